Context: an optimization exercise on an open-source flow, tuned for a short achievable clock period. The choices shown serve that exercise and are no tape-out recipe.
Where RTL was checked, it was by simulation tests only, not by an equivalence proof against the original.
Order is by start time. A run may have started before the one above it ended, and the first run may already hold edits.
Some runs may be left out. An edit can pass the tests and still lose a function that they never use.
The RTL of runs 1 to 7 was laid out without a check of its function.
Power and IR drop assume default switching activity.

==> flow/design.v <==
module ALU (a, b, func, result);
input	[31:0] 	a, b;
input	[3:0] 	func;
output	[31:0] 	result;
reg		[31:0]	result;
always @ ( * )
	case (func)
		0:	result = a & b;
		1:	result = a | b;
		2:	result = a ^ b;
		3:	result = a + b;
		4:	result = a - b;
		default:	result = 0;
	endcase
endmodule
module FPSubInstructionDecode(
	FPSubInstruction,
	discard,
	WMem,
	INT_Wn,
	INT_WReg,
	INT_Rn,
	INT_RReg,
	FP_Wn,
	FP_WReg,
	FP_Rna,
	FP_Rnb,
	FP_InPathSel,
	FP_OutPathSel,
	FP_AddSub,
	FP_AbsOpp,
	iFMOV,
	iFADD_iFSUB,
	iTRNS,
	iFSVFL,
	iFMEM_iFSTK,
	iFSTK,
	LowWordSel
	);
localparam 					FPRegWidth = 43;
localparam					F_Null 		= 0;
localparam					F_AddSub 	= 1;
localparam					F_Mul 		= 2;
localparam					F_Div 		= 3;
localparam					F_Sqrt 		= 4;
localparam					F_AbsOpp 	= 5;
localparam					F_Trns 		= 6;
input	[14:0]			FPSubInstruction;
input					discard;
output					WMem;
output	[3:0]			INT_Wn;
output					INT_WReg;
output	[3:0]			INT_Rn;
output					INT_RReg;
output	[3:0]			FP_Wn;
output					FP_WReg;
output	[3:0]			FP_Rna, FP_Rnb;
output	[2:0]			FP_InPathSel;
output	[2:0]			FP_OutPathSel;
output					FP_AddSub;
output					FP_AbsOpp;
output					iFMOV;
output					iFADD_iFSUB;
output					iTRNS;
output					iFSVFL;
output					iFMEM_iFSTK;
output					iFSTK;
output					LowWordSel;
reg						FP_WReg;
reg		[2:0]			FP_InPathSel;
reg		[2:0]			FP_OutPathSel;
reg		[2:0]			FP_Fun;
reg						iTRNS;
reg						iFMOV;
reg						iFADD_iFSUB;
reg						iNOP;
reg						iFSVFL;
reg						iFMEM;
reg						iFSTK;
reg						FP_AddSub;		 
reg						FP_AbsOpp;		 
wire 	[3:0]			FPOpCode;
wire					FP_IsSend;
wire					LowWordSel;
wire					INT_WReg;
wire					iFMEM_iFSTK;
wire					WMem;
wire					RMem;
assign iFMEM_iFSTK = iFMEM | iFSTK;
assign FP_IsSend = FPSubInstruction[2];												 
assign LowWordSel = FPSubInstruction[1];											 
assign FPOpCode = FPSubInstruction[14:11];
assign INT_Wn = iFSTK ? 14 : FPSubInstruction[10:7];								 
assign INT_Rn = iFSTK ? 14 : FPSubInstruction[6:3];									 
assign FP_Wn = FPSubInstruction[10:7];
assign FP_Rna = (WMem | RMem) ? FPSubInstruction[10:7] : FPSubInstruction[6:3];
assign FP_Rnb = FPSubInstruction[10:7];
assign INT_RReg = (iTRNS && (!FP_IsSend)) || iFMEM_iFSTK;							 
assign INT_WReg = ((iTRNS && FP_IsSend) || iFSVFL || iFSTK) && (!discard);			 
assign WMem = (iFMEM_iFSTK && FP_IsSend) && (!discard);								 
assign RMem = (iFMEM_iFSTK && !FP_IsSend);											 
always @ ( * ) begin
	FP_WReg = 0;
	FP_InPathSel = F_Null;
	FP_OutPathSel = F_Null;
	FP_Fun = F_Null;
	iTRNS = 0;
	iFMOV = 0;
	iFADD_iFSUB = 0;
	iNOP = 0;
	iFSVFL = 0;
	iFMEM = 0;
	iFSTK = 0;
	FP_AddSub = 0;
	FP_AbsOpp = 0;
	case (FPOpCode)
		4'b0000 : begin			 
			iNOP = 1;
			end
		4'b0001 : begin			 
			FP_Fun = F_Trns;
			iTRNS = 1;
			end
		4'b0010 : begin			 
			FP_WReg = 1;
			iFMOV = 1;
			end
		4'b0011 : begin			 
			FP_Fun = F_AddSub;
			iFADD_iFSUB = 1;
			FP_AddSub = 1;
			end
		4'b0100 : begin			 
			FP_Fun = F_AddSub;
			iFADD_iFSUB = 1;
			FP_AddSub = 0;
			end
		4'b0101 : begin			 
			FP_Fun = F_Mul;
			end
		4'b0110 : begin			 
			FP_Fun = F_Div;
			end
		4'b0111 : begin			 
			FP_Fun = F_Sqrt;
			end
		4'b1000 : begin			 
			FP_Fun = F_AbsOpp;
			FP_AbsOpp = 1;
			FP_OutPathSel = F_AbsOpp;
			FP_WReg = 1;
			end
		4'b1001 : begin			 
			FP_Fun = F_AbsOpp;
			FP_AbsOpp = 0;
			FP_OutPathSel = F_AbsOpp;
			FP_WReg = 1;
			end
		4'b1010 : begin			 
			iFSVFL = 1;
			end
		4'b1011 : begin			 
			FP_Fun = F_Trns;
			iFMEM = 1;
			end
		4'b1100 : begin			 
			FP_Fun = F_Trns;
			iFSTK = 1;
			end
		default : ;
	endcase
	if(FP_IsSend)	begin
		FP_InPathSel = FP_Fun;
		end
	else begin
		FP_OutPathSel = FP_Fun;
		FP_WReg = 1;
		end
	if(discard || iNOP)	begin
		FP_InPathSel = F_Null;
		FP_OutPathSel = F_Null;		
		FP_WReg = 0;
		end
end
endmodule
module FPUPathSel (
	a1,
	b1,
	a2,
	b2,
	InSel1,
	InSel2,
	OutSel1,
	OutSel2,
	TrnsOut,
	AddSubOut,
	MulOut,
	DivOut,
	SqrtOut,
	AbsOpp1Out,
	AbsOpp2Out,
	TrnsIn,
	AddSubIn1,
	AddSubIn2,
	MulIn1,
	MulIn2,
	DivIn1,
	DivIn2,
	SqrtIn,
	AbsOpp1In,
	AbsOpp2In,
	result1,
	result2
	);
localparam 					FPRegWidth = 43;
localparam					F_Null 		= 0;
localparam					F_AddSub 	= 1;
localparam					F_Mul 		= 2;
localparam					F_Div 		= 3;
localparam					F_Sqrt 		= 4;
localparam					F_AbsOpp 	= 5;
localparam					F_Trns 		= 6;
input	[FPRegWidth - 1:0]	a1, b1, a2, b2;
input	[2:0]				InSel1, InSel2, OutSel1, OutSel2;
input	[FPRegWidth - 1:0]	TrnsOut;	 
input	[FPRegWidth - 1:0]	AddSubOut;
input	[FPRegWidth - 1:0]	MulOut;
input	[FPRegWidth - 1:0]	DivOut;
input	[FPRegWidth - 1:0]	SqrtOut;
input	[FPRegWidth - 1:0]	AbsOpp1Out, AbsOpp2Out;
output	[FPRegWidth - 1:0]	TrnsIn;		 
output	[FPRegWidth - 1:0]	AddSubIn1, AddSubIn2;
output	[FPRegWidth - 1:0]	MulIn1, MulIn2;
output	[FPRegWidth - 1:0]	DivIn1, DivIn2;
output	[FPRegWidth - 1:0]	SqrtIn;
output	[FPRegWidth - 1:0]	AbsOpp1In, AbsOpp2In;
output	[FPRegWidth - 1:0]	result1, result2;
reg		[FPRegWidth - 1:0]	TrnsIn;
reg		[FPRegWidth - 1:0]	AddSubIn1, AddSubIn2;
reg		[FPRegWidth - 1:0]	MulIn1, MulIn2;
reg		[FPRegWidth - 1:0]	DivIn1, DivIn2;
reg		[FPRegWidth - 1:0]	SqrtIn;
reg		[FPRegWidth - 1:0]	result1, result2;
always @ ( * ) begin
	if (InSel1 == F_Trns) begin
		TrnsIn = a1;
		end
	else begin
		TrnsIn = a2;
		end	
	end
always @ ( * ) begin
	if (InSel1 == F_AddSub) begin
		AddSubIn1 = a1;
		AddSubIn2 = b1;
		end
	else begin
		AddSubIn1 = a2;
		AddSubIn2 = b2;
		end	
	end
always @ ( * ) begin
	if (InSel1 == F_Mul) begin
		MulIn1 = a1;
		MulIn2 = b1;
		end
	else begin
		MulIn1 = a2;
		MulIn2 = b2;
		end	
	end
always @ ( * ) begin
	if (InSel1 == F_Div) begin
		DivIn1 = a1;
		DivIn2 = b1;
		end
	else begin
		DivIn1 = a2;
		DivIn2 = b2;
		end	
	end
always @ ( * ) begin
	if (InSel1 == F_Sqrt) begin
		SqrtIn = a1;
		end
	else begin
		SqrtIn = a2;
		end	
	end
assign AbsOpp1In = a1;
assign AbsOpp2In = a2;
always @ ( * )
	case (OutSel1)
	F_AddSub	: result1 = AddSubOut;
	F_Mul		: result1 = MulOut;
	F_Div		: result1 = DivOut;
	F_Sqrt		: result1 = SqrtOut;
	F_AbsOpp	: result1 = AbsOpp1Out;
	F_Trns		: result1 = TrnsOut;
	default		: result1 = 0;
	endcase
always @ ( * )
	case (OutSel2)
	F_AddSub	: result2 = AddSubOut;
	F_Mul		: result2 = MulOut;
	F_Div		: result2 = DivOut;
	F_Sqrt 		: result2 = SqrtOut;
	F_AbsOpp 	: result2 = AbsOpp2Out;
	F_Trns 		: result2 = TrnsOut;	
	default 	: result2 = 0;
	endcase
endmodule
module FP_ALU(
	clock,
	nReset,
	AddSubSel,
	AbsOpp1Sel,
	AbsOpp2Sel,
	AddSubOut,
	MulOut,
	DivOut,
	SqrtOut,
	AbsOpp1Out,
	AbsOpp2Out,
	AddSubIn1,
	AddSubIn2,
	MulIn1,
	MulIn2,
	DivIn1,
	DivIn2,
	SqrtIn,
	AbsOpp1In,
	AbsOpp2In
	);
localparam 					FPRegWidth = 43;
localparam					F_Null 		= 0;
localparam					F_AddSub 	= 1;
localparam					F_Mul 		= 2;
localparam					F_Div 		= 3;
localparam					F_Sqrt 		= 4;
localparam					F_AbsOpp 	= 5;
localparam					F_Trns 		= 6;
input 						clock;
input						nReset;
input						AddSubSel;
input						AbsOpp1Sel, AbsOpp2Sel;
input	[FPRegWidth - 1:0]	AddSubIn1, AddSubIn2;
input	[FPRegWidth - 1:0]	MulIn1, MulIn2;
input	[FPRegWidth - 1:0]	DivIn1, DivIn2;
input	[FPRegWidth - 1:0]	SqrtIn;
input	[FPRegWidth - 1:0]	AbsOpp1In, AbsOpp2In;
output	[FPRegWidth - 1:0]	AddSubOut;
output	[FPRegWidth - 1:0]	MulOut;
output	[FPRegWidth - 1:0]	DivOut;
output	[FPRegWidth - 1:0]	SqrtOut;
output	[FPRegWidth - 1:0]	AbsOpp1Out, AbsOpp2Out;
wire	[FPRegWidth - 1:0]	Abs1, Abs2, Opp1, Opp2;
assign Abs1 = {1'b0, AbsOpp1In[FPRegWidth - 2:0]};
assign Abs2 = {1'b0, AbsOpp2In[FPRegWidth - 2:0]};
assign Opp1 = {~AbsOpp1In[FPRegWidth - 1], AbsOpp1In[FPRegWidth - 2:0]};
assign Opp2 = {~AbsOpp2In[FPRegWidth - 1], AbsOpp2In[FPRegWidth - 2:0]};
assign AbsOpp1Out = AbsOpp1Sel ? Abs1 : Opp1;
assign AbsOpp2Out = AbsOpp2Sel ? Abs2 : Opp2;
assign AddSubOut = {FPRegWidth{1'b0}};
assign MulOut = {FPRegWidth{1'b0}};
assign DivOut = {FPRegWidth{1'b0}};
assign SqrtOut = {FPRegWidth{1'b0}};
endmodule
module RegFile (rna, rnb, d1, d2, wn1, wn2, we1, we2, clk, nClr, qa, qb);
input	[3:0]	rna, rnb, wn1, wn2;
input	[31:0]	d1, d2;
input			we1, we2, clk, nClr;
output	[31:0]	qa, qb;
reg		[31:0]	registers	[0:15];
integer 		i;
assign qa = registers[rna];
assign qb = registers[rnb];
always @(posedge clk or negedge nClr)
	if(!nClr) begin
		for(i = 0; i < 16; i = i + 1)
			registers[i] <= 0;
		end
	else begin
		if(we1)
			registers[wn1] <= d1;
		if(we2 && (!we1 || (wn1 != wn2)))
			registers[wn2] <= d2;
		end
endmodule
module FPRegFile (
	rn1a,
	rn1b,
	rn2a,
	rn2b,
	d1,
	d2,
	wn1,
	wn2,
	we1,
	we2,
	clk,
	nClr,
	q1a,
	q1b,
	q2a,
	q2b
	);
localparam 					FPRegWidth = 43;
localparam					F_Null 		= 0;
localparam					F_AddSub 	= 1;
localparam					F_Mul 		= 2;
localparam					F_Div 		= 3;
localparam					F_Sqrt 		= 4;
localparam					F_AbsOpp 	= 5;
localparam					F_Trns 		= 6;
input	[3:0]				rn1a, rn1b, wn1;
input	[3:0]				rn2a, rn2b, wn2;
input	[FPRegWidth - 1:0]	d1, d2;
input						we1, we2, clk, nClr;
output	[FPRegWidth - 1:0]	q1a, q1b, q2a, q2b;
reg		[FPRegWidth - 1:0]	registers	[0:15];
integer 		i;
assign q1a = registers[rn1a];
assign q1b = registers[rn1b];
assign q2a = registers[rn2a];
assign q2b = registers[rn2b];
always @(posedge clk or negedge nClr)
	if(!nClr) begin
		for(i = 0; i < 16; i = i + 1)
			registers[i] <= 0;
		end
	else begin
		if(we1)
			registers[wn1] <= d1;
		if(we2 && (!we1 || (wn1 != wn2)))
			registers[wn2] <= d2;
		end
endmodule
module InstructionFetch (clock, nReset, NPC1, NPCSel, freeze, IMemDataOut, IMemAddr, PC, instruction);
input			clock;
input			nReset;
input	[19:0]	NPC1;
input			NPCSel;
input			freeze;
input	[31:0]	IMemDataOut;
output	[19:0]	IMemAddr;
output	[31:0]	instruction;
output	[19:0]	PC;
reg		[19:0]	PC;
wire	[19:0]	NPC0;
wire	[19:0]	NextPC;
assign NPC0 = PC + 4;
assign IMemAddr = PC;
assign instruction = IMemDataOut;
assign NextPC = (NPCSel == 0) ? NPC0 : NPC1;
always @(posedge clock or negedge nReset)
	if(!nReset)
		PC <= 0;
	else if(!freeze)
		PC <= NextPC;
endmodule
module InstuctionDecode(
		clock,
		nReset,
		instruction,
		pc,
		INT_Zero,
		INT_Neg,
		qa,
		qb,
		ewn1,
		ewn2,
		ewreg1,
		ewreg2,
		ed1,
		ed2,
		FP_q1a,
		FP_q1b,
		FP_q2a,
		FP_q2b,
		eFP_Wn_CH1,
		eFP_Wn_CH2,
		eFP_WReg_CH1,
		eFP_WReg_CH2,
		eFP_ed1,
		eFP_ed2,
		FP_Neg_CH1,
		FP_Neg_CH2,
		FP_Zero_CH1,
		FP_Zero_CH2,		
		rna,
		rnb,
		wn1,
		wn2,
		wreg1,
		wreg2,
		wmem,
		da,
		db,
		ALUFun,
		NPCSel,
		NPC1,
		IFFreeze,
		DatRAMAddr,
		iLD,
		iPOP_iFPOP,
		wra,
		FP_Wn_CH1,
		FP_Wn_CH2,																
		FP_WReg_CH1,
		FP_WReg_CH2,
		FP_Rna_CH1,
		FP_Rnb_CH1,
		FP_Rna_CH2,
		FP_Rnb_CH2,
		FP_InPathSel_CH1,
		FP_InPathSel_CH2,
		FP_OutPathSel_CH1,
		FP_OutPathSel_CH2,
		FP_AddSub,
		FP_AbsOpp_CH1,
		FP_AbsOpp_CH2,
		FP_LowWordSel,
		FP_WMem,
		iFMOV_CH1,
		iFMOV_CH2,
		iFMEM_iFSTK_CH1,
		iFMEM_iFSTK_CH2,
		iTRNS2INT,
		FP_d1a,
		FP_d1b,
		FP_d2a,
		FP_d2b
		);
localparam 					FPRegWidth = 43;
localparam					F_Null 		= 0;
localparam					F_AddSub 	= 1;
localparam					F_Mul 		= 2;
localparam					F_Div 		= 3;
localparam					F_Sqrt 		= 4;
localparam					F_AbsOpp 	= 5;
localparam					F_Trns 		= 6;
input						clock;
input						nReset;
input	[31:0]				instruction;
input	[19:0]				pc;
input						INT_Zero;
input						INT_Neg;
input	[31:0]				qa;							 
input	[31:0]				qb;							 
input	[3:0]				ewn1, ewn2;					 
input						ewreg1, ewreg2;				 
input	[31:0]				ed1, ed2;					 
input	[FPRegWidth - 1:0]	FP_q1a, FP_q1b;				 
input	[FPRegWidth - 1:0]	FP_q2a, FP_q2b;				 
input	[3:0]				eFP_Wn_CH1, eFP_Wn_CH2;		 
input						eFP_WReg_CH1, eFP_WReg_CH2;	 
input	[FPRegWidth - 1:0]	eFP_ed1, eFP_ed2;			 
input						FP_Neg_CH1, FP_Neg_CH2;
input						FP_Zero_CH1, FP_Zero_CH2;
output	[3:0]				rna;																
output	[3:0]				rnb;																
output	[3:0]				wn1, wn2;																
output						wreg1, wreg2;																
output						wmem;																
output	[31:0]				da;																
output	[31:0]				db;																
output	[3:0]				ALUFun;																
output						NPCSel;																
output	[19:0]				NPC1;																
output						IFFreeze;																
output	[19:0]				DatRAMAddr;																
output						iLD;
output						iPOP_iFPOP;																
output						wra;																
output	[3:0]				FP_Wn_CH1, FP_Wn_CH2;																
output						FP_WReg_CH1, FP_WReg_CH2;
output	[3:0]				FP_Rna_CH1, FP_Rnb_CH1, FP_Rna_CH2, FP_Rnb_CH2;
output	[2:0]				FP_InPathSel_CH1, FP_InPathSel_CH2;
output	[2:0]				FP_OutPathSel_CH1, FP_OutPathSel_CH2;
output						FP_AddSub;
output						iFMOV_CH1, iFMOV_CH2;
output						iFMEM_iFSTK_CH1, iFMEM_iFSTK_CH2;
output						iTRNS2INT;									
output	[FPRegWidth - 1:0]	FP_d1a, FP_d1b;
output	[FPRegWidth - 1:0]	FP_d2a, FP_d2b;
output						FP_AbsOpp_CH1, FP_AbsOpp_CH2;
output						FP_LowWordSel;
output						FP_WMem;
reg		[19:0]				IDPC;
reg		[31:0]				IR;
reg							wreg1, wreg2;
reg							wmem;
reg							NextDiscard;
reg		[31:0]				da;
reg		[31:0]				db;
reg		[3:0]				ALUFun;
reg							NPCSel;
reg		[19:0]				NPC1;
reg		[19:0]				DatRAMAddr;
wire	[5:0]				OpCode;
wire						IFFreeze;
wire	[17:0]				imm;
wire	[31:0]				zeimm;		 
wire	[31:0]				seimm;		 
wire	[15:0]				luimm;
wire	[31:0]				fqa;
wire	[31:0]				fqb;
wire	[31:0]				fqa_p4, fqa_m4;
wire	[3:0]				RegALUFun;
wire	[14:0]				FPSubInstruction_CH1, FPSubInstruction_CH2;
wire						FP_WMem_CH1, FP_WMem_CH2;
wire	[3:0]				INT_Wn_CH1, INT_Wn_CH2;
wire						INT_WReg_CH1, INT_WReg_CH2;
wire	[3:0]				INT_Rn_CH1, INT_Rn_CH2;
wire						INT_RReg_CH1, INT_RReg_CH2;
wire	[3:0]				FP_Wn_CH1, FP_Wn_CH2;
wire						FP_WReg_CH1, FP_WReg_CH2;
wire	[3:0]				FP_Rna_CH1, FP_Rnb_CH1, FP_Rna_CH2, FP_Rnb_CH2;
wire	[2:0]				FP_InPathSel_CH1, FP_InPathSel_CH2;
wire	[2:0]				FP_OutPathSel_CH1, FP_OutPathSel_CH2;
wire						FP_AddSub_CH1, FP_AddSub_CH2;
wire						iFMOV_CH1, iFMOV_CH2;
wire						iFADD_iFSUB_CH1, iFADD_iFSUB_CH2;
wire						iTRNS_CH1, iTRNS_CH2;
wire						iFSVFL_CH1, iFSVFL_CH2;
wire						iFMEM_iFSTK_CH1, iFMEM_iFSTK_CH2;
wire						FP_LowWordSel_CH1, FP_LowWordSel_CH2;
wire						FP_LowWordSel;
wire	[FPRegWidth - 1:0]	FP_fq1a, FP_fq1b;
wire	[FPRegWidth - 1:0]	FP_fq2a, FP_fq2b;
wire						FP_Discard;
wire						FP_AddSub;
wire	[FPRegWidth - 1:0]	FP_d1a, FP_d1b;
wire	[FPRegWidth - 1:0]	FP_d2a, FP_d2b;
wire	[1:0]				FlagSel;
wire						INT_Pos;
wire						FP_Pos_CH1, FP_Pos_CH2;
wire	[3:0]				FP_Wn1;
wire						iPUSH_iPOP;
wire						iPOP_iFPOP;
wire						FP_WMem;
wire						iFSTK_CH1, iFSTK_CH2;
wire 						iFPUSH_CH1, iFPUSH_CH2, iFPOP_CH1, iFPOP_CH2;
reg							iLD;
reg							iCALL;
reg							iPUSH;
reg							iPOP;
reg							wra;
reg							iFP;
reg							discard;
reg							positive, negtive, zero;
reg		[3:0]				INT_Wn;
assign iPUSH_iPOP = iPUSH | iPOP | (iFP & (iFSTK_CH1 | iFSTK_CH2));
assign OpCode = IR[31:26];
assign FP_Wn1 = INT_WReg_CH1 ? INT_Wn_CH1 : INT_Wn_CH2;
always @ ( * )
	case ({iCALL, iPUSH_iPOP})
		2'b10 : INT_Wn = 15;				 
		2'b01 : INT_Wn = 14;				 
		default : INT_Wn = IR[25:22];		 
	endcase
assign wn1 = iFP ? FP_Wn1 : INT_Wn;
assign wn2 = iPOP ? IR[25:22] : wn1 | 4'b0001;
assign rna = iFP ? (INT_RReg_CH1 ? INT_Rn_CH1 : INT_Rn_CH2) : (iPUSH_iPOP ? 14 : IR[21:18]);
assign rnb = iFP ? (rna | 4'b0001) : IR[17:14];
assign imm = IR[17:0];
assign zeimm = {14'b0, IR[17:0]};
assign seimm = {{14{IR[17]}}, IR[17:0]};
assign luimm = IR[15:0];
assign RegALUFun = IR[3:0];
assign FlagSel = IR[21:20];
assign fqa = (ewn1 == rna && ewreg1) ? ed1 : 
			((ewn2 == rna && ewreg2) ? ed2 : qa);					
assign fqb = (ewn1 == rnb && ewreg1) ? ed1 :
			((ewn2 == rnb && ewreg2) ? ed2 : qb);
assign fqa_p4 = fqa + 4;
assign fqa_m4 = fqa - 4;
assign FP_fq1a = (eFP_Wn_CH1 == FP_Rna_CH1 && eFP_WReg_CH1) ? eFP_ed1 :
			((eFP_Wn_CH2 == FP_Rna_CH1 && eFP_WReg_CH2) ? eFP_ed2 : FP_q1a);
assign FP_fq1b = (eFP_Wn_CH1 == FP_Rnb_CH1 && eFP_WReg_CH1) ? eFP_ed1 :
			((eFP_Wn_CH2 == FP_Rnb_CH1 && eFP_WReg_CH2) ? eFP_ed2 : FP_q1b);
assign FP_fq2a = (eFP_Wn_CH1 == FP_Rna_CH2 && eFP_WReg_CH1) ? eFP_ed1 :
			((eFP_Wn_CH2 == FP_Rna_CH2 && eFP_WReg_CH2) ? eFP_ed2 : FP_q2a);
assign FP_fq2b = (eFP_Wn_CH1 == FP_Rnb_CH2 && eFP_WReg_CH1) ? eFP_ed1 :
			((eFP_Wn_CH2 == FP_Rnb_CH2 && eFP_WReg_CH2) ? eFP_ed2 : FP_q2b);
assign FP_d1a = FP_fq1a;
assign FP_d1b = FP_fq1b;
assign FP_d2a = FP_fq2a;
assign FP_d2b = FP_fq2b;
assign FP_Discard = discard | (~iFP);			
assign FP_AddSub = (iFADD_iFSUB_CH1 && !FP_WReg_CH1) ? FP_AddSub_CH1 : FP_AddSub_CH2;
assign FP_LowWordSel = iFMEM_iFSTK_CH1 ? FP_LowWordSel_CH1 : FP_LowWordSel_CH2;
assign iTRNS2INT = (iTRNS_CH1 && INT_WReg_CH1) | (iTRNS_CH2 && INT_WReg_CH2);
assign FP_WMem = wmem & iFP;
assign FPSubInstruction_CH1 = IR[29:15];
assign FPSubInstruction_CH2 = IR[14:0];
always @ ( * ) begin
	case (FlagSel)
		2'b01 : begin		 
			negtive = FP_Neg_CH1;
			zero = FP_Zero_CH1;
			positive = FP_Pos_CH1;			
			end
		2'b10 : begin		 
			negtive = FP_Neg_CH2;
			zero = FP_Zero_CH2;
			positive = FP_Pos_CH2;
			end
		default: begin		 
			negtive = INT_Neg;
			zero = INT_Zero;
			positive = INT_Pos;
			end
	endcase
end
assign INT_Pos = (~INT_Neg) & (~INT_Zero);
assign FP_Pos_CH1 = (~FP_Neg_CH1) & (~FP_Zero_CH1);
assign FP_Pos_CH2 = (~FP_Neg_CH2) & (~FP_Zero_CH2);
assign iFPUSH_CH1 = iFP & (iFSTK_CH1 & FP_WMem_CH1);
assign iFPUSH_CH2 = iFP & (iFSTK_CH2 & FP_WMem_CH2);
assign iFPOP_CH1 = iFP & (iFSTK_CH1 & FP_WReg_CH1);
assign iFPOP_CH2 = iFP & (iFSTK_CH2 & FP_WReg_CH2);
assign iPOP_iFPOP = iPOP | iFPOP_CH1 | iFPOP_CH2;
FPSubInstructionDecode FPSID_CH1(
	.FPSubInstruction(FPSubInstruction_CH1),
	.discard(FP_Discard),
	.WMem(FP_WMem_CH1),
	.INT_Wn(INT_Wn_CH1),
	.INT_WReg(INT_WReg_CH1),
	.INT_Rn(INT_Rn_CH1),
	.INT_RReg(INT_RReg_CH1),
	.FP_Wn(FP_Wn_CH1),
	.FP_WReg(FP_WReg_CH1),
	.FP_Rna(FP_Rna_CH1),
	.FP_Rnb(FP_Rnb_CH1),
	.FP_InPathSel(FP_InPathSel_CH1),
	.FP_OutPathSel(FP_OutPathSel_CH1),
	.FP_AddSub(FP_AddSub_CH1),
	.FP_AbsOpp(FP_AbsOpp_CH1),	
	.iFMOV(iFMOV_CH1),
	.iFADD_iFSUB(iFADD_iFSUB_CH1),
	.iTRNS(iTRNS_CH1),
	.iFSVFL(iFSVFL_CH1),
	.iFMEM_iFSTK(iFMEM_iFSTK_CH1),
	.iFSTK(iFSTK_CH1),	
	.LowWordSel(FP_LowWordSel_CH1)
	);
FPSubInstructionDecode FPSID_CH2(
	.FPSubInstruction(FPSubInstruction_CH2),
	.discard(FP_Discard),
	.WMem(FP_WMem_CH2),	
	.INT_Wn(INT_Wn_CH2),
	.INT_WReg(INT_WReg_CH2),
	.INT_Rn(INT_Rn_CH2),
	.INT_RReg(INT_RReg_CH2),
	.FP_Wn(FP_Wn_CH2),
	.FP_WReg(FP_WReg_CH2),
	.FP_Rna(FP_Rna_CH2),
	.FP_Rnb(FP_Rnb_CH2),
	.FP_InPathSel(FP_InPathSel_CH2),
	.FP_OutPathSel(FP_OutPathSel_CH2),
	.FP_AddSub(FP_AddSub_CH2),
	.FP_AbsOpp(FP_AbsOpp_CH2),
	.iFMOV(iFMOV_CH2),
	.iFADD_iFSUB(iFADD_iFSUB_CH2),
	.iTRNS(iTRNS_CH2),
	.iFSVFL(iFSVFL_CH2),
	.iFMEM_iFSTK(iFMEM_iFSTK_CH2),
	.iFSTK(iFSTK_CH2),
	.LowWordSel(FP_LowWordSel_CH2)
	);
always @(posedge clock or negedge nReset)
	if(!nReset)
		IDPC <= 0;
	else
		IDPC <= pc;
always @(posedge clock or negedge nReset)
	if(!nReset)
		IR <= 0;
	else
		IR <= instruction;			
always @(posedge clock or negedge nReset)
	if(!nReset)
		discard <= 1;
	else
		discard <= NextDiscard;
assign IFFreeze	= 0;
always @ ( * ) begin
	NPCSel = 0;
	NPC1 = IDPC + {imm, 2'b00};
	wreg1 = 0;
	wreg2 = 0;
	wmem = 0;
	ALUFun = 0;
	da = fqa;
	db = fqb;
	NextDiscard = 0;
	iLD = 0;
	iCALL = 0;
	iPUSH = 0;
	iPOP = 0;
	wra = 0;
	iFP = 0;
	DatRAMAddr = 0;
	casex (OpCode)
		6'b000000 : ;				 
		6'b000001 : begin			 
			ALUFun = RegALUFun;
			wreg1 = 1;
			end
		6'b000010 : begin			 
			NPCSel = 1;
			NPC1 = {imm, 2'b00};
			NextDiscard = 1;
			end
		6'b000011 : begin			 
			if(zero)	begin
				NPCSel = 1;
				NextDiscard = 1;
				end
			end
		6'b000100 : begin			 
			if(!zero) begin
				NPCSel = 1;
				NextDiscard = 1;
				end
			end
		6'b000101 : begin			 
			if(negtive) begin
				NPCSel = 1;
				NextDiscard = 1;
				end
			end
		6'b000110 : begin			 
			if(positive) begin
				NPCSel = 1;
				NextDiscard = 1;
				end
			end
		6'b000111 : begin			 
			db = seimm;
			ALUFun = 3;
			wreg1 = 1;
			end
		6'b001000 : begin			 
			db = seimm;
			ALUFun = 4;
			wreg1 = 1;
			end
		6'b001001 : begin			 
			db = zeimm;
			ALUFun = 0;
			wreg1 = 1;
			end
		6'b001010 : begin			 
			db = zeimm;
			ALUFun = 1;
			wreg1 = 1;
			end
		6'b001011 : begin			 
			db = zeimm;
			ALUFun = 2;
			wreg1 = 1;
			end
		6'b001100 : begin			 
			da = IDPC + 4;
			wra = 1;
			wreg1 = 1;
			NPCSel = 1;
			NPC1 = {imm, 2'b00};
			NextDiscard = 1;
			iCALL = 1;
			end
		6'b001101 : begin			 
			NPCSel = 1;
			NextDiscard = 1;
			NPC1 = fqa;
			end
		6'b001110 : begin			 
			wmem = 1;
			DatRAMAddr = fqa;
			end
		6'b001111 : begin			 
			wreg1 = 1;
			iLD = 1;
			DatRAMAddr = fqa;
			end
		6'b010000 : begin			 
			wreg1 = 1;
			wra = 1;
			da = {luimm, 16'b0};
			end
		6'b010001 : begin			 
			wreg1 = 1;
			wra = 1;
			da = {29'b0, INT_Zero, INT_Pos, INT_Neg};
			end
		6'b010010 : begin			 
			iPUSH = 1;
			end
		6'b010011 : begin			 
			iPOP = 1;			
			wreg2 = 1;
			end
		6'b11xxxx: begin			 
			wreg1 = INT_WReg_CH1 | INT_WReg_CH2;
			wreg2 = iTRNS2INT ? wreg1 : 0;
			wmem = FP_WMem_CH1 | FP_WMem_CH2;
			DatRAMAddr = FP_LowWordSel ? fqa : fqa_p4;				 
			iFP = 1;
			if(iFSVFL_CH1) begin
				wra = 1;
				da = {29'b0, FP_Zero_CH1, FP_Pos_CH1, FP_Neg_CH1};
				wreg2 = 0;
				end
			else if(iFSVFL_CH2) begin
				wra = 1;
				da = {29'b0, FP_Zero_CH2, FP_Pos_CH2, FP_Neg_CH2};		
				wreg2 = 0;
				end
			end
		default : ;
	endcase
	if(iPUSH | iFPUSH_CH1 | iFPUSH_CH2) begin
		wmem = 1;
		DatRAMAddr = fqa;
		wreg1 = 1;
		wra = 1;
		da = fqa_m4;			 
		end
	if(iPOP_iFPOP) begin
		wreg1 = 1;
		DatRAMAddr = fqa_p4;					
		end
	if(discard) begin
		wreg1 = 0;
		wreg2 = 0;
		wmem = 0;
		NextDiscard = 0;
		NPCSel = 0;
		end
end
endmodule
module execute (
		clock,
		nReset,
		da,
		db,
		DatRAMOut,
		ALUFun,
		DatRAMAddr,
		iLD,
		iPOP_iFPOP,
		wra,
		wn1,
		wn2,
		wreg1,
		wreg2,
		wmem,
		FP_Wn_CH1,
		FP_Wn_CH2,
		FP_WReg_CH1,
		FP_WReg_CH2,
		FP_InPathSel_CH1,
		FP_InPathSel_CH2,
		FP_OutPathSel_CH1,
		FP_OutPathSel_CH2,
		FP_AddSub,
		FP_AbsOpp_CH1,
		FP_AbsOpp_CH2,
		iFMOV_CH1,
		iFMOV_CH2,
		iFMEM_iFSTK_CH1,
		iFMEM_iFSTK_CH2,
		iTRNS2INT,
		FP_LowWordSel,		
		FP_WMem,
		FP_d1a,
		FP_d1b,
		FP_d2a,
		FP_d2b,
		ed1,
		ed2,
		eDatRAMAddr,
		DatRAMIn,
		ewn1,
		ewn2,
		ewreg1,
		ewreg2,
		INT_Neg,
		INT_Zero,
		ewmem,
		eFP_ed1,
		eFP_ed2,
		eFP_Wn_CH1,
		eFP_Wn_CH2,
		eFP_WReg_CH1,
		eFP_WReg_CH2,
		FP_Neg_CH1,
		FP_Neg_CH2,
		FP_Zero_CH1,
		FP_Zero_CH2
		);
localparam 					FPRegWidth = 43;
localparam					F_Null 		= 0;
localparam					F_AddSub 	= 1;
localparam					F_Mul 		= 2;
localparam					F_Div 		= 3;
localparam					F_Sqrt 		= 4;
localparam					F_AbsOpp 	= 5;
localparam					F_Trns 		= 6;
input						clock;
input						nReset;
input	[31:0]				da;
input	[31:0]				db;
input	[31:0]				DatRAMOut;
input	[3:0]				ALUFun;
input	[19:0]				DatRAMAddr;
input						iLD;
input						iPOP_iFPOP;
input						wra;
input	[3:0]				wn1, wn2;
input						wreg1, wreg2;
input						wmem;
input	[3:0]				FP_Wn_CH1, FP_Wn_CH2;																
input						FP_WReg_CH1, FP_WReg_CH2;
input	[2:0]				FP_InPathSel_CH1, FP_InPathSel_CH2;
input	[2:0]				FP_OutPathSel_CH1, FP_OutPathSel_CH2;
input						FP_AddSub;
input						FP_AbsOpp_CH1, FP_AbsOpp_CH2;
input						iFMOV_CH1, iFMOV_CH2;
input						iFMEM_iFSTK_CH1, iFMEM_iFSTK_CH2;
input						iTRNS2INT;
input						FP_WMem;
input						FP_LowWordSel;
input	[FPRegWidth - 1:0]	FP_d1a, FP_d1b;
input	[FPRegWidth - 1:0]	FP_d2a, FP_d2b;
output	[31:0]				ed1, ed2;
output	[3:0]				ewn1, ewn2;
output						ewreg1, ewreg2;
output						ewmem;
output	[19:0]				eDatRAMAddr;
output						INT_Neg;
output						INT_Zero;
output	[31:0]				DatRAMIn;
output	[FPRegWidth - 1:0]	eFP_ed1, eFP_ed2;
output	[3:0]				eFP_Wn_CH1, eFP_Wn_CH2;
output						eFP_WReg_CH1, eFP_WReg_CH2;
output						FP_Neg_CH1, FP_Neg_CH2;
output						FP_Zero_CH1, FP_Zero_CH2;
reg		[31:0]				ed1, ed2;
reg		[3:0]				ewn1, ewn2;
reg							ewreg1, ewreg2;
reg							ewmem;
reg		[19:0]				eDatRAMAddr;
reg		[3:0]				eALUFun;
reg		[31:0]				ea;
reg		[31:0]				eb;
reg							eiLD;
reg							eiPOP_iFPOP;
reg							ewra;
reg		[3:0]				eFP_Wn_CH1, eFP_Wn_CH2;
reg							eFP_WReg_CH1, eFP_WReg_CH2;
reg							eFP_AddSub;
reg							eFP_AbsOpp_CH1, eFP_AbsOpp_CH2;
reg							eiFMOV_CH1, eiFMOV_CH2;
reg							eiTRNS2INT;
reg							eFP_WMem;
reg		[FPRegWidth - 1:0]	eFP_d1a, eFP_d1b;
reg		[FPRegWidth - 1:0]	eFP_d2a, eFP_d2b;
reg		[2:0]				eFP_InPathSel_CH1, eFP_InPathSel_CH2;
reg		[2:0]				eFP_OutPathSel_CH1, eFP_OutPathSel_CH2;
reg							eiFMEM_iFSTK_CH1, eiFMEM_iFSTK_CH2;
reg							eFP_LowWordSel;
reg		[FPRegWidth - 1:0]	TrnsOut;
wire 	[31:0]				ALUResult;
wire	[31:0]				TrnsInLowWord, TrnsInHighWord;
wire	[FPRegWidth - 1:0]	eFP_ed1, eFP_ed2;
wire	[FPRegWidth - 1:0]	TrnsIn;
wire	[FPRegWidth - 1:0]	AddSubOut, AddSubIn1, AddSubIn2;
wire	[FPRegWidth - 1:0]	MulOut, MulIn1, MulIn2;
wire	[FPRegWidth - 1:0]	DivOut, DivIn1, DivIn2;
wire	[FPRegWidth - 1:0]	SqrtOut, SqrtIn;
wire	[FPRegWidth - 1:0]	AbsOpp1Out, AbsOpp2Out, AbsOpp1In, AbsOpp2In;
wire	[FPRegWidth - 1:0]	FP_result1, FP_result2;
wire	[FPRegWidth - 1:0]	FP_RMemDWord1, FP_RMemDWord2;
assign TrnsInLowWord = TrnsIn[31:0];
assign TrnsInHighWord = {{(32 - (FPRegWidth - 32)){1'b0}}, TrnsIn[FPRegWidth - 1:32]};
always @(posedge clock or negedge nReset)
if(!nReset)	begin
	ewreg1 <= 0;
	ewreg2 <= 0;
	end
else begin
	ewreg1 <= wreg1;
	ewreg2 <= wreg2;
	end
always @(posedge clock or negedge nReset)
if(!nReset)
	ewmem <= 0;
else
	ewmem <= wmem;
always @(posedge clock or negedge nReset)
if(!nReset)	begin
	eFP_WReg_CH1 <= 0;
	eFP_WReg_CH2 <= 0;
	end
else begin
	eFP_WReg_CH1 <= FP_WReg_CH1;
	eFP_WReg_CH2 <= FP_WReg_CH2;
	end
always @(posedge clock)
	begin
	ea <= da;
	eb <= db;
	ewn1 <= wn1;
	ewn2 <= wn2;	
	eALUFun <= ALUFun;
	eDatRAMAddr <= DatRAMAddr;
	eiLD <= iLD;
	eiPOP_iFPOP <= iPOP_iFPOP;
	ewra <= wra;
	eFP_Wn_CH1 <= FP_Wn_CH1;
	eFP_Wn_CH2 <= FP_Wn_CH2;
	eFP_AddSub <= FP_AddSub;
	eFP_AbsOpp_CH1 <= FP_AbsOpp_CH1;
	eFP_AbsOpp_CH2 <= FP_AbsOpp_CH2;
	eiFMOV_CH1 <= iFMOV_CH1;
	eiFMOV_CH2 <= iFMOV_CH2;
	eiTRNS2INT <= iTRNS2INT;	
	eFP_d1a <= FP_d1a;
	eFP_d1b <= FP_d1b;
	eFP_d2a <= FP_d2a;
	eFP_d2b <= FP_d2b;
	eFP_InPathSel_CH1 <= FP_InPathSel_CH1;
	eFP_InPathSel_CH2 <= FP_InPathSel_CH2;
	eFP_OutPathSel_CH1 <= FP_OutPathSel_CH1;
	eFP_OutPathSel_CH2 <= FP_OutPathSel_CH2;
	eFP_WMem <= FP_WMem;
	eiFMEM_iFSTK_CH1 <= iFMEM_iFSTK_CH1;
	eiFMEM_iFSTK_CH2 <= iFMEM_iFSTK_CH2;
	eFP_LowWordSel <= FP_LowWordSel;
	end
always @ ( * )
	case ({eiLD, ewra, eiTRNS2INT, eiPOP_iFPOP})
		4'b1000 : ed1 = DatRAMOut;			 
		4'b0100 : ed1 = ea;					 
		4'b0010 : ed1 = TrnsInLowWord;		 
		4'b0001 : ed1 = eDatRAMAddr;		 
		default : ed1 = ALUResult;
	endcase
always @ ( * ) begin
	if(eiPOP_iFPOP)
		ed2 = DatRAMOut;					 
	else
		ed2 = TrnsInHighWord;
	end
assign DatRAMIn = eFP_WMem ? (eFP_LowWordSel ? TrnsInLowWord : TrnsInHighWord) : eb;
ALU iALU(.a(ea), .b(eb), .func(eALUFun), .result(ALUResult));
assign FP_RMemDWord1 = eFP_LowWordSel ? {eFP_d1a[FPRegWidth - 1:32], DatRAMOut} : {DatRAMOut[FPRegWidth - 32 - 1:0], eFP_d1a[31:0]};
assign FP_RMemDWord2 = eFP_LowWordSel ? {eFP_d2a[FPRegWidth - 1:32], DatRAMOut} : {DatRAMOut[FPRegWidth - 32 - 1:0], eFP_d2a[31:0]};
always @ ( * )
	if (eiFMEM_iFSTK_CH1)
		TrnsOut = FP_RMemDWord1;
	else if (eiFMEM_iFSTK_CH2)
		TrnsOut = FP_RMemDWord2;
	else
		TrnsOut = {eb[FPRegWidth - 32 - 1 : 0], ea[31:0]};
assign eFP_ed1 = eiFMOV_CH1 ? eFP_d1a : FP_result1;
assign eFP_ed2 = eiFMOV_CH2 ? eFP_d2a : FP_result2;
assign INT_Zero = ~|ed1;
assign INT_Neg = ed1[31];
assign FP_Zero_CH1 = ~|eFP_ed1[FPRegWidth - 2:0];
assign FP_Zero_CH2 = ~|eFP_ed2[FPRegWidth - 2:0];
assign FP_Neg_CH1 = eFP_ed1[FPRegWidth - 1];
assign FP_Neg_CH2 = eFP_ed2[FPRegWidth - 1];
FPUPathSel iFPPathSel(
	.a1(eFP_d1a),
	.b1(eFP_d1b),
	.a2(eFP_d2a),
	.b2(eFP_d2b),
	.InSel1(eFP_InPathSel_CH1),
	.InSel2(eFP_InPathSel_CH2),
	.OutSel1(eFP_OutPathSel_CH1),
	.OutSel2(eFP_OutPathSel_CH2),
	.TrnsOut(TrnsOut),
	.AddSubOut(AddSubOut),
	.MulOut(MulOut),
	.DivOut(DivOut),
	.SqrtOut(SqrtOut),
	.AbsOpp1Out(AbsOpp1Out),
	.AbsOpp2Out(AbsOpp2Out),	
	.TrnsIn(TrnsIn),
	.AddSubIn1(AddSubIn1),
	.AddSubIn2(AddSubIn2),
	.MulIn1(MulIn1),
	.MulIn2(MulIn2),
	.DivIn1(DivIn1),
	.DivIn2(DivIn2),
	.SqrtIn(SqrtIn),
	.AbsOpp1In(AbsOpp1In),
	.AbsOpp2In(AbsOpp2In),	
	.result1(FP_result1),
	.result2(FP_result2)
	);
FP_ALU iFP_ALU(
	.clock(clock),
	.nReset(nReset),
	.AddSubSel(eFP_AddSub),
	.AbsOpp1Sel(eFP_AbsOpp_CH1),
	.AbsOpp2Sel(eFP_AbsOpp_CH2),
	.AddSubOut(AddSubOut),
	.MulOut(MulOut),
	.DivOut(DivOut),
	.SqrtOut(SqrtOut),
	.AbsOpp1Out(AbsOpp1Out),
	.AbsOpp2Out(AbsOpp2Out),	
	.AddSubIn1(AddSubIn1),
	.AddSubIn2(AddSubIn2),
	.MulIn1(MulIn1),
	.MulIn2(MulIn2),
	.DivIn1(DivIn1),
	.DivIn2(DivIn2),
	.SqrtIn(SqrtIn),
	.AbsOpp1In(AbsOpp1In),
	.AbsOpp2In(AbsOpp2In)
	);
endmodule
module CPU(clock, nReset, iMemOut, dMemOut, iAddr, dAddr, dWr, dMemIn);
localparam 					FPRegWidth = 43;
localparam					F_Null 		= 0;
localparam					F_AddSub 	= 1;
localparam					F_Mul 		= 2;
localparam					F_Div 		= 3;
localparam					F_Sqrt 		= 4;
localparam					F_AbsOpp 	= 5;
localparam					F_Trns 		= 6;
input						clock;
input						nReset;
input	[31:0]				iMemOut;
input	[31:0]				dMemOut;
output	[19:0]				iAddr;
output	[19:0]				dAddr;
output						dWr;
output	[31:0]				dMemIn;
wire	[31:0]				ed1, ed2;
wire						ewreg1, ewreg2;
wire						ewmem;
wire	[3:0]				rna, rnb, wn1, wn2, ewn1, ewn2;
wire	[31:0]				qa, qb, da, db;
wire	[19:0]				NPC1, PC, DatRAMAddr;
wire	[31:0]				instruction;
wire	[3:0]				ALUFun;
wire	[3:0]				rn1a, rn1b, rn2a, rn2b, eFP_Wn_CH1, eFP_Wn_CH2;
wire	[3:0]				FP_Wn_CH1, FP_Wn_CH2;
wire						eFP_WReg_CH1, eFP_WReg_CH2, FP_WReg_CH1, FP_WReg_CH2;
wire	[FPRegWidth - 1:0]	eFP_ed1, eFP_ed2, FP_q1a, FP_q1b, FP_q2a, FP_q2b;
wire	[2:0]				FP_InPathSel_CH1, FP_InPathSel_CH2, FP_OutPathSel_CH1, FP_OutPathSel_CH2;
wire						FP_AddSub, iFMOV_CH1, iFMOV_CH2;
wire	[FPRegWidth - 1:0]	FP_d1a, FP_d1b, FP_d2a, FP_d2b;
wire						FP_Neg_CH1, FP_Neg_CH2;
wire						FP_Zero_CH1, FP_Zero_CH2;
wire						FP_AbsOpp_CH1, FP_AbsOpp_CH2;
assign dWr = ewmem;
RegFile i_RegFile(
	.rna(rna),
	.rnb(rnb),
	.d1(ed1),
	.d2(ed2),
	.wn1(ewn1),
	.wn2(ewn2),
	.we1(ewreg1),
	.we2(ewreg2),
	.clk(clock),
	.nClr(nReset),
	.qa(qa),
	.qb(qb)
	);
FPRegFile i_FPRegFile(
	.rn1a(rn1a),
	.rn1b(rn1b),
	.rn2a(rn2a),
	.rn2b(rn2b),
	.d1(eFP_ed1),
	.d2(eFP_ed2),
	.wn1(eFP_Wn_CH1),
	.wn2(eFP_Wn_CH2),
	.we1(eFP_WReg_CH1),
	.we2(eFP_WReg_CH2),
	.clk(clock),
	.nClr(nReset),
	.q1a(FP_q1a),
	.q1b(FP_q1b),
	.q2a(FP_q2a),
	.q2b(FP_q2b)
	);	
InstructionFetch i_IF(
	.clock(clock),
	.nReset(nReset),
	.NPC1(NPC1),
	.NPCSel(NPCSel),
	.freeze(IFFreeze),
	.IMemDataOut(iMemOut),
	.IMemAddr(iAddr),
	.PC(PC),
	.instruction(instruction)
	);
InstuctionDecode i_ID(
	.clock(clock),
	.nReset(nReset),
	.instruction(instruction),
	.pc(PC),
	.INT_Zero(INT_Zero),
	.INT_Neg(INT_Neg),
	.qa(qa),
	.qb(qb),
	.ewn1(ewn1),
	.ewn2(ewn2),
	.ed1(ed1),
	.ed2(ed2),
	.FP_q1a(FP_q1a),
	.FP_q1b(FP_q1b),
	.FP_q2a(FP_q2a),
	.FP_q2b(FP_q2b),
	.eFP_Wn_CH1(eFP_Wn_CH1),
	.eFP_Wn_CH2(eFP_Wn_CH2),
	.eFP_WReg_CH1(eFP_WReg_CH1),
	.eFP_WReg_CH2(eFP_WReg_CH2),
	.eFP_ed1(eFP_ed1),
	.eFP_ed2(eFP_ed2),
	.FP_Neg_CH1(FP_Neg_CH1),
	.FP_Neg_CH2(FP_Neg_CH2),
	.FP_Zero_CH1(FP_Zero_CH1),
	.FP_Zero_CH2(FP_Zero_CH2),
	.rna(rna),
	.rnb(rnb),
	.wn1(wn1),
	.wn2(wn2),
	.ewreg1(ewreg1),
	.ewreg2(ewreg2),
	.wreg1(wreg1),
	.wreg2(wreg2),
	.wmem(wmem),
	.da(da),
	.db(db),
	.ALUFun(ALUFun),
	.NPCSel(NPCSel),
	.NPC1(NPC1),
	.IFFreeze(IFFreeze),
	.DatRAMAddr(DatRAMAddr),
	.iLD(iLD),
	.iPOP_iFPOP(iPOP_iFPOP),
	.wra(wra),
	.FP_Wn_CH1(FP_Wn_CH1),
	.FP_Wn_CH2(FP_Wn_CH2),																
	.FP_WReg_CH1(FP_WReg_CH1),
	.FP_WReg_CH2(FP_WReg_CH2),
	.FP_Rna_CH1(rn1a),
	.FP_Rnb_CH1(rn1b),
	.FP_Rna_CH2(rn2a),
	.FP_Rnb_CH2(rn2b),
	.FP_InPathSel_CH1(FP_InPathSel_CH1),
	.FP_InPathSel_CH2(FP_InPathSel_CH2),
	.FP_OutPathSel_CH1(FP_OutPathSel_CH1),
	.FP_OutPathSel_CH2(FP_OutPathSel_CH2),
	.FP_AddSub(FP_AddSub),
	.FP_AbsOpp_CH1(FP_AbsOpp_CH1),
	.FP_AbsOpp_CH2(FP_AbsOpp_CH2),
	.FP_LowWordSel(FP_LowWordSel),
	.FP_WMem(FP_WMem),	
	.iFMOV_CH1(iFMOV_CH1),
	.iFMOV_CH2(iFMOV_CH2),
	.iFMEM_iFSTK_CH1(iFMEM_iFSTK_CH1),
	.iFMEM_iFSTK_CH2(iFMEM_iFSTK_CH2),	
	.iTRNS2INT(iTRNS2INT),
	.FP_d1a(FP_d1a),
	.FP_d1b(FP_d1b),
	.FP_d2a(FP_d2a),
	.FP_d2b(FP_d2b)
	);
execute i_EXE(
	.clock(clock),
	.nReset(nReset),
	.da(da),
	.db(db),
	.DatRAMOut(dMemOut),
	.ALUFun(ALUFun),
	.DatRAMAddr(DatRAMAddr),
	.iLD(iLD),
	.iPOP_iFPOP(iPOP_iFPOP),
	.wra(wra),
	.wn1(wn1),
	.wn2(wn2),
	.wreg1(wreg1),
	.wreg2(wreg2),
	.wmem(wmem),
	.FP_Wn_CH1(FP_Wn_CH1),
	.FP_Wn_CH2(FP_Wn_CH2),
	.FP_WReg_CH1(FP_WReg_CH1),
	.FP_WReg_CH2(FP_WReg_CH2),
	.FP_InPathSel_CH1(FP_InPathSel_CH1),
	.FP_InPathSel_CH2(FP_InPathSel_CH2),
	.FP_OutPathSel_CH1(FP_OutPathSel_CH1),
	.FP_OutPathSel_CH2(FP_OutPathSel_CH2),
	.FP_AddSub(FP_AddSub),
	.FP_AbsOpp_CH1(FP_AbsOpp_CH1),
	.FP_AbsOpp_CH2(FP_AbsOpp_CH2),	
	.iFMOV_CH1(iFMOV_CH1),
	.iFMOV_CH2(iFMOV_CH2),
	.iFMEM_iFSTK_CH1(iFMEM_iFSTK_CH1),
	.iFMEM_iFSTK_CH2(iFMEM_iFSTK_CH2),	
	.iTRNS2INT(iTRNS2INT),
	.FP_LowWordSel(FP_LowWordSel),
	.FP_WMem(FP_WMem),	
	.FP_d1a(FP_d1a),
	.FP_d1b(FP_d1b),
	.FP_d2a(FP_d2a),
	.FP_d2b(FP_d2b),
	.ed1(ed1),
	.ed2(ed2),
	.eDatRAMAddr(dAddr),
	.DatRAMIn(dMemIn),
	.ewn1(ewn1),
	.ewn2(ewn2),
	.ewreg1(ewreg1),
	.ewreg2(ewreg2),
	.INT_Neg(INT_Neg),
	.INT_Zero(INT_Zero),
	.ewmem(ewmem),
	.eFP_ed1(eFP_ed1),
	.eFP_ed2(eFP_ed2),
	.eFP_Wn_CH1(eFP_Wn_CH1),
	.eFP_Wn_CH2(eFP_Wn_CH2),
	.eFP_WReg_CH1(eFP_WReg_CH1),
	.eFP_WReg_CH2(eFP_WReg_CH2),
	.FP_Neg_CH1(FP_Neg_CH1),
	.FP_Neg_CH2(FP_Neg_CH2),
	.FP_Zero_CH1(FP_Zero_CH1),
	.FP_Zero_CH2(FP_Zero_CH2)	
	);
endmodule
==> flow/run.sh <==
#!/bin/bash
# synth_recipe.tcl (not shown) runs the flow's synth.tcl, then flattens the netlist and writes it again
# the make line also repeats each setting of config.mk as NAME=value (left out here)
make -C /OpenROAD-flow-scripts/flow DESIGN_CONFIG=/design/flow/config.mk WORK_HOME=/design/flow/orfs CLKGATE_MAP_FILE= SYNTH_SCRIPT=/design/flow/synth_recipe.tcl finish
==> flow/config.mk <==
export PLATFORM = sky130hd
export DESIGN_NAME = CPU
export DESIGN_NICKNAME = CPU
export VERILOG_FILES = /design/flow/design.v
export SDC_FILE = /design/flow/constraint.sdc
export NUM_CORES = 8
export LEC_CHECK = 0
export CAP_MARGIN = 20
export CORE_MARGIN = 2
export CORE_UTILIZATION = 40
export SLEW_MARGIN = 20
==> flow/constraint.sdc <==
create_clock -name core_clock -period 9.0 [get_ports {clock}]
set_input_delay 1.8000 -clock core_clock [delete_from_list [all_inputs] [get_ports {clock}]]
set_output_delay 1.8000 -clock core_clock [all_outputs]
set_load 0.01 [all_outputs]
==> summary.txt, run 1 <==
* Count of vias placed by the detailed router at 103000
* Worst hold stages at 0
* # hold bufs at CTS at 0
* Number of buffers created by CTS at 175
* Fraction of layout instances using a drive strength above 1 at 9.82%
* Die Width at 483 µm
* # IOs at 139
* Post-Route Setup TNS at 0 ps
* Number of DRC violations after detailed-routing iteration 0 at 20400
* Count of endpoints failing setup in the final report at 0
* Chip height at 483 µm
* Crit path max-delay family: simple AND/OR/NAND/NOR gates
* Initial antenna violation count at 44
* Post-detailed-placement half-perimeter wirelength at 318 mm
* Endpoints failing hold at 0
* TritonCTS clock tree: done
* RSZ-0062 raised after global routing: false
* Per-cell routed wire length at 38.3 µm
* Number of H-tree levels at 4
* Most used cell, CP: nand4_1
* Highest achievable clock rate at 135 MHz
* Maximum number of pins on one net before global-route repair at 158
* Insertion delay of the later-clocked pin in the worst-skew pair at 900 ps
* Leak Pwr at 37.9 nW
* Yosys top cell by area: dfrtp_1
* Post_cts resized at 0
* Max-capacitance violation count at 0
* Critical path endpoint category: flop
* YS warnings at 25
* Total global routing overflow at 0
* Number of library cell types mapped by synthesis at 105
* Cells along the critical path: nor3_1 -> nand4_1 -> nor3_1 -> nor2_1 -> xnor2_1 -> ha_1 -> a21oi_1 -> o21ai_0 -> a2111oi_0 -> a211oi_1 -> a211oi_2 -> buf_4 -> nand4_1 -> nor4_1 -> nand4_1 -> or4b_1 -> a21bo_2 -> a32oi_2 -> buf_4 -> mux2_2
* WP data required at 9790 ps
* Clock-pin slew of the registers on the worst-case setup and hold paths at 70 ps
* Number of max-slew violations in the final report at 0
* Master of the slowest instance on the critical path: a2111oi_0
* Starting Density at 40.3%
* Overall routing resource usage at 43.6%
* GPL Wtd Cong at 1.03
* Seq/Total Area, Yosys at 39.5%
* Total core area at 0.227 mm²
* Cell depth of the worst flop-to-flop path at 20
* Detailed-routing iteration count for the pre-antenna-repair pass at 13
* Clk sinks at 1489
* Mapped Cells at 10900
* Relative max-transition margin at 9.63%
* Total power density per cell area at 282 mW/mm²
* Final standard cell count with taps included and fillers excluded at 13700
* Final worst path period need at 7430 ps
* Share of async-settable or async-resettable flops after synthesis at 85.8%
* Biggest cell delay along the critical path at 730 ps
* Placed insts at 13400
* DRC errors left at 0
* Worst hold path class: reg2reg
* Worst VDD drop at 0.183 mV
* Final Cycle Share at 82.5%
* Setup Fix Bufs, Post-CTS at 0
* Most used standard cells in the synthesized netlist: nand2_1, o21ai_0, dfrtp_1, o211ai_1, clkbuf_1
* Mean area per synthesized cell at 8.38 µm²
* Cell with the most instances after synthesis: nand2_1
* Port Buf Inserts at 138
* Final #Nets at 10700
* Flops & latches, synth at 1489
* Number of vias per cell after detailed routing at 7.51
* Leading register cell type out of synthesis: dfrtp_1
* Residual antenna-violating net count after detailed routing at 0
* Area share of the largest cell type after synthesis at 34.9%
* Logic depth of the worst setup path including buffers at 20
* # rows at 175
* Vias in the first global route at 95000
* Data arrival time at the worst-slack endpoint at 8220 ps
* Critical path buffer and inverter count at 2
* Result of the run: complete, no violations
* Measured slew at the worst slew-check pin at 1350 ps
* Wire length of the first global-routing pass at 731 mm
* Clock tree root buffer cell: clkbuf_16
* Growth of design area from synthesis to finish at 12.7%
* Type of origin of the critical path: flop
* Die outline area at 0.233 mm²
* Max Buffers Root-to-Sink at 3
* Number of synthesized flops with an enable pin at 0
* Fin Clk Skew at 117 ps
* Fill count at 21800
* Total routed wirelength at 525 mm
* Critical setup path kind: reg2reg
* Worst-path maximum fanout at 21
* Biggest area contributors in the synthesized netlist: dfrtp_1, o211ai_1, o21ai_0, nand2_1, a22oi_1
* Post-synthesis cell area at 0.0916 mm²
-- state kept, by name, summed over array words and instances, names as in the netlist, 3 cells and up --
signal,flops
i_FPRegFile.registers,688
i_EXE.eFP_Wn_CH2,4
i_EXE.eFP_OutPathSel_CH1,3
i_EXE.eb,32
i_EXE.eFP_InPathSel_CH1,3
i_EXE.ewn1,4
i_EXE.eFP_Wn_CH1,4
i_IF.PC,20
i_ID.IR,32
i_EXE.eFP_d2a,43
i_EXE.ewn2,4
i_EXE.eFP_d1a,43
i_EXE.eFP_OutPathSel_CH2,3
i_EXE.eALUFun,4
i_EXE.ea,32
i_RegFile.registers,512
i_EXE.eDatRAMAddr,20
i_ID.IDPC,20
-- per-stage QoR --
step | total power (W) | hold slack, ps | worst slack (ps) | area (µm²) | utilization [%]
after global routing | 0.0301 | 437 | 1140 | 103000 | 45.4
after floorplan | 0.0162 | 384 | 3190 | 91600 | -
after CTS | 0.0284 | 432 | 1790 | 103000 | 45.3
after global placement | 0.0203 | 411 | 1460 | 96700 | 42.5
after detailed placement | 0.0205 | 412 | 1460 | 96700 | 42.5
final | 0.0291 | 431 | 1570 | 103000 | 45.4
-- worst reg2reg max path: cells and delay by family (launching register included) --
kind	cells	cell delay (ps)
buffers and inverters	2	690
adder cells (fa/ha/maj)	1	380
flip-flops	1	370
XOR/XNOR	1	160
AO/OA/AOI/OAI	7	2030
AND/OR/NAND/NOR	8	3290
multiplexers	1	390
-- layout make-up --
cell class / instances / area [µm²] / share of cell area (%)
repair buffers: 578 / 5020 / 4.86
well taps: 3009 / 3760 / 3.65
diodes: 27 / 67.6 / 0.0654
multi-input cells: 8159 / 51400 / 49.8
clock buffers: 245 / 5080 / 4.92
inverters: 124 / 465 / 0.451
flip-flops and latches: 1489 / 36200 / 35.1
clock inverters: 84 / 1270 / 1.23
-- logic make-up after synthesis --
group / after synthesis / share of synthesized area (%)
AOI/OAI and AO/OA: 4820 / 35.2
and+or+nand+nor: 2780 / 13.3
DFF: 1489 / 39.5
buffers and inverters: 1278 / 5.54
muxes: 274 / 3.11
xor gates and xnor gates: 155 / 1.49
adders and majority gates: 130 / 1.79
-- final timing paths --
kind	startpoint	end	slack [ps]
worst max-delay path	i_EXE.eb[2]	i_IF.PC[1]	1570
worst min-delay path	i_IF.PC[0]	i_ID.IDPC[0]	430
worst max register to register	i_EXE.eb[2]	i_IF.PC[1]	1570
worst min register to register	i_IF.PC[0]	i_ID.IDPC[0]	430
max in group asynchronous	nReset	i_FPRegFile.registers[1][0]	6020
min in group asynchronous	nReset	i_RegFile.registers[8][12]	840
-- per-layer routing --
layer	global-route usage [%]	wire length (µm)
met1	55.3	188000
met2	58.0	200000
met3	19.8	88800
met4	31.0	48900
met5	0.0817	270
-- cell usage in the layout (no fill, tap or decap), types with 78 or more instances in the layout --
master and n:
dfrtp_1 1277, o211ai_1 1224, o22a_1 91, nand3_1 185
a211oi_1 126, nor3_1 78, a21oi_1 493, nand4_1 196
o21ai_0 1422, nor2_1 389, a22oi_1 705, clkdlybuf4s50_1 137
ha_1 128, dfxtp_1 205, a32oi_1 107, nand2_1 1569
mux2i_1 196, xnor2_1 108, inv_1 124, buf_4 416
clkbuf_16 176, o221ai_1 81, a221oi_1 137, a22o_1 116
-- power breakdown --
group / internal [W] / total, W / switching, W
registers: 0.00892 / 0.0115 / 0.00259
clock network: 0.00459 / 0.00795 / 0.00336
logic: 0.00374 / 0.00967 / 0.00593
total: 0.0173 / 0.0291 / 0.0119
==> run 2: changes to the inputs <==
==> flow/design.v (replaced) <==
module CPU(clock, nReset, iMemOut, dMemOut, iAddr, dAddr, dWr, dMemIn);
input						clock;
input						nReset;
input	[31:0]				iMemOut;
input	[31:0]				dMemOut;
output	[19:0]				iAddr;
output	[19:0]				dAddr;
output						dWr;
output	[31:0]				dMemIn;
genvar gi;
integer k;
reg		[19:0]	PC;
reg		[31:0]	IR;
reg		[19:0]	IDPC;
reg				discard;
reg		[31:0]	ea;				 
reg		[31:0]	ebx;			 
reg				eADD, eAND, eOR, eXOR, eCIN;
reg				sMem, sAlu, sAndM4, sEa, sEaM4, sTrns, sAddr;
reg		[3:0]	ewn1, ewn2;
reg				ewreg1, ewreg2;
reg				ewmem;
reg		[19:0]	eDatRAMAddr;
reg		[31:0]	eDMemIn;
reg				eiPOP_iFPOP;
reg		[42:0]	eFP_d1a, eFP_d2a;
reg		[3:0]	eFP_Wn_CH1, eFP_Wn_CH2;
reg				eFP_WReg_CH1, eFP_WReg_CH2;
reg				eiFMOV_CH1, eiFMOV_CH2;
reg				eoAbs_CH1, eoAbs_CH2, eoTrns_CH1, eoTrns_CH2;
reg				eAbs_CH1, eAbs_CH2;
reg				eMS_CH1, eMS_CH2;
reg				eLWS;
reg				eInTrns1;
reg		[31:0]	wd1, wd2;
reg		[3:0]	wwn1, wwn2;
reg				wwe1, wwe2;
reg		[42:0]	wfd1, wfd2;
reg		[3:0]	wfwn1, wfwn2;
reg				wfwe1, wfwe2;
assign iAddr = PC;
assign dAddr = eDatRAMAddr;
assign dWr = ewmem;
assign dMemIn = eDMemIn;
wire	[511:0]	Rflat;
reg		[15:0]	Rv;
wire	[687:0]	Fflat;
reg		[15:0]	Fv;
wire	[15:0]	w1hit, w2hit, fw1hit, fw2hit;
generate for (gi = 0; gi < 16; gi = gi + 1) begin : GREG
	reg [31:0] r;
	reg [42:0] f;
	assign Rflat[gi*32 +: 32] = r;
	assign Fflat[gi*43 +: 43] = f;
	assign w1hit[gi] = wwe1 & (wwn1 == gi);
	assign w2hit[gi] = wwe2 & (wwn2 == gi);
	assign fw1hit[gi] = wfwe1 & (wfwn1 == gi);
	assign fw2hit[gi] = wfwe2 & (wfwn2 == gi);
	always @(posedge clock)
		if (w1hit[gi])
			r <= wd1;
		else if (w2hit[gi])
			r <= wd2;
	always @(posedge clock)
		if (fw1hit[gi])
			f <= wfd1;
		else if (fw2hit[gi])
			f <= wfd2;
end endgenerate
always @(posedge clock or negedge nReset)
	if (!nReset) begin
		Rv <= 16'b0;
		Fv <= 16'b0;
	end else begin
		Rv <= Rv | w1hit | w2hit;
		Fv <= Fv | fw1hit | fw2hit;
	end
function [31:0] rd32;
	input [511:0] flat;
	input [15:0] v;
	input [3:0] n;
	integer j;
	begin
		rd32 = 32'b0;
		for (j = 0; j < 16; j = j + 1)
			if (n == j && v[j])
				rd32 = rd32 | flat[j*32 +: 32];
	end
endfunction
function [42:0] rd43;
	input [687:0] flat;
	input [15:0] v;
	input [3:0] n;
	integer j;
	begin
		rd43 = 43'b0;
		for (j = 0; j < 16; j = j + 1)
			if (n == j && v[j])
				rd43 = rd43 | flat[j*43 +: 43];
	end
endfunction
wire	[31:0]	aluSum = ea + ebx + {31'b0, eCIN};
wire	[31:0]	aluLog = ({32{eAND}} & (ea & ebx)) | ({32{eOR}} & (ea | ebx)) | ({32{eXOR}} & (ea ^ ebx));
wire	[31:0]	aluRes = eADD ? aluSum : aluLog;
wire	[31:0]	aluT = ea ^ ebx;
wire	[31:0]	aluK = {ea[30:0] | ebx[30:0], eCIN};
wire			aluSumZero = (aluT == aluK);
wire			aluZero = eADD ? aluSumZero : ~|aluLog;
wire	[19:0]	csS = ea[19:0] ^ ebx[19:0] ^ 20'h4;
wire	[19:0]	csC = {(ea[18:0] & ebx[18:0]) | {16'b0, ea[2] | ebx[2], 2'b0}, eCIN};
wire	[19:0]	aluSumP4 = csS + csC;
wire	[19:0]	aluLogP4 = aluLog[19:0] + 20'd4;
wire	[19:0]	aluResP4 = eADD ? aluSumP4 : aluLogP4;
wire	[31:0]	eaM4 = ea - 32'd4;
wire	[31:0]	andM4 = eaM4 & ebx;
wire	[42:0]	TrnsIn = eInTrns1 ? eFP_d1a : eFP_d2a;
wire	[31:0]	TrnsLow = TrnsIn[31:0];
wire	[31:0]	TrnsHigh = {21'b0, TrnsIn[42:32]};
wire	[31:0]	addr32 = {12'b0, eDatRAMAddr};
wire	[31:0]	early1 = ({32{sEa}} & ea) | ({32{sEaM4}} & eaM4) | ({32{sAndM4}} & andM4) |
					({32{sTrns}} & TrnsLow) | ({32{sAddr}} & addr32);
wire	[19:0]	early1P4 = ({20{sEa}} & (ea[19:0] + 20'd4)) | ({20{sEaM4}} & ea[19:0]) |
					({20{sAndM4}} & (andM4[19:0] + 20'd4)) | ({20{sTrns}} & (TrnsLow[19:0] + 20'd4)) |
					({20{sAddr}} & (eDatRAMAddr + 20'd4));
wire	[19:0]	memP4 = dMemOut[19:0] + 20'd4;
wire	[31:0]	ed1 = sMem ? dMemOut : (sAlu ? aluRes : early1);
wire	[19:0]	ed1P4 = sMem ? memP4 : (sAlu ? aluResP4 : early1P4);
wire	[31:0]	ed2 = eiPOP_iFPOP ? dMemOut : TrnsHigh;
wire	[19:0]	ed2P4 = eiPOP_iFPOP ? memP4 : (TrnsHigh[19:0] + 20'd4);
wire			earlyZero = ~|early1;
wire			INT_Zero = sMem ? ~|dMemOut : (sAlu ? aluZero : earlyZero);
wire			INT_Neg = ed1[31];
wire	[42:0]	RMem1 = eLWS ? {eFP_d1a[42:32], dMemOut} : {dMemOut[10:0], eFP_d1a[31:0]};
wire	[42:0]	RMem2 = eLWS ? {eFP_d2a[42:32], dMemOut} : {dMemOut[10:0], eFP_d2a[31:0]};
wire	[42:0]	TrnsOut = eMS_CH1 ? RMem1 : (eMS_CH2 ? RMem2 : {ebx[10:0], ea[31:0]});
wire	[42:0]	AbsOpp1 = {eAbs_CH1 ? 1'b0 : ~eFP_d1a[42], eFP_d1a[41:0]};
wire	[42:0]	AbsOpp2 = {eAbs_CH2 ? 1'b0 : ~eFP_d2a[42], eFP_d2a[41:0]};
wire	[42:0]	eFP_ed1 = eiFMOV_CH1 ? eFP_d1a : (eoAbs_CH1 ? AbsOpp1 : (eoTrns_CH1 ? TrnsOut : 43'b0));
wire	[42:0]	eFP_ed2 = eiFMOV_CH2 ? eFP_d2a : (eoAbs_CH2 ? AbsOpp2 : (eoTrns_CH2 ? TrnsOut : 43'b0));
wire			FP_Zero_CH1 = ~|eFP_ed1[41:0];
wire			FP_Zero_CH2 = ~|eFP_ed2[41:0];
wire			FP_Neg_CH1 = eFP_ed1[42];
wire			FP_Neg_CH2 = eFP_ed2[42];
wire	[5:0]	OpCode = IR[31:26];
wire			isFP = OpCode[5] & OpCode[4];
wire			iALU  = OpCode == 6'd1;
wire			iJMP  = OpCode == 6'd2;
wire			iJZ   = OpCode == 6'd3;
wire			iJNZ  = OpCode == 6'd4;
wire			iJNEG = OpCode == 6'd5;
wire			iJPOS = OpCode == 6'd6;
wire			iADDI = OpCode == 6'd7;
wire			iSUBI = OpCode == 6'd8;
wire			iANDI = OpCode == 6'd9;
wire			iORI  = OpCode == 6'd10;
wire			iXORI = OpCode == 6'd11;
wire			iCALL = OpCode == 6'd12;
wire			iLDPC = OpCode == 6'd13;
wire			iST   = OpCode == 6'd14;
wire			iLD   = OpCode == 6'd15;
wire			iLUI  = OpCode == 6'd16;
wire			iSVFL = OpCode == 6'd17;
wire			iPUSH = OpCode == 6'd18;
wire			iPOP  = OpCode == 6'd19;
wire			fdisc = discard | ~isFP;
wire	[14:0]	s1 = IR[29:15];
wire	[14:0]	s2 = IR[14:0];
wire	[3:0]	fop1 = s1[14:11], fop2 = s2[14:11];
wire			send1 = s1[2], send2 = s2[2];
wire			lws1 = s1[1], lws2 = s2[1];
wire	[3:0]	fw1 = s1[10:7], fw2 = s2[10:7];
wire	[3:0]	fr1 = s1[6:3], fr2 = s2[6:3];
wire			tr1 = fop1 == 4'd1, tr2 = fop2 == 4'd1;
wire			mv1 = fop1 == 4'd2, mv2 = fop2 == 4'd2;
wire			abs1 = fop1 == 4'd8, abs2 = fop2 == 4'd8;
wire			ao1 = (fop1 == 4'd8) | (fop1 == 4'd9), ao2 = (fop2 == 4'd8) | (fop2 == 4'd9);
wire			svfl1 = fop1 == 4'd10, svfl2 = fop2 == 4'd10;
wire			fmem1 = fop1 == 4'd11, fmem2 = fop2 == 4'd11;
wire			fstk1 = fop1 == 4'd12, fstk2 = fop2 == 4'd12;
wire			nop1 = fop1 == 4'd0, nop2 = fop2 == 4'd0;
wire			ms1 = fmem1 | fstk1, ms2 = fmem2 | fstk2;
wire			funTrns1 = tr1 | ms1, funTrns2 = tr2 | ms2;
wire			act1 = ~fdisc & ~nop1, act2 = ~fdisc & ~nop2;
wire			FP_WReg_CH1 = act1 & (mv1 | ao1 | ~send1);
wire			FP_WReg_CH2 = act2 & (mv2 | ao2 | ~send2);
wire			oAbs1 = act1 & ao1, oAbs2 = act2 & ao2;				 
wire			oTrns1 = act1 & ~send1 & funTrns1, oTrns2 = act2 & ~send2 & funTrns2;	 
wire			inTrns1 = act1 & send1 & funTrns1;					 
wire	[3:0]	INT_Wn_CH1 = fstk1 ? 4'd14 : fw1, INT_Wn_CH2 = fstk2 ? 4'd14 : fw2;
wire	[3:0]	INT_Rn_CH1 = fstk1 ? 4'd14 : fr1, INT_Rn_CH2 = fstk2 ? 4'd14 : fr2;
wire			WMem_CH1 = ms1 & send1 & ~fdisc, WMem_CH2 = ms2 & send2 & ~fdisc;
wire			RMem_CH1 = ms1 & ~send1, RMem_CH2 = ms2 & ~send2;
wire	[3:0]	FP_Rna_CH1 = (WMem_CH1 | RMem_CH1) ? fw1 : fr1;
wire	[3:0]	FP_Rna_CH2 = (WMem_CH2 | RMem_CH2) ? fw2 : fr2;
wire			INT_RReg_CH1 = (tr1 & ~send1) | ms1, INT_RReg_CH2 = (tr2 & ~send2) | ms2;
wire			INT_WReg_CH1 = ((tr1 & send1) | svfl1 | fstk1) & ~fdisc;
wire			INT_WReg_CH2 = ((tr2 & send2) | svfl2 | fstk2) & ~fdisc;
wire			FP_LowWordSel = ms1 ? lws1 : lws2;
wire			iTRNS2INT = (tr1 & INT_WReg_CH1) | (tr2 & INT_WReg_CH2);
wire			iFPUSH = isFP & ((fstk1 & WMem_CH1) | (fstk2 & WMem_CH2));
wire			iFPOP = isFP & ((fstk1 & FP_WReg_CH1) | (fstk2 & FP_WReg_CH2));
wire			iPUSH_iPOP = iPUSH | iPOP | (isFP & (fstk1 | fstk2));
wire			iPOP_iFPOP = iPOP | iFPOP;
wire			pushAny = iPUSH | iFPUSH;
wire	[3:0]	INT_Wn = iCALL ? 4'd15 : (iPUSH_iPOP ? 4'd14 : IR[25:22]);
wire	[3:0]	FP_Wn1 = INT_WReg_CH1 ? INT_Wn_CH1 : INT_Wn_CH2;
wire	[3:0]	wn1 = isFP ? FP_Wn1 : INT_Wn;
wire	[3:0]	wn2 = iPOP ? IR[25:22] : (wn1 | 4'b0001);
wire	[3:0]	rna = isFP ? (INT_RReg_CH1 ? INT_Rn_CH1 : INT_Rn_CH2) : (iPUSH_iPOP ? 4'd14 : IR[21:18]);
wire	[3:0]	rnb = isFP ? (rna | 4'b0001) : IR[17:14];
wire	[31:0]	qa = rd32(Rflat, Rv, rna);
wire	[31:0]	qb = rd32(Rflat, Rv, rnb);
wire			mEa1 = ewreg1 & (ewn1 == rna), mEa2 = ewreg2 & (ewn2 == rna);
wire			mWa1 = wwe1 & (wwn1 == rna), mWa2 = wwe2 & (wwn2 == rna);
wire			mEb1 = ewreg1 & (ewn1 == rnb), mEb2 = ewreg2 & (ewn2 == rnb);
wire			mWb1 = wwe1 & (wwn1 == rnb), mWb2 = wwe2 & (wwn2 == rnb);
wire	[31:0]	fqaEarly = mWa1 ? wd1 : (mWa2 ? wd2 : qa);
wire	[31:0]	fqbEarly = mWb1 ? wd1 : (mWb2 ? wd2 : qb);
wire	[31:0]	fqa = mEa1 ? ed1 : (mEa2 ? ed2 : fqaEarly);
wire	[31:0]	fqb = mEb1 ? ed1 : (mEb2 ? ed2 : fqbEarly);
wire	[19:0]	fqaP4 = mEa1 ? ed1P4 : (mEa2 ? ed2P4 : (fqaEarly[19:0] + 20'd4));
wire	[42:0]	fq1Early, fq2Early;
wire	[42:0]	FP_q1a = rd43(Fflat, Fv, FP_Rna_CH1);
wire	[42:0]	FP_q2a = rd43(Fflat, Fv, FP_Rna_CH2);
assign fq1Early = (wfwe1 & (wfwn1 == FP_Rna_CH1)) ? wfd1 : ((wfwe2 & (wfwn2 == FP_Rna_CH1)) ? wfd2 : FP_q1a);
assign fq2Early = (wfwe1 & (wfwn1 == FP_Rna_CH2)) ? wfd1 : ((wfwe2 & (wfwn2 == FP_Rna_CH2)) ? wfd2 : FP_q2a);
wire	[42:0]	FP_d1a = (eFP_WReg_CH1 & (eFP_Wn_CH1 == FP_Rna_CH1)) ? eFP_ed1 :
					((eFP_WReg_CH2 & (eFP_Wn_CH2 == FP_Rna_CH1)) ? eFP_ed2 : fq1Early);
wire	[42:0]	FP_d2a = (eFP_WReg_CH1 & (eFP_Wn_CH1 == FP_Rna_CH2)) ? eFP_ed1 :
					((eFP_WReg_CH2 & (eFP_Wn_CH2 == FP_Rna_CH2)) ? eFP_ed2 : fq2Early);
wire			INT_Pos = ~INT_Neg & ~INT_Zero;
wire			FP_Pos_CH1 = ~FP_Neg_CH1 & ~FP_Zero_CH1;
wire			FP_Pos_CH2 = ~FP_Neg_CH2 & ~FP_Zero_CH2;
wire	[1:0]	FlagSel = IR[21:20];
wire			zero = (FlagSel == 2'b01) ? FP_Zero_CH1 : ((FlagSel == 2'b10) ? FP_Zero_CH2 : INT_Zero);
wire			negtive = (FlagSel == 2'b01) ? FP_Neg_CH1 : ((FlagSel == 2'b10) ? FP_Neg_CH2 : INT_Neg);
wire			positive = ~zero & ~negtive;
wire			condTaken = (iJZ & zero) | (iJNZ & ~zero) | (iJNEG & negtive) | (iJPOS & positive);
wire			NPCSel = ~discard & (iJMP | iCALL | iLDPC | condTaken);
wire	[19:0]	immTgt = {IR[17:0], 2'b00};
wire	[19:0]	brTgt = (iJMP | iCALL) ? immTgt : (IDPC + immTgt);
wire	[19:0]	NPC1 = iLDPC ? fqa[19:0] : brTgt;
wire	[19:0]	NextPC = NPCSel ? NPC1 : (PC + 20'd4);
wire			wregFP = INT_WReg_CH1 | INT_WReg_CH2;
wire			wreg1 = ~discard & (iALU | iADDI | iSUBI | iANDI | iORI | iXORI | iCALL | iLD | iLUI | iSVFL |
							iPOP | (isFP & wregFP) | pushAny | iPOP_iFPOP);
wire			wreg2 = ~discard & (iPOP | (isFP & iTRNS2INT & wregFP & ~svfl1 & ~svfl2));
wire			wmem = ~discard & (iST | (isFP & (WMem_CH1 | WMem_CH2)) | pushAny);
wire			wra = iCALL | iLUI | iSVFL | (isFP & (svfl1 | svfl2)) | pushAny;
wire	[3:0]	RegFun = IR[3:0];
wire			fADD = (iALU & RegFun == 4'd3) | iADDI;
wire			fSUB = (iALU & RegFun == 4'd4) | iSUBI;
wire			fAND = (iALU & RegFun == 4'd0) | iANDI | ~(iALU | iADDI | iSUBI | iANDI | iORI | iXORI);
wire			fOR  = (iALU & RegFun == 4'd1) | iORI;
wire			fXOR = (iALU & RegFun == 4'd2) | iXORI;
wire	[31:0]	seimm = {{14{IR[17]}}, IR[17:0]};
wire	[31:0]	zeimm = {14'b0, IR[17:0]};
wire	[31:0]	db = (iADDI | iSUBI) ? seimm : ((iANDI | iORI | iXORI) ? zeimm : fqb);
wire	[31:0]	da = iCALL ? ({12'b0, IDPC} + 32'd4) :
				 iLUI ? {IR[15:0], 16'b0} :
				 iSVFL ? {29'b0, INT_Zero, INT_Pos, INT_Neg} :
				 (isFP & ~pushAny & svfl1) ? {29'b0, FP_Zero_CH1, FP_Pos_CH1, FP_Neg_CH1} :
				 (isFP & ~pushAny & svfl2) ? {29'b0, FP_Zero_CH2, FP_Pos_CH2, FP_Neg_CH2} :
				 fqa;			 
wire	[3:0]	srcVec = {iLD, wra, iTRNS2INT, iPOP_iFPOP};
wire			nsMem  = srcVec == 4'b1000;
wire			nsEaAny = srcVec == 4'b0100;
wire			nsTrns = srcVec == 4'b0010;
wire			nsAddr = srcVec == 4'b0001;
wire			nsAluAny = ~(nsMem | nsEaAny | nsTrns | nsAddr);
wire			useP = iPOP_iFPOP | (isFP & ~FP_LowWordSel & ~iFPUSH);
wire			useA = ~useP & (iST | iLD | pushAny | isFP);
wire	[19:0]	DatRAMAddr = useP ? fqaP4 : (useA ? fqa[19:0] : 20'b0);
wire	[42:0]	TrnsInD = inTrns1 ? FP_d1a : FP_d2a;
wire	[31:0]	DMemInD = isFP ? (FP_LowWordSel ? TrnsInD[31:0] : {21'b0, TrnsInD[42:32]}) : fqb;
always @(posedge clock or negedge nReset)
	if (!nReset) begin
		PC <= 20'b0;
		IR <= 32'b0;
		IDPC <= 20'b0;
		discard <= 1'b1;
		ewreg1 <= 1'b0;
		ewreg2 <= 1'b0;
		ewmem <= 1'b0;
		eFP_WReg_CH1 <= 1'b0;
		eFP_WReg_CH2 <= 1'b0;
		wwe1 <= 1'b0;
		wwe2 <= 1'b0;
		wfwe1 <= 1'b0;
		wfwe2 <= 1'b0;
	end else begin
		PC <= NextPC;
		IR <= iMemOut;
		IDPC <= PC;
		discard <= NPCSel;
		ewreg1 <= wreg1;
		ewreg2 <= wreg2;
		ewmem <= wmem;
		eFP_WReg_CH1 <= FP_WReg_CH1;
		eFP_WReg_CH2 <= FP_WReg_CH2;
		wwe1 <= ewreg1;
		wwe2 <= ewreg2;
		wfwe1 <= eFP_WReg_CH1;
		wfwe2 <= eFP_WReg_CH2;
	end
always @(posedge clock) begin
	ea <= da;
	ebx <= fSUB ? ~db : db;
	eADD <= fADD | fSUB;
	eCIN <= fSUB;
	eAND <= fAND;
	eOR <= fOR;
	eXOR <= fXOR;
	sMem <= nsMem;
	sAlu <= nsAluAny & ~pushAny;
	sAndM4 <= nsAluAny & pushAny;
	sEa <= nsEaAny & ~pushAny;
	sEaM4 <= nsEaAny & pushAny;
	sTrns <= nsTrns;
	sAddr <= nsAddr;
	ewn1 <= wn1;
	ewn2 <= wn2;
	eDatRAMAddr <= DatRAMAddr;
	eDMemIn <= DMemInD;
	eiPOP_iFPOP <= iPOP_iFPOP;
	eFP_d1a <= FP_d1a;
	eFP_d2a <= FP_d2a;
	eFP_Wn_CH1 <= fw1;
	eFP_Wn_CH2 <= fw2;
	eiFMOV_CH1 <= mv1;
	eiFMOV_CH2 <= mv2;
	eoAbs_CH1 <= oAbs1;
	eoAbs_CH2 <= oAbs2;
	eoTrns_CH1 <= oTrns1;
	eoTrns_CH2 <= oTrns2;
	eAbs_CH1 <= abs1;
	eAbs_CH2 <= abs2;
	eMS_CH1 <= ms1;
	eMS_CH2 <= ms2;
	eLWS <= FP_LowWordSel;
	eInTrns1 <= inTrns1;
	wd1 <= ed1;
	wd2 <= ed2;
	wwn1 <= ewn1;
	wwn2 <= ewn2;
	wfd1 <= eFP_ed1;
	wfd2 <= eFP_ed2;
	wfwn1 <= eFP_Wn_CH1;
	wfwn2 <= eFP_Wn_CH2;
end
endmodule
==> run 2 against run 1 <==
  * Still clean on timing, DRC and antenna
  * Power down 13%
  * Die area up 12%
  * Worst hold slack worse by 140 ps
  * First-iteration DRC count down 1.5%
  * Core utilization down 0.66 points
  * Sequential share of layout area up 5.9 points
  * Clock-buffer cell count up 24
  * Fmax up 5.0%
  * Largest power group unchanged
==> summary.txt, run 2 <==
* Xor/xnor cell area share of the yosys netlist at 2.83%
* Overall routing resource usage at 38.6%
* Number of flip-flops in the largest register at 688
* Total core area at 0.257 mm²
* Initial antenna violation count at 38
* TritonCTS clock tree: done
* Data arrival time at the worst-slack endpoint at 7770 ps
* Fraction of the mapped netlist area in adder cells at 1.79%
* Port Buf Inserts at 138
* Yosys top cell by area: edfxtp_1
* Starting Density at 40.2%
* Post-detailed-placement half-perimeter wirelength at 343 mm
* Maximum number of pins on one net before global-route repair at 65
* Die Width at 512 µm
* Detailed-routing iteration count for the pre-antenna-repair pass at 15
* Biggest cell delay along the critical path at 1140 ps
* Internal Pwr Total at 0.0161 W
* Final worst path period need at 7080 ps
* Clock-pin slew of the registers on the worst-case setup and hold paths at 60 ps
* Commonest non-fill, non-tap cell in the layout: mux2_2
* Crit path max-delay family: compound AO/OA/AOI/OAI gates
* Number of library cell types mapped by synthesis at 111
* Post-placement worst setup slack at 2060 ps
* Max Buffers Root-to-Sink at 4
* Flops & latches, synth at 1723
* Clock tree root buffer cell: clkbuf_16
* Sequential group share of total power at 40.5%
* Total power density per cell area at 220 mW/mm²
* Result of the run: complete, no violations
* Insertion delay of the later-clocked pin in the worst-skew pair at 930 ps
* Worst-path maximum fanout at 28
* Cell with the most instances after synthesis: mux2_2
* Endpoints failing hold at 0
* WP data required at 9690 ps
* Post_cts resized at 0
* YS warnings at 1
* Per-cell routed wire length at 41.1 µm
* Number of H-tree levels at 4
* Cells along the critical path: nand4bb_1 -> a22oi_1 -> buf_4 -> mux2i_1 -> and3_2 -> buf_4 -> a22o_1 -> a221oi_1 -> nand4_1 -> mux2i_1 -> a21o_1 -> mux2_2 -> a21oi_1 -> o22ai_1 -> a211oi_2
* Worst hold path class: reg2reg
* Count of vias placed by the detailed router at 95300
* Leak Pwr at 42.7 nW
* Clk sinks at 1723
* Fraction of layout instances using a drive strength above 1 at 22.2%
* Switch Pwr at 0.00921 W
* Fin Clk Skew at 136 ps
* Max-capacitance violation count at 0
* Highest achievable clock rate at 141 MHz
* Number of buffers created by CTS at 201
* Number of DRC violations after detailed-routing iteration 0 at 20100
* Mean area per synthesized cell at 10.7 µm²
* Worst VDD drop at 0.175 mV
* Crit path setup slack, layout at 1920 ps
* Share of async-settable or async-resettable flops after synthesis at 6.62%
* Final #Nets at 9573
* Critical setup path kind: reg2reg
* Most used cells in the layout excluding fill and tap cells: mux2_2, edfxtp_1, nand2_1
* Biggest area contributors in the synthesized netlist: edfxtp_1, mux2_2, dfxtp_1, a221oi_1, a22o_1
* Relative max-transition margin at 14.4%
* Measured slew at the worst slew-check pin at 1280 ps
* Fraction of synthesized area in multiplexers at 16.2%
* Leading registers by flop count: GREG.f: 688 flops, GREG.r: 512 flops
* Mapped Cells at 9654
* Proportion of power drawn by the clock network at 32.4%
* Chip height at 512 µm
* Most used standard cells in the synthesized netlist: mux2_2, edfxtp_1, clkbuf_1, nor2_1, nand2_1
* Master of the slowest instance on the critical path: and3_2
* Setup Fix Bufs, Post-CTS at 0
* Synth Area in Simple Gates at 10.3%
* Vias in the first global route at 89800
* Power after layout at 0.0253 W
* Type of origin of the critical path: flop
* Post-synthesis cell area at 0.103 mm²
* # IOs at 139
* Area fraction in compound gates after synthesis at 18.9%
* RSZ-0062 raised after global routing: false
* DRC errors left at 0
* # hold bufs at CTS at 0
* Critical path buffer and inverter count at 2
* Area share of the largest cell type after synthesis at 34.9%
* Count of endpoints failing setup in the final report at 0
* Total global routing overflow at 0
* Post-Route Setup TNS at 0 ps
* Leading register cell type out of synthesis: edfxtp_1
* Largest register by flop count: GREG.f
* Number of vias per cell after detailed routing at 7.37
* Final Cycle Share at 78.7%
* Wire length of the first global-routing pass at 720 mm
* Combinational power share at 27.1%
* GPL Wtd Cong at 1.09
* Number of max-slew violations in the final report at 0
* Total routed wirelength at 531 mm
* Seq/Total Area, Yosys at 45.7%
* Growth of design area from synthesis to finish at 11.4%
* Residual antenna-violating net count after detailed routing at 0
* # rows at 186
* Die outline area at 0.262 mm²
* Number of synthesized flops with an enable pin at 1200
* Largest family of logic cells by synthesized area: compound AO/OA/AOI/OAI gates
* Critical path endpoint category: flop
* Switching Fraction at 36.4%
run 2: logic make-up (layout without fill, tap and decap cells):
group	Yosys count	count (layout)
other	0	18
DFF	1723	1723
muxes	1512	1512
buffers and inverters	1168	1047
AOI/OAI and AO/OA	2647	2647
and+or+nand+nor	2136	2136
adders and majority gates	135	135
xor gates and xnor gates	333	333
run 2: routing by layer:
layer	up-vias	track usage, %	share of wire [%]
met4	20	24.5	8.1
met1	46400	48.7	35
met3	2395	14.9	16
met2	9348	55.1	41
met5	-	0.219	0.037
li1	37100	-	-
run 2: worst register-to-register path: stages, from the launching register on:
cell	delay [ps]
dfrtp_1	700
nand4bb_1	630
a22oi_1	400
buf_4	320
mux2i_1	820
and3_2	1150
buf_4	520
a22o_1	180
a221oi_1	50
nand4_1	220
mux2i_1	220
a21o_1	280
mux2_2	260
a21oi_1	140
o22ai_1	300
a211oi_2	770
run 2: metrics by stage:
stage               util [%]  hold slack (ps)  instances  cell area, µm²
floorplan                  -              345       9654          103000
global placement        42.2              384      12500          108000
detailed placement      42.2              385      12500          108000
CTS                     44.7              308      12900          115000
global route            44.7              323      12900          115000
finish                  44.7              291      12900          115000
run 2: area by class of cell:
type / count / area (µm²)
inverters: 216 / 811
well taps: 3384 / 4230
repair buffers: 467 / 3890
flip-flops and latches: 1723 / 47100
diodes: 18 / 45.0
clock buffers: 269 / 5540
fillers: 23900 / 142000
clock inverters: 95 / 801
multi-input cells: 6763 / 52400
run 2: path summary, 6_finish.rpt:
kind | start | slack, ps | depth (start not counted) | to
min in group asynchronous | nReset | 890 | 1 | IR[5]
max in group asynchronous | nReset | 6550 | 2 | Rv[11]
hold reg to reg | eFP_Wn_CH2[2] | 290 | 0 | wfwn2[2]
hold / removal | eFP_Wn_CH2[2] | 290 | 0 | wfwn2[2]
setup / recovery | IR[27] | 1920 | 15 | eDMemIn[7]
setup reg to reg | IR[27] | 1920 | 15 | eDMemIn[7]
run 2: power by group through the flow:
stage | registers, W | logic [W] | clock network (W)
floorplan | 0.00964 | 0.00393 | 0
global route | 0.0102 | 0.00701 | 0.00846
finish | 0.0102 | 0.00687 | 0.00818
CTS | 0.0101 | 0.00646 | 0.00815
global placement | 0.0103 | 0.00639 | 0
detailed placement | 0.0103 | 0.00642 | 0
==> run 3: changes to the inputs <==
--- a/flow/design.v
+++ b/flow/design.v
@@ -10,7 +10,58 @@
 genvar gi;
-integer k;
+localparam PDW = 63;
+function [PDW-1:0] predecode;
+	input [31:0] x;
+	reg [5:0] op;
+	reg isFP, iPUSH, iPOP, iCALL;
+	reg [3:0] fop1, fop2;
+	reg fstk1, fstk2, ms1, ms2, tr1, tr2, send1, send2, rr1;
+	reg [3:0] rna, rnb, frna1, frna2;
+	begin
+		op = x[31:26];
+		isFP = op[5] & op[4];
+		iPUSH = op == 6'd18;
+		iPOP = op == 6'd19;
+		iCALL = op == 6'd12;
+		fop1 = x[29:26];
+		fop2 = x[14:11];
+		send1 = x[17];
+		send2 = x[2];
+		tr1 = fop1 == 4'd1;
+		tr2 = fop2 == 4'd1;
+		fstk1 = fop1 == 4'd12;
+		fstk2 = fop2 == 4'd12;
+		ms1 = (fop1 == 4'd11) | fstk1;
+		ms2 = (fop2 == 4'd11) | fstk2;
+		rr1 = (tr1 & ~send1) | ms1;
+		if (isFP)
+			rna = rr1 ? (fstk1 ? 4'd14 : x[21:18]) : (fstk2 ? 4'd14 : x[6:3]);
+		else
+			rna = (iPUSH | iPOP) ? 4'd14 : x[21:18];
+		rnb = isFP ? (rna | 4'b0001) : x[17:14];
+		frna1 = ms1 ? x[25:22] : x[21:18];
+		frna2 = ms2 ? x[10:7] : x[6:3];
+		predecode = {
+			frna2, frna1, rnb, rna,								 
+			isFP,												 
+			op == 6'd1, op == 6'd2, op == 6'd3, op == 6'd4,		 
+			op == 6'd5, op == 6'd6, op == 6'd7, op == 6'd8,		 
+			op == 6'd9, op == 6'd10, op == 6'd11, iCALL,			 
+			op == 6'd13, op == 6'd14, op == 6'd15, op == 6'd16,	 
+			op == 6'd17, iPUSH, iPOP,								 
+			tr1, fop1 == 4'd2, fop1 == 4'd8, (fop1 == 4'd8) | (fop1 == 4'd9),
+			fop1 == 4'd10, ms1, fstk1, fop1 == 4'd0, send1, x[16], tr1 | ms1,
+			tr2, fop2 == 4'd2, fop2 == 4'd8, (fop2 == 4'd8) | (fop2 == 4'd9),
+			fop2 == 4'd10, ms2, fstk2, fop2 == 4'd0, send2, x[1], tr2 | ms2,
+			x[3:0] == 4'd4, x[3:0] == 4'd3, x[3:0] == 4'd2, x[3:0] == 4'd1, x[3:0] == 4'd0
+		};
+	end
+endfunction
 reg		[19:0]	PC;
 reg		[31:0]	IR;
+reg		[PDW-1:0] PD;
 reg		[19:0]	IDPC;
 reg				discard;
+reg		[15:0]	selA, selB, selF1, selF2;
+reg				mEa1, mEa2, mWa1, mWa2, mEb1, mEb2, mWb1, mWb2;
+reg				mF1E1, mF1E2, mF1W1, mF1W2, mF2E1, mF2E2, mF2W1, mF2W2;
 reg		[31:0]	ea;				 
@@ -28,7 +79,5 @@
 reg				eFP_WReg_CH1, eFP_WReg_CH2;
-reg				eiFMOV_CH1, eiFMOV_CH2;
-reg				eoAbs_CH1, eoAbs_CH2, eoTrns_CH1, eoTrns_CH2;
+reg				pD1, pAb1, pL1a, pH1a, pL1b, pH1b, pE1;
+reg				pD2, pAb2, pL2a, pH2a, pL2b, pH2b, pE2;
 reg				eAbs_CH1, eAbs_CH2;
-reg				eMS_CH1, eMS_CH2;
-reg				eLWS;
 reg				eInTrns1;
@@ -49,2 +98,4 @@
 wire	[15:0]	w1hit, w2hit, fw1hit, fw2hit;
+wire	[15:0]	RvNext = Rv | w1hit | w2hit;
+wire	[15:0]	FvNext = Fv | fw1hit | fw2hit;
 generate for (gi = 0; gi < 16; gi = gi + 1) begin : GREG
@@ -74,4 +125,4 @@
 	end else begin
-		Rv <= Rv | w1hit | w2hit;
-		Fv <= Fv | fw1hit | fw2hit;
+		Rv <= RvNext;
+		Fv <= FvNext;
 	end
@@ -79,4 +130,3 @@
 	input [511:0] flat;
-	input [15:0] v;
-	input [3:0] n;
+	input [15:0] sel;
 	integer j;
@@ -85,4 +135,3 @@
 		for (j = 0; j < 16; j = j + 1)
-			if (n == j && v[j])
-				rd32 = rd32 | flat[j*32 +: 32];
+			rd32 = rd32 | ({32{sel[j]}} & flat[j*32 +: 32]);
 	end
@@ -91,4 +140,3 @@
 	input [687:0] flat;
-	input [15:0] v;
-	input [3:0] n;
+	input [15:0] sel;
 	integer j;
@@ -97,4 +145,11 @@
 		for (j = 0; j < 16; j = j + 1)
-			if (n == j && v[j])
-				rd43 = rd43 | flat[j*43 +: 43];
+			rd43 = rd43 | ({43{sel[j]}} & flat[j*43 +: 43]);
+	end
+endfunction
+function [15:0] onehot4;
+	input [3:0] n;
+	integer j;
+	begin
+		for (j = 0; j < 16; j = j + 1)
+			onehot4[j] = (n == j);
 	end
@@ -129,55 +184,38 @@
 wire	[19:0]	ed2P4 = eiPOP_iFPOP ? memP4 : (TrnsHigh[19:0] + 20'd4);
-wire			earlyZero = ~|early1;
-wire			INT_Zero = sMem ? ~|dMemOut : (sAlu ? aluZero : earlyZero);
+wire			memZero32 = ~|dMemOut;
+wire			memZero10 = ~|dMemOut[9:0];
+wire			INT_Zero = sMem ? memZero32 : (sAlu ? aluZero : ~|early1);
 wire			INT_Neg = ed1[31];
-wire	[42:0]	RMem1 = eLWS ? {eFP_d1a[42:32], dMemOut} : {dMemOut[10:0], eFP_d1a[31:0]};
-wire	[42:0]	RMem2 = eLWS ? {eFP_d2a[42:32], dMemOut} : {dMemOut[10:0], eFP_d2a[31:0]};
-wire	[42:0]	TrnsOut = eMS_CH1 ? RMem1 : (eMS_CH2 ? RMem2 : {ebx[10:0], ea[31:0]});
 wire	[42:0]	AbsOpp1 = {eAbs_CH1 ? 1'b0 : ~eFP_d1a[42], eFP_d1a[41:0]};
 wire	[42:0]	AbsOpp2 = {eAbs_CH2 ? 1'b0 : ~eFP_d2a[42], eFP_d2a[41:0]};
-wire	[42:0]	eFP_ed1 = eiFMOV_CH1 ? eFP_d1a : (eoAbs_CH1 ? AbsOpp1 : (eoTrns_CH1 ? TrnsOut : 43'b0));
-wire	[42:0]	eFP_ed2 = eiFMOV_CH2 ? eFP_d2a : (eoAbs_CH2 ? AbsOpp2 : (eoTrns_CH2 ? TrnsOut : 43'b0));
-wire			FP_Zero_CH1 = ~|eFP_ed1[41:0];
-wire			FP_Zero_CH2 = ~|eFP_ed2[41:0];
-wire			FP_Neg_CH1 = eFP_ed1[42];
-wire			FP_Neg_CH2 = eFP_ed2[42];
-wire	[5:0]	OpCode = IR[31:26];
-wire			isFP = OpCode[5] & OpCode[4];
-wire			iALU  = OpCode == 6'd1;
-wire			iJMP  = OpCode == 6'd2;
-wire			iJZ   = OpCode == 6'd3;
-wire			iJNZ  = OpCode == 6'd4;
-wire			iJNEG = OpCode == 6'd5;
-wire			iJPOS = OpCode == 6'd6;
-wire			iADDI = OpCode == 6'd7;
-wire			iSUBI = OpCode == 6'd8;
-wire			iANDI = OpCode == 6'd9;
-wire			iORI  = OpCode == 6'd10;
-wire			iXORI = OpCode == 6'd11;
-wire			iCALL = OpCode == 6'd12;
-wire			iLDPC = OpCode == 6'd13;
-wire			iST   = OpCode == 6'd14;
-wire			iLD   = OpCode == 6'd15;
-wire			iLUI  = OpCode == 6'd16;
-wire			iSVFL = OpCode == 6'd17;
-wire			iPUSH = OpCode == 6'd18;
-wire			iPOP  = OpCode == 6'd19;
+wire	[42:0]	pairE = {ebx[10:0], ea[31:0]};
+wire	[42:0]	fpE1 = ({43{pD1}} & eFP_d1a) | ({43{pAb1}} & AbsOpp1) | ({43{pE1}} & pairE) |
+					({43{pL1a}} & {eFP_d1a[42:32], 32'b0}) | ({43{pH1a}} & {11'b0, eFP_d1a[31:0]}) |
+					({43{pL1b}} & {eFP_d2a[42:32], 32'b0}) | ({43{pH1b}} & {11'b0, eFP_d2a[31:0]});
+wire	[42:0]	fpE2 = ({43{pD2}} & eFP_d2a) | ({43{pAb2}} & AbsOpp2) | ({43{pE2}} & pairE) |
+					({43{pL2a}} & {eFP_d1a[42:32], 32'b0}) | ({43{pH2a}} & {11'b0, eFP_d1a[31:0]}) |
+					({43{pL2b}} & {eFP_d2a[42:32], 32'b0}) | ({43{pH2b}} & {11'b0, eFP_d2a[31:0]});
+wire			pL1 = pL1a | pL1b, pH1 = pH1a | pH1b;
+wire			pL2 = pL2a | pL2b, pH2 = pH2a | pH2b;
+wire	[42:0]	eFP_ed1 = fpE1 | ({43{pL1}} & {11'b0, dMemOut}) | ({43{pH1}} & {dMemOut[10:0], 32'b0});
+wire	[42:0]	eFP_ed2 = fpE2 | ({43{pL2}} & {11'b0, dMemOut}) | ({43{pH2}} & {dMemOut[10:0], 32'b0});
+wire			FP_Zero_CH1 = ~|fpE1[41:0] & (~pL1 | memZero32) & (~pH1 | memZero10);
+wire			FP_Zero_CH2 = ~|fpE2[41:0] & (~pL2 | memZero32) & (~pH2 | memZero10);
+wire			FP_Neg_CH1 = fpE1[42] | (pH1 & dMemOut[10]);
+wire			FP_Neg_CH2 = fpE2[42] | (pH2 & dMemOut[10]);
+wire	[3:0]	rna = PD[50:47];
+wire	[3:0]	rnb = PD[54:51];
+wire			isFP = PD[46];
+wire			iALU = PD[45], iJMP = PD[44], iJZ = PD[43], iJNZ = PD[42];
+wire			iJNEG = PD[41], iJPOS = PD[40], iADDI = PD[39], iSUBI = PD[38];
+wire			iANDI = PD[37], iORI = PD[36], iXORI = PD[35], iCALL = PD[34];
+wire			iLDPC = PD[33], iST = PD[32], iLD = PD[31], iLUI = PD[30];
+wire			iSVFL = PD[29], iPUSH = PD[28], iPOP = PD[27];
+wire			tr1 = PD[26], mv1 = PD[25], abs1 = PD[24], ao1 = PD[23], svfl1 = PD[22];
+wire			ms1 = PD[21], fstk1 = PD[20], nop1 = PD[19], send1 = PD[18], lws1 = PD[17], funTrns1 = PD[16];
+wire			tr2 = PD[15], mv2 = PD[14], abs2 = PD[13], ao2 = PD[12], svfl2 = PD[11];
+wire			ms2 = PD[10], fstk2 = PD[9], nop2 = PD[8], send2 = PD[7], lws2 = PD[6], funTrns2 = PD[5];
+wire			rf4 = PD[4], rf3 = PD[3], rf2 = PD[2], rf1 = PD[1], rf0 = PD[0];
+wire	[3:0]	fw1 = IR[25:22], fw2 = IR[10:7];
 wire			fdisc = discard | ~isFP;
-wire	[14:0]	s1 = IR[29:15];
-wire	[14:0]	s2 = IR[14:0];
-wire	[3:0]	fop1 = s1[14:11], fop2 = s2[14:11];
-wire			send1 = s1[2], send2 = s2[2];
-wire			lws1 = s1[1], lws2 = s2[1];
-wire	[3:0]	fw1 = s1[10:7], fw2 = s2[10:7];
-wire	[3:0]	fr1 = s1[6:3], fr2 = s2[6:3];
-wire			tr1 = fop1 == 4'd1, tr2 = fop2 == 4'd1;
-wire			mv1 = fop1 == 4'd2, mv2 = fop2 == 4'd2;
-wire			abs1 = fop1 == 4'd8, abs2 = fop2 == 4'd8;
-wire			ao1 = (fop1 == 4'd8) | (fop1 == 4'd9), ao2 = (fop2 == 4'd8) | (fop2 == 4'd9);
-wire			svfl1 = fop1 == 4'd10, svfl2 = fop2 == 4'd10;
-wire			fmem1 = fop1 == 4'd11, fmem2 = fop2 == 4'd11;
-wire			fstk1 = fop1 == 4'd12, fstk2 = fop2 == 4'd12;
-wire			nop1 = fop1 == 4'd0, nop2 = fop2 == 4'd0;
-wire			ms1 = fmem1 | fstk1, ms2 = fmem2 | fstk2;
-wire			funTrns1 = tr1 | ms1, funTrns2 = tr2 | ms2;
 wire			act1 = ~fdisc & ~nop1, act2 = ~fdisc & ~nop2;
@@ -189,10 +227,7 @@
 wire	[3:0]	INT_Wn_CH1 = fstk1 ? 4'd14 : fw1, INT_Wn_CH2 = fstk2 ? 4'd14 : fw2;
-wire	[3:0]	INT_Rn_CH1 = fstk1 ? 4'd14 : fr1, INT_Rn_CH2 = fstk2 ? 4'd14 : fr2;
 wire			WMem_CH1 = ms1 & send1 & ~fdisc, WMem_CH2 = ms2 & send2 & ~fdisc;
-wire			RMem_CH1 = ms1 & ~send1, RMem_CH2 = ms2 & ~send2;
-wire	[3:0]	FP_Rna_CH1 = (WMem_CH1 | RMem_CH1) ? fw1 : fr1;
-wire	[3:0]	FP_Rna_CH2 = (WMem_CH2 | RMem_CH2) ? fw2 : fr2;
-wire			INT_RReg_CH1 = (tr1 & ~send1) | ms1, INT_RReg_CH2 = (tr2 & ~send2) | ms2;
-wire			INT_WReg_CH1 = ((tr1 & send1) | svfl1 | fstk1) & ~fdisc;
-wire			INT_WReg_CH2 = ((tr2 & send2) | svfl2 | fstk2) & ~fdisc;
+wire			INT_WRegN_CH1 = (tr1 & send1) | svfl1 | fstk1;		 
+wire			INT_WRegN_CH2 = (tr2 & send2) | svfl2 | fstk2;
+wire			INT_WReg_CH1 = INT_WRegN_CH1 & ~fdisc;
+wire			INT_WReg_CH2 = INT_WRegN_CH2 & ~fdisc;
 wire			FP_LowWordSel = ms1 ? lws1 : lws2;
@@ -205,13 +240,7 @@
 wire	[3:0]	INT_Wn = iCALL ? 4'd15 : (iPUSH_iPOP ? 4'd14 : IR[25:22]);
-wire	[3:0]	FP_Wn1 = INT_WReg_CH1 ? INT_Wn_CH1 : INT_Wn_CH2;
+wire	[3:0]	FP_Wn1 = INT_WRegN_CH1 ? INT_Wn_CH1 : INT_Wn_CH2;
 wire	[3:0]	wn1 = isFP ? FP_Wn1 : INT_Wn;
 wire	[3:0]	wn2 = iPOP ? IR[25:22] : (wn1 | 4'b0001);
-wire	[3:0]	rna = isFP ? (INT_RReg_CH1 ? INT_Rn_CH1 : INT_Rn_CH2) : (iPUSH_iPOP ? 4'd14 : IR[21:18]);
-wire	[3:0]	rnb = isFP ? (rna | 4'b0001) : IR[17:14];
-wire	[31:0]	qa = rd32(Rflat, Rv, rna);
-wire	[31:0]	qb = rd32(Rflat, Rv, rnb);
-wire			mEa1 = ewreg1 & (ewn1 == rna), mEa2 = ewreg2 & (ewn2 == rna);
-wire			mWa1 = wwe1 & (wwn1 == rna), mWa2 = wwe2 & (wwn2 == rna);
-wire			mEb1 = ewreg1 & (ewn1 == rnb), mEb2 = ewreg2 & (ewn2 == rnb);
-wire			mWb1 = wwe1 & (wwn1 == rnb), mWb2 = wwe2 & (wwn2 == rnb);
+wire	[31:0]	qa = rd32(Rflat, selA);
+wire	[31:0]	qb = rd32(Rflat, selB);
 wire	[31:0]	fqaEarly = mWa1 ? wd1 : (mWa2 ? wd2 : qa);
@@ -221,11 +250,8 @@
 wire	[19:0]	fqaP4 = mEa1 ? ed1P4 : (mEa2 ? ed2P4 : (fqaEarly[19:0] + 20'd4));
-wire	[42:0]	fq1Early, fq2Early;
-wire	[42:0]	FP_q1a = rd43(Fflat, Fv, FP_Rna_CH1);
-wire	[42:0]	FP_q2a = rd43(Fflat, Fv, FP_Rna_CH2);
-assign fq1Early = (wfwe1 & (wfwn1 == FP_Rna_CH1)) ? wfd1 : ((wfwe2 & (wfwn2 == FP_Rna_CH1)) ? wfd2 : FP_q1a);
-assign fq2Early = (wfwe1 & (wfwn1 == FP_Rna_CH2)) ? wfd1 : ((wfwe2 & (wfwn2 == FP_Rna_CH2)) ? wfd2 : FP_q2a);
-wire	[42:0]	FP_d1a = (eFP_WReg_CH1 & (eFP_Wn_CH1 == FP_Rna_CH1)) ? eFP_ed1 :
-					((eFP_WReg_CH2 & (eFP_Wn_CH2 == FP_Rna_CH1)) ? eFP_ed2 : fq1Early);
-wire	[42:0]	FP_d2a = (eFP_WReg_CH1 & (eFP_Wn_CH1 == FP_Rna_CH2)) ? eFP_ed1 :
-					((eFP_WReg_CH2 & (eFP_Wn_CH2 == FP_Rna_CH2)) ? eFP_ed2 : fq2Early);
+wire	[42:0]	FP_q1a = rd43(Fflat, selF1);
+wire	[42:0]	FP_q2a = rd43(Fflat, selF2);
+wire	[42:0]	fq1Early = mF1W1 ? wfd1 : (mF1W2 ? wfd2 : FP_q1a);
+wire	[42:0]	fq2Early = mF2W1 ? wfd1 : (mF2W2 ? wfd2 : FP_q2a);
+wire	[42:0]	FP_d1a = mF1E1 ? eFP_ed1 : (mF1E2 ? eFP_ed2 : fq1Early);
+wire	[42:0]	FP_d2a = mF2E1 ? eFP_ed1 : (mF2E2 ? eFP_ed2 : fq2Early);
 wire			INT_Pos = ~INT_Neg & ~INT_Zero;
@@ -246,11 +272,10 @@
 							iPOP | (isFP & wregFP) | pushAny | iPOP_iFPOP);
-wire			wreg2 = ~discard & (iPOP | (isFP & iTRNS2INT & wregFP & ~svfl1 & ~svfl2));
+wire			wreg2 = ~discard & (iPOP | (isFP & iTRNS2INT & ~svfl1 & ~svfl2));
 wire			wmem = ~discard & (iST | (isFP & (WMem_CH1 | WMem_CH2)) | pushAny);
 wire			wra = iCALL | iLUI | iSVFL | (isFP & (svfl1 | svfl2)) | pushAny;
-wire	[3:0]	RegFun = IR[3:0];
-wire			fADD = (iALU & RegFun == 4'd3) | iADDI;
-wire			fSUB = (iALU & RegFun == 4'd4) | iSUBI;
-wire			fAND = (iALU & RegFun == 4'd0) | iANDI | ~(iALU | iADDI | iSUBI | iANDI | iORI | iXORI);
-wire			fOR  = (iALU & RegFun == 4'd1) | iORI;
-wire			fXOR = (iALU & RegFun == 4'd2) | iXORI;
+wire			fADD = (iALU & rf3) | iADDI;
+wire			fSUB = (iALU & rf4) | iSUBI;
+wire			fAND = (iALU & rf0) | iANDI | ~(iALU | iADDI | iSUBI | iANDI | iORI | iXORI);
+wire			fOR  = (iALU & rf1) | iORI;
+wire			fXOR = (iALU & rf2) | iXORI;
 wire	[31:0]	seimm = {{14{IR[17]}}, IR[17:0]};
@@ -270,2 +295,7 @@
 wire			nsAluAny = ~(nsMem | nsEaAny | nsTrns | nsAddr);
+wire			nD1 = mv1, nD2 = mv2;
+wire			nAb1 = ~mv1 & oAbs1, nAb2 = ~mv2 & oAbs2;
+wire			nT1 = ~mv1 & ~oAbs1 & oTrns1, nT2 = ~mv2 & ~oAbs2 & oTrns2;
+wire			nT1a = nT1 & ms1, nT1b = nT1 & ~ms1 & ms2, nT1e = nT1 & ~ms1 & ~ms2;
+wire			nT2a = nT2 & ms1, nT2b = nT2 & ~ms1 & ms2, nT2e = nT2 & ~ms1 & ~ms2;
 wire			useP = iPOP_iFPOP | (isFP & ~FP_LowWordSel & ~iFPUSH);
@@ -275,2 +305,4 @@
 wire	[31:0]	DMemInD = isFP ? (FP_LowWordSel ? TrnsInD[31:0] : {21'b0, TrnsInD[42:32]}) : fqb;
+wire	[PDW-1:0] pdN = predecode(iMemOut);
+wire	[3:0]	rnaN = pdN[50:47], rnbN = pdN[54:51], frna1N = pdN[58:55], frna2N = pdN[62:59];
 always @(posedge clock or negedge nReset)
@@ -279,4 +311,13 @@
 		IR <= 32'b0;
+		PD <= predecode(32'b0);
 		IDPC <= 20'b0;
 		discard <= 1'b1;
+		selA <= 16'b0;
+		selB <= 16'b0;
+		selF1 <= 16'b0;
+		selF2 <= 16'b0;
+		mEa1 <= 1'b0; mEa2 <= 1'b0; mWa1 <= 1'b0; mWa2 <= 1'b0;
+		mEb1 <= 1'b0; mEb2 <= 1'b0; mWb1 <= 1'b0; mWb2 <= 1'b0;
+		mF1E1 <= 1'b0; mF1E2 <= 1'b0; mF1W1 <= 1'b0; mF1W2 <= 1'b0;
+		mF2E1 <= 1'b0; mF2E2 <= 1'b0; mF2W1 <= 1'b0; mF2W2 <= 1'b0;
 		ewreg1 <= 1'b0;
@@ -293,4 +334,25 @@
 		IR <= iMemOut;
+		PD <= pdN;
 		IDPC <= PC;
 		discard <= NPCSel;
+		selA <= onehot4(rnaN) & RvNext;
+		selB <= onehot4(rnbN) & RvNext;
+		selF1 <= onehot4(frna1N) & FvNext;
+		selF2 <= onehot4(frna2N) & FvNext;
+		mEa1 <= wreg1 & (wn1 == rnaN);
+		mEa2 <= wreg2 & (wn2 == rnaN);
+		mWa1 <= ewreg1 & (ewn1 == rnaN);
+		mWa2 <= ewreg2 & (ewn2 == rnaN);
+		mEb1 <= wreg1 & (wn1 == rnbN);
+		mEb2 <= wreg2 & (wn2 == rnbN);
+		mWb1 <= ewreg1 & (ewn1 == rnbN);
+		mWb2 <= ewreg2 & (ewn2 == rnbN);
+		mF1E1 <= FP_WReg_CH1 & (fw1 == frna1N);
+		mF1E2 <= FP_WReg_CH2 & (fw2 == frna1N);
+		mF1W1 <= eFP_WReg_CH1 & (eFP_Wn_CH1 == frna1N);
+		mF1W2 <= eFP_WReg_CH2 & (eFP_Wn_CH2 == frna1N);
+		mF2E1 <= FP_WReg_CH1 & (fw1 == frna2N);
+		mF2E2 <= FP_WReg_CH2 & (fw2 == frna2N);
+		mF2W1 <= eFP_WReg_CH1 & (eFP_Wn_CH1 == frna2N);
+		mF2W2 <= eFP_WReg_CH2 & (eFP_Wn_CH2 == frna2N);
 		ewreg1 <= wreg1;
@@ -329,13 +391,12 @@
 	eFP_Wn_CH2 <= fw2;
-	eiFMOV_CH1 <= mv1;
-	eiFMOV_CH2 <= mv2;
-	eoAbs_CH1 <= oAbs1;
-	eoAbs_CH2 <= oAbs2;
-	eoTrns_CH1 <= oTrns1;
-	eoTrns_CH2 <= oTrns2;
+	pD1 <= nD1;  pAb1 <= nAb1;
+	pL1a <= nT1a & FP_LowWordSel;  pH1a <= nT1a & ~FP_LowWordSel;
+	pL1b <= nT1b & FP_LowWordSel;  pH1b <= nT1b & ~FP_LowWordSel;
+	pE1 <= nT1e;
+	pD2 <= nD2;  pAb2 <= nAb2;
+	pL2a <= nT2a & FP_LowWordSel;  pH2a <= nT2a & ~FP_LowWordSel;
+	pL2b <= nT2b & FP_LowWordSel;  pH2b <= nT2b & ~FP_LowWordSel;
+	pE2 <= nT2e;
 	eAbs_CH1 <= abs1;
 	eAbs_CH2 <= abs2;
-	eMS_CH1 <= ms1;
-	eMS_CH2 <= ms2;
-	eLWS <= FP_LowWordSel;
 	eInTrns1 <= inTrns1;
--- a/flow/config.mk
+++ b/flow/config.mk
@@ -7,2 +7,3 @@
 export LEC_CHECK = 0
+export ABC_CLOCK_PERIOD_IN_PS = 2500
 export CAP_MARGIN = 20
@@ -10,2 +11,4 @@
 export CORE_UTILIZATION = 40
+export SETUP_SLACK_MARGIN = 5
 export SLEW_MARGIN = 20
+export TNS_END_PERCENT = 100
==> run 3 against run 2 <==
  * Largest power group unchanged
  * Still clean
  * Critical path type unchanged
  * Fmax is 58% higher
  * Highest routed layer unchanged
  * Synthesized cell count is 2.5% lower
  * Combinational power up 23%
  * Clock-buffer cell count increased by 10
==> summary.txt, run 3 <==
* Result of the run: complete, no violations
* Mean area per synthesized cell at 11.1 µm²
* Most used standard cells in the synthesized netlist: mux2_2, edfxtp_1, clkbuf_1, a22o_1, a221oi_1
* Number of max-slew violations in the final report at 0
* Total power density per cell area at 237 mW/mm²
* Worst hold path class: reg2reg
* Maximum number of pins on one net before global-route repair at 131
* Endpoints failing hold at 0
* Die Width at 515 µm
* Worst setup path startpoint: pH2a
* Number of H-tree levels at 4
* Fin Clk Skew at 97.5 ps
* Register-to-register setup slack at 4510 ps
* Worst setup endpoint: PC[1]
* Number of vias per cell after detailed routing at 7.32
* Biggest area contributors in the synthesized netlist: edfxtp_1, mux2_2, dfxtp_1, dfrtp_1, a22o_1
* DRC errors left at 0
* Max-capacitance violation count at 0
* Mapped Cells at 9416
* Critical path endpoint category: flop
* Clock-pin slew of the registers on the worst-case setup and hold paths at 60 ps
* Number of synthesized flops with an enable pin at 1200
* Fill count at 23900
* Leading registers by flop count: GREG.f: 688 flops, GREG.r: 512 flops, PD: 47 flops
* Post-Route Setup TNS at 0 ps
* Switch Pwr at 0.0107 W
* Count of vias placed by the detailed router at 94400
* Internal Pwr Total at 0.0178 W
* RSZ-0062 raised after global routing: true
* # IOs at 139
* Leading register cell type out of synthesis: edfxtp_1
* Leak Pwr at 44.0 nW
* Die outline area at 0.265 mm²
* Count of endpoints failing setup in the final report at 0
* Worst-path maximum fanout at 29
* Yosys top cell by area: edfxtp_1
* Share of async-settable or async-resettable flops after synthesis at 12.4%
* Worst VDD drop at 0.258 mV
* Total routed wirelength at 547 mm
* Number of buffers created by CTS at 204
* Overall routing resource usage at 39.6%
* Starting Density at 40.2%
* Fraction of layout instances using a drive strength above 1 at 26.4%
* Finished layout cell area at 0.120 mm²
* Post-synthesis cell area at 0.104 mm²
* Flops & latches, synth at 1843
* Total global routing overflow at 0
* Chip height at 515 µm
* Residual antenna-violating net count after detailed routing at 0
* Area share of the largest cell type after synthesis at 34.5%
* Initial antenna violation count at 33
* Largest register by flop count: GREG.f
* Type of origin of the critical path: flop
* Combinational power share at 29.7%
* Cell depth of the worst flop-to-flop path at 13
* Clock tree root buffer cell: clkbuf_16
* Vias in the first global route at 89000
* Total core area at 0.260 mm²
* Growth of design area from synthesis to finish at 15.1%
* Number of library cell types mapped by synthesis at 100
* Clk sinks at 1843
* Cell with the most instances after synthesis: mux2_2
* GPL Wtd Cong at 1.10
* WP data required at 9750 ps
* Relative max-transition margin at 9.47%
* Most used cells in the layout excluding fill and tap cells: mux2_2, edfxtp_1, a22o_1
* YS warnings at 1
* TritonCTS clock tree: done
* Highest achievable clock rate at 223 MHz
* Data arrival time at the worst-slack endpoint at 5240 ps
* # rows at 187
* Final #Nets at 9489
* Per-cell routed wire length at 42.4 µm
* Final worst path period need at 4490 ps
* # hold bufs at CTS at 0
* Hold Startpoint: PD[24]
* Proportion of power drawn by the clock network at 31.2%
* Switching Fraction at 37.5%
* Post-DP Area at 0.110 mm²
* Max Buffers Root-to-Sink at 3
* Detailed-routing iteration count for the pre-antenna-repair pass at 10
* Critical R2R Launch: pH2a
* Port Buf Inserts at 138
* Final Cycle Share at 49.9%
* Seq/Total Area, Yosys at 47.9%
* Post-detailed-placement half-perimeter wirelength at 341 mm
* End of the worst register-to-register path: PC[1]
* Number of DRC violations after detailed-routing iteration 0 at 18400
* Number of flip-flops in the largest register at 688
* Commonest non-fill, non-tap cell in the layout: mux2_2
* Wire length of the first global-routing pass at 735 mm
* Sequential group share of total power at 39.1%
* Measured slew at the worst slew-check pin at 1350 ps
* Critical setup path kind: reg2reg
* Insertion delay of the later-clocked pin in the worst-skew pair at 920 ps
-- run 3: cell count changes in the layout (fill, tap and decap cells not counted), sizes merged, moves of 69 or more --
| cell | before | now |
|---|---|---|
| and3 | 121 | 36 |
| a22oi | 366 | 169 |
| nor2 | 527 | 419 |
| buf | 328 | 413 |
| o22ai | 107 | 38 |
| dfrtp | 113 | 225 |
| a221oi | 390 | 583 |
| a21oi | 373 | 264 |
| nand3 | 238 | 130 |
| a22o | 385 | 593 |
-- run 3: what timing repair did --
action	CTS	global route
gates resized for setup	315	222
setup endpoints to repair	171	115
cloned	3	3
buffers inserted	78	47
pin swaps	37	63
-- run 3: area by class of cell --
cell class	count	area [µm²]	share of cell area [%]
diodes	29	72.6	0.0604
multi-input cells	6438	52400	43.6
well taps	3402	4260	3.54
clock inverters	107	1260	1.05
flip-flops and latches	1843	50300	41.9
clock buffers	279	5790	4.81
repair buffers	554	5150	4.29
inverters	247	955	0.794
-- run 3: metrics by stage --
step	total power [W]	hold WS, ps	cells	util (%)	setup slack (ps)
6_report	0.0285	378	12900	46.3	4510
5_1_grt	0.0289	397	12900	46.3	4530
4_1_cts	0.0276	383	12800	45.7	4710
3_5_place_dp	0.0183	338	12400	42.2	3210
3_3_place_gp	0.0182	336	12400	42.2	3240
2_1_floorplan	0.0146	324	9416	-	4440
-- run 3: critical path: stages, from the launching register on --
cell and delay, ps:
dfxtp_1 520, buf_4 380, a22oi_2 540, nand4_1 150, nor4b_1 590, nand3_1 420
nor4_2 400, a211o_1 170, o41ai_2 90, a31o_1 240, a211oi_4 200, buf_6 200
buf_12 150, mux2_4 300
-- run 3: cells by family (layout without fill, tap and decap cells) --
logic type / count (synthesis) / after routing / synth area share, %
adder cells (fa/ha/maj): 135 / 135 / 1.77
other: 0 / 29 / 0
XOR/XNOR: 323 / 323 / 2.71
multiplexers: 1516 / 1516 / 16.0
AND/OR/NAND/NOR: 1880 / 1880 / 8.80
flip-flops: 1843 / 1843 / 47.9
buffers and inverters: 1135 / 1187 / 4.10
AO/OA/AOI/OAI: 2584 / 2584 / 18.7
-- run 3: power by group through the flow --
stage	registers [W]	clock network, W	logic, W
2_1_floorplan	0.0104	0	0.00421
3_3_place_gp	0.0112	0	0.00708
3_5_place_dp	0.0112	0	0.00710
4_1_cts	0.0110	0.00886	0.00772
5_1_grt	0.0111	0.00918	0.00861
6_report	0.0111	0.00888	0.00847
-- run 3: metal layers --
| metal | GRT usage, % | share of wire, % | vias to the layer above |
|---|---|---|---|
| met4 | 28.6 | 9.1 | 14 |
| met1 | 50.7 | 36 | 46300 |
| met5 | 0.0183 | 0.049 | - |
| met3 | 13.8 | 15 | 2358 |
| met2 | 54.9 | 40 | 9269 |
| li1 | - | - | 36400 |
-- run 3: worst min-delay path by stage --
| stage | to | slack, ps | cells past startpoint |
|---|---|---|---|
| after floorplan | eAbs_CH1 | 320 | 0 |
| after global placement | eAbs_CH2 | 340 | 0 |
| after detailed placement | eAbs_CH1 | 340 | 0 |
| after CTS | eAbs_CH1 | 380 | 0 |
| after global routing | wfwn1[0] | 400 | 0 |
| final | eAbs_CH1 | 380 | 0 |
==> run 4: changes to the inputs <==
--- a/flow/design.v
+++ b/flow/design.v
@@ -156,3 +156,65 @@
 endfunction
-wire	[31:0]	aluSum = ea + ebx + {31'b0, eCIN};
+function [31:0] add32;
+	input [31:0] a, b;
+	input cin;
+	reg [31:0] g, p, gn, pn;
+	integer i, d;
+	begin
+		g = a & b;
+		p = a ^ b;
+		g[0] = g[0] | (p[0] & cin);
+		for (d = 1; d < 32; d = d * 2) begin
+			gn = g;
+			pn = p;
+			for (i = d; i < 32; i = i + 1) begin
+				gn[i] = g[i] | (p[i] & g[i-d]);
+				pn[i] = p[i] & p[i-d];
+			end
+			g = gn;
+			p = pn;
+		end
+		add32 = a ^ b ^ {g[30:0], cin};
+	end
+endfunction
+function [19:0] add20;
+	input [19:0] a, b;
+	input cin;
+	reg [19:0] g, p, gn, pn;
+	integer i, d;
+	begin
+		g = a & b;
+		p = a ^ b;
+		g[0] = g[0] | (p[0] & cin);
+		for (d = 1; d < 20; d = d * 2) begin
+			gn = g;
+			pn = p;
+			for (i = d; i < 20; i = i + 1) begin
+				gn[i] = g[i] | (p[i] & g[i-d]);
+				pn[i] = p[i] & p[i-d];
+			end
+			g = gn;
+			p = pn;
+		end
+		add20 = a ^ b ^ {g[18:0], cin};
+	end
+endfunction
+function [19:0] inc4;
+	input [19:0] x;
+	integer i;
+	begin
+		inc4[1:0] = x[1:0];
+		for (i = 2; i < 20; i = i + 1)
+			inc4[i] = x[i] ^ (&(x[19:2] | ({18{1'b1}} << (i - 2))));
+	end
+endfunction
+function [31:0] dec4;
+	input [31:0] x;
+	integer i;
+	begin
+		dec4[1:0] = x[1:0];
+		for (i = 2; i < 32; i = i + 1)
+			dec4[i] = x[i] ^ ~(|(x[31:2] & ~({30{1'b1}} << (i - 2))));
+	end
+endfunction
+wire	[31:0]	aluSum = add32(ea, ebx, eCIN);
 wire	[31:0]	aluLog = ({32{eAND}} & (ea & ebx)) | ({32{eOR}} & (ea | ebx)) | ({32{eXOR}} & (ea ^ ebx));
@@ -165,6 +227,6 @@
 wire	[19:0]	csC = {(ea[18:0] & ebx[18:0]) | {16'b0, ea[2] | ebx[2], 2'b0}, eCIN};
-wire	[19:0]	aluSumP4 = csS + csC;
-wire	[19:0]	aluLogP4 = aluLog[19:0] + 20'd4;
+wire	[19:0]	aluSumP4 = add20(csS, csC, 1'b0);
+wire	[19:0]	aluLogP4 = inc4(aluLog[19:0]);
 wire	[19:0]	aluResP4 = eADD ? aluSumP4 : aluLogP4;
-wire	[31:0]	eaM4 = ea - 32'd4;
+wire	[31:0]	eaM4 = dec4(ea);
 wire	[31:0]	andM4 = eaM4 & ebx;
@@ -176,6 +238,6 @@
 					({32{sTrns}} & TrnsLow) | ({32{sAddr}} & addr32);
-wire	[19:0]	early1P4 = ({20{sEa}} & (ea[19:0] + 20'd4)) | ({20{sEaM4}} & ea[19:0]) |
-					({20{sAndM4}} & (andM4[19:0] + 20'd4)) | ({20{sTrns}} & (TrnsLow[19:0] + 20'd4)) |
-					({20{sAddr}} & (eDatRAMAddr + 20'd4));
-wire	[19:0]	memP4 = dMemOut[19:0] + 20'd4;
+wire	[19:0]	early1P4 = ({20{sEa}} & inc4(ea[19:0])) | ({20{sEaM4}} & ea[19:0]) |
+					({20{sAndM4}} & inc4(andM4[19:0])) | ({20{sTrns}} & inc4(TrnsLow[19:0])) |
+					({20{sAddr}} & inc4(eDatRAMAddr));
+wire	[19:0]	memP4 = inc4(dMemOut[19:0]);
 wire	[31:0]	ed1 = sMem ? dMemOut : (sAlu ? aluRes : early1);
@@ -183,3 +245,3 @@
 wire	[31:0]	ed2 = eiPOP_iFPOP ? dMemOut : TrnsHigh;
-wire	[19:0]	ed2P4 = eiPOP_iFPOP ? memP4 : (TrnsHigh[19:0] + 20'd4);
+wire	[19:0]	ed2P4 = eiPOP_iFPOP ? memP4 : inc4(TrnsHigh[19:0]);
 wire			memZero32 = ~|dMemOut;
@@ -249,3 +311,3 @@
 wire	[31:0]	fqb = mEb1 ? ed1 : (mEb2 ? ed2 : fqbEarly);
-wire	[19:0]	fqaP4 = mEa1 ? ed1P4 : (mEa2 ? ed2P4 : (fqaEarly[19:0] + 20'd4));
+wire	[19:0]	fqaP4 = mEa1 ? ed1P4 : (mEa2 ? ed2P4 : inc4(fqaEarly[19:0]));
 wire	[42:0]	FP_q1a = rd43(Fflat, selF1);
@@ -266,5 +328,5 @@
 wire	[19:0]	immTgt = {IR[17:0], 2'b00};
-wire	[19:0]	brTgt = (iJMP | iCALL) ? immTgt : (IDPC + immTgt);
+wire	[19:0]	brTgt = (iJMP | iCALL) ? immTgt : add20(IDPC, immTgt, 1'b0);
 wire	[19:0]	NPC1 = iLDPC ? fqa[19:0] : brTgt;
-wire	[19:0]	NextPC = NPCSel ? NPC1 : (PC + 20'd4);
+wire	[19:0]	NextPC = NPCSel ? NPC1 : inc4(PC);
 wire			wregFP = INT_WReg_CH1 | INT_WReg_CH2;
==> flow/flow/run.sh (new file) <==
#!/bin/bash
set -euo pipefail
bash standard.sh SETUP_SLACK_MARGIN=6.3 finish > standard_flow.log 2>&1
==> flow/standard.sh (new file) <==
#!/bin/bash
# synth_recipe.tcl (not shown) runs the flow's synth.tcl, then flattens the netlist and writes it again
# the make line also repeats each setting of config.mk as NAME=value (left out here)
make -C /OpenROAD-flow-scripts/flow DESIGN_CONFIG=/design/flow/config.mk WORK_HOME=/design/flow/orfs CLKGATE_MAP_FILE= SYNTH_SCRIPT=/design/flow/synth_recipe.tcl "${@:-finish}"
--- a/flow/config.mk
+++ b/flow/config.mk
@@ -7,7 +7,6 @@
 export LEC_CHECK = 0
-export ABC_CLOCK_PERIOD_IN_PS = 2500
+export ABC_CLOCK_PERIOD_IN_PS = 2000
 export CAP_MARGIN = 20
 export CORE_MARGIN = 2
-export CORE_UTILIZATION = 40
-export SETUP_SLACK_MARGIN = 5
+export CORE_UTILIZATION = 50
 export SLEW_MARGIN = 20
removed: flow/run.sh
==> run 4 against run 3 <==
  * Synthesized area shrank 0.46%
  * Synthesized cell count shrank 0.51%
  * Combinational power grew about 20%
  * Worst hold slack lost 24 ps
  * Worst setup slack lost 420 ps
  * Cell count shrank 2.4%
  * Largest cell class unchanged
  * Clock skew shrank 14 ps
  * Register-to-register slack lost 420 ps
  * Critical path depth grew 8
  * Die area shrank 20%
  * Sequential share of layout area shrank 2.8 points
  * Clock power shrank 2.6%
  * Still clean
==> summary.txt, run 4 <==
* Result of the run: complete, no violations
* Switching Fraction at 37.7%
* Final #Nets at 9914
* Fin Clk Skew at 83.0 ps
* Mean area per synthesized cell at 11.1 µm²
* Post-Route Setup TNS at 0 ps
* Critical path endpoint category: flop
* Combinational power share at 34.0%
* Commonest non-fill, non-tap cell in the layout: edfxtp_1
* Logic depth of the worst setup path including buffers at 21
* Worst-path maximum fanout at 5
* Chip height at 460 µm
* Clock tree root buffer cell: clkbuf_16
* Measured slew at the worst slew-check pin at 1220 ps
* Highest achievable clock rate at 204 MHz
* Detailed-routing iteration count for the pre-antenna-repair pass at 10
* Post-Route Hold Slack at 354 ps
* Per-cell routed wire length at 44.5 µm
* Cell depth of the worst flop-to-flop path at 21
* Port Buf Inserts at 138
* Master of the slowest instance on the critical path: or4_4
* Growth of design area from synthesis to finish at 24.5%
* Total global routing overflow at 0
* Count of vias placed by the detailed router at 97100
* Yosys top cell by area: edfxtp_1
* Max Buffers Root-to-Sink at 3
* Number of buffers created by CTS at 200
* Number of library cell types mapped by synthesis at 91
* Critical setup path kind: reg2reg
* Fill count at 16400
* Starting Density at 50.3%
* Switch Pwr at 0.0113 W
* Max-capacitance violation count at 0
* Leak Pwr at 47.7 nW
* Cells along the critical path: inv_4 -> ha_4 -> or3b_4 -> clkinv_4 -> nand2_8 -> nor4_4 -> ha_4 -> inv_2 -> a222oi_1 -> nand3_2 -> or4_4 -> nor4_4 -> nand4_1 -> nor4_4 -> buf_4 -> o211a_1 -> o31ai_4 -> a31oi_4 -> buf_12 -> buf_16 -> mux2_4
* Number of flip-flops in the largest register at 688
* # rows at 167
* Most used cell, CP: nor4_4
* Overall routing resource usage at 51.3%
* Number of max-slew violations in the final report at 0
* Critical R2R Launch: ea[3]
* Worst setup endpoint: PC[14]
* TritonCTS clock tree: done
* RSZ-0062 raised after global routing: true
* Total core area at 0.207 mm²
* Initial antenna violation count at 47
* Count of endpoints failing setup in the final report at 0
* Worst VDD drop at 0.247 mV
* Leading register cell type out of synthesis: edfxtp_1
* Critical path buffer and inverter count at 6
* Final worst path period need at 4910 ps
* GPL Wtd Cong at 1.03
* Total power density per cell area at 231 mW/mm²
* Number of H-tree levels at 4
* Clock-pin slew of the registers on the worst-case setup and hold paths at 70 ps
* Sequential group share of total power at 37.1%
* Post-DP Area at 0.109 mm²
* Register-to-register setup slack at 4090 ps
* Biggest area contributors in the synthesized netlist: edfxtp_1, mux2_2, dfxtp_1, dfrtp_1, a22o_1
* Wire length of the first global-routing pass at 754 mm
* Most used cells in the layout excluding fill and tap cells: edfxtp_1, mux2_2, nand2_1
* Most used standard cells in the synthesized netlist: mux2_2, edfxtp_1, clkbuf_1, nand2_1, a22o_1
* Seq/Total Area, Yosys at 48.1%
* Crit path max-delay family: simple AND/OR/NAND/NOR gates
* Post-detailed-placement half-perimeter wirelength at 337 mm
* Final Cycle Share at 54.6%
* Post-synthesis cell area at 0.104 mm²
* Number of vias per cell after detailed routing at 7.72
* Leading registers by flop count: GREG.f: 688 flops, GREG.r: 512 flops, PD: 45 flops
* Mapped Cells at 9368
* Endpoints failing hold at 0
* Die Width at 460 µm
* Type of origin of the critical path: flop
* Clk sinks at 1843
* Die outline area at 0.212 mm²
* Share of async-settable or async-resettable flops after synthesis at 12.4%
* Power after layout at 0.0299 W
* Biggest cell delay along the critical path at 590 ps
* # IOs at 139
* Area share of the largest cell type after synthesis at 34.7%
* End of the worst register-to-register path: PC[14]
* Maximum number of pins on one net before global-route repair at 145
* DRC errors left at 0
* Number of synthesized flops with an enable pin at 1200
* Relative max-transition margin at 17.9%
* Number of DRC violations after detailed-routing iteration 0 at 18600
* Fraction of layout instances using a drive strength above 1 at 36.8%
* Vias in the first global route at 91500
* Worst hold path class: reg2reg
* Cell with the most instances after synthesis: mux2_2
* YS warnings at 1
* Residual antenna-violating net count after detailed routing at 0
* Data arrival time at the worst-slack endpoint at 5660 ps
* Worst setup path startpoint: ea[3]
* Finished layout cell area at 0.129 mm²
* Proportion of power drawn by the clock network at 28.9%
* Largest register by flop count: GREG.f
* Internal Pwr Total at 0.0186 W
* WP data required at 9750 ps
* Flops & latches, synth at 1843
* Insertion delay of the later-clocked pin in the worst-skew pair at 910 ps
* Total routed wirelength at 560 mm
* Core utilization of the finished layout at 62.6%
-- run 4: cell types whose count changed after synthesis, moves of 33 or more --
cell / change
a22oi_1: +66
o21ai_0: +41
ha_1: +39
nand2_1: +39
a22o_1: -37
mux2_2: -33
-- run 4: how the worst min path moves through the flow --
stage | cells past startpoint | to | slack (ps) | from
floorplan | 0 | eAbs_CH1 | 320 | PD[24]
global placement | 0 | eAbs_CH2 | 340 | PD[13]
detailed placement | 0 | eAbs_CH2 | 340 | PD[13]
CTS | 0 | eAbs_CH2 | 350 | PD[13]
global route | 0 | eAbs_CH2 | 360 | PD[13]
finish | 0 | eAbs_CH2 | 350 | PD[13]
-- run 4: logic make-up after synthesis --
group | Yosys count | share of synthesized area [%]
fa+ha+maj | 174 | 2.25
simple gates | 1840 | 8.52
flops | 1843 | 48.1
xor+xnor | 280 | 2.36
mux | 1474 | 15.7
compound gates | 2626 | 18.9
buf+inv | 1131 | 4.11
-- run 4: final cells by class --
| class | instances | area (µm²) | area share (%) |
|---|---|---|---|
| diodes | 29 | 72.6 | 0.0561 |
| clock buffers | 285 | 5760 | 4.45 |
| clock inverters | 93 | 1000 | 0.775 |
| inverters | 251 | 998 | 0.771 |
| multi-input cells | 6396 | 56700 | 43.8 |
| flip-flops and latches | 1843 | 50500 | 39.0 |
| well taps | 2704 | 3380 | 2.61 |
| repair buffers | 981 | 11000 | 8.53 |
| repair inverters | 1 | 5.00 | 0.00387 |
-- run 4: per-stage QoR --
step,worst slack [ps],instances
floorplan,4690,9368
global placement,2730,11600
detailed placement,2730,11600
CTS,4230,12500
global route,4070,12600
finish,4090,12600
-- run 4: power groups by stage --
| stage | logic [W] | registers (W) | clock network, W |
|---|---|---|---|
| 2_1_floorplan | 0.00463 | 0.0104 | 0 |
| 3_3_place_gp | 0.00734 | 0.0112 | 0 |
| 3_5_place_dp | 0.00738 | 0.0112 | 0 |
| 4_1_cts | 0.00920 | 0.0110 | 0.00859 |
| 5_1_grt | 0.0103 | 0.0111 | 0.00892 |
| 6_report | 0.0102 | 0.0111 | 0.00865 |
-- run 4: timing repair --
| action | in CTS | in global routing |
|---|---|---|
| endpoints found under the setup margin | 1798 | 747 |
| gates cloned | 28 | 3 |
| resized for setup | 1788 | 353 |
| hold buffers | 0 | 0 |
| pin swaps | 356 | 270 |
| setup buffers | 471 | 93 |
-- run 4: per-layer routing --
layer | vias up | GRT usage [%] | wire length (µm)
met1 | 47700 | 64.1 | 196000
met2 | 9340 | 71.6 | 225000
met3 | 2801 | 17.9 | 82600
li1 | 37200 | - | -
met4 | 32 | 40.8 | 57000
met5 | - | 0.827 | 412
==> run 5: changes to the inputs <==
==> flow/run.sh (new file) <==
#!/bin/bash
# synth_recipe.tcl (not shown) runs the flow's synth.tcl, then flattens the netlist and writes it again
# the make line also repeats each setting of config.mk as NAME=value (left out here)
make -C /OpenROAD-flow-scripts/flow DESIGN_CONFIG=/design/flow/config.mk WORK_HOME=/design/flow/orfs CLKGATE_MAP_FILE= SYNTH_SCRIPT=/design/flow/synth_recipe.tcl finish
--- a/flow/config.mk
+++ b/flow/config.mk
@@ -11,2 +11,3 @@
 export CORE_UTILIZATION = 50
+export SETUP_SLACK_MARGIN = 5
 export SLEW_MARGIN = 20
removed: flow/flow/run.sh
removed: flow/standard.sh
==> run 5 against run 4 <==
  * Sequential cell count stayed put
  * Cell area is 9.0% lower
  * Die area stayed put
  * Still clean on timing, DRC and antenna
  * Non-clock buffer count fell by 477
  * Core utilization down 5.7 points
  * Largest power group unchanged
==> summary.txt, run 5 <==
* Result of the run: complete, no violations
* Sequential group share of total power at 39.0%
* Cells along the critical path: buf_4 -> a222oi_1 -> nand4_1 -> nor4_1 -> and4b_2 -> nand2_1 -> o211ai_1 -> buf_4 -> o2111ai_4 -> o31ai_4 -> a31oi_4 -> buf_6 -> buf_16 -> mux2_4
* Commonest non-fill, non-tap cell in the layout: mux2_2
* Worst-path maximum fanout at 37
* Share of async-settable or async-resettable flops after synthesis at 12.4%
* Clock-pin slew of the registers on the worst-case setup and hold paths at 70 ps
* Final #Nets at 9435
* Biggest area contributors in the synthesized netlist: edfxtp_1, mux2_2, dfxtp_1, dfrtp_1, a22o_1
* Insertion delay of the later-clocked pin in the worst-skew pair at 900 ps
* Total global routing overflow at 0
* Final worst path period need at 4870 ps
* Clock tree root buffer cell: clkbuf_16
* Count of vias placed by the detailed router at 93300
* Mean area per synthesized cell at 11.1 µm²
* Number of buffers created by CTS at 200
* RSZ-0062 raised after global routing: true
* Number of H-tree levels at 4
* Core utilization of the finished layout at 56.9%
* Crit path setup slack, layout at 4130 ps
* Total routed wirelength at 532 mm
* # rows at 167
* Switching Fraction at 37.1%
* # IOs at 139
* Residual antenna-violating net count after detailed routing at 0
* Worst VDD drop at 0.231 mV
* Number of synthesized flops with an enable pin at 1200
* Clk sinks at 1843
* Fraction of layout instances using a drive strength above 1 at 25.1%
* Count of endpoints failing setup in the final report at 0
* Combinational power share at 30.2%
* Initial antenna violation count at 45
* Biggest cell delay along the critical path at 980 ps
* Critical path endpoint category: flop
* Internal Pwr Total at 0.0177 W
* Master of the slowest instance on the critical path: a222oi_1
* Vias in the first global route at 88600
* Fin Clk Skew at 57.6 ps
* Relative max-transition margin at 12.8%
* DRC errors left at 0
* Highest achievable clock rate at 205 MHz
* Seq/Total Area, Yosys at 48.1%
* YS warnings at 1
* Leading register cell type out of synthesis: edfxtp_1
* Port Buf Inserts at 138
* Chip height at 460 µm
* Wire length of the first global-routing pass at 720 mm
* Flops & latches, synth at 1843
* Max-capacitance violation count at 0
* Die outline area at 0.212 mm²
* Number of flip-flops in the largest register at 688
* Number of library cell types mapped by synthesis at 91
* Number of max-slew violations in the final report at 0
* Total power density per cell area at 239 mW/mm²
* Yosys top cell by area: edfxtp_1
* Fill count at 17600
* Type of origin of the critical path: flop
* Post-Route Hold Slack at 397 ps
* Post-synthesis cell area at 0.104 mm²
* GPL Wtd Cong at 1.05
* Die Width at 460 µm
* Largest register by flop count: GREG.f
* WP data required at 9760 ps
* Most used cell, CP: buf_4
* Worst hold path class: reg2reg
* Area share of the largest cell type after synthesis at 34.7%
* Post-detailed-placement half-perimeter wirelength at 336 mm
* Most used standard cells in the synthesized netlist: mux2_2, edfxtp_1, clkbuf_1, nand2_1, a22o_1
* Post-placement worst setup slack at 2230 ps
* Post-Route Setup TNS at 0 ps
* Overall routing resource usage at 48.8%
* Number of vias per cell after detailed routing at 7.71
* Growth of design area from synthesis to finish at 13.2%
* Endpoints failing hold at 0
* Maximum number of pins on one net before global-route repair at 100
* Leak Pwr at 43.1 nW
* TritonCTS clock tree: done
* Switch Pwr at 0.0105 W
* Most used cells in the layout excluding fill and tap cells: mux2_2, edfxtp_1, nand2_1
* Critical setup path kind: reg2reg
* Final Cycle Share at 54.1%
* Total core area at 0.207 mm²
* Mapped Cells at 9368
* Leading registers by flop count: GREG.f: 688 flops, GREG.r: 512 flops, PD: 45 flops
* Starting Density at 50.3%
* Per-cell routed wire length at 44.0 µm
* Number of DRC violations after detailed-routing iteration 0 at 16500
* Measured slew at the worst slew-check pin at 1290 ps
* Cell with the most instances after synthesis: mux2_2
* # hold bufs at CTS at 0
* Detailed-routing iteration count for the pre-antenna-repair pass at 10
* Proportion of power drawn by the clock network at 30.8%
* Max Buffers Root-to-Sink at 3
* Data arrival time at the worst-slack endpoint at 5630 ps
run 5: cell counts after synthesis:
No cell type changed its count.
run 5: worst paths after layout:
path	start	end	slack (ps)	cells after the start
setup / recovery	pE2	PC[7]	4130	14
hold / removal	eFP_Wn_CH1[2]	wfwn1[2]	400	0
setup reg to reg	pE2	PC[7]	4130	14
hold reg to reg	eFP_Wn_CH1[2]	wfwn1[2]	400	0
max in group asynchronous	nReset	selA[12]	6430	2
min in group asynchronous	nReset	PD[3]	910	1
run 5: layout make-up:
type,count,area (µm²),share of cell area [%]
diodes,28,70.1,0.0595
clock buffers,288,5710,4.85
clock inverters,94,1080,0.920
inverters,251,973,0.827
multi-input cells,6395,51800,44.0
flip-flops and latches,1843,50300,42.7
well taps,2704,3380,2.87
repair buffers,504,4460,3.79
run 5: logic make-up after synthesis:
logic type	after synthesis	synth area share, %
mux	1474	15.7
xor+xnor	280	2.36
simple gates	1840	8.52
fa+ha+maj	174	2.25
compound gates	2626	18.9
flops	1843	48.1
buf+inv	1131	4.11
run 5: power by group through the flow:
| stage | sequential [W] | clock (W) | combinational [W] |
|---|---|---|---|
| after global placement | 0.0111 | 0 | 0.00730 |
| after floorplan | 0.0104 | 0 | 0.00442 |
| after CTS | 0.0109 | 0.00865 | 0.00781 |
| after global routing | 0.0110 | 0.00895 | 0.00874 |
| after detailed placement | 0.0111 | 0 | 0.00733 |
| final | 0.0110 | 0.00867 | 0.00850 |
run 5: metal layers:
metal	GRT usage [%]	part of all wire, %
met4	34.6	9.1
met2	71.1	42
met5	0.482	0.057
met3	16.3	14
met1	60.6	35
run 5: worst max-delay path, delay by kind of cell (launching register included):
kind	cells	cell delay [ps]
AOI/OAI and AO/OA	5	1620
and+or+nand+nor	4	1440
buffers and inverters	4	880
DFF	1	500
muxes	1	290
run 5: repair_timing:
action / CTS / global route
gates resized for setup: 262 / 176
endpoints found under the setup margin: 168 / 122
pin swaps: 44 / 45
cloned: 2 / 1
buffers inserted: 54 / 43
run 5: through the flow:
step	cells	power (W)	area (µm²)
2_1_floorplan	9368	0.0148	104000
3_3_place_gp	11600	0.0184	108000
3_5_place_dp	11600	0.0184	108000
4_1_cts	12000	0.0274	116000
5_1_grt	12100	0.0287	118000
6_report	12100	0.0282	118000
==> run 6: changes to the inputs <==
--- a/flow/design.v
+++ b/flow/design.v
@@ -1 +1,14 @@
+module BranchSel (
+	input	discard,
+	input	kUnc, kJZ, kJNZ, kJNEG, kJPOS,	 
+	input	Ze, Ne,							 
+	input	cz32, cz10, czA,				 
+	input	cn31, cn10, cnA,				 
+	input	z32, z10, d31, d10, aluZ, alu31,
+	output	T
+	);
+wire zero = Ze & (~cz32 | z32) & (~cz10 | z10) & (~czA | aluZ);
+wire neg = Ne | (cn31 & d31) | (cn10 & d10) | (cnA & alu31);
+assign T = ~discard & (kUnc | (kJZ & zero) | (kJNZ & ~zero) | (kJNEG & neg) | (kJPOS & ~zero & ~neg));
+endmodule
 module CPU(clock, nReset, iMemOut, dMemOut, iAddr, dAddr, dWr, dMemIn);
@@ -83,2 +96,3 @@
 reg				eInTrns1;
+reg				bI, bF1, bF2, bz32, bz10, bzA, bz31;
 reg		[31:0]	wd1, wd2;
@@ -321,8 +335,14 @@
 wire			FP_Pos_CH2 = ~FP_Neg_CH2 & ~FP_Zero_CH2;
-wire	[1:0]	FlagSel = IR[21:20];
-wire			zero = (FlagSel == 2'b01) ? FP_Zero_CH1 : ((FlagSel == 2'b10) ? FP_Zero_CH2 : INT_Zero);
-wire			negtive = (FlagSel == 2'b01) ? FP_Neg_CH1 : ((FlagSel == 2'b10) ? FP_Neg_CH2 : INT_Neg);
-wire			positive = ~zero & ~negtive;
-wire			condTaken = (iJZ & zero) | (iJNZ & ~zero) | (iJNEG & negtive) | (iJPOS & positive);
-wire			NPCSel = ~discard & (iJMP | iCALL | iLDPC | condTaken);
+wire			NPCSel;
+BranchSel i_BranchSel(
+	.discard(discard),
+	.kUnc(iJMP | iCALL | iLDPC), .kJZ(iJZ), .kJNZ(iJNZ), .kJNEG(iJNEG), .kJPOS(iJPOS),
+	.Ze((bI & (sMem | sAlu | ~|early1)) | (bF1 & ~|fpE1[41:0]) | (bF2 & ~|fpE2[41:0])),
+	.Ne((bI & ~sMem & ~sAlu & early1[31]) | (bF1 & fpE1[42]) | (bF2 & fpE2[42])),
+	.cz32(bz32), .cz10(bz10), .czA(bzA),
+	.cn31(bz31), .cn10(bz10), .cnA(bzA),
+	.z32(memZero32), .z10(memZero10), .d31(dMemOut[31]), .d10(dMemOut[10]),
+	.aluZ(aluZero), .alu31(aluRes[31]),
+	.T(NPCSel)
+	);
 wire	[19:0]	immTgt = {IR[17:0], 2'b00};
@@ -369,2 +389,7 @@
 wire	[3:0]	rnaN = pdN[50:47], rnbN = pdN[54:51], frna1N = pdN[58:55], frna2N = pdN[62:59];
+wire	[1:0]	fsN = iMemOut[21:20];
+wire			fsF1N = fsN == 2'b01, fsF2N = fsN == 2'b10, fsIN = ~fsF1N & ~fsF2N;
+wire			nsAlu = nsAluAny & ~pushAny;
+wire			nL1 = (nT1a | nT1b) & FP_LowWordSel, nH1 = (nT1a | nT1b) & ~FP_LowWordSel;
+wire			nL2 = (nT2a | nT2b) & FP_LowWordSel, nH2 = (nT2a | nT2b) & ~FP_LowWordSel;
 always @(posedge clock or negedge nReset)
@@ -438,3 +463,3 @@
 	sMem <= nsMem;
-	sAlu <= nsAluAny & ~pushAny;
+	sAlu <= nsAlu;
 	sAndM4 <= nsAluAny & pushAny;
@@ -464,2 +489,9 @@
 	eInTrns1 <= inTrns1;
+	bI <= fsIN;
+	bF1 <= fsF1N;
+	bF2 <= fsF2N;
+	bz32 <= (fsIN & nsMem) | (fsF1N & nL1) | (fsF2N & nL2);
+	bz10 <= (fsF1N & nH1) | (fsF2N & nH2);
+	bzA <= fsIN & nsAlu;
+	bz31 <= fsIN & nsMem;
 	wd1 <= ed1;
==> flow/flow/run.sh (new file) <==
#!/bin/bash
# The standard layout (standard.sh: unchanged synthesis, floorplan,
# power grid, placement, CTS and routing steps) with three repair settings:
#  - resizing may change a cell's footprint (drive strength);
#  - port buffers are buf_4 cells rather than the library's default pick.
# The constraints (constraint.sdc, the design's clock period) are unchanged.
set -euo pipefail
bash standard.sh SETUP_SLACK_MARGIN=6.3 MATCH_CELL_FOOTPRINT=0 \
	"BUFFER_PORTS_ARGS=-buffer_cell sky130_fd_sc_hd__buf_4" finish > standard_flow.log 2>&1
==> flow/standard.sh (new file) <==
#!/bin/bash
# synth_recipe.tcl (not shown) runs the flow's synth.tcl, then flattens the netlist and writes it again
# the make line also repeats each setting of config.mk as NAME=value (left out here)
make -C /OpenROAD-flow-scripts/flow DESIGN_CONFIG=/design/flow/config.mk WORK_HOME=/design/flow/orfs CLKGATE_MAP_FILE= SYNTH_SCRIPT=/design/flow/synth_recipe.tcl "${@:-finish}"
--- a/flow/config.mk
+++ b/flow/config.mk
@@ -11,4 +11,5 @@
 export CORE_UTILIZATION = 50
-export SETUP_SLACK_MARGIN = 5
 export SLEW_MARGIN = 20
+export SYNTH_HIERARCHICAL = 1
+export SYNTH_MINIMUM_KEEP_SIZE = 0
 export TNS_END_PERCENT = 100
removed: flow/run.sh
==> run 6 against run 5 <==
  * Sequential share of layout area shrank 3.7 points
  * Routed wire length increased by 5.5%
  * Register-to-register slack worse by 110 ps
  * Clock-buffer cell count decreased by 18
  * Cell count grew 4.2%
  * Sequential power barely moved
  * Still clean
  * Clock power rose by 0.6%
  * Highest routed layer unchanged
  * Worst setup slack worse by 110 ps
  * Clock skew is 5.4 ps higher
  * Combinational power hardly changed
  * Non-clock buffer count rose by 513
  * Sequential cell count grew 5
==> summary.txt, run 6 <==
* Result of the run: complete, no violations
* Starting Density at 50.2%
* Commonest non-fill, non-tap cell in the layout: mux2_2
* Post-detailed-placement half-perimeter wirelength at 336 mm
* Count of vias placed by the detailed router at 97100
* Wire length of the first global-routing pass at 746 mm
* RSZ-0062 raised after global routing: true
* Data arrival time at the worst-slack endpoint at 5730 ps
* Total core area at 0.207 mm²
* Share of async-settable or async-resettable flops after synthesis at 12.3%
* Number of H-tree levels at 4
* Area share of the largest cell type after synthesis at 34.7%
* Most used standard cells in the synthesized netlist: mux2_2, edfxtp_1, clkbuf_1, nand2_1, a221oi_1
* # IOs at 139
* Die outline area at 0.211 mm²
* Seq/Total Area, Yosys at 48.3%
* Relative max-transition margin at 14.4%
* Critical path endpoint category: flop
* Vias in the first global route at 90100
* Measured slew at the worst slew-check pin at 1280 ps
* DRC errors left at 0
* Leak Pwr at 48.6 nW
* Clock tree root buffer cell: clkbuf_16
* Maximum number of pins on one net before global-route repair at 134
* Number of buffers created by CTS at 202
* Flops & latches, synth at 1848
* Finished layout cell area at 0.130 mm²
* Critical setup path kind: reg2reg
* Number of max-slew violations in the final report at 0
* Post-synthesis cell area at 0.104 mm²
* Worst VDD drop at 0.235 mV
* Port Buf Inserts at 138
* Final standard cell count with taps included and fillers excluded at 12600
* Final #Nets at 9952
* Endpoints failing hold at 0
* Fraction of layout instances using a drive strength above 1 at 38.4%
* Total global routing overflow at 0
* Max Buffers Root-to-Sink at 3
* Per-cell routed wire length at 44.5 µm
* Initial antenna violation count at 38
* Total routed wirelength at 562 mm
* Final Cycle Share at 55.3%
* Total power density per cell area at 215 mW/mm²
* # rows at 167
* Worst-path maximum fanout at 10
* Clk sinks at 1848
* Number of DRC violations after detailed-routing iteration 0 at 18900
* Number of vias per cell after detailed routing at 7.70
* Biggest area contributors in the synthesized netlist: edfxtp_1, mux2_2, dfxtp_1, dfrtp_1, a221oi_1
* Yosys top cell by area: edfxtp_1
* Overall routing resource usage at 50.9%
* Placed insts at 11600
* Mapped Cells at 9362
* Post-Route Setup TNS at 0 ps
* YS warnings at 7
* Leading registers by flop count: GREG.f: 688 flops, GREG.r: 512 flops, PD: 45 flops
* GPL Wtd Cong at 1.05
* Clock-pin slew of the registers on the worst-case setup and hold paths at 60 ps
* Type of origin of the critical path: flop
* Number of library cell types mapped by synthesis at 100
* Chip height at 460 µm
* WP data required at 9750 ps
* Leading register cell type out of synthesis: edfxtp_1
* Insertion delay of the later-clocked pin in the worst-skew pair at 910 ps
* Mean area per synthesized cell at 11.1 µm²
* Count of endpoints failing setup in the final report at 0
* Final worst path period need at 4980 ps
* Number of synthesized flops with an enable pin at 1200
* Growth of design area from synthesis to finish at 25.2%
* Power after layout at 0.0280 W
* Highest achievable clock rate at 201 MHz
* Die Width at 460 µm
* Residual antenna-violating net count after detailed routing at 0
* # hold bufs at CTS at 0
* Most used cells in the layout excluding fill and tap cells: mux2_2, edfxtp_1, nand2_1
* Detailed-routing iteration count for the pre-antenna-repair pass at 8
* TritonCTS clock tree: done
* Number of flip-flops in the largest register at 688
* Max-capacitance violation count at 0
* Cell with the most instances after synthesis: mux2_2
* Post-DP Area at 0.109 mm²
* Fin Clk Skew at 63.1 ps
* Worst hold path class: reg2reg
* Largest register by flop count: GREG.f
* Post-Route Hold Slack at 358 ps
## run 6: cells by family (layout without fill, tap and decap cells)
kind of cell | Yosys count | in the layout | share of synthesized area [%]
xor gates and xnor gates | 288 | 288 | 2.45
adders and majority gates | 176 | 176 | 2.27
AOI/OAI and AO/OA | 2591 | 2593 | 18.5
DFF | 1848 | 1848 | 48.3
and+or+nand+nor | 1870 | 1874 | 8.63
other | 0 | 22 | 0
buffers and inverters | 1134 | 1654 | 4.25
muxes | 1455 | 1455 | 15.5
## run 6: final cells by class
type	instances	area, µm²
Antenna cell	22	55.1
Sequential cell	1848	50600
Tap cell	2704	3380
Fill cell	16300	76700
Timing Repair Buffer	1017	11300
Multi-Input combinational cell	6386	56700
Clock inverter	112	1090
Clock buffer	270	5750
Inverter	255	993
## run 6: final timing paths
path                              to  startpoint  cells past startpoint  slack, ps
max                           PC[16]         pD2                     16       4020
min                         eAbs_CH1      PD[24]                      0        360
max reg2reg                   PC[16]         pD2                     16       4020
min reg2reg                 eAbs_CH1      PD[24]                      0        360
max in group asynchronous  selF2[12]      nReset                      2       6570
min in group asynchronous     PD[18]      nReset                      1        950
## run 6: power breakdown
| group | total (W) | switching, W | internal, W |
|---|---|---|---|
| clock network | 0.00872 | 0.00384 | 0.00488 |
| registers | 0.0108 | 0.00114 | 0.00966 |
| logic | 0.00848 | 0.00506 | 0.00342 |
| total | 0.0280 | 0.0100 | 0.0180 |
## run 6: what timing repair did
action                     4_1_cts  5_1_grt
gates cloned                    27        7
buffers inserted               472      145
setup endpoints to repair     1541      617
pin swaps                      343      282
gates resized for setup       1485      441
## run 6: critical path, cell delays in order, from the launching register on
cell and delay (ps):
dfxtp_1 320, or3_1 570, a222oi_1 730, nand2_1 90
or4_1 440, nor3_1 280, nand4_1 180, a2111oi_2 530
a22oi_1 310, o21ai_1 210, o2111ai_2 180, mux2i_4 250
buf_12 150, buf_6 110, a21oi_4 210, buf_12 170
a31oi_4 80
## run 6: routing by layer
metal | track usage (%) | vias to the layer above | wire (µm) | share of wire [%]
met4 | 35.3 | 31 | 49800 | 8.9
met1 | 66.0 | 47600 | 198000 | 35
li1 | - | 37200 | - | -
met5 | 1.03 | - | 483 | 0.086
met2 | 68.9 | 9789 | 221000 | 39
met3 | 20.2 | 2543 | 93000 | 17
## run 6: Yosys stat by module (local to each module, per instance)
module / cell area, µm² / times used / flip-flops and latches / cells
BranchSel: 85.1 / 1 / 0 / 11
CPU: 104000 / 1 / 1848 / 9351
## run 6: stage by stage
stage	setup WS [ps]	utilization, %
after floorplan	4700	-
after global placement	2750	52.5
after detailed placement	2870	52.5
after CTS	4150	61.1
after global routing	3910	62.9
final	4020	62.9
==> run 7: changes to the inputs <==
--- a/flow/design.v
+++ b/flow/design.v
@@ -3,5 +3,8 @@
 	input	kUnc, kJZ, kJNZ, kJNEG, kJPOS,	 
-	input	Ze, Ne,							 
+	input	bI, bF1, bF2,					 
+	input	sMA,							 
+	input	zEarly, nEarly,					 
+	input	zE1, nE1, zE2, nE2,				 
 	input	cz32, cz10, czA,				 
-	input	cn31, cn10, cnA,				 
+	input	cn31,							 
 	input	z32, z10, d31, d10, aluZ, alu31,
@@ -9,4 +12,6 @@
 	);
+wire Ze = (bI & (sMA | zEarly)) | (bF1 & zE1) | (bF2 & zE2);
+wire Ne = (bI & ~sMA & nEarly) | (bF1 & nE1) | (bF2 & nE2);
 wire zero = Ze & (~cz32 | z32) & (~cz10 | z10) & (~czA | aluZ);
-wire neg = Ne | (cn31 & d31) | (cn10 & d10) | (cnA & alu31);
+wire neg = Ne | (cn31 & d31) | (cz10 & d10) | (czA & alu31);
 assign T = ~discard & (kUnc | (kJZ & zero) | (kJNZ & ~zero) | (kJNEG & neg) | (kJPOS & ~zero & ~neg));
@@ -80,2 +85,3 @@
 reg		[31:0]	ea;				 
+reg		[31:0]	eaX;			 
 reg		[31:0]	ebx;			 
@@ -244,4 +250,3 @@
 wire	[19:0]	aluResP4 = eADD ? aluSumP4 : aluLogP4;
-wire	[31:0]	eaM4 = dec4(ea);
-wire	[31:0]	andM4 = eaM4 & ebx;
+wire	[31:0]	andM4 = eaX & ebx;
 wire	[42:0]	TrnsIn = eInTrns1 ? eFP_d1a : eFP_d2a;
@@ -250,3 +255,3 @@
 wire	[31:0]	addr32 = {12'b0, eDatRAMAddr};
-wire	[31:0]	early1 = ({32{sEa}} & ea) | ({32{sEaM4}} & eaM4) | ({32{sAndM4}} & andM4) |
+wire	[31:0]	early1 = ({32{sEa}} & ea) | ({32{sEaM4}} & eaX) | ({32{sAndM4}} & andM4) |
 					({32{sTrns}} & TrnsLow) | ({32{sAddr}} & addr32);
@@ -256,5 +261,11 @@
 wire	[19:0]	memP4 = inc4(dMemOut[19:0]);
+wire	[31:0]	csSm = ea ^ ebx ^ 32'hfffffffc;
+wire	[31:0]	csCm = {ea[30:2] | ebx[30:2], ea[1:0] & ebx[1:0], eCIN};
+wire	[31:0]	aluResM4 = eADD ? add32(csSm, csCm, 1'b0) : dec4(aluLog);
+wire	[31:0]	memM4 = dec4(dMemOut);
 wire	[31:0]	ed1 = sMem ? dMemOut : (sAlu ? aluRes : early1);
 wire	[19:0]	ed1P4 = sMem ? memP4 : (sAlu ? aluResP4 : early1P4);
+wire	[31:0]	ed1M4 = sMem ? memM4 : (sAlu ? aluResM4 : dec4(early1));
 wire	[31:0]	ed2 = eiPOP_iFPOP ? dMemOut : TrnsHigh;
+wire	[31:0]	ed2M4 = eiPOP_iFPOP ? memM4 : dec4(TrnsHigh);
 wire	[19:0]	ed2P4 = eiPOP_iFPOP ? memP4 : inc4(TrnsHigh[19:0]);
@@ -325,2 +336,3 @@
 wire	[31:0]	fqb = mEb1 ? ed1 : (mEb2 ? ed2 : fqbEarly);
+wire	[31:0]	fqaM4 = mEa1 ? ed1M4 : (mEa2 ? ed2M4 : dec4(fqaEarly));
 wire	[19:0]	fqaP4 = mEa1 ? ed1P4 : (mEa2 ? ed2P4 : inc4(fqaEarly[19:0]));
@@ -339,6 +351,6 @@
 	.kUnc(iJMP | iCALL | iLDPC), .kJZ(iJZ), .kJNZ(iJNZ), .kJNEG(iJNEG), .kJPOS(iJPOS),
-	.Ze((bI & (sMem | sAlu | ~|early1)) | (bF1 & ~|fpE1[41:0]) | (bF2 & ~|fpE2[41:0])),
-	.Ne((bI & ~sMem & ~sAlu & early1[31]) | (bF1 & fpE1[42]) | (bF2 & fpE2[42])),
-	.cz32(bz32), .cz10(bz10), .czA(bzA),
-	.cn31(bz31), .cn10(bz10), .cnA(bzA),
+	.bI(bI), .bF1(bF1), .bF2(bF2), .sMA(sMem | sAlu),
+	.zEarly(~|early1), .nEarly(early1[31]),
+	.zE1(~|fpE1[41:0]), .nE1(fpE1[42]), .zE2(~|fpE2[41:0]), .nE2(fpE2[42]),
+	.cz32(bz32), .cz10(bz10), .czA(bzA), .cn31(bz31),
 	.z32(memZero32), .z10(memZero10), .d31(dMemOut[31]), .d10(dMemOut[10]),
@@ -456,2 +468,3 @@
 	ea <= da;
+	eaX <= fqaM4;
 	ebx <= fSUB ? ~db : db;
--- a/flow/config.mk
+++ b/flow/config.mk
@@ -7,3 +7,3 @@
 export LEC_CHECK = 0
-export ABC_CLOCK_PERIOD_IN_PS = 2000
+export ABC_CLOCK_PERIOD_IN_PS = 1000
 export CAP_MARGIN = 20
==> run 7 against run 6 <==
  * Critical path type unchanged
  * Via count grew 8.4%
  * Non-clock buffer count grew 78
  * Clock-buffer cell count grew 15
==> summary.txt, run 7 <==
* RSZ-0062 raised after global routing: true
* Residual antenna-violating net count after detailed routing at 0
* Initial antenna violation count at 63
* Yosys top cell by area: edfxtp_1
* Result of the run: complete, no violations
* Measured slew at the worst slew-check pin at 1320 ps
* Crit path setup slack, layout at 4280 ps
* DRC errors left at 0
* Growth of design area from synthesis to finish at 26.5%
* Switching Fraction at 38.7%
* Post-DP Area at 0.114 mm²
* Fin Clk Skew at 74.9 ps
* Overall routing resource usage at 52.6%
* Insertion delay of the later-clocked pin in the worst-skew pair at 930 ps
* GPL Wtd Cong at 1.09
* Number of flip-flops in the largest register at 688
* Relative max-transition margin at 11.6%
* Die outline area at 0.220 mm²
* Wire length of the first global-routing pass at 801 mm
* Number of max-slew violations in the final report at 0
* Critical path endpoint category: flop
* Total power density per cell area at 237 mW/mm²
* Seq/Total Area, Yosys at 47.0%
* Proportion of power drawn by the clock network at 28.2%
* Fraction of layout instances using a drive strength above 1 at 36.3%
* Chip height at 469 µm
* Sequential group share of total power at 34.5%
* Worst hold path class: reg2reg
* Mean area per synthesized cell at 10.6 µm²
* Number of library cell types mapped by synthesis at 97
* Largest register by flop count: GREG.f
* Most used standard cells in the synthesized netlist: edfxtp_1, mux2_2, nand2_1, clkbuf_1, o21ai_0
* Starting Density at 50.3%
* Endpoints failing hold at 0
* Port Buf Inserts at 138
* Combinational power share at 37.3%
* Worst VDD drop at 0.250 mV
* Cell with the most instances after synthesis: edfxtp_1
* Core utilization of the finished layout at 63.7%
* Detailed-routing iteration count for the pre-antenna-repair pass at 13
* Biggest area contributors in the synthesized netlist: edfxtp_1, mux2_2, dfxtp_1, dfrtp_1, a221oi_1
* YS warnings at 7
* Per-cell routed wire length at 44.6 µm
* Post-synthesis cell area at 0.108 mm²
* Data arrival time at the worst-slack endpoint at 5490 ps
* Critical setup path kind: reg2reg
* Clock-pin slew of the registers on the worst-case setup and hold paths at 70 ps
* Count of vias placed by the detailed router at 105000
* Mapped Cells at 10200
* Post-detailed-placement half-perimeter wirelength at 373 mm
* # rows at 170
* Number of synthesized flops with an enable pin at 1200
* Final standard cell count with taps included and fillers excluded at 13600
* Maximum number of pins on one net before global-route repair at 93
* Placed insts at 12500
* Total core area at 0.215 mm²
* Most used cells in the layout excluding fill and tap cells: edfxtp_1, mux2_2, nand2_1
* Final worst path period need at 4720 ps
* Final #Nets at 10900
* Number of vias per cell after detailed routing at 7.72
* Clock tree root buffer cell: clkbuf_16
* Area share of the largest cell type after synthesis at 33.3%
* Post-placement worst setup slack at 3240 ps
* Internal Pwr Total at 0.0199 W
* WP data required at 9780 ps
* Number of H-tree levels at 4
* Final Cycle Share at 52.4%
* TritonCTS clock tree: done
* Number of DRC violations after detailed-routing iteration 0 at 21400
* Type of origin of the critical path: flop
* Switch Pwr at 0.0126 W
* Leading register cell type out of synthesis: edfxtp_1
* Leak Pwr at 51.1 nW
* Clk sinks at 1880
* # IOs at 139
* Total global routing overflow at 0
* Vias in the first global route at 96700
* Finished layout cell area at 0.137 mm²
* Max Buffers Root-to-Sink at 3
* Max-capacitance violation count at 0
* Leading registers by flop count: GREG.f: 688 flops, GREG.r: 512 flops, PD: 45 flops
* Number of buffers created by CTS at 205
* Highest achievable clock rate at 212 MHz
* Cell depth of the worst flop-to-flop path at 22
* Worst-path maximum fanout at 8
* Die Width at 469 µm
* Post-Route Setup TNS at 0 ps
* Share of async-settable or async-resettable flops after synthesis at 12.1%
* Flops & latches, synth at 1880
* Worst hold stages at 0
* Count of endpoints failing setup in the final report at 0
* Total routed wirelength at 608 mm
* Commonest non-fill, non-tap cell in the layout: edfxtp_1
[run 7: cell types whose count changed after synthesis, moves of 38 or more]
cell | previous run | this run
xnor2_1 | 191 | 258
o211ai_1 | 42 | 90
a22o_1 | 552 | 488
nand2_1 | 642 | 857
a221oi_1 | 556 | 506
inv_1 | 246 | 345
o21ai_0 | 482 | 576
mux2_2 | 1230 | 1095
nor3_1 | 118 | 176
nor2_1 | 397 | 435
ha_1 | 155 | 198
a22oi_1 | 227 | 290
[run 7: worst paths after layout]
path | slack [ps] | endpoint | startpoint
worst min-delay path | 360 | eAbs_CH1 | PD[24]
worst max register to register | 4280 | PC[8] | ea[3]
max in group asynchronous | 6720 | selF2[9] | nReset
worst min register to register | 360 | eAbs_CH1 | PD[24]
worst max-delay path | 4280 | PC[8] | ea[3]
min in group asynchronous | 1010 | PC[9] | nReset
[run 7: cell type report]
cell class / instances / area, µm²
fillers: 16800 / 78000
multi-input cells: 7032 / 61300
flip-flops and latches: 1880 / 51200
repair buffers: 1095 / 12000
clock buffers: 285 / 5830
well taps: 2838 / 3550
inverters: 357 / 1450
clock inverters: 106 / 1320
diodes: 47 / 118
repair inverters: 1 / 7.51
[run 7: per-module statistics from Yosys, one instance, submodules excluded]
module / copies in the design / flip-flops and latches
BranchSel: 1 / 0
CPU: 1 / 1880
[run 7: cell families (layout without fill, tap and decap cells)]
group | count (synthesis) | in the layout | share of synthesized area [%]
flops | 1880 | 1880 | 47.0
fa+ha+maj | 219 | 219 | 2.68
compound gates | 2893 | 2893 | 19.6
buf+inv | 1269 | 1844 | 4.46
xor+xnor | 341 | 341 | 2.76
simple gates | 2239 | 2244 | 9.77
mux | 1335 | 1335 | 13.7
other cells | 0 | 47 | 0
[run 7: critical path: stages (launching register included)]
cell       delay, ps
dfxtp_4          390
ha_4             190
fa_2             440
a21oi_4          190
o21bai_4          90
nand4_1          200
o211a_4          250
nor4_4            60
buf_4            170
o2111a_1         280
nor3_4           290
xor2_2           290
o21bai_1         140
a22oi_1          150
o211ai_1         180
a221oi_2         410
a21oi_4          110
buf_4            150
buf_6            130
clkbuf_16        180
buf_12           140
nor2_2            90
a21oi_1           40
[run 7: per-stage QoR]
stage	hold slack (ps)	power, W
3_5_place_dp	332	0.0199
5_1_grt	369	0.0329
6_report	365	0.0324
4_1_cts	353	0.0306
2_1_floorplan	324	0.0159
3_3_place_gp	325	0.0198
[run 7: layer usage]
metal  up-vias  wire length (µm)  global-route usage, %
li1      40100                 -                      -
met1     51200            211000                   66.9
met2     11000            233000                   69.3
met3      2937            106000                   24.1
met4        32             58100                   38.6
met5         -               734                 0.0649
[run 7: timing repair]
item / in CTS / in global routing
buffers inserted: 431 / 218
resized for setup: 1523 / 647
pin swaps: 334 / 322
gates cloned: 23 / 13
setup endpoints to repair: 1581 / 1051
hold buffers: 0 / 0
[run 7: power groups by stage]
stage | combinational [W] | sequential, W | clock [W]
floorplan | 0.00540 | 0.0105 | 0
global placement | 0.00857 | 0.0112 | 0
detailed placement | 0.00861 | 0.0112 | 0
CTS | 0.0105 | 0.0111 | 0.00906
global route | 0.0123 | 0.0112 | 0.00940
finish | 0.0121 | 0.0112 | 0.00913
==> run 8: changes to the inputs <==
--- a/flow/design.v
+++ b/flow/design.v
@@ -1,18 +1,352 @@
-module BranchSel (
-	input	discard,
-	input	kUnc, kJZ, kJNZ, kJNEG, kJPOS,	 
-	input	bI, bF1, bF2,					 
-	input	sMA,							 
-	input	zEarly, nEarly,					 
-	input	zE1, nE1, zE2, nE2,				 
-	input	cz32, cz10, czA,				 
-	input	cn31,							 
-	input	z32, z10, d31, d10, aluZ, alu31,
-	output	T
+module ExALU (a, b, cin, fADD, fAND, fOR, fXOR, res, sum31, log31, zero, resP4, resM4);
+input	[31:0]	a, b;
+input			cin, fADD, fAND, fOR, fXOR;
+output	[31:0]	res;
+output			sum31, log31;
+output			zero;
+output	[19:0]	resP4;
+output	[31:0]	resM4;
+function [31:0] add32;
+	input [31:0] a, b;
+	input cin;
+	reg [31:0] g, p, gn, pn;
+	integer i, d;
+	begin
+		g = a & b;
+		p = a ^ b;
+		g[0] = g[0] | (p[0] & cin);
+		for (d = 1; d < 32; d = d * 2) begin
+			gn = g;
+			pn = p;
+			for (i = d; i < 32; i = i + 1) begin
+				gn[i] = g[i] | (p[i] & g[i-d]);
+				pn[i] = p[i] & p[i-d];
+			end
+			g = gn;
+			p = pn;
+		end
+		add32 = a ^ b ^ {g[30:0], cin};
+	end
+endfunction
+function [19:0] add20;
+	input [19:0] a, b;
+	input cin;
+	reg [19:0] g, p, gn, pn;
+	integer i, d;
+	begin
+		g = a & b;
+		p = a ^ b;
+		g[0] = g[0] | (p[0] & cin);
+		for (d = 1; d < 20; d = d * 2) begin
+			gn = g;
+			pn = p;
+			for (i = d; i < 20; i = i + 1) begin
+				gn[i] = g[i] | (p[i] & g[i-d]);
+				pn[i] = p[i] & p[i-d];
+			end
+			g = gn;
+			p = pn;
+		end
+		add20 = a ^ b ^ {g[18:0], cin};
+	end
+endfunction
+function [19:0] inc4;
+	input [19:0] x;
+	integer i;
+	begin
+		inc4[1:0] = x[1:0];
+		for (i = 2; i < 20; i = i + 1)
+			inc4[i] = x[i] ^ (&(x[19:2] | ({18{1'b1}} << (i - 2))));
+	end
+endfunction
+function [31:0] dec4;
+	input [31:0] x;
+	integer i;
+	begin
+		dec4[1:0] = x[1:0];
+		for (i = 2; i < 32; i = i + 1)
+			dec4[i] = x[i] ^ ~(|(x[31:2] & ~({30{1'b1}} << (i - 2))));
+	end
+endfunction
+wire	[31:0]	sum;
+KSADD #(.W(32), .L(5)) u_sum (.a(a), .b(b), .cin(cin), .s(sum));
+wire	[31:0]	log = ({32{fAND}} & (a & b)) | ({32{fOR}} & (a | b)) | ({32{fXOR}} & (a ^ b));
+assign res = fADD ? sum : log;
+assign sum31 = sum[31];
+assign log31 = log[31];
+wire	[31:0]	t = a ^ b;
+wire	[31:0]	k = {a[30:0] | b[30:0], cin};
+wire	[31:0]	zb;
+genvar gi;
+generate for (gi = 0; gi < 32; gi = gi + 1) begin : GZ
+	ZB u (.t(t[gi]), .k(k[gi]), .z(zb[gi]));
+end endgenerate
+assign zero = fADD ? &zb : ~|log;
+wire	[19:0]	csS = a[19:0] ^ b[19:0] ^ 20'h4;
+wire	[19:0]	csC = {(a[18:0] & b[18:0]) | {16'b0, a[2] | b[2], 2'b0}, cin};
+wire	[19:0]	sumP4;
+KSADD #(.W(20), .L(5)) u_sumP4 (.a(csS), .b(csC), .cin(1'b0), .s(sumP4));
+assign resP4 = fADD ? sumP4 : inc4(log[19:0]);
+wire	[31:0]	csSm = a ^ b ^ 32'hfffffffc;
+wire	[31:0]	csCm = {a[30:2] | b[30:2], a[1:0] & b[1:0], cin};
+wire	[31:0]	sumM4;
+KSADD #(.W(32), .L(5)) u_sumM4 (.a(csSm), .b(csCm), .cin(1'b0), .s(sumM4));
+assign resM4 = fADD ? sumM4 : dec4(log);
+endmodule
+module ZB (input t, input k, output z);
+assign z = ~(t ^ k);
+endmodule
+module FPEarly (pD, pAb, pE, pLa, pHa, pLb, pHb, abs, own, da, db, pair, v);
+input			pD, pAb, pE, pLa, pHa, pLb, pHb, abs;
+input	[42:0]	own, da, db, pair;
+output	[42:0]	v;
+wire	[42:0]	absOpp = {abs ? 1'b0 : ~own[42], own[41:0]};
+assign v = ({43{pD}} & own) | ({43{pAb}} & absOpp) | ({43{pE}} & pair) |
+			({43{pLa}} & {da[42:32], 32'b0}) | ({43{pHa}} & {11'b0, da[31:0]}) |
+			({43{pLb}} & {db[42:32], 32'b0}) | ({43{pHb}} & {11'b0, db[31:0]});
+endmodule
+module FPEarlyFlags (pD, pAb, pE, pLa, pHa, pLb, pHb, abs, own, da, db, pair, z, n);
+input			pD, pAb, pE, pLa, pHa, pLb, pHb, abs;
+input	[42:0]	own, da, db, pair;
+output			z, n;
+assign z = ~((pD | pAb) & |own[41:0]) & ~(pE & |pair[41:0]) &
+			~(pLa & |da[41:32]) & ~(pHa & |da[31:0]) & ~(pLb & |db[41:32]) & ~(pHb & |db[31:0]);
+assign n = (pD & own[42]) | (pAb & ~abs & ~own[42]) | (pE & pair[42]) | (pLa & da[42]) | (pLb & db[42]);
+endmodule
+module MemPath (d, p4, m4, z32, z10);
+input	[31:0]	d;
+output	[19:0]	p4;
+output	[31:0]	m4;
+output			z32, z10;
+function [31:0] add32;
+	input [31:0] a, b;
+	input cin;
+	reg [31:0] g, p, gn, pn;
+	integer i, d;
+	begin
+		g = a & b;
+		p = a ^ b;
+		g[0] = g[0] | (p[0] & cin);
+		for (d = 1; d < 32; d = d * 2) begin
+			gn = g;
+			pn = p;
+			for (i = d; i < 32; i = i + 1) begin
+				gn[i] = g[i] | (p[i] & g[i-d]);
+				pn[i] = p[i] & p[i-d];
+			end
+			g = gn;
+			p = pn;
+		end
+		add32 = a ^ b ^ {g[30:0], cin};
+	end
+endfunction
+function [19:0] add20;
+	input [19:0] a, b;
+	input cin;
+	reg [19:0] g, p, gn, pn;
+	integer i, d;
+	begin
+		g = a & b;
+		p = a ^ b;
+		g[0] = g[0] | (p[0] & cin);
+		for (d = 1; d < 20; d = d * 2) begin
+			gn = g;
+			pn = p;
+			for (i = d; i < 20; i = i + 1) begin
+				gn[i] = g[i] | (p[i] & g[i-d]);
+				pn[i] = p[i] & p[i-d];
+			end
+			g = gn;
+			p = pn;
+		end
+		add20 = a ^ b ^ {g[18:0], cin};
+	end
+endfunction
+function [19:0] inc4;
+	input [19:0] x;
+	integer i;
+	begin
+		inc4[1:0] = x[1:0];
+		for (i = 2; i < 20; i = i + 1)
+			inc4[i] = x[i] ^ (&(x[19:2] | ({18{1'b1}} << (i - 2))));
+	end
+endfunction
+function [31:0] dec4;
+	input [31:0] x;
+	integer i;
+	begin
+		dec4[1:0] = x[1:0];
+		for (i = 2; i < 32; i = i + 1)
+			dec4[i] = x[i] ^ ~(|(x[31:2] & ~({30{1'b1}} << (i - 2))));
+	end
+endfunction
+assign p4 = inc4(d[19:0]);
+assign m4 = dec4(d);
+assign z32 = ~|d;
+assign z10 = ~|d[9:0];
+endmodule
+module GPC (input gh, input ph, input gl, input pl, output g, output p);
+assign g = gh | (ph & gl);
+assign p = ph & pl;
+endmodule
+module GC (input gh, input ph, input gl, output g);
+assign g = gh | (ph & gl);
+endmodule
+module KSADD #(parameter W = 32, parameter L = 5) (input [W-1:0] a, input [W-1:0] b, input cin, output [W-1:0] s);
+wire [W-1:0] g0 = a & b;
+wire [W-1:0] p0 = a ^ b;
+wire [W*(L+1)-1:0] G, P;
+assign G[W-1:0] = {g0[W-1:1], g0[0] | (p0[0] & cin)};
+assign P[W-1:0] = p0;
+genvar l, i;
+generate for (l = 0; l < L; l = l + 1) begin : LV
+	for (i = 0; i < W; i = i + 1) begin : B
+		if (i >= (1 << l)) begin : N
+			GPC u (.gh(G[W*l+i]), .ph(P[W*l+i]), .gl(G[W*l+i-(1<<l)]), .pl(P[W*l+i-(1<<l)]),
+				.g(G[W*(l+1)+i]), .p(P[W*(l+1)+i]));
+		end else begin : T
+			assign G[W*(l+1)+i] = G[W*l+i];
+			assign P[W*(l+1)+i] = P[W*l+i];
+		end
+	end
+end endgenerate
+assign s = p0 ^ {G[W*L+W-2:W*L], cin};
+endmodule
+module MUX2 (input s, input a, input b, output y);
+assign y = s ? a : b;
+endmodule
+module BranchPC (
+	input			discard,
+	input			kUnc, kJZ, kJNZ, kJNEG, kJPOS,	 
+	input			bI, bF1, bF2,					 
+	input			sMA,							 
+	input			zEarly, nEarly,					 
+	input			zE1, nE1, zE2, nE2,				 
+	input			cz32, cz10, czA,				 
+	input			fADD, log31,					 
+	input			aluZ, sum31,					 
+	input			z32, d31, z10, d10,				 
+	input			kLDPC,							 
+	input	[19:0]	ldTgt,							 
+	input	[19:0]	NPC1, PC4,						 
+	output	[19:0]	NextPC,
+	output			NPCSel
 	);
-wire Ze = (bI & (sMA | zEarly)) | (bF1 & zE1) | (bF2 & zE2);
-wire Ne = (bI & ~sMA & nEarly) | (bF1 & nE1) | (bF2 & nE2);
-wire zero = Ze & (~cz32 | z32) & (~cz10 | z10) & (~czA | aluZ);
-wire neg = Ne | (cn31 & d31) | (cz10 & d10) | (czA & alu31);
-assign T = ~discard & (kUnc | (kJZ & zero) | (kJNZ & ~zero) | (kJNEG & neg) | (kJPOS & ~zero & ~neg));
+function taken;
+	input zero, neg;
+	begin
+		taken = ~discard & (kUnc | (kJZ & zero) | (kJNZ & ~zero) | (kJNEG & neg) | (kJPOS & ~zero & ~neg));
+	end
+endfunction
+wire	Ze = (bI & (sMA | zEarly)) | (bF1 & zE1) | (bF2 & zE2);
+wire	Ne = (bI & ~sMA & nEarly) | (bF1 & nE1) | (bF2 & nE2);
+wire	cE = ~czA & ~cz32 & ~cz10;
+wire	zero = (czA & aluZ) | (cz32 & Ze & z32) | (cz10 & Ze & z10) | (cE & Ze);
+wire	neg = (czA & (fADD ? sum31 : log31)) | (cz32 & (Ne | (bI & d31))) | (cz10 & d10) | (cE & Ne);
+wire	t00 = taken(1'b0, 1'b0), t01 = taken(1'b0, 1'b1), t10 = taken(1'b1, 1'b0), t11 = taken(1'b1, 1'b1);
+wire	[20:0]	c00 = {t00, t00 ? NPC1 : PC4}, c01 = {t01, t01 ? NPC1 : PC4};
+wire	[20:0]	c10 = {t10, t10 ? NPC1 : PC4}, c11 = {t11, t11 ? NPC1 : PC4};
+wire	[20:0]	xL = {1'b1, ldTgt};
+wire			sL = ~discard & kLDPC;
+wire	[20:0]	x0, x1, x, y;
+genvar i;
+generate for (i = 0; i < 21; i = i + 1) begin : G
+	MUX2 n0 (.s(neg), .a(c01[i]), .b(c00[i]), .y(x0[i]));
+	MUX2 n1 (.s(neg), .a(c11[i]), .b(c10[i]), .y(x1[i]));
+	MUX2 z (.s(zero), .a(x1[i]), .b(x0[i]), .y(x[i]));
+	MUX2 l (.s(sL), .a(xL[i]), .b(x[i]), .y(y[i]));
+end endgenerate
+assign NextPC = y[19:0];
+assign NPCSel = y[20];
+endmodule
+module EarlyVals (sEa, sEaM4, sAndM4, sTrns, sAddr, ea, eaX, eb, trns, addr, v, vP4, vM4);
+input			sEa, sEaM4, sAndM4, sTrns, sAddr;
+input	[31:0]	ea, eaX, eb, trns;
+input	[19:0]	addr;
+output	[31:0]	v, vM4;
+output	[19:0]	vP4;
+function [31:0] add32;
+	input [31:0] a, b;
+	input cin;
+	reg [31:0] g, p, gn, pn;
+	integer i, d;
+	begin
+		g = a & b;
+		p = a ^ b;
+		g[0] = g[0] | (p[0] & cin);
+		for (d = 1; d < 32; d = d * 2) begin
+			gn = g;
+			pn = p;
+			for (i = d; i < 32; i = i + 1) begin
+				gn[i] = g[i] | (p[i] & g[i-d]);
+				pn[i] = p[i] & p[i-d];
+			end
+			g = gn;
+			p = pn;
+		end
+		add32 = a ^ b ^ {g[30:0], cin};
+	end
+endfunction
+function [19:0] add20;
+	input [19:0] a, b;
+	input cin;
+	reg [19:0] g, p, gn, pn;
+	integer i, d;
+	begin
+		g = a & b;
+		p = a ^ b;
+		g[0] = g[0] | (p[0] & cin);
+		for (d = 1; d < 20; d = d * 2) begin
+			gn = g;
+			pn = p;
+			for (i = d; i < 20; i = i + 1) begin
+				gn[i] = g[i] | (p[i] & g[i-d]);
+				pn[i] = p[i] & p[i-d];
+			end
+			g = gn;
+			p = pn;
+		end
+		add20 = a ^ b ^ {g[18:0], cin};
+	end
+endfunction
+function [19:0] inc4;
+	input [19:0] x;
+	integer i;
+	begin
+		inc4[1:0] = x[1:0];
+		for (i = 2; i < 20; i = i + 1)
+			inc4[i] = x[i] ^ (&(x[19:2] | ({18{1'b1}} << (i - 2))));
+	end
+endfunction
+function [31:0] dec4;
+	input [31:0] x;
+	integer i;
+	begin
+		dec4[1:0] = x[1:0];
+		for (i = 2; i < 32; i = i + 1)
+			dec4[i] = x[i] ^ ~(|(x[31:2] & ~({30{1'b1}} << (i - 2))));
+	end
+endfunction
+wire	[31:0]	andM4 = eaX & eb;
+wire	[31:0]	addr32 = {12'b0, addr};
+wire	[31:0]	eaM4 = dec4(ea);
+wire	[31:0]	eaM8 = {ea[31:3] - 29'd1, ea[2:0]};
+assign v = ({32{sEa}} & ea) | ({32{sEaM4}} & eaM4) | ({32{sAndM4}} & andM4) |
+			({32{sTrns}} & trns) | ({32{sAddr}} & addr32);
+assign vP4 = ({20{sEa}} & inc4(ea[19:0])) | ({20{sEaM4}} & ea[19:0]) |
+			({20{sAndM4}} & inc4(andM4[19:0])) | ({20{sTrns}} & inc4(trns[19:0])) |
+			({20{sAddr}} & inc4(addr));
+assign vM4 = ({32{sEa}} & eaM4) | ({32{sEaM4}} & eaM8) | ({32{sAndM4}} & dec4(andM4)) |
+			({32{sTrns}} & dec4(trns)) | ({32{sAddr}} & dec4(addr32));
+endmodule
+module EarlyFlags (sEa, sEaM4, sAndM4, sTrns, sAddr, ea, eaX, eb, trns, addr, zLui, nLui, z, n);
+input			sEa, sEaM4, sAndM4, sTrns, sAddr;
+input	[31:0]	ea, eaX, eb, trns;
+input	[19:0]	addr;
+input			zLui, nLui;
+output			z, n;
+wire	[31:0]	andM4 = eaX & eb;
+assign z = (sEa & zLui) | (sEaM4 & (ea == 32'd4)) | (sAndM4 & ~|andM4) |
+			(sTrns & ~|trns) | (sAddr & ~|addr);
+assign n = (sEa & nLui) | (sEaM4 & (ea[31] ^ ~|ea[30:2])) | (sAndM4 & andM4[31]) | (sTrns & trns[31]);
 endmodule
@@ -80,2 +414,3 @@
 reg		[19:0]	IDPC;
+reg		[19:0]	brTgt;			 
 reg				discard;
@@ -101,5 +436,8 @@
 reg				eAbs_CH1, eAbs_CH2;
-reg				eInTrns1;
+reg		[42:0]	eTrns;			 
+reg				eZLui, eNLui;	 
 reg				bI, bF1, bF2, bz32, bz10, bzA, bz31;
 reg		[31:0]	wd1, wd2;
+reg		[31:0]	wd1M4, wd2M4;	 
+reg		[31:0]	R14m4;			 
 reg		[3:0]	wwn1, wwn2;
@@ -238,32 +576,24 @@
 endfunction
-wire	[31:0]	aluSum = add32(ea, ebx, eCIN);
-wire	[31:0]	aluLog = ({32{eAND}} & (ea & ebx)) | ({32{eOR}} & (ea | ebx)) | ({32{eXOR}} & (ea ^ ebx));
-wire	[31:0]	aluRes = eADD ? aluSum : aluLog;
-wire	[31:0]	aluT = ea ^ ebx;
-wire	[31:0]	aluK = {ea[30:0] | ebx[30:0], eCIN};
-wire			aluSumZero = (aluT == aluK);
-wire			aluZero = eADD ? aluSumZero : ~|aluLog;
-wire	[19:0]	csS = ea[19:0] ^ ebx[19:0] ^ 20'h4;
-wire	[19:0]	csC = {(ea[18:0] & ebx[18:0]) | {16'b0, ea[2] | ebx[2], 2'b0}, eCIN};
-wire	[19:0]	aluSumP4 = add20(csS, csC, 1'b0);
-wire	[19:0]	aluLogP4 = inc4(aluLog[19:0]);
-wire	[19:0]	aluResP4 = eADD ? aluSumP4 : aluLogP4;
-wire	[31:0]	andM4 = eaX & ebx;
-wire	[42:0]	TrnsIn = eInTrns1 ? eFP_d1a : eFP_d2a;
-wire	[31:0]	TrnsLow = TrnsIn[31:0];
-wire	[31:0]	TrnsHigh = {21'b0, TrnsIn[42:32]};
-wire	[31:0]	addr32 = {12'b0, eDatRAMAddr};
-wire	[31:0]	early1 = ({32{sEa}} & ea) | ({32{sEaM4}} & eaX) | ({32{sAndM4}} & andM4) |
-					({32{sTrns}} & TrnsLow) | ({32{sAddr}} & addr32);
-wire	[19:0]	early1P4 = ({20{sEa}} & inc4(ea[19:0])) | ({20{sEaM4}} & ea[19:0]) |
-					({20{sAndM4}} & inc4(andM4[19:0])) | ({20{sTrns}} & inc4(TrnsLow[19:0])) |
-					({20{sAddr}} & inc4(eDatRAMAddr));
-wire	[19:0]	memP4 = inc4(dMemOut[19:0]);
-wire	[31:0]	csSm = ea ^ ebx ^ 32'hfffffffc;
-wire	[31:0]	csCm = {ea[30:2] | ebx[30:2], ea[1:0] & ebx[1:0], eCIN};
-wire	[31:0]	aluResM4 = eADD ? add32(csSm, csCm, 1'b0) : dec4(aluLog);
-wire	[31:0]	memM4 = dec4(dMemOut);
+wire	[31:0]	aluRes, aluResM4;
+wire	[19:0]	aluResP4;
+wire			aluZero, aluSum31, aluLog31;
+ExALU i_ExALU(.a(ea), .b(ebx), .cin(eCIN), .fADD(eADD), .fAND(eAND), .fOR(eOR), .fXOR(eXOR),
+	.res(aluRes), .sum31(aluSum31), .log31(aluLog31), .zero(aluZero), .resP4(aluResP4), .resM4(aluResM4));
+wire	[31:0]	TrnsHigh = {21'b0, eTrns[42:32]};
+wire	[31:0]	early1, early1M4;
+wire	[19:0]	early1P4;
+wire			zEarly, nEarly;
+EarlyVals i_EarlyVals(.sEa(sEa), .sEaM4(sEaM4), .sAndM4(sAndM4), .sTrns(sTrns), .sAddr(sAddr),
+	.ea(ea), .eaX(eaX), .eb(ebx), .trns(eTrns[31:0]), .addr(eDatRAMAddr),
+	.v(early1), .vP4(early1P4), .vM4(early1M4));
+EarlyFlags i_EarlyFlags(.sEa(sEa), .sEaM4(sEaM4), .sAndM4(sAndM4), .sTrns(sTrns), .sAddr(sAddr),
+	.ea(ea), .eaX(eaX), .eb(ebx), .trns(eTrns[31:0]), .addr(eDatRAMAddr), .zLui(eZLui), .nLui(eNLui),
+	.z(zEarly), .n(nEarly));
+wire	[19:0]	memP4;
+wire	[31:0]	memM4;
+wire			memZero32, memZero10;
+MemPath i_MemPath(.d(dMemOut), .p4(memP4), .m4(memM4), .z32(memZero32), .z10(memZero10));
 wire	[31:0]	ed1 = sMem ? dMemOut : (sAlu ? aluRes : early1);
 wire	[19:0]	ed1P4 = sMem ? memP4 : (sAlu ? aluResP4 : early1P4);
-wire	[31:0]	ed1M4 = sMem ? memM4 : (sAlu ? aluResM4 : dec4(early1));
+wire	[31:0]	ed1M4 = sMem ? memM4 : (sAlu ? aluResM4 : early1M4);
 wire	[31:0]	ed2 = eiPOP_iFPOP ? dMemOut : TrnsHigh;
@@ -271,15 +601,15 @@
 wire	[19:0]	ed2P4 = eiPOP_iFPOP ? memP4 : inc4(TrnsHigh[19:0]);
-wire			memZero32 = ~|dMemOut;
-wire			memZero10 = ~|dMemOut[9:0];
-wire			INT_Zero = sMem ? memZero32 : (sAlu ? aluZero : ~|early1);
+wire			INT_Zero = sMem ? memZero32 : (sAlu ? aluZero : zEarly);
 wire			INT_Neg = ed1[31];
-wire	[42:0]	AbsOpp1 = {eAbs_CH1 ? 1'b0 : ~eFP_d1a[42], eFP_d1a[41:0]};
-wire	[42:0]	AbsOpp2 = {eAbs_CH2 ? 1'b0 : ~eFP_d2a[42], eFP_d2a[41:0]};
 wire	[42:0]	pairE = {ebx[10:0], ea[31:0]};
-wire	[42:0]	fpE1 = ({43{pD1}} & eFP_d1a) | ({43{pAb1}} & AbsOpp1) | ({43{pE1}} & pairE) |
-					({43{pL1a}} & {eFP_d1a[42:32], 32'b0}) | ({43{pH1a}} & {11'b0, eFP_d1a[31:0]}) |
-					({43{pL1b}} & {eFP_d2a[42:32], 32'b0}) | ({43{pH1b}} & {11'b0, eFP_d2a[31:0]});
-wire	[42:0]	fpE2 = ({43{pD2}} & eFP_d2a) | ({43{pAb2}} & AbsOpp2) | ({43{pE2}} & pairE) |
-					({43{pL2a}} & {eFP_d1a[42:32], 32'b0}) | ({43{pH2a}} & {11'b0, eFP_d1a[31:0]}) |
-					({43{pL2b}} & {eFP_d2a[42:32], 32'b0}) | ({43{pH2b}} & {11'b0, eFP_d2a[31:0]});
+wire	[42:0]	fpE1, fpE2;
+wire			zE1, nE1, zE2, nE2;
+FPEarly i_FPEarly1(.pD(pD1), .pAb(pAb1), .pE(pE1), .pLa(pL1a), .pHa(pH1a), .pLb(pL1b), .pHb(pH1b),
+	.abs(eAbs_CH1), .own(eFP_d1a), .da(eFP_d1a), .db(eFP_d2a), .pair(pairE), .v(fpE1));
+FPEarly i_FPEarly2(.pD(pD2), .pAb(pAb2), .pE(pE2), .pLa(pL2a), .pHa(pH2a), .pLb(pL2b), .pHb(pH2b),
+	.abs(eAbs_CH2), .own(eFP_d2a), .da(eFP_d1a), .db(eFP_d2a), .pair(pairE), .v(fpE2));
+FPEarlyFlags i_FPEarlyFlags1(.pD(pD1), .pAb(pAb1), .pE(pE1), .pLa(pL1a), .pHa(pH1a), .pLb(pL1b), .pHb(pH1b),
+	.abs(eAbs_CH1), .own(eFP_d1a), .da(eFP_d1a), .db(eFP_d2a), .pair(pairE), .z(zE1), .n(nE1));
+FPEarlyFlags i_FPEarlyFlags2(.pD(pD2), .pAb(pAb2), .pE(pE2), .pLa(pL2a), .pHa(pH2a), .pLb(pL2b), .pHb(pH2b),
+	.abs(eAbs_CH2), .own(eFP_d2a), .da(eFP_d1a), .db(eFP_d2a), .pair(pairE), .z(zE2), .n(nE2));
 wire			pL1 = pL1a | pL1b, pH1 = pH1a | pH1b;
@@ -336,3 +666,4 @@
 wire	[31:0]	fqb = mEb1 ? ed1 : (mEb2 ? ed2 : fqbEarly);
-wire	[31:0]	fqaM4 = mEa1 ? ed1M4 : (mEa2 ? ed2M4 : dec4(fqaEarly));
+wire	[31:0]	fqaM4 = mEa1 ? ed1M4 : (mEa2 ? ed2M4 : (mWa1 ? wd1M4 : (mWa2 ? wd2M4 :
+					(Rv[14] ? R14m4 : 32'hfffffffc))));
 wire	[19:0]	fqaP4 = mEa1 ? ed1P4 : (mEa2 ? ed2P4 : inc4(fqaEarly[19:0]));
@@ -348,17 +679,18 @@
 wire			NPCSel;
-BranchSel i_BranchSel(
+wire	[19:0]	PC4 = inc4(PC);
+wire	[19:0]	NextPC;
+BranchPC i_BranchPC(
 	.discard(discard),
-	.kUnc(iJMP | iCALL | iLDPC), .kJZ(iJZ), .kJNZ(iJNZ), .kJNEG(iJNEG), .kJPOS(iJPOS),
+	.kUnc(iJMP | iCALL), .kJZ(iJZ), .kJNZ(iJNZ), .kJNEG(iJNEG), .kJPOS(iJPOS),
 	.bI(bI), .bF1(bF1), .bF2(bF2), .sMA(sMem | sAlu),
-	.zEarly(~|early1), .nEarly(early1[31]),
-	.zE1(~|fpE1[41:0]), .nE1(fpE1[42]), .zE2(~|fpE2[41:0]), .nE2(fpE2[42]),
-	.cz32(bz32), .cz10(bz10), .czA(bzA), .cn31(bz31),
-	.z32(memZero32), .z10(memZero10), .d31(dMemOut[31]), .d10(dMemOut[10]),
-	.aluZ(aluZero), .alu31(aluRes[31]),
-	.T(NPCSel)
+	.zEarly(zEarly), .nEarly(nEarly),
+	.zE1(zE1), .nE1(nE1), .zE2(zE2), .nE2(nE2),
+	.cz32(bz32), .cz10(bz10), .czA(bzA),
+	.kLDPC(iLDPC), .ldTgt(fqa[19:0]),
+	.fADD(eADD), .log31(aluLog31),
+	.aluZ(aluZero), .sum31(aluSum31),
+	.z32(memZero32), .d31(dMemOut[31]), .z10(memZero10), .d10(dMemOut[10]),
+	.NPC1(brTgt), .PC4(PC4),
+	.NextPC(NextPC), .NPCSel(NPCSel)
 	);
-wire	[19:0]	immTgt = {IR[17:0], 2'b00};
-wire	[19:0]	brTgt = (iJMP | iCALL) ? immTgt : add20(IDPC, immTgt, 1'b0);
-wire	[19:0]	NPC1 = iLDPC ? fqa[19:0] : brTgt;
-wire	[19:0]	NextPC = NPCSel ? NPC1 : inc4(PC);
 wire			wregFP = INT_WReg_CH1 | INT_WReg_CH2;
@@ -400,2 +732,6 @@
 wire	[PDW-1:0] pdN = predecode(iMemOut);
+wire	[19:0]	immTgtN = {iMemOut[17:0], 2'b00};
+wire	[19:0]	relTgtN;
+KSADD #(.W(20), .L(5)) u_relTgt (.a(PC), .b(immTgtN), .cin(1'b0), .s(relTgtN));
+wire	[19:0]	brTgtN = ((iMemOut[31:26] == 6'd2) | (iMemOut[31:26] == 6'd12)) ? immTgtN : relTgtN;
 wire	[3:0]	rnaN = pdN[50:47], rnbN = pdN[54:51], frna1N = pdN[58:55], frna2N = pdN[62:59];
@@ -412,2 +748,3 @@
 		IDPC <= 20'b0;
+		brTgt <= 20'b0;
 		discard <= 1'b1;
@@ -435,2 +772,3 @@
 		IDPC <= PC;
+		brTgt <= brTgtN;
 		discard <= NPCSel;
@@ -501,3 +839,5 @@
 	eAbs_CH2 <= abs2;
-	eInTrns1 <= inTrns1;
+	eTrns <= TrnsInD;
+	eZLui <= iLUI & ~|IR[15:0];
+	eNLui <= iLUI & IR[15];
 	bI <= fsIN;
@@ -511,2 +851,8 @@
 	wd2 <= ed2;
+	wd1M4 <= ed1M4;
+	wd2M4 <= ed2M4;
+	if (w1hit[14])
+		R14m4 <= wd1M4;
+	else if (w2hit[14])
+		R14m4 <= wd2M4;
 	wwn1 <= ewn1;
==> flow/flow/run.sh (replaced) <==
#!/bin/bash
# The standard layout (standard.sh: its synthesis script, floorplan,
# power grid, placement, CTS and routing steps) with these settings changed:
#  - resizing may change a cell's footprint (drive strength);
#  - port buffers are buf_4 cells rather than the library's default pick;
#  - slow cells with three or four series transistors in the pull-up
#    (or3/or4/nor3/nor4 and a2111o/o2111a kinds) are added to the don't-use
#    list, for mapping and for repair.
# The constraints (constraint.sdc, the design's clock period) are unchanged.
set -euo pipefail
DONT_USE="sky130_fd_sc_hd__probe_p_8 sky130_fd_sc_hd__probec_p_8 sky130_fd_sc_hd__lpflow_bleeder_1 sky130_fd_sc_hd__lpflow_clkbufkapwr_1 sky130_fd_sc_hd__lpflow_clkbufkapwr_16 sky130_fd_sc_hd__lpflow_clkbufkapwr_2 sky130_fd_sc_hd__lpflow_clkbufkapwr_4 sky130_fd_sc_hd__lpflow_clkbufkapwr_8 sky130_fd_sc_hd__lpflow_clkinvkapwr_1 sky130_fd_sc_hd__lpflow_clkinvkapwr_16 sky130_fd_sc_hd__lpflow_clkinvkapwr_2 sky130_fd_sc_hd__lpflow_clkinvkapwr_4 sky130_fd_sc_hd__lpflow_clkinvkapwr_8 sky130_fd_sc_hd__lpflow_decapkapwr_12 sky130_fd_sc_hd__lpflow_decapkapwr_3 sky130_fd_sc_hd__lpflow_decapkapwr_4 sky130_fd_sc_hd__lpflow_decapkapwr_6 sky130_fd_sc_hd__lpflow_decapkapwr_8 sky130_fd_sc_hd__lpflow_inputiso0n_1 sky130_fd_sc_hd__lpflow_inputiso0p_1 sky130_fd_sc_hd__lpflow_inputiso1n_1 sky130_fd_sc_hd__lpflow_inputiso1p_1 sky130_fd_sc_hd__lpflow_inputisolatch_1 sky130_fd_sc_hd__lpflow_isobufsrc_1 sky130_fd_sc_hd__lpflow_isobufsrc_16 sky130_fd_sc_hd__lpflow_isobufsrc_2 sky130_fd_sc_hd__lpflow_isobufsrc_4 sky130_fd_sc_hd__lpflow_isobufsrc_8 sky130_fd_sc_hd__lpflow_isobufsrckapwr_16 sky130_fd_sc_hd__lpflow_lsbuf_lh_hl_isowell_tap_1 sky130_fd_sc_hd__lpflow_lsbuf_lh_hl_isowell_tap_2 sky130_fd_sc_hd__lpflow_lsbuf_lh_hl_isowell_tap_4 sky130_fd_sc_hd__lpflow_lsbuf_lh_isowell_4 sky130_fd_sc_hd__lpflow_lsbuf_lh_isowell_tap_1 sky130_fd_sc_hd__lpflow_lsbuf_lh_isowell_tap_2 sky130_fd_sc_hd__lpflow_lsbuf_lh_isowell_tap_4 sky130_fd_sc_hd__or3_1 sky130_fd_sc_hd__or3_2 sky130_fd_sc_hd__or3_4 sky130_fd_sc_hd__or3b_1 sky130_fd_sc_hd__or3b_2 sky130_fd_sc_hd__or3b_4 sky130_fd_sc_hd__or4_1 sky130_fd_sc_hd__or4_2 sky130_fd_sc_hd__or4_4 sky130_fd_sc_hd__or4b_1 sky130_fd_sc_hd__or4b_2 sky130_fd_sc_hd__or4b_4 sky130_fd_sc_hd__or4bb_1 sky130_fd_sc_hd__or4bb_2 sky130_fd_sc_hd__or4bb_4 sky130_fd_sc_hd__nor3_1 sky130_fd_sc_hd__nor3_2 sky130_fd_sc_hd__nor3_4 sky130_fd_sc_hd__nor3b_1 sky130_fd_sc_hd__nor3b_2 sky130_fd_sc_hd__nor3b_4 sky130_fd_sc_hd__nor4_1 sky130_fd_sc_hd__nor4_2 sky130_fd_sc_hd__nor4_4 sky130_fd_sc_hd__nor4b_1 sky130_fd_sc_hd__nor4b_2 sky130_fd_sc_hd__nor4b_4 sky130_fd_sc_hd__nor4bb_1 sky130_fd_sc_hd__nor4bb_2 sky130_fd_sc_hd__nor4bb_4 sky130_fd_sc_hd__a2111o_1 sky130_fd_sc_hd__a2111o_2 sky130_fd_sc_hd__a2111o_4 sky130_fd_sc_hd__a2111oi_0 sky130_fd_sc_hd__a2111oi_1 sky130_fd_sc_hd__a2111oi_2 sky130_fd_sc_hd__a2111oi_4 sky130_fd_sc_hd__o2111a_1 sky130_fd_sc_hd__o2111a_2 sky130_fd_sc_hd__o2111a_4 sky130_fd_sc_hd__o2111ai_1 sky130_fd_sc_hd__o2111ai_2 sky130_fd_sc_hd__o2111ai_4"
bash standard.sh SETUP_SLACK_MARGIN=6.3 MATCH_CELL_FOOTPRINT=0 \
	"BUFFER_PORTS_ARGS=-buffer_cell sky130_fd_sc_hd__buf_4" \
	"DONT_USE_CELLS=$DONT_USE" finish > standard_flow.log 2>&1
==> run 8 against run 7 <==
  * Non-clock buffer count rose by 62
  * First-iteration DRC count grew 9.2%
  * Power up 26%
  * Fmax up 20%
  * Highest routed layer unchanged
  * Synthesized cell count rose by 17%
  * Clock power rose by 5.9%
  * Via count is 13% higher
  * Synthesized area up 14%
  * Cell count increased by 17%
  * Still clean on timing, DRC and antenna
  * Worst hold slack lost 21 ps
==> summary.txt, run 8 <==
* Result of the run: complete, no violations
* Insertion delay of the later-clocked pin in the worst-skew pair at 990 ps
* Fraction of layout instances using a drive strength above 1 at 33.9%
* Count of endpoints failing setup in the final report at 0
* Met3 wirelength from detailed routing at 104 mm
* Wire length of the first global-routing pass at 911 mm
* Placed insts at 14700
* Chip height at 502 µm
* Clock-pin slew of the registers on the worst-case setup and hold paths at 60 ps
* Commonest non-fill, non-tap cell in the layout: mux2_2
* Residual antenna-violating net count after detailed routing at 0
* Endpoints failing hold at 0
* YS warnings at 11
* Final standard cell count with taps included and fillers excluded at 15900
* Final worst path period need at 3930 ps
* Power after layout at 0.0409 W
* Worst VDD drop at 0.239 mV
* Worst hold path class: reg2reg
* Vias in the first global route at 113000
* Leading registers by flop count: GREG.f: 688 flops, GREG.r: 512 flops, PD: 45 flops
* Starting Density at 50.3%
* Post-synthesis cell area at 0.124 mm²
* WP data required at 9810 ps
* Type of origin of the critical path: flop
* Clock tree root buffer cell: clkbuf_16
* Number of max-slew violations in the final report at 0
* Largest register by flop count: GREG.f
* TritonCTS clock tree: done
* Count of vias placed by the detailed router at 119000
* Die Width at 502 µm
* Number of buffers created by CTS at 220
* # hold bufs at CTS at 0
* Number of H-tree levels at 4
* Highest achievable clock rate at 255 MHz
* Fill count at 20000
* GPL Wtd Cong at 1.06
* Wl on met1 at 224 mm
* Max-capacitance violation count at 0
* Max Buffers Root-to-Sink at 3
* Number of vias per cell after detailed routing at 7.48
* Data arrival time at the worst-slack endpoint at 4740 ps
* Growth of design area from synthesis to finish at 22.8%
* Initial antenna violation count at 37
* Port Buf Inserts at 138
* Critical setup path kind: reg2reg
* RSZ-0062 raised after global routing: true
* Detailed-routing iteration count for the pre-antenna-repair pass at 14
* Mapped Cells at 12000
* Met2 layer wire length in the routed design at 269 mm
* Overall routing resource usage at 51.8%
* Relative max-transition margin at 12.9%
* Final Cycle Share at 43.6%
* Mean area per synthesized cell at 10.4 µm²
* Critical path endpoint category: flop
* Total routed wirelength at 676 mm
* Per-cell routed wire length at 42.5 µm
* Clk sinks at 2039
* Die outline area at 0.252 mm²
* Total power density per cell area at 269 mW/mm²
* Worst-path maximum fanout at 7
* Total global routing overflow at 0
* Fin Clk Skew at 133 ps
* Post-Route Setup TNS at 0 ps
* Number of DRC violations after detailed-routing iteration 0 at 23300
* Total core area at 0.246 mm²
* Post-DP Area at 0.129 mm²
* Maximum number of pins on one net before global-route repair at 110
* Most used cells in the layout excluding fill and tap cells: mux2_2, edfxtp_1, a22oi_1
* Final #Nets at 12700
* Leak Pwr at 60.1 nW
* DRC errors left at 0
* Number of flip-flops in the largest register at 688
* # IOs at 139
* Measured slew at the worst slew-check pin at 1310 ps
* Finished layout cell area at 0.152 mm²
* # rows at 182
* Post-detailed-placement half-perimeter wirelength at 412 mm
* Highest layer used for signal routing: met5
[run 8: cell count changes in the layout (fill, tap and decap cells not counted), sizes merged, moves of 179 or more]
cell / before / now
nor2: 438 / 759
nand4: 178 / 367
mux2: 1095 / 1379
a22o: 488 / 86
a221oi: 507 / 119
a21o: 54 / 389
and2: 32 / 341
a22oi: 290 / 1095
a21oi: 300 / 479
[run 8: worst paths after layout]
check,from,slack (ps),depth (start not counted),to
worst max-delay path,ea[6],5070,19,ea[18]
worst min-delay path,eFP_Wn_CH2[1],340,0,wfwn2[1]
worst max register to register,ea[6],5070,19,ea[18]
worst min register to register,eFP_Wn_CH2[1],340,0,wfwn2[1]
max in group asynchronous,nReset,6680,2,PC[10]
min in group asynchronous,nReset,920,1,IR[7]
[run 8: final cells by class]
cell class | instances | area [µm²] | area share [%]
multi-input cells | 8538 | 71600 | 47.1
flip-flops and latches | 2039 | 55000 | 36.1
repair buffers | 1157 | 12000 | 7.88
clock buffers | 334 | 6560 | 4.31
well taps | 3312 | 4140 | 2.72
inverters | 413 | 1630 | 1.07
clock inverters | 87 | 1120 | 0.738
diodes | 25 | 62.6 | 0.0411
repair inverters | 1 | 5.00 | 0.00329
[run 8: critical path, stage by stage, from the launching register on]
cell and delay, ps:
dfxtp_4 550, ha_4 270, buf_4 130, buf_6 100
buf_6 100, buf_6 100, buf_6 100, and2_4 130
and2_4 140, a21o_1 180, a21o_1 170, a21o_1 190
xor2_2 240, mux2_4 240, mux2i_4 80, o21ai_4 290
o22ai_2 110, o21ba_4 390, nand3_2 110, a22oi_2 170
[run 8: routing by layer]
layer / up-vias / global-route usage (%)
met2: 11600 / 72.6
met3: 3772 / 20.5
met1: 57200 / 60.9
met5: - / 0.0772
li1: 46400 / -
met4: 34 / 46.1
[run 8: timing repair]
action / in CTS / in global routing
buffers inserted: 536 / 178
pin swaps: 266 / 252
gates cloned: 23 / 3
endpoints found under the setup margin: 1785 / 876
gates resized for setup: 1689 / 433
[run 8: power breakdown]
| part | total (W) | internal [W] | switching [W] |
|---|---|---|---|
| clock network | 0.00967 | 0.00547 | 0.00420 |
| registers | 0.0128 | 0.0109 | 0.00192 |
| logic | 0.0184 | 0.00797 | 0.0104 |
| total | 0.0409 | 0.0243 | 0.0165 |
[run 8: metrics by stage]
step	setup slack [ps]	utilization (%)	hold WS, ps
4_1_cts	5180	60.3	349
3_5_place_dp	3940	52.4	334
5_1_grt	5130	61.8	363
3_3_place_gp	3930	52.4	331
2_1_floorplan	5190	-	324
6_report	5070	61.8	343
==> run 9: changes to the inputs <==
--- a/flow/design.v
+++ b/flow/design.v
@@ -1,5 +1,9 @@
-module ExALU (a, b, cin, fADD, fAND, fOR, fXOR, res, sum31, log31, zero, resP4, resM4);
-input	[31:0]	a, b;
+module ExALU (a, b, aL, bL, cin, fADD, fAND, fOR, fXOR, res, sum, log, sum31, log31, zero, resP4, resM4,
+	sumP4, logP4, sumM4, logM4);
+input	[31:0]	a, b;			 
+input	[31:0]	aL, bL;			 
 input			cin, fADD, fAND, fOR, fXOR;
-output	[31:0]	res;
+output	[31:0]	res, sum, log;
+output	[19:0]	sumP4, logP4;
+output	[31:0]	sumM4, logM4;
 output			sum31, log31;
@@ -70,5 +74,4 @@
 endfunction
-wire	[31:0]	sum;
 KSADD #(.W(32), .L(5)) u_sum (.a(a), .b(b), .cin(cin), .s(sum));
-wire	[31:0]	log = ({32{fAND}} & (a & b)) | ({32{fOR}} & (a | b)) | ({32{fXOR}} & (a ^ b));
+assign log = ({32{fAND}} & (aL & bL)) | ({32{fOR}} & (aL | bL)) | ({32{fXOR}} & (aL ^ bL));
 assign res = fADD ? sum : log;
@@ -86,10 +89,10 @@
 wire	[19:0]	csC = {(a[18:0] & b[18:0]) | {16'b0, a[2] | b[2], 2'b0}, cin};
-wire	[19:0]	sumP4;
 KSADD #(.W(20), .L(5)) u_sumP4 (.a(csS), .b(csC), .cin(1'b0), .s(sumP4));
-assign resP4 = fADD ? sumP4 : inc4(log[19:0]);
+assign logP4 = inc4(log[19:0]);
+assign resP4 = fADD ? sumP4 : logP4;
 wire	[31:0]	csSm = a ^ b ^ 32'hfffffffc;
 wire	[31:0]	csCm = {a[30:2] | b[30:2], a[1:0] & b[1:0], cin};
-wire	[31:0]	sumM4;
 KSADD #(.W(32), .L(5)) u_sumM4 (.a(csSm), .b(csCm), .cin(1'b0), .s(sumM4));
-assign resM4 = fADD ? sumM4 : dec4(log);
+assign logM4 = dec4(log);
+assign resM4 = fADD ? sumM4 : logM4;
 endmodule
@@ -217,2 +220,16 @@
 endmodule
+module SEL3 (input s0, input a0, input s1, input a1, input s2, input a2, output y);
+assign y = (s0 & a0) | (s1 & a1) | (s2 & a2);
+endmodule
+module SEL4 (input s0, input a0, input s1, input a1, input s2, input a2, input s3, input a3, output y);
+assign y = (s0 & a0) | (s1 & a1) | (s2 & a2) | (s3 & a3);
+endmodule
+module INC4 (input [19:0] x, output [19:0] y);
+genvar i;
+assign y[1:0] = x[1:0];
+assign y[2] = ~x[2];
+generate for (i = 3; i < 20; i = i + 1) begin : G
+	assign y[i] = x[i] ^ (&x[i-1:2]);
+end endgenerate
+endmodule
 module BranchPC (
@@ -243,4 +260,5 @@
 wire	cE = ~czA & ~cz32 & ~cz10;
+wire	czAs = czA & fADD;
 wire	zero = (czA & aluZ) | (cz32 & Ze & z32) | (cz10 & Ze & z10) | (cE & Ze);
-wire	neg = (czA & (fADD ? sum31 : log31)) | (cz32 & (Ne | (bI & d31))) | (cz10 & d10) | (cE & Ne);
+wire	negR = (czA & ~fADD & log31) | (cz32 & (Ne | (bI & d31))) | (cz10 & d10) | (cE & Ne);
 wire	t00 = taken(1'b0, 1'b0), t01 = taken(1'b0, 1'b1), t10 = taken(1'b1, 1'b0), t11 = taken(1'b1, 1'b1);
@@ -250,9 +268,13 @@
 wire			sL = ~discard & kLDPC;
-wire	[20:0]	x0, x1, x, y;
+wire			neg0 = negR, neg1 = negR | czAs;
+wire	[20:0]	p0, p1, q0, q1, r0, r1, y;
 genvar i;
 generate for (i = 0; i < 21; i = i + 1) begin : G
-	MUX2 n0 (.s(neg), .a(c01[i]), .b(c00[i]), .y(x0[i]));
-	MUX2 n1 (.s(neg), .a(c11[i]), .b(c10[i]), .y(x1[i]));
-	MUX2 z (.s(zero), .a(x1[i]), .b(x0[i]), .y(x[i]));
-	MUX2 l (.s(sL), .a(xL[i]), .b(x[i]), .y(y[i]));
+	MUX2 n00 (.s(neg0), .a(c01[i]), .b(c00[i]), .y(p0[i]));
+	MUX2 n01 (.s(neg0), .a(c11[i]), .b(c10[i]), .y(p1[i]));
+	MUX2 n10 (.s(neg1), .a(c01[i]), .b(c00[i]), .y(q0[i]));
+	MUX2 n11 (.s(neg1), .a(c11[i]), .b(c10[i]), .y(q1[i]));
+	MUX2 z0 (.s(zero), .a(p1[i]), .b(p0[i]), .y(r0[i]));
+	MUX2 z1 (.s(zero), .a(q1[i]), .b(q0[i]), .y(r1[i]));
+	SEL3 l (.s0(sL), .a0(xL[i]), .s1(~sL & ~sum31), .a1(r0[i]), .s2(~sL & sum31), .a2(r1[i]), .y(y[i]));
 end endgenerate
@@ -418,2 +440,3 @@
 reg				mEa1, mEa2, mWa1, mWa2, mEb1, mEb2, mWb1, mWb2;
+reg				fAs1, fAl1, fM1, fR1, fAs2, fAl2, fM2, fR2;
 reg				mF1E1, mF1E2, mF1W1, mF1W2, mF2E1, mF2E2, mF2W1, mF2W2;
@@ -421,3 +444,5 @@
 reg		[31:0]	eaX;			 
+reg		[31:0]	eaA;			 
 reg		[31:0]	ebx;			 
+reg		[31:0]	eb;				 
 reg				eADD, eAND, eOR, eXOR, eCIN;
@@ -441,2 +466,3 @@
 reg		[31:0]	wd1M4, wd2M4;	 
+reg		[19:0]	wd1P4, wd2P4;	 
 reg		[31:0]	R14m4;			 
@@ -576,7 +602,8 @@
 endfunction
-wire	[31:0]	aluRes, aluResM4;
-wire	[19:0]	aluResP4;
+wire	[31:0]	aluRes, aluResM4, aluSum, aluLog, aluSumM4, aluLogM4;
+wire	[19:0]	aluResP4, aluSumP4, aluLogP4;
 wire			aluZero, aluSum31, aluLog31;
-ExALU i_ExALU(.a(ea), .b(ebx), .cin(eCIN), .fADD(eADD), .fAND(eAND), .fOR(eOR), .fXOR(eXOR),
-	.res(aluRes), .sum31(aluSum31), .log31(aluLog31), .zero(aluZero), .resP4(aluResP4), .resM4(aluResM4));
+ExALU i_ExALU(.a(eaA), .b(ebx), .aL(ea), .bL(eb), .cin(eCIN), .fADD(eADD), .fAND(eAND), .fOR(eOR), .fXOR(eXOR),
+	.res(aluRes), .sum(aluSum), .log(aluLog), .sum31(aluSum31), .log31(aluLog31), .zero(aluZero),
+	.resP4(aluResP4), .resM4(aluResM4), .sumP4(aluSumP4), .logP4(aluLogP4), .sumM4(aluSumM4), .logM4(aluLogM4));
 wire	[31:0]	TrnsHigh = {21'b0, eTrns[42:32]};
@@ -586,6 +613,6 @@
 EarlyVals i_EarlyVals(.sEa(sEa), .sEaM4(sEaM4), .sAndM4(sAndM4), .sTrns(sTrns), .sAddr(sAddr),
-	.ea(ea), .eaX(eaX), .eb(ebx), .trns(eTrns[31:0]), .addr(eDatRAMAddr),
+	.ea(ea), .eaX(eaX), .eb(eb), .trns(eTrns[31:0]), .addr(eDatRAMAddr),
 	.v(early1), .vP4(early1P4), .vM4(early1M4));
 EarlyFlags i_EarlyFlags(.sEa(sEa), .sEaM4(sEaM4), .sAndM4(sAndM4), .sTrns(sTrns), .sAddr(sAddr),
-	.ea(ea), .eaX(eaX), .eb(ebx), .trns(eTrns[31:0]), .addr(eDatRAMAddr), .zLui(eZLui), .nLui(eNLui),
+	.ea(ea), .eaX(eaX), .eb(eb), .trns(eTrns[31:0]), .addr(eDatRAMAddr), .zLui(eZLui), .nLui(eNLui),
 	.z(zEarly), .n(nEarly));
@@ -603,3 +630,3 @@
 wire			INT_Neg = ed1[31];
-wire	[42:0]	pairE = {ebx[10:0], ea[31:0]};
+wire	[42:0]	pairE = {eb[10:0], ea[31:0]};
 wire	[42:0]	fpE1, fpE2;
@@ -664,7 +691,23 @@
 wire	[31:0]	fqbEarly = mWb1 ? wd1 : (mWb2 ? wd2 : qb);
-wire	[31:0]	fqa = mEa1 ? ed1 : (mEa2 ? ed2 : fqaEarly);
-wire	[31:0]	fqb = mEb1 ? ed1 : (mEb2 ? ed2 : fqbEarly);
-wire	[31:0]	fqaM4 = mEa1 ? ed1M4 : (mEa2 ? ed2M4 : (mWa1 ? wd1M4 : (mWa2 ? wd2M4 :
+wire	[31:0]	fqaRest = mEa1 ? early1 : (mEa2 ? TrnsHigh : fqaEarly);
+wire	[31:0]	fqbRest = mEb1 ? early1 : (mEb2 ? TrnsHigh : fqbEarly);
+wire	[19:0]	qaP4;
+INC4 u_qaP4 (.x(qa[19:0]), .y(qaP4));
+wire	[19:0]	fqaRestP4 = mEa1 ? early1P4 : (mEa2 ? inc4(TrnsHigh[19:0]) : (mWa1 ? wd1P4 : (mWa2 ? wd2P4 : qaP4)));
+wire	[31:0]	fqaRestM4 = mEa1 ? early1M4 : (mEa2 ? dec4(TrnsHigh) : (mWa1 ? wd1M4 : (mWa2 ? wd2M4 :
 					(Rv[14] ? R14m4 : 32'hfffffffc))));
-wire	[19:0]	fqaP4 = mEa1 ? ed1P4 : (mEa2 ? ed2P4 : inc4(fqaEarly[19:0]));
+wire	[31:0]	fqa, fqb, fqaM4;
+wire	[19:0]	fqaP4;
+generate for (gi = 0; gi < 32; gi = gi + 1) begin : GFWD
+	SEL4 ua (.s0(fAs1), .a0(aluSum[gi]), .s1(fAl1), .a1(aluLog[gi]), .s2(fM1), .a2(dMemOut[gi]),
+		.s3(fR1), .a3(fqaRest[gi]), .y(fqa[gi]));
+	SEL4 ub (.s0(fAs2), .a0(aluSum[gi]), .s1(fAl2), .a1(aluLog[gi]), .s2(fM2), .a2(dMemOut[gi]),
+		.s3(fR2), .a3(fqbRest[gi]), .y(fqb[gi]));
+	SEL4 um (.s0(fAs1), .a0(aluSumM4[gi]), .s1(fAl1), .a1(aluLogM4[gi]), .s2(fM1), .a2(memM4[gi]),
+		.s3(fR1), .a3(fqaRestM4[gi]), .y(fqaM4[gi]));
+	if (gi < 20) begin : P
+		SEL4 up (.s0(fAs1), .a0(aluSumP4[gi]), .s1(fAl1), .a1(aluLogP4[gi]), .s2(fM1), .a2(memP4[gi]),
+			.s3(fR1), .a3(fqaRestP4[gi]), .y(fqaP4[gi]));
+	end
+end endgenerate
 wire	[42:0]	FP_q1a = rd43(Fflat, selF1);
@@ -737,2 +780,4 @@
 wire	[3:0]	rnaN = pdN[50:47], rnbN = pdN[54:51], frna1N = pdN[58:55], frna2N = pdN[62:59];
+wire			mEa1N = wreg1 & (wn1 == rnaN), mEa2N = wreg2 & (wn2 == rnaN);
+wire			mEb1N = wreg1 & (wn1 == rnbN), mEb2N = wreg2 & (wn2 == rnbN);
 wire	[1:0]	fsN = iMemOut[21:20];
@@ -756,2 +801,4 @@
 		mEb1 <= 1'b0; mEb2 <= 1'b0; mWb1 <= 1'b0; mWb2 <= 1'b0;
+		fAs1 <= 1'b0; fAl1 <= 1'b0; fM1 <= 1'b0; fR1 <= 1'b1;
+		fAs2 <= 1'b0; fAl2 <= 1'b0; fM2 <= 1'b0; fR2 <= 1'b1;
 		mF1E1 <= 1'b0; mF1E2 <= 1'b0; mF1W1 <= 1'b0; mF1W2 <= 1'b0;
@@ -778,8 +825,16 @@
 		selF2 <= onehot4(frna2N) & FvNext;
-		mEa1 <= wreg1 & (wn1 == rnaN);
-		mEa2 <= wreg2 & (wn2 == rnaN);
+		fAs1 <= mEa1N & nsAlu & (fADD | fSUB);
+		fAl1 <= mEa1N & nsAlu & ~(fADD | fSUB);
+		fM1 <= (mEa1N & nsMem) | (~mEa1N & mEa2N & iPOP_iFPOP);
+		fR1 <= ~(mEa1N & nsAlu) & ~((mEa1N & nsMem) | (~mEa1N & mEa2N & iPOP_iFPOP));
+		fAs2 <= mEb1N & nsAlu & (fADD | fSUB);
+		fAl2 <= mEb1N & nsAlu & ~(fADD | fSUB);
+		fM2 <= (mEb1N & nsMem) | (~mEb1N & mEb2N & iPOP_iFPOP);
+		fR2 <= ~(mEb1N & nsAlu) & ~((mEb1N & nsMem) | (~mEb1N & mEb2N & iPOP_iFPOP));
+		mEa1 <= mEa1N;
+		mEa2 <= mEa2N;
 		mWa1 <= ewreg1 & (ewn1 == rnaN);
 		mWa2 <= ewreg2 & (ewn2 == rnaN);
-		mEb1 <= wreg1 & (wn1 == rnbN);
-		mEb2 <= wreg2 & (wn2 == rnbN);
+		mEb1 <= mEb1N;
+		mEb2 <= mEb2N;
 		mWb1 <= ewreg1 & (ewn1 == rnbN);
@@ -808,2 +863,4 @@
 	ebx <= fSUB ? ~db : db;
+	eb <= db;
+	eaA <= fqa;
 	eADD <= fADD | fSUB;
@@ -852,2 +909,4 @@
 	wd1M4 <= ed1M4;
+	wd1P4 <= ed1P4;
+	wd2P4 <= ed2P4;
 	wd2M4 <= ed2M4;
==> run 9 against run 8 <==
  * Non-clock buffer count grew 97
  * Synthesized area grew 5.0%
  * Via count grew 8.2%
  * Synthesized cell count grew 7.5%
  * Clock-buffer cell count shrank 34
  * Global-route usage grew 2.5 points
  * Highest routed layer unchanged
  * Combinational power grew 13%
  * Power grew 9.1%
  * Sequential cell count grew 112
  * Cell count grew 6.7%
  * Critical path depth shrank 2
  * First-iteration DRC count grew 12%
  * Largest cell class unchanged
==> summary.txt, run 9 <==
* Insertion delay of the later-clocked pin in the worst-skew pair at 1030 ps
* Register-to-register setup slack at 5160 ps
* Number of flip-flops in the largest register at 688
* Leak Pwr at 65.4 nW
* Switch Pwr at 0.0185 W
* RSZ-0062 raised after global routing: true
* Post-Route Setup TNS at 0 ps
* # rows at 187
* Residual antenna-violating net count after detailed routing at 0
* Post-synthesis cell area at 0.130 mm²
* Power after layout at 0.0446 W
* Total global routing overflow at 0
* Largest register by flop count: GREG.f
* Internal Pwr Total at 0.0261 W
* Total core area at 0.259 mm²
* Type of origin of the critical path: flop
* Clk sinks at 2151
* Growth of design area from synthesis to finish at 26.0%
* YS warnings at 11
* # IOs at 139
* Clock tree root buffer cell: clkbuf_16
* Total power density per cell area at 272 mW/mm²
* Met2 layer wire length in the routed design at 294 mm
* Number of H-tree levels at 4
* Number of buffers created by CTS at 235
* Result of the run: complete, no violations
* Placed insts at 15600
* Combinational power share at 46.3%
* Initial antenna violation count at 63
* Final Cycle Share at 42.6%
* Endpoints failing hold at 0
* End of the worst register-to-register path: eDatRAMAddr[2]
* Worst hold path class: reg2reg
* Post-Route Hold Slack at 330 ps
* Critical R2R Launch: selA[10]
* Fin Clk Skew at 85.1 ps
* DRC errors left at 0
* Maximum number of pins on one net before global-route repair at 74
* Data arrival time at the worst-slack endpoint at 4680 ps
* Total routed wirelength at 751 mm
* Most used cells in the layout excluding fill and tap cells: edfxtp_1, nand2_1, mux2_2
* Port Buf Inserts at 138
* Switching Fraction at 41.4%
* Measured slew at the worst slew-check pin at 1240 ps
* Worst VDD drop at 0.239 mV
* Per-cell routed wire length at 44.2 µm
* Cell depth of the worst flop-to-flop path at 17
* Number of DRC violations after detailed-routing iteration 0 at 26100
* GPL Wtd Cong at 1.12
* Critical path endpoint category: flop
* Wl on met1 at 251 mm
* Worst setup endpoint: eDatRAMAddr[2]
* Count of vias placed by the detailed router at 129000
* Chip height at 514 µm
* Worst setup path startpoint: selA[10]
* Final #Nets at 13700
* Fraction of layout instances using a drive strength above 1 at 34.7%
* WP data required at 9850 ps
* Fill count at 20500
* Die outline area at 0.264 mm²
* Vias in the first global route at 120000
* Clock-pin slew of the registers on the worst-case setup and hold paths at 70 ps
* Leading registers by flop count: GREG.f: 688 flops, GREG.r: 512 flops, PD: 45 flops
* Highest achievable clock rate at 261 MHz
* Mapped Cells at 12800
* Wire length of the first global-routing pass at 997 mm
* Number of vias per cell after detailed routing at 7.58
* Sequential group share of total power at 29.9%
* # hold bufs at CTS at 0
* Met3 wirelength from detailed routing at 119 mm
* TritonCTS clock tree: done
* Number of max-slew violations in the final report at 0
* Post-detailed-placement half-perimeter wirelength at 470 mm
* Count of endpoints failing setup in the final report at 0
* Critical setup path kind: reg2reg
* Final worst path period need at 3840 ps
* Highest layer used for signal routing: met5
* Max Buffers Root-to-Sink at 4
* Mean area per synthesized cell at 10.1 µm²
* Worst-path maximum fanout at 32
* Starting Density at 50.2%
* Max-capacitance violation count at 0
* Relative max-transition margin at 17.0%
* Overall routing resource usage at 54.2%
* Final standard cell count with taps included and fillers excluded at 17000
* Proportion of power drawn by the clock network at 23.8%
* Commonest non-fill, non-tap cell in the layout: edfxtp_1
* Detailed-routing iteration count for the pre-antenna-repair pass at 15
* Die Width at 514 µm
run 9: per-stage QoR:
| stage | area [µm²] | util [%] | setup WS [ps] |
|---|---|---|---|
| 2_1_floorplan | 132000 | - | 3900 |
| 3_5_place_dp | 135000 | 52.2 | 3230 |
| 6_report | 164000 | 63.2 | 5160 |
| 4_1_cts | 159000 | 61.5 | 5360 |
| 5_1_grt | 164000 | 63.2 | 5170 |
| 3_3_place_gp | 135000 | 52.2 | 3190 |
run 9: final cells by class:
cell class              instances  area (µm²)  share of cell area (%)
repair inverters                2        16.3                 0.00992
inverters                     457        1840                    1.12
multi-input cells            9200       77800                    47.4
well taps                    3402        4260                    2.60
clock inverters               141        1770                    1.08
flip-flops and latches       2151       57200                    34.9
clock buffers                 300        6450                    3.94
diodes                         71         178                   0.108
repair buffers               1254       14500                    8.82
run 9: metal layers:
metal / vias up / GRT usage [%]
met4: 22 / 47.5
met5: - / 0.785
met2: 13000 / 74.7
met3: 4145 / 24.0
li1: 49600 / -
met1: 61900 / 63.6
run 9: repair_timing:
action / in CTS / in global routing
gates resized for setup: 2402 / 558
pin swaps: 573 / 482
gates cloned: 58 / 11
endpoints found under the setup margin: 1733 / 982
buffers inserted: 572 / 177
run 9: critical path, stage by stage, from the launching register on:
cell	delay, ps
dfrtp_2	380
buf_8	400
a22o_1	220
a221oi_2	40
nand4_1	230
buf_4	160
buf_6	80
buf_6	80
buf_6	80
inv_1	150
mux2i_1	180
nor2_1	50
a21oi_1	120
o21ai_0	90
mux2_2	300
a22oi_1	730
nand2_1	110
a22o_1	230
run 9: power groups by stage:
stage | Sequential [W] | Clock (W) | Combinational [W]
2_1_floorplan | 0.0124 | 0 | 0.00880
3_5_place_dp | 0.0134 | 0 | 0.0146
5_1_grt | 0.0133 | 0.0109 | 0.0209
3_3_place_gp | 0.0134 | 0 | 0.0145
4_1_cts | 0.0132 | 0.0105 | 0.0185
6_report | 0.0133 | 0.0106 | 0.0207
run 9: worst min-delay path by stage:
stage                 from  endpoint  slack, ps  cells after the start
floorplan           PD[24]  eAbs_CH1        320                      0
global placement    PD[13]  eAbs_CH2        340                      0
detailed placement  PD[13]  eAbs_CH2        340                      0
CTS                 PD[13]  eAbs_CH2        330                      0
global route        PD[13]  eAbs_CH2        350                      0
finish              PD[13]  eAbs_CH2        330                      0
==> run 10: changes to the inputs <==
--- a/flow/design.v
+++ b/flow/design.v
@@ -81,8 +81,6 @@
 wire	[31:0]	k = {a[30:0] | b[30:0], cin};
-wire	[31:0]	zb;
-genvar gi;
-generate for (gi = 0; gi < 32; gi = gi + 1) begin : GZ
-	ZB u (.t(t[gi]), .k(k[gi]), .z(zb[gi]));
-end endgenerate
-assign zero = fADD ? &zb : ~|log;
+wire			zSum, zLog;
+ZTREE #(.W(32)) u_zs (.x(t ^ k), .z(zSum));
+ZTREE #(.W(32)) u_zl (.x(log), .z(zLog));
+assign zero = fADD ? zSum : zLog;
 wire	[19:0]	csS = a[19:0] ^ b[19:0] ^ 20'h4;
@@ -98,5 +96,2 @@
 endmodule
-module ZB (input t, input k, output z);
-assign z = ~(t ^ k);
-endmodule
 module FPEarly (pD, pAb, pE, pLa, pHa, pLb, pHb, abs, own, da, db, pair, v);
@@ -114,4 +109,10 @@
 output			z, n;
-assign z = ~((pD | pAb) & |own[41:0]) & ~(pE & |pair[41:0]) &
-			~(pLa & |da[41:32]) & ~(pHa & |da[31:0]) & ~(pLb & |db[41:32]) & ~(pHb & |db[31:0]);
+wire			zOwn, zPair, zDaH, zDaL, zDbH, zDbL;
+ZTREE #(.W(42)) u_own (.x(own[41:0]), .z(zOwn));
+ZTREE #(.W(42)) u_pair (.x(pair[41:0]), .z(zPair));
+ZTREE #(.W(10)) u_dah (.x(da[41:32]), .z(zDaH));
+ZTREE #(.W(32)) u_dal (.x(da[31:0]), .z(zDaL));
+ZTREE #(.W(10)) u_dbh (.x(db[41:32]), .z(zDbH));
+ZTREE #(.W(32)) u_dbl (.x(db[31:0]), .z(zDbL));
+assign z = ~((pD | pAb) & ~zOwn) & ~(pE & ~zPair) & ~(pLa & ~zDaH) & ~(pHa & ~zDaL) & ~(pLb & ~zDbH) & ~(pHb & ~zDbL);
 assign n = (pD & own[42]) | (pAb & ~abs & ~own[42]) | (pE & pair[42]) | (pLa & da[42]) | (pLb & db[42]);
@@ -187,4 +188,4 @@
 assign m4 = dec4(d);
-assign z32 = ~|d;
-assign z10 = ~|d[9:0];
+ZTREE #(.W(32)) u_z32 (.x(d), .z(z32));
+ZTREE #(.W(10)) u_z10 (.x(d[9:0]), .z(z10));
 endmodule
@@ -234,2 +235,45 @@
 endmodule
+module NOR2M (input a, input b, output y);
+assign y = ~(a | b);
+endmodule
+module NAND2M (input a, input b, output y);
+assign y = ~(a & b);
+endmodule
+module INVM (input a, output y);
+assign y = ~a;
+endmodule
+module ZTREE #(parameter W = 32) (input [W-1:0] x, output z);
+localparam P = (W <= 32) ? 32 : 64;
+wire [P-1:0] x0 = {{(P-W){1'b0}}, x};
+wire [P/2-1:0] l1;
+wire [P/4-1:0] l2;
+wire [P/8-1:0] l3;
+wire [P/16-1:0] l4;
+wire [P/32-1:0] l5;
+genvar i;
+generate
+	for (i = 0; i < P/2; i = i + 1) begin : A
+		NOR2M u (.a(x0[2*i]), .b(x0[2*i+1]), .y(l1[i]));
+	end
+	for (i = 0; i < P/4; i = i + 1) begin : B
+		NAND2M u (.a(l1[2*i]), .b(l1[2*i+1]), .y(l2[i]));
+	end
+	for (i = 0; i < P/8; i = i + 1) begin : C
+		NOR2M u (.a(l2[2*i]), .b(l2[2*i+1]), .y(l3[i]));
+	end
+	for (i = 0; i < P/16; i = i + 1) begin : D
+		NAND2M u (.a(l3[2*i]), .b(l3[2*i+1]), .y(l4[i]));
+	end
+	for (i = 0; i < P/32; i = i + 1) begin : E
+		NOR2M u (.a(l4[2*i]), .b(l4[2*i+1]), .y(l5[i]));
+	end
+	if (P == 32) begin : F32
+		assign z = l5[0];
+	end else begin : F64
+		wire nz;
+		NAND2M u (.a(l5[0]), .b(l5[1]), .y(nz));
+		INVM v (.a(nz), .y(z));
+	end
+endgenerate
+endmodule
 module BranchPC (
@@ -251,6 +295,8 @@
 	);
+wire	[5:0]	kk = {~discard, kUnc, kJZ, kJNZ, kJNEG, kJPOS};
 function taken;
+	input [5:0] k;
 	input zero, neg;
 	begin
-		taken = ~discard & (kUnc | (kJZ & zero) | (kJNZ & ~zero) | (kJNEG & neg) | (kJPOS & ~zero & ~neg));
+		taken = k[5] & (k[4] | (k[3] & zero) | (k[2] & ~zero) | (k[1] & neg) | (k[0] & ~zero & ~neg));
 	end
@@ -259,22 +305,36 @@
 wire	Ne = (bI & ~sMA & nEarly) | (bF1 & nE1) | (bF2 & nE2);
-wire	cE = ~czA & ~cz32 & ~cz10;
-wire	czAs = czA & fADD;
-wire	zero = (czA & aluZ) | (cz32 & Ze & z32) | (cz10 & Ze & z10) | (cE & Ze);
-wire	negR = (czA & ~fADD & log31) | (cz32 & (Ne | (bI & d31))) | (cz10 & d10) | (cE & Ne);
-wire	t00 = taken(1'b0, 1'b0), t01 = taken(1'b0, 1'b1), t10 = taken(1'b1, 1'b0), t11 = taken(1'b1, 1'b1);
-wire	[20:0]	c00 = {t00, t00 ? NPC1 : PC4}, c01 = {t01, t01 ? NPC1 : PC4};
-wire	[20:0]	c10 = {t10, t10 ? NPC1 : PC4}, c11 = {t11, t11 ? NPC1 : PC4};
+function [20:0] cand;
+	input [5:0] k;
+	input zero, neg;
+	input [19:0] a, b;
+	reg t;
+	begin
+		t = taken(k, zero, neg);
+		cand = {t, t ? a : b};
+	end
+endfunction
+wire	[20:0]	cA00 = cand(kk, 1'b0, fADD ? 1'b0 : log31, NPC1, PC4), cA01 = cand(kk, 1'b0, fADD ? 1'b1 : log31, NPC1, PC4);
+wire	[20:0]	cA10 = cand(kk, 1'b1, fADD ? 1'b0 : log31, NPC1, PC4), cA11 = cand(kk, 1'b1, fADD ? 1'b1 : log31, NPC1, PC4);
+wire	[20:0]	cM00 = cand(kk, 1'b0, Ne, NPC1, PC4), cM01 = cand(kk, 1'b0, Ne | bI, NPC1, PC4);
+wire	[20:0]	cM10 = cand(kk, Ze, Ne, NPC1, PC4), cM11 = cand(kk, Ze, Ne | bI, NPC1, PC4);
+wire	[20:0]	cH00 = cand(kk, 1'b0, Ne, NPC1, PC4), cH01 = cand(kk, 1'b0, 1'b1, NPC1, PC4);
+wire	[20:0]	cH10 = cand(kk, Ze, Ne, NPC1, PC4), cH11 = cand(kk, Ze, 1'b1, NPC1, PC4);
+wire	[20:0]	cE = cand(kk, Ze, Ne, NPC1, PC4);
 wire	[20:0]	xL = {1'b1, ldTgt};
 wire			sL = ~discard & kLDPC;
-wire			neg0 = negR, neg1 = negR | czAs;
-wire	[20:0]	p0, p1, q0, q1, r0, r1, y;
+wire			cE_ = ~czA & ~cz32 & ~cz10;
+wire	[20:0]	rA0, rA1, rM0, rM1, rH0, rH1, y;
 genvar i;
 generate for (i = 0; i < 21; i = i + 1) begin : G
-	MUX2 n00 (.s(neg0), .a(c01[i]), .b(c00[i]), .y(p0[i]));
-	MUX2 n01 (.s(neg0), .a(c11[i]), .b(c10[i]), .y(p1[i]));
-	MUX2 n10 (.s(neg1), .a(c01[i]), .b(c00[i]), .y(q0[i]));
-	MUX2 n11 (.s(neg1), .a(c11[i]), .b(c10[i]), .y(q1[i]));
-	MUX2 z0 (.s(zero), .a(p1[i]), .b(p0[i]), .y(r0[i]));
-	MUX2 z1 (.s(zero), .a(q1[i]), .b(q0[i]), .y(r1[i]));
-	SEL3 l (.s0(sL), .a0(xL[i]), .s1(~sL & ~sum31), .a1(r0[i]), .s2(~sL & sum31), .a2(r1[i]), .y(y[i]));
+	MUX2 a0 (.s(aluZ), .a(cA10[i]), .b(cA00[i]), .y(rA0[i]));
+	MUX2 a1 (.s(aluZ), .a(cA11[i]), .b(cA01[i]), .y(rA1[i]));
+	MUX2 m0 (.s(d31), .a(cM01[i]), .b(cM00[i]), .y(rM0[i]));
+	MUX2 m1 (.s(d31), .a(cM11[i]), .b(cM10[i]), .y(rM1[i]));
+	MUX2 h0 (.s(d10), .a(cH01[i]), .b(cH00[i]), .y(rH0[i]));
+	MUX2 h1 (.s(d10), .a(cH11[i]), .b(cH10[i]), .y(rH1[i]));
+	SEL8 u (.s0(sL), .a0(xL[i]),
+		.s1(~sL & czA & ~sum31), .a1(rA0[i]), .s2(~sL & czA & sum31), .a2(rA1[i]),
+		.s3(~sL & cz32 & ~z32), .a3(rM0[i]), .s4(~sL & cz32 & z32), .a4(rM1[i]),
+		.s5(~sL & cz10 & ~z10), .a5(rH0[i]), .s6(~sL & cz10 & z10), .a6(rH1[i]),
+		.s7(~sL & cE_), .a7(cE[i]), .y(y[i]));
 end endgenerate
@@ -283,2 +343,6 @@
 endmodule
+module SEL8 (input s0, input a0, input s1, input a1, input s2, input a2, input s3, input a3,
+	input s4, input a4, input s5, input a5, input s6, input a6, input s7, input a7, output y);
+assign y = (s0 & a0) | (s1 & a1) | (s2 & a2) | (s3 & a3) | (s4 & a4) | (s5 & a5) | (s6 & a6) | (s7 & a7);
+endmodule
 module EarlyVals (sEa, sEaM4, sAndM4, sTrns, sAddr, ea, eaX, eb, trns, addr, v, vP4, vM4);
@@ -370,4 +434,8 @@
 wire	[31:0]	andM4 = eaX & eb;
-assign z = (sEa & zLui) | (sEaM4 & (ea == 32'd4)) | (sAndM4 & ~|andM4) |
-			(sTrns & ~|trns) | (sAddr & ~|addr);
+wire			zEq4, zAnd, zTrns, zAddr;
+ZTREE #(.W(32)) u_eq4 (.x(ea ^ 32'd4), .z(zEq4));
+ZTREE #(.W(32)) u_and (.x(andM4), .z(zAnd));
+ZTREE #(.W(32)) u_trns (.x(trns), .z(zTrns));
+ZTREE #(.W(20)) u_addr (.x(addr), .z(zAddr));
+assign z = (sEa & zLui) | (sEaM4 & zEq4) | (sAndM4 & zAnd) | (sTrns & zTrns) | (sAddr & zAddr);
 assign n = (sEa & nLui) | (sEaM4 & (ea[31] ^ ~|ea[30:2])) | (sAndM4 & andM4[31]) | (sTrns & trns[31]);
@@ -438,3 +506,4 @@
 reg				discard;
-reg		[15:0]	selA, selB, selF1, selF2;
+reg		[31:0]	qa, qb;
+reg		[42:0]	FP_q1a, FP_q2a;
 reg				mEa1, mEa2, mWa1, mWa2, mEb1, mEb2, mWb1, mWb2;
@@ -453,2 +522,3 @@
 reg		[19:0]	eDatRAMAddr;
+reg		[19:0]	eAddrV;			 
 reg		[31:0]	eDMemIn;
@@ -484,2 +554,4 @@
 wire	[15:0]	FvNext = Fv | fw1hit | fw2hit;
+wire	[511:0]	RnFlat;
+wire	[687:0]	FnFlat;
 generate for (gi = 0; gi < 16; gi = gi + 1) begin : GREG
@@ -493,12 +565,8 @@
 	assign fw2hit[gi] = wfwe2 & (wfwn2 == gi);
+	assign RnFlat[gi*32 +: 32] = w1hit[gi] ? wd1 : (w2hit[gi] ? wd2 : r);
+	assign FnFlat[gi*43 +: 43] = fw1hit[gi] ? wfd1 : (fw2hit[gi] ? wfd2 : f);
 	always @(posedge clock)
-		if (w1hit[gi])
-			r <= wd1;
-		else if (w2hit[gi])
-			r <= wd2;
+		r <= RnFlat[gi*32 +: 32];
 	always @(posedge clock)
-		if (fw1hit[gi])
-			f <= wfd1;
-		else if (fw2hit[gi])
-			f <= wfd2;
+		f <= FnFlat[gi*43 +: 43];
 end endgenerate
@@ -613,6 +681,6 @@
 EarlyVals i_EarlyVals(.sEa(sEa), .sEaM4(sEaM4), .sAndM4(sAndM4), .sTrns(sTrns), .sAddr(sAddr),
-	.ea(ea), .eaX(eaX), .eb(eb), .trns(eTrns[31:0]), .addr(eDatRAMAddr),
+	.ea(ea), .eaX(eaX), .eb(eb), .trns(eTrns[31:0]), .addr(eAddrV),
 	.v(early1), .vP4(early1P4), .vM4(early1M4));
 EarlyFlags i_EarlyFlags(.sEa(sEa), .sEaM4(sEaM4), .sAndM4(sAndM4), .sTrns(sTrns), .sAddr(sAddr),
-	.ea(ea), .eaX(eaX), .eb(eb), .trns(eTrns[31:0]), .addr(eDatRAMAddr), .zLui(eZLui), .nLui(eNLui),
+	.ea(ea), .eaX(eaX), .eb(eb), .trns(eTrns[31:0]), .addr(eAddrV), .zLui(eZLui), .nLui(eNLui),
 	.z(zEarly), .n(nEarly));
@@ -687,4 +755,2 @@
 wire	[3:0]	wn2 = iPOP ? IR[25:22] : (wn1 | 4'b0001);
-wire	[31:0]	qa = rd32(Rflat, selA);
-wire	[31:0]	qb = rd32(Rflat, selB);
 wire	[31:0]	fqaEarly = mWa1 ? wd1 : (mWa2 ? wd2 : qa);
@@ -712,4 +778,2 @@
 end endgenerate
-wire	[42:0]	FP_q1a = rd43(Fflat, selF1);
-wire	[42:0]	FP_q2a = rd43(Fflat, selF2);
 wire	[42:0]	fq1Early = mF1W1 ? wfd1 : (mF1W2 ? wfd2 : FP_q1a);
@@ -795,6 +859,6 @@
 		discard <= 1'b1;
-		selA <= 16'b0;
-		selB <= 16'b0;
-		selF1 <= 16'b0;
-		selF2 <= 16'b0;
+		qa <= 32'b0;
+		qb <= 32'b0;
+		FP_q1a <= 43'b0;
+		FP_q2a <= 43'b0;
 		mEa1 <= 1'b0; mEa2 <= 1'b0; mWa1 <= 1'b0; mWa2 <= 1'b0;
@@ -821,6 +885,6 @@
 		discard <= NPCSel;
-		selA <= onehot4(rnaN) & RvNext;
-		selB <= onehot4(rnbN) & RvNext;
-		selF1 <= onehot4(frna1N) & FvNext;
-		selF2 <= onehot4(frna2N) & FvNext;
+		qa <= rd32(RnFlat, onehot4(rnaN) & RvNext);
+		qb <= rd32(RnFlat, onehot4(rnbN) & RvNext);
+		FP_q1a <= rd43(FnFlat, onehot4(frna1N) & FvNext);
+		FP_q2a <= rd43(FnFlat, onehot4(frna2N) & FvNext);
 		fAs1 <= mEa1N & nsAlu & (fADD | fSUB);
@@ -880,2 +944,3 @@
 	eDatRAMAddr <= DatRAMAddr;
+	eAddrV <= nsAddr ? DatRAMAddr : 20'b0;
 	eDMemIn <= DMemInD;
==> flow/flow/run.sh (replaced) <==
#!/bin/bash
# The standard layout (standard.sh: its synthesis script, floorplan,
# power grid, placement, CTS and routing steps) with these settings changed:
#  - resizing may change a cell's footprint (drive strength);
#  - port buffers are buf_4 cells rather than the library's default pick;
#  - slow cells with three or four series transistors in the pull-up
#    (or3/or4/nor3/nor4, a2111o/o2111a, a41o/o41a, a311o/o311a kinds) are
#    added to the don't-use list, for mapping and for repair.
# The constraints (constraint.sdc, the design's clock period) are unchanged.
set -euo pipefail
DONT_USE="sky130_fd_sc_hd__probe_p_8 sky130_fd_sc_hd__probec_p_8 sky130_fd_sc_hd__lpflow_bleeder_1 sky130_fd_sc_hd__lpflow_clkbufkapwr_1 sky130_fd_sc_hd__lpflow_clkbufkapwr_16 sky130_fd_sc_hd__lpflow_clkbufkapwr_2 sky130_fd_sc_hd__lpflow_clkbufkapwr_4 sky130_fd_sc_hd__lpflow_clkbufkapwr_8 sky130_fd_sc_hd__lpflow_clkinvkapwr_1 sky130_fd_sc_hd__lpflow_clkinvkapwr_16 sky130_fd_sc_hd__lpflow_clkinvkapwr_2 sky130_fd_sc_hd__lpflow_clkinvkapwr_4 sky130_fd_sc_hd__lpflow_clkinvkapwr_8 sky130_fd_sc_hd__lpflow_decapkapwr_12 sky130_fd_sc_hd__lpflow_decapkapwr_3 sky130_fd_sc_hd__lpflow_decapkapwr_4 sky130_fd_sc_hd__lpflow_decapkapwr_6 sky130_fd_sc_hd__lpflow_decapkapwr_8 sky130_fd_sc_hd__lpflow_inputiso0n_1 sky130_fd_sc_hd__lpflow_inputiso0p_1 sky130_fd_sc_hd__lpflow_inputiso1n_1 sky130_fd_sc_hd__lpflow_inputiso1p_1 sky130_fd_sc_hd__lpflow_inputisolatch_1 sky130_fd_sc_hd__lpflow_isobufsrc_1 sky130_fd_sc_hd__lpflow_isobufsrc_16 sky130_fd_sc_hd__lpflow_isobufsrc_2 sky130_fd_sc_hd__lpflow_isobufsrc_4 sky130_fd_sc_hd__lpflow_isobufsrc_8 sky130_fd_sc_hd__lpflow_isobufsrckapwr_16 sky130_fd_sc_hd__lpflow_lsbuf_lh_hl_isowell_tap_1 sky130_fd_sc_hd__lpflow_lsbuf_lh_hl_isowell_tap_2 sky130_fd_sc_hd__lpflow_lsbuf_lh_hl_isowell_tap_4 sky130_fd_sc_hd__lpflow_lsbuf_lh_isowell_4 sky130_fd_sc_hd__lpflow_lsbuf_lh_isowell_tap_1 sky130_fd_sc_hd__lpflow_lsbuf_lh_isowell_tap_2 sky130_fd_sc_hd__lpflow_lsbuf_lh_isowell_tap_4 sky130_fd_sc_hd__or3_1 sky130_fd_sc_hd__or3_2 sky130_fd_sc_hd__or3_4 sky130_fd_sc_hd__or3b_1 sky130_fd_sc_hd__or3b_2 sky130_fd_sc_hd__or3b_4 sky130_fd_sc_hd__or4_1 sky130_fd_sc_hd__or4_2 sky130_fd_sc_hd__or4_4 sky130_fd_sc_hd__or4b_1 sky130_fd_sc_hd__or4b_2 sky130_fd_sc_hd__or4b_4 sky130_fd_sc_hd__or4bb_1 sky130_fd_sc_hd__or4bb_2 sky130_fd_sc_hd__or4bb_4 sky130_fd_sc_hd__nor3_1 sky130_fd_sc_hd__nor3_2 sky130_fd_sc_hd__nor3_4 sky130_fd_sc_hd__nor3b_1 sky130_fd_sc_hd__nor3b_2 sky130_fd_sc_hd__nor3b_4 sky130_fd_sc_hd__nor4_1 sky130_fd_sc_hd__nor4_2 sky130_fd_sc_hd__nor4_4 sky130_fd_sc_hd__nor4b_1 sky130_fd_sc_hd__nor4b_2 sky130_fd_sc_hd__nor4b_4 sky130_fd_sc_hd__nor4bb_1 sky130_fd_sc_hd__nor4bb_2 sky130_fd_sc_hd__nor4bb_4 sky130_fd_sc_hd__a2111o_1 sky130_fd_sc_hd__a2111o_2 sky130_fd_sc_hd__a2111o_4 sky130_fd_sc_hd__a2111oi_0 sky130_fd_sc_hd__a2111oi_1 sky130_fd_sc_hd__a2111oi_2 sky130_fd_sc_hd__a2111oi_4 sky130_fd_sc_hd__o2111a_1 sky130_fd_sc_hd__o2111a_2 sky130_fd_sc_hd__o2111a_4 sky130_fd_sc_hd__o2111ai_1 sky130_fd_sc_hd__o2111ai_2 sky130_fd_sc_hd__o2111ai_4 sky130_fd_sc_hd__o41a_1 sky130_fd_sc_hd__o41a_2 sky130_fd_sc_hd__o41a_4 sky130_fd_sc_hd__o41ai_1 sky130_fd_sc_hd__o41ai_2 sky130_fd_sc_hd__o41ai_4 sky130_fd_sc_hd__a41o_1 sky130_fd_sc_hd__a41o_2 sky130_fd_sc_hd__a41o_4 sky130_fd_sc_hd__a41oi_1 sky130_fd_sc_hd__a41oi_2 sky130_fd_sc_hd__a41oi_4 sky130_fd_sc_hd__o311a_1 sky130_fd_sc_hd__o311a_2 sky130_fd_sc_hd__o311a_4 sky130_fd_sc_hd__o311ai_0 sky130_fd_sc_hd__o311ai_1 sky130_fd_sc_hd__o311ai_2 sky130_fd_sc_hd__o311ai_4 sky130_fd_sc_hd__a311o_1 sky130_fd_sc_hd__a311o_2 sky130_fd_sc_hd__a311o_4 sky130_fd_sc_hd__a311oi_1 sky130_fd_sc_hd__a311oi_2 sky130_fd_sc_hd__a311oi_4"
bash standard.sh SETUP_SLACK_MARGIN=6.3 MATCH_CELL_FOOTPRINT=0 \
	"BUFFER_PORTS_ARGS=-buffer_cell sky130_fd_sc_hd__buf_4" \
	"DONT_USE_CELLS=$DONT_USE" finish > standard_flow.log 2>&1
--- a/flow/config.mk
+++ b/flow/config.mk
@@ -10,3 +10,3 @@
 export CORE_MARGIN = 2
-export CORE_UTILIZATION = 50
+export CORE_UTILIZATION = 40
 export SLEW_MARGIN = 20
==> run 10 against run 9 <==
  * Combinational power is about 20% higher
  * Register-to-register slack better by 50 ps
  * Non-clock buffer count is 544 higher
  * First-iteration DRC count is 26% higher
  * Routed wire length is 19% higher
  * Cell area is 12% higher
  * Worst hold slack better by 23 ps
==> summary.txt, run 10 <==
* Commonest non-fill, non-tap cell in the layout: nand2_1
* TritonCTS clock tree: done
* WP data required at 9860 ps
* Wire length of the first global-routing pass at 1180 mm
* Starting Density at 40.2%
* YS warnings at 11
* Final #Nets at 18100
* Die Width at 591 µm
* Max-capacitance violation count at 0
* Post-synthesis cell area at 0.138 mm²
* Residual antenna-violating net count after detailed routing at 0
* Critical setup path kind: reg2reg
* Type of origin of the critical path: flop
* Number of H-tree levels at 5
* Worst VDD drop at 0.330 mV
* Post-Route Setup TNS at 0 ps
* Max Buffers Root-to-Sink at 4
* Worst hold stages at 0
* Port Buf Inserts at 138
* Cell depth of the worst flop-to-flop path at 18
* Growth of design area from synthesis to finish at 33.3%
* Number of vias per cell after detailed routing at 7.03
* Measured slew at the worst slew-check pin at 1180 ps
* Endpoints failing hold at 0
* Critical R2R Launch: eaX[28]
* # rows at 215
* Met2 layer wire length in the routed design at 329 mm
* Maximum number of pins on one net before global-route repair at 104
* # IOs at 139
* Count of vias placed by the detailed router at 160000
* Most used cells in the layout excluding fill and tap cells: nand2_1, dfxtp_1, nor2_1
* Final worst path period need at 3790 ps
* Number of DRC violations after detailed-routing iteration 0 at 32800
* Mean area per synthesized cell at 8.13 µm²
* Per-cell routed wire length at 39.4 µm
* Total global routing overflow at 0
* Fill count at 30400
* Leading registers by flop count: GREG.f: 688 flops, GREG.r: 512 flops, PD: 45 flops
* Largest register by flop count: GREG.f
* Mapped Cells at 17000
* Critical path endpoint category: flop
* Number of flip-flops in the largest register at 688
* Number of max-slew violations in the final report at 0
* Overall routing resource usage at 48.3%
* Clock-pin slew of the registers on the worst-case setup and hold paths at 60 ps
* Detailed-routing iteration count for the pre-antenna-repair pass at 41
* Fin Clk Skew at 85.8 ps
* Leak Pwr at 79.6 nW
* Worst hold path class: reg2reg
* Wl on met1 at 299 mm
* Total power density per cell area at 277 mW/mm²
* Destination of the worst hold path: eAbs_CH1
* Highest achievable clock rate at 264 MHz
* Register-to-register setup slack at 5210 ps
* Worst-path maximum fanout at 20
* Final Cycle Share at 42.1%
* End of the worst register-to-register path: PC[19]
* Number of buffers created by CTS at 276
* Result of the run: complete, no violations
* Hold Startpoint: PD[24]
* DRC errors left at 0
* GPL Wtd Cong at 1.06
* Highest layer used for signal routing: met5
* Total core area at 0.343 mm²
* Chip height at 591 µm
* Met3 wirelength from detailed routing at 150 mm
* RSZ-0062 raised after global routing: true
* Post-detailed-placement half-perimeter wirelength at 490 mm
* Clock tree root buffer cell: clkbuf_16
* # hold bufs at CTS at 0
* Die outline area at 0.350 mm²
* Post-Route Hold Slack at 353 ps
* Vias in the first global route at 140000
* Insertion delay of the later-clocked pin in the worst-skew pair at 1030 ps
* Data arrival time at the worst-slack endpoint at 4640 ps
* Count of endpoints failing setup in the final report at 0
* Relative max-transition margin at 20.7%
* Fraction of layout instances using a drive strength above 1 at 27.4%
* Total routed wirelength at 894 mm
* Initial antenna violation count at 122
* Clk sinks at 2257
[run 10: worst max-delay path, stage by stage, from the launching register on]
cell and delay, ps:
dfxtp_1 560, and2_1 200, nor2_1 40, nand2_1 130, nor2_1 100, nand2_2 140, nor2_4 80, a22oi_2 180
nand2_2 150, o21ai_4 290, buf_6 160, nand4_1 150, buf_6 220, clkbuf_16 200, o211ai_1 270, o211ai_1 210
mux2_4 310, a22oi_1 170, nand4_1 100
[run 10: layer usage]
metal  GRT usage, %  up-vias
met5           4.75        -
met1           54.7    74800
met2           62.9    16200
met4           45.0      106
met3           26.7     5992
li1               -    62400
[run 10: power breakdown]
| group | internal, W | switching (W) |
|---|---|---|
| registers | 0.0121 | 0.00201 |
| clock network | 0.00690 | 0.00508 |
| logic | 0.0102 | 0.0146 |
[run 10: through the flow]
step / cell area, µm² / cells / setup WS, ps / util (%) / total power (W)
floorplan: 141000 / 17200 / 5050 / - / 0.0236
global placement: 144000 / 20600 / 3440 / 41.9 / 0.0303
detailed placement: 144000 / 20600 / 3360 / 41.9 / 0.0304
CTS: 177000 / 22200 / 5500 / 51.5 / 0.0474
global route: 184000 / 22600 / 5300 / 53.5 / 0.0516
finish: 184000 / 22700 / 5210 / 53.6 / 0.0509
[run 10: repair_timing]
item / in CTS / in global routing
setup buffers: 870 / 307
gates cloned: 197 / 25
endpoints found under the hold margin: 0 / 0
resized for setup: 2788 / 901
endpoints found under the setup margin: 1208 / 1028
pin swaps: 813 / 656
[run 10: area by class of cell]
class | instances | area [µm²] | share of cell area, %
multi-input cells | 12900 | 96500 | 52.5
flip-flops and latches | 2257 | 47700 | 26.0
repair inverters | 2 | 15.0 | 0.00816
diodes | 140 | 350 | 0.190
well taps | 4557 | 5700 | 3.10
inverters | 490 | 1950 | 1.06
clock buffers | 413 | 8340 | 4.54
clock inverters | 87 | 1030 | 0.562
repair buffers | 1798 | 22300 | 12.1
[run 10: worst max-delay path by stage]
stage / from / endpoint / slack, ps
after floorplan: iMemOut[27] / qa[4] / 5050
after CTS: PC[3] / iAddr[3] / 5500
after global routing: ea[19] / PC[3] / 5300
final: eaX[28] / PC[19] / 5210
after global placement: iMemOut[14] / qb[18] / 3440
after detailed placement: iMemOut[14] / qb[18] / 3360

## separate check: timing with driven ports
In the flow no input, the clock included, has a driving cell. The finished layouts below were timed again as built, in two steps.
Step 1 (the two cells are an assumption about what drives the block):
set clk [get_ports {clock}]
set_driving_cell -lib_cell sky130_fd_sc_hd__clkbuf_16 $clk
set_driving_cell -lib_cell sky130_fd_sc_hd__buf_2 [delete_from_list [all_inputs] $clk]
Step 2, shift: input delay + t, output delay - t, t = (earliest + latest rising clock arrival at the registers) / 2. This alone moves slack from input paths to output paths.
Slacks: ideal / step 1 / step 2; pairs: ideal / step 1.
run	shift t [ns]	setup WS [ns]	hold slack, ns	worst slew at a driven data input, ns	pins driven straight from the clock port
run 1	0.950	1.571 / 1.571 / 1.134	0.431 / 0.431 / 0.431	0.19	1
run 2	0.959	1.921 / 1.921 / 1.828	0.291 / 0.291 / 0.291	0.15	1
run 3	0.975	4.507 / 4.507 / 3.654	0.378 / 0.378 / 0.378	0.24	1
run 4	0.975	4.090 / 4.090 / 3.310	0.354 / 0.354 / 0.354	0.19	1
run 5	0.967	4.131 / 4.131 / 3.348	0.397 / 0.397 / 0.397	0.22	1
run 6	0.967	4.024 / 4.024 / 4.024	0.358 / 0.358 / 0.358	0.22	1
run 7	1.006	4.282 / 4.282 / 3.862	0.365 / 0.365 / 0.365	0.33	1
run 8	1.027	5.072 / 5.072 / 4.358	0.343 / 0.343 / 0.343	0.11	1
run 9	1.094	5.162 / 5.162 / 4.126	0.330 / 0.330 / 0.330	0.38	1
run 10	1.111	5.212 / 5.212 / 4.148	0.353 / 0.353 / 0.353	0.59	1
After both steps every run listed still meets setup and hold. The setup slack of run 10, which loses most, moves by 0.000 ns with the drivers and by -1.064 ns with both steps.
